Background: an optimization exercise with open tools, aiming at small area. Do not read the settings as production practice. At most, simulation tests tie the RTL to the original design; equivalence was not proved. The runs stand in the order in which they began. Some may have run side by side, so a run need not build on the results above it, and the first need not be the original design. Not every run is shown, and edits may drop behaviour that the tests do not exercise. Only the layout flow was run in runs 3, 4, 11 and 12; the RTL was not checked for function there. No activity file was given, so power comes from the tool's default toggle rates.

### flow/constraint.sdc
create_clock -name core_clock -period 5.0 [get_ports {mco}]
set_input_delay 1.0000 -clock core_clock [delete_from_list [all_inputs] [get_ports {mco}]]
set_output_delay 1.0000 -clock core_clock [all_outputs]
set_load 0.01 [all_outputs]
### flow/run.sh
#!/bin/bash
# synth_recipe.tcl (not shown) runs the flow's synth.tcl, then flattens the netlist and writes it again
# the make line also repeats each setting of config.mk as NAME=value (left out here)
make -C /OpenROAD-flow-scripts/flow DESIGN_CONFIG=/design/flow/config.mk WORK_HOME=/design/flow/orfs CLKGATE_MAP_FILE= SYNTH_SCRIPT=/design/flow/synth_recipe.tcl finish
### flow/design.v
module synchronizer (
    input   wire            i_clk,
    input   wire            i_sig,
    output	wire			o_sig
    );
    reg	[1:0]	r_ff;
    always @(posedge i_clk) begin
        r_ff[1:0] <= {r_ff[0] , i_sig};
    end
    assign o_sig = r_ff[1];
endmodule
module spi_slave (
    input   wire            i_clk,
    input   wire            i_rst_n,
    input   wire            i_spi_clk,
    input   wire            i_spi_cs,
    input   wire            i_spi_mosi,
    input   wire            i_dc,
    output  reg     [ 7:0]  o_data,
    output  reg             o_dc,
    output  reg             o_rxdone
    );
    reg [ 2:0]  r_sck_ff;
    reg [ 1:0]  r_cs_ff;
    reg [ 1:0]  r_mosi_ff;
    reg [ 1:0]  r_dc_ff;
    always @(posedge i_clk or negedge i_rst_n) begin
        if (~i_rst_n) begin
            r_sck_ff[2:0]  <= 3'd0;
            r_cs_ff[1:0]   <= 2'b11;
            r_mosi_ff[1:0] <= 2'd0;
            r_dc_ff[1:0]   <= 2'd0;
        end else begin
            r_sck_ff[2:0]  <= {r_sck_ff[1:0], i_spi_clk};
            r_cs_ff[1:0]   <= {r_cs_ff[0], i_spi_cs};
            r_mosi_ff[1:0] <= {r_mosi_ff[0], i_spi_mosi};
            r_dc_ff[1:0]   <= {r_dc_ff[0], i_dc};
        end
    end
    wire        w_sck_rise = (r_sck_ff[2:1] == 2'b01);
    wire        w_cs       = r_cs_ff[1];
    wire        w_mosi     = r_mosi_ff[1];
    wire        w_dc       = r_dc_ff[1];
    reg [ 7:0]  r_mosi_shift_8;
    reg [ 2:0]  r_mosi_8bitCnt;
    wire        w_mosi_8bit_rx_fin = &r_mosi_8bitCnt[2:0];
    always @(posedge i_clk or negedge i_rst_n) begin
        if (~i_rst_n) begin
            r_mosi_8bitCnt[2:0] <= 3'd0;
            o_rxdone <= 1'b0;
        end else begin
            o_rxdone <= 1'b0;
            if (w_cs) begin
                r_mosi_8bitCnt[2:0] <= 3'd0;
            end else if (w_sck_rise) begin
                r_mosi_8bitCnt[2:0] <= r_mosi_8bitCnt[2:0] + 3'd1;
                if (w_mosi_8bit_rx_fin) begin
                    o_rxdone <= 1'b1;
                end
            end
        end
    end
    always @(posedge i_clk) begin
        if (~w_cs & w_sck_rise) begin
            r_mosi_shift_8[7:0] <= {r_mosi_shift_8[6:0], w_mosi};
            if (w_mosi_8bit_rx_fin) begin
                o_data[7:0] <= {r_mosi_shift_8[6:0], w_mosi};
                o_dc <= w_dc;
            end
        end
    end
endmodule
module inst_dec_reg (
    input   wire            i_clk,           
    input   wire            i_rst_n,         
    input	wire    [ 7:0]  i_spi_data,
    input   wire            i_spi_dc,
    input   wire            i_spi_rxdone,
    output  wire    [15:0]  o_pixel_data,
    output  reg     [31:0]  o_col_addr,      
    output  reg     [31:0]  o_row_addr,      
    output  wire            o_sram_clr_req,          
    output  wire            o_sram_write_req,        
    output  wire            o_sram_waddr_set_req,    
    output  reg             o_dispOn,
    output  reg     [ 7:0]  o_pwm_duty       
    );
    localparam CMD_NOP      = 8'h00;     
    localparam CMD_SWRESET  = 8'h01;     
    localparam CMD_DISPOFF  = 8'h28;     
    localparam CMD_DISPON   = 8'h29;     
    localparam CMD_CASET    = 8'h2A;     
    localparam CMD_RASET    = 8'h2B;     
    localparam CMD_RAMWR    = 8'h2C;     
    localparam CMD_PWMDS    = 8'h02;     
    reg [15:0]  r_mosi_16_pixel_data;
    reg         r_pixel_data_fin;
    reg [1:0]   r_inst_byte_cnt;
    reg [ 7:0]  r_inst_data;                 
    reg [3:0]   r_sram_clr_req;
    reg [3:0]   r_sram_write_req;
    reg [3:0]   r_sram_waddr_set_req;
    reg         r_inst_en;
    always @(posedge i_clk or negedge i_rst_n) begin
        if (~i_rst_n) begin
            r_inst_data[7:0] <= 8'd0;
            r_pixel_data_fin <= 1'b0;
            o_col_addr[31:0] <= 32'd0;
            r_inst_byte_cnt[1:0] <= 2'd0;
            o_row_addr[31:0] <= 32'd0;
            o_pwm_duty <= 8'd255;
            o_dispOn <= 1'b0;
            r_sram_clr_req[3:0] <= 4'd0;
            r_sram_write_req[3:0] <= 4'd0;
            r_sram_waddr_set_req[3:0] <= 4'd0;
        end else begin
            if (i_spi_rxdone & ~i_spi_dc) begin
                r_inst_data[7:0] <= i_spi_data[7:0];
                r_pixel_data_fin <= 1'b0;
                r_inst_byte_cnt[1:0] <= 2'd0;
                case (i_spi_data[7:0])
                    CMD_NOP : ;
                    CMD_SWRESET : begin
                            o_pwm_duty[7:0] <= 8'd255;
                            r_sram_clr_req[3:0] <= 4'd1;       
                            o_dispOn <= 1'b0;                  
                        end
                    CMD_DISPOFF : begin
                            o_dispOn <= 1'b0;
                        end
                    CMD_DISPON  : begin
                            o_dispOn <= 1'b1;
                        end
                    default : ;
                endcase
            end else if (i_spi_rxdone & i_spi_dc) begin
                case (r_inst_data[7:0])
                    CMD_RAMWR : begin
                            r_mosi_16_pixel_data[15:0] <= {r_mosi_16_pixel_data[7:0], i_spi_data[7:0]};
                            r_pixel_data_fin <= ~r_pixel_data_fin;
                            if (r_pixel_data_fin) begin
                                r_sram_write_req[3:0] <= 4'd1;
                            end
                        end
                    CMD_CASET : begin
                            o_col_addr[31:0] <= {o_col_addr[23:0], i_spi_data[7:0]};
                        end
                    CMD_RASET : begin
                            o_row_addr[31:0] <= {o_row_addr[23:0], i_spi_data[7:0]};
                            r_inst_byte_cnt[1:0] <= r_inst_byte_cnt[1:0] + 2'd1;
                            if (r_inst_byte_cnt[1:0] == 2'd3) begin
                                r_sram_waddr_set_req[3:0] <= 4'd1;
                            end
                        end
                    CMD_PWMDS : begin
                            o_pwm_duty[7:0] <= i_spi_data[7:0];
                        end
                    default : ;
                endcase
            end else begin
                r_sram_clr_req[3:0] <= {r_sram_clr_req[2:0], 1'b0};
                r_sram_write_req[3:0] <= {r_sram_write_req[2:0], 1'b0};
                r_sram_waddr_set_req[3:0] <= {r_sram_waddr_set_req[2:0], 1'b0};
            end
        end
    end
    assign o_pixel_data[15:0]   = r_mosi_16_pixel_data[15:0];
    assign o_sram_clr_req       = |r_sram_clr_req[3:0];
    assign o_sram_write_req     = |r_sram_write_req[3:0];
    assign o_sram_waddr_set_req = |r_sram_waddr_set_req[3:0];
endmodule
module pwm (
    input   wire            i_clk,
    input   wire            i_rst_n,
    input   wire    [7:0]   i_duty,
    output  wire            o_pwm
);
    reg [6:0]   r_prsc;
    wire        w_prsc_pls = &r_prsc[6:0];
    always @(posedge i_clk or negedge i_rst_n) begin
        if (~i_rst_n) begin
            r_prsc[6:0] <= 7'd0;
        end else begin
            r_prsc[6:0] <= r_prsc[6:0] + 7'd1;
        end
    end
    reg [7:0]  r_pwm_cmp;
    always @(posedge i_clk or negedge i_rst_n) begin
        if (~i_rst_n) begin
            r_pwm_cmp[7:0] <= 8'd0;
        end else if (w_prsc_pls) begin
            r_pwm_cmp[7:0] <= r_pwm_cmp[7:0] + 8'd1;
        end
    end
    assign o_pwm = (r_pwm_cmp[7:0] < i_duty) ? 1'b1 : 1'b0;
endmodule
module lcd_controller (
    input   wire            i_clk,           
    input   wire            i_rst_n,         
	output	wire	[16:0]	o_sram_raddr,
	output	wire	[16:0]	o_sram_raddr_max,
	output  wire	[15:0]	o_disp_width,
	output  reg             o_DispClockPort,
    output  wire            o_DispHsyncPort,
    output  wire            o_DispVsyncPort,
    output  wire            o_DispDataEnablePort,
    output  wire            o_DispDispPort
	);
    localparam DispWidth        = 480;
    localparam DispHeight       = 272;
    localparam DispHBackPorch   = 43;
    localparam DispHFrontPorch  = DispWidth + DispHBackPorch;
    localparam DispVBackPorch   = 12;
    localparam DispVFrontPorch  = DispHeight + DispVBackPorch;
    localparam DispHPeriodTime  = 531;
    localparam DispVPeriodTime  = 288;
    localparam DispSramMaxAddr  = DispWidth * DispHeight;
	assign o_DispDispPort        = 1'b1;
    assign o_DispDataEnablePort  = 1'b0;     
	reg [ 1:0]  r_state;
	always @(posedge i_clk or negedge i_rst_n) begin
		if (~i_rst_n) begin
			r_state[1:0] <= 2'd0;
		end else begin
			r_state[1:0] <= r_state[1:0] + 2'd1;
		end
	end
    reg [16:0]  r_displayCnt;
    reg [ 9:0]  r_hPeriodCnt;
    reg [ 8:0]  r_vPeriodCnt;
    reg         r_hInVisibleArea;
    reg         r_vInVisibleArea;
    always @(posedge i_clk or negedge i_rst_n) begin
        if (~i_rst_n) begin
            r_displayCnt[16:0] <= 17'd0;
            r_hPeriodCnt[9:0] <= 10'd0;
            r_vPeriodCnt[8:0] <= 9'd0;
            r_hInVisibleArea <= 1'd0;
            r_vInVisibleArea <= 1'd0;
            o_DispClockPort <= 1'b0;
        end else begin
            case (r_state[1:0])
                2'b01 : begin
                    o_DispClockPort <= 1'b1;
                    if (r_hPeriodCnt[9:0] == (DispHPeriodTime - 10'd1)) begin
                        r_hPeriodCnt[9:0] <= 10'd0;
                    end else begin
                        r_hPeriodCnt[9:0] <= r_hPeriodCnt[9:0] + 10'b1;
                    end
                    if (r_hPeriodCnt[9:0] == (DispHPeriodTime - 10'd1)) begin
                        if (r_vPeriodCnt[8:0] == (DispVPeriodTime - 9'd1)) begin
                            r_vPeriodCnt[8:0] <= 9'd0;
                            r_displayCnt[16:0] <= 17'd0;
                        end else begin
                            r_vPeriodCnt[8:0] <= r_vPeriodCnt[8:0] + 9'b1;
                        end
                    end
                end
                2'b10 : begin
                    r_hInVisibleArea <= (r_hPeriodCnt[9:0] == DispHBackPorch)  ? 1'b1 :
                                        (r_hPeriodCnt[9:0] == DispHFrontPorch) ? 1'b0 : r_hInVisibleArea;
                    r_vInVisibleArea <= (r_vPeriodCnt[8:0] == DispVBackPorch)  ? 1'b1 :
                                        (r_vPeriodCnt[8:0] == DispVFrontPorch) ? 1'b0 : r_vInVisibleArea;
                end
                2'b11 : begin
                    o_DispClockPort <= 1'b0;
                    if (r_hInVisibleArea & r_vInVisibleArea) begin
                        r_displayCnt[16:0] <= r_displayCnt[16:0] + 17'd1;
                    end
                end
            endcase
        end
    end
    assign o_DispHsyncPort 			= (r_hPeriodCnt[9:0] == 10'd0) ? 1'b0 : 1'b1;    
    assign o_DispVsyncPort 			= (r_vPeriodCnt[8:0] <= 9'd9)  ? 1'b0 : 1'b1;    
	assign o_sram_raddr[16:0]		= r_displayCnt[16:0];
	assign o_sram_raddr_max[16:0]	= DispSramMaxAddr;
	assign o_disp_width[15:0]		= DispWidth;
endmodule
module sram_controller (
    input   wire            i_clk,           
    input   wire            i_rst_n,         
    input   wire            i_height_is_270,
    input   wire    [15:0]  i_pixel_data,
    input   wire    [31:0]  i_col_addr,      
    input   wire    [31:0]  i_row_addr,      
    input   wire            i_sram_clr_req,
    input   wire            i_sram_write_req,
    input   wire            i_sram_waddr_set_req,
    input   wire            i_dispOn,
    input   wire    [16:0]  i_sram_raddr,
    input   wire    [16:0]  i_sram_raddr_max,
    input   wire    [15:0]  i_disp_width,
    output  wire            o_SRAMWriteEnablePort,
    output  wire            o_SRAMOutputEnablePort,
    output  wire    [23:0]  o_SRAMDataPort,
    output  wire            o_SRAMDataDrivePort,
    output  wire    [17:0]  o_SRAMAddrPort
    );
    reg [ 1:0]  r_state;
	always @(posedge i_clk or negedge i_rst_n) begin
		if (~i_rst_n) begin
			r_state[1:0] <= 2'd0;
		end else begin
			r_state[1:0] <= r_state[1:0] + 2'd1;
		end
	end
    reg     [16:0]  r_sramWriteAddr;
    reg             r_sram_OE;
    reg             r_sram_WE;
    reg             r_sram_clr_busy;
    reg     [8:0]   r_pos_win_x;
    reg     [8:0]   r_pos_win_y;
    wire    [23:0]  w_sram_wdata;
    always @(posedge i_clk or negedge i_rst_n) begin
        if (~i_rst_n) begin
            r_sramWriteAddr[16:0] <= 17'd0;
            r_sram_OE <= 1'b0;
            r_sram_WE <= 1'b0;
            r_sram_clr_busy <= 1'b0;
            r_pos_win_x[8:0] <= 9'd0;
            r_pos_win_y[8:0] <= 9'd0;
        end else begin
            case (r_state[1:0])
                2'b00: begin
                    if (i_sram_clr_req & ~r_sram_clr_busy) begin
                        r_sramWriteAddr[16:0] <= 17'd0;
                        r_sram_clr_busy <= 1'b1;
                        r_sram_OE <= 1'b0;
                        r_sram_WE <= 1'b1;
                    end if (r_sram_clr_busy) begin
                        if (r_sramWriteAddr[16:0] == i_sram_raddr_max[16:0]) begin
                            r_sram_clr_busy <= 1'b0;
                        end else begin
                            r_sramWriteAddr[16:0] <= r_sramWriteAddr[16:0] + 17'd1;
                            r_sram_OE <= 1'b0;
                            r_sram_WE <= 1'b1;
                        end
                    end else if (i_sram_write_req) begin
                        r_pos_win_x[8:0] <= r_pos_win_x[8:0] + 9'd1;
                        if (r_pos_win_x[8:0] >= i_col_addr[8:0]) begin
                            r_pos_win_x[8:0] <= i_col_addr[24:16];       
                            r_pos_win_y[8:0] <= r_pos_win_y[8:0] + 9'd1;
                            if (r_pos_win_y[8:0] >= i_row_addr[8:0]) begin
                                r_pos_win_y[8:0] <= i_row_addr[24:16];   
                            end
                        end
                        r_sramWriteAddr[16:0] <= ({8'd0, r_pos_win_y[8:0]} * i_disp_width[15:0]) + {8'd0, r_pos_win_x[8:0]} +
                                                 (i_height_is_270 ? 17'd480 : 17'd0);
                        r_sram_OE <= 1'b0;
                        r_sram_WE <= 1'b1;
                    end else if (i_sram_waddr_set_req) begin
                        r_pos_win_x[8:0] <= i_col_addr[24:16];     
                        r_pos_win_y[8:0] <= i_row_addr[24:16];     
                    end
                end
                2'b01: ;
                2'b10: begin
                    r_sram_OE <= i_dispOn;
                    r_sram_WE <= 1'b0;
                end
                2'b11: ;
            endcase
        end
    end
    assign o_SRAMWriteEnablePort  = ~r_sram_WE;
    assign o_SRAMOutputEnablePort = ~r_sram_OE;
    assign w_sram_wdata[23:0]    = (i_sram_clr_req | r_sram_clr_busy) ? 24'd0 :
                                  {8'b0, i_pixel_data[4:0], i_pixel_data[10:5], i_pixel_data[15:11]};
    assign o_SRAMDataPort[23:0]   = r_sram_WE ? w_sram_wdata[23:0] : 24'd0;
    assign o_SRAMDataDrivePort    = r_sram_WE | ~i_dispOn;
    assign o_SRAMAddrPort  = r_sram_OE ? {1'b0, i_sram_raddr[16:0]} :
                                         {1'b0, r_sramWriteAddr[16:0]};
endmodule
module spi_display_controller_top (
    input   wire            mco,
    input   wire            rst_n,
    input   wire            SPI_CLK,
    input   wire            SPI_CS,
    input   wire            SPI_MOSI,
    input   wire            DC,
    input   wire    [ 5:0]  iModeSelectorPort,
    output  wire            oDispClockPort,
    output  wire            oDispHsyncPort,
    output  wire            oDispVsyncPort,
    output  wire            oDispDataEnablePort,
    output  wire            oDispDispPort,
    output  wire            oDispLedSHDNPort,
    output  wire    [17:0]  oSRAMAddrPort,
    output  wire    [23:0]  oSRAMDataPort,
    output  wire            oSRAMDataDrivePort,
    output  wire            oSRAMWriteEnablePort,
    output  wire            oSRAMOutputEnablePort
    );
    wire        w_rst_n_sync;
    wire [ 7:0] w_spi_mosi_data;
    wire        w_spi_dc;
    wire        w_spi_rxdone;
    wire [15:0] w_pixel_data;
    wire [31:0] w_col_addr;
    wire [31:0] w_row_addr;
    wire        w_sram_clr_req;
    wire        w_sram_write_req;
    wire        w_sram_waddr_set_req;
    wire        w_dispOn;
    wire [ 7:0] w_pwm_duty;
    wire [16:0] w_sram_raddr;
    wire [16:0] w_sram_raddr_max;
    wire [15:0] w_disp_width;
    synchronizer sync_reset_inst (
        .i_clk ( mco ),                              
        .i_sig ( rst_n ),
        .o_sig ( w_rst_n_sync )                     
	);
    spi_slave spi_slave_inst (
        .i_clk ( mco ),                              
        .i_rst_n ( w_rst_n_sync ),                   
        .i_spi_clk ( SPI_CLK ),                      
        .i_spi_cs ( SPI_CS ),                        
        .i_spi_mosi ( SPI_MOSI ),                    
        .i_dc ( DC ),                                
        .o_data ( w_spi_mosi_data[7:0] ),            
        .o_dc ( w_spi_dc ),                          
        .o_rxdone ( w_spi_rxdone )                   
    );
    inst_dec_reg inst_dec_reg_inst (
        .i_clk ( mco ),                              
        .i_rst_n ( w_rst_n_sync ),                   
        .i_spi_data ( w_spi_mosi_data[7:0] ),        
        .i_spi_dc ( w_spi_dc ),                      
        .i_spi_rxdone ( w_spi_rxdone ),              
        .o_pixel_data ( w_pixel_data[15:0] ),        
        .o_col_addr ( w_col_addr[31:0] ),            
        .o_row_addr ( w_row_addr[31:0] ),            
        .o_sram_clr_req ( w_sram_clr_req ),              
        .o_sram_write_req ( w_sram_write_req ),          
        .o_sram_waddr_set_req ( w_sram_waddr_set_req ),  
        .o_dispOn ( w_dispOn ),                      
        .o_pwm_duty ( w_pwm_duty[7:0] )              
    );
    pwm pwm_lcd_inst (
        .i_clk ( mco ),                              
        .i_rst_n ( w_rst_n_sync ),                   
        .i_duty ( w_pwm_duty[7:0] ),                 
        .o_pwm ( oDispLedSHDNPort )                  
    );
    lcd_controller lcd_controller_inst (
        .i_clk ( mco ),                              
        .i_rst_n ( w_rst_n_sync ),                   
        .o_sram_raddr ( w_sram_raddr[16:0] ),        
        .o_sram_raddr_max ( w_sram_raddr_max[16:0] ),    
        .o_disp_width ( w_disp_width[15:0] ),
        .o_DispClockPort ( oDispClockPort ),         
        .o_DispHsyncPort ( oDispHsyncPort ),         
        .o_DispVsyncPort ( oDispVsyncPort ),         
        .o_DispDataEnablePort ( oDispDataEnablePort ),   
        .o_DispDispPort ( oDispDispPort )            
    );
    sram_controller sram_controller_inst (
        .i_clk ( mco ),                              
        .i_rst_n ( w_rst_n_sync ),                   
        .i_height_is_270 ( iModeSelectorPort[0] ),   
        .i_pixel_data ( w_pixel_data[15:0] ),        
        .i_col_addr ( w_col_addr[31:0] ),            
        .i_row_addr ( w_row_addr[31:0] ),            
        .i_sram_clr_req ( w_sram_clr_req ),          
        .i_sram_write_req ( w_sram_write_req ),      
        .i_sram_waddr_set_req ( w_sram_waddr_set_req ),  
        .i_dispOn ( w_dispOn ),                      
        .i_sram_raddr ( w_sram_raddr[16:0] ),        
        .i_sram_raddr_max ( w_sram_raddr_max[16:0] ),    
        .i_disp_width ( w_disp_width[15:0] ),
        .o_SRAMWriteEnablePort ( oSRAMWriteEnablePort ),     
        .o_SRAMOutputEnablePort ( oSRAMOutputEnablePort ),   
        .o_SRAMDataPort ( oSRAMDataPort ),
        .o_SRAMDataDrivePort ( oSRAMDataDrivePort ),                 
        .o_SRAMAddrPort ( oSRAMAddrPort )                    
    );
endmodule
### flow/config.mk
export PLATFORM = sky130hd
export DESIGN_NAME = spi_display_controller_top
export DESIGN_NICKNAME = spi_display_controller_top
export VERILOG_FILES = /design/flow/design.v
export SDC_FILE = /design/flow/constraint.sdc
export NUM_CORES = 4
export LEC_CHECK = 0
export CAP_MARGIN = 20
export CORE_MARGIN = 2
export CORE_UTILIZATION = 40
export SLEW_MARGIN = 20
==> flow_metrics.tcl, run 1 <==
set metrics [dict create \
    nets 1352 \
    worst-slew-pin-transition_ns 1.08 \
    cp-end-kind "register" \
    hold_path.class "reg -> async" \
    grt_pass1_wl_um 42100 \
    synth-async-reset-ratio 0.849 \
    grt_pass1_vias 8438 \
    drt_iter0_markers 522 \
    fmax_mhz 241 \
    final_common_cell "dfrtp_1" \
    avgSynthCellArea_um2 10.0 \
    finalPower_w 0.00382 \
    drt_wl_total_um 24800 \
    multiInputGateArea_mm2 0.00576 \
    clock_path_buffers 3 \
    num_rows 63 \
    grt_antenna_before_repair 0 \
    vdd_drop_max_mv 0.256 \
    rsz0062_at_grt "false" \
    synth-seq-cells 225 \
    status "timing/DRC/antenna clean" \
    p_sw_frac 0.208 \
    clkPwrFrac 0.499 \
    intPower_w 0.00302 \
    diodes 0 \
    post_cts_buffers 0 \
    grt_max_degree 78 \
    seqCellArea_mm2 0.00580 \
    crit_buf_inv 2 \
    gp_congestion 0.803 \
    cts.repair.resized 0 \
    p_leak_nw 6.12 \
    hpwl_um 17300 \
    synth_xor_area_frac 0.0332 \
    core_mm2 0.0297 \
    yosys_most_used_dff "dfrtp_1" \
    port_buffers 46 \
    final_hold_viol_count 0 \
    finalSetupTns_ns 0 \
    synth_fa_ha_area_frac 0.104 \
    io_pins 63 \
    num_vias 8587 \
    cts_hold_buffers 0 \
    drc 0 \
    drive_above_1_share 0.0906 \
    slew_viol_final 0 \
    finalCriticalPeriod_ns 4.15 \
    critPathMostFrequentCell "fa_1" \
    synth_mux_area_frac 0.0526 \
    start_util 0.408 \
    syn_inst 1208 \
    overflow 0 \
    syn_area_mm2 0.0121 \
    clk_pin_slew_ns 0.06 \
    first_pass_iters 4 \
    yosys.area_share.simple 0.165 \
    gr-usage-all-layers 0.162 \
    max_slew_margin 0.272 \
    startpoint_type "register" \
    tritoncts "built" \
    synth_top_family_by_area "simple AND/OR/NAND/NOR gates" \
    synth_top_cell_area_share 0.374 \
    cts-htree-levels 1 \
    dpl.cell_count 1614 \
    synthTopCellsByArea "dfrtp_1, edfxtp_1, ha_1, mux2_2, nand2_1" \
    p_switching_w 0.000796 \
    via_per_inst 5.18 \
    path_cells "fa_1 > fa_1 > inv_1 > fa_1 > fa_1 > inv_1 > ha_1 > nor2b_1 > o21ai_0 > nand2b_1 > nand4_1 > nor4bb_1 > xnor2_1 > a21oi_1" \
    p_per_area_mw_per_mm2 276 \
    cp.arrival_ns 4.57 \
    finalHoldWorstSlack_ns 0.239 \
    fin_cells 1659 \
    cts-root-buf "clkbuf_16" \
    postRouteAntennaNets 0 \
    p_seq_frac 0.490 \
    yosysSeqAreaShare 0.478 \
    cpMaxStageDelayCell "fa_1" \
    worstPathMaxFanout 8 \
    cts-buffers-inserted 25 \
    synth_compound_area_frac 0.116 \
    p_comb_frac 0.011 \
    final_cell_mix "dfrtp_1, nand2_1, inv_1" \
    drt-wirelength-per-cell_um 15.0 \
    fin_crit_sh 0.831 \
    yosysTopAreaCell "dfrtp_1" \
    finClkSkew_ns 0.00957 \
    synth_edf_count 32 \
    crit_required_ns 5.41 \
    fp.dieH_um 178 \
    die_x_um 178 \
    insertion_delay_ns 0.53 \
    area.growth.synth_to_final_pct 14.0 \
    cpPeakStageDelay_ns 0.55 \
    critical_path_class "reg -> reg" \
    synth.distinct_cells 60 \
    numClockSinks 225 \
    critical_path.top_delay_family "adder cells" \
    yosys_warnings 6 \
    die-area_mm2 0.0317 \
    drv_cap 0 \
    setup_violations 0 \
    nFillCells 2707 \
]
## final cells by class
type | instances | area share
clock buffer | 37 | 0.0545
clock inverter | 8 | 0.00823
inverter | 105 | 0.0285
multi-input combinational | 840 | 0.417
sequential | 225 | 0.419
tap | 390 | 0.0353
timing repair buffer | 54 | 0.0376
## stage by stage
step	worst slack, ns	cell area [um^2]	utilization
final	0.847	13800	0.465
after global routing	0.539	13800	0.465
after CTS	0.814	13800	0.465
after detailed placement	0.827	13000	0.436
after global placement	0.890	13000	0.436
after floorplan	1.12	12200	-
## power by group through the flow
stage	clock, W	sequential (W)	combinational, W
floorplan	0	0.00192	0.0000186
global placement	0	0.00191	0.0000453
detailed placement	0	0.00191	0.0000455
CTS	0.00196	0.00187	0.0000458
global route	0.00203	0.00187	0.0000517
finish	0.00190	0.00187	0.0000434
## synthesized netlist by cell type (6+ instances only)
library cell	n
nand2_1	128
o21ai_0	82
xnor2_1	27
dfrtp_1	181
a21o_1	17
xor2_1	19
nor2_1	71
buf_4	11
clkbuf_1	34
dfstp_2	10
nand3_1	51
o22ai_1	10
nor2b_1	8
o221ai_1	6
fa_1	20
nor3_1	26
nand2b_1	13
mux2i_1	12
nand4_1	21
a31oi_1	6
mux2_2	46
o31ai_1	11
o211ai_1	7
and2_1	29
inv_1	105
ha_1	69
a21oi_1	61
edfxtp_1	32
a22oi_1	7
and3_1	22
## sequential cells by signal, summed over array words and instances, names as in the netlist, 9 cells and up
register                                cells
inst_dec_reg_inst.o_col_addr               25
inst_dec_reg_inst.o_row_addr               25
inst_dec_reg_inst.r_mosi_16_pixel_data     16
lcd_controller_inst.r_displayCnt           17
lcd_controller_inst.r_hPeriodCnt           10
lcd_controller_inst.r_vPeriodCnt            9
sram_controller_inst.r_pos_win_x            9
sram_controller_inst.r_pos_win_y            9
sram_controller_inst.r_sramWriteAddr       17
## cell families after synthesis
family	count (synthesis)
AO/OA/AOI/OAI	234
XOR/XNOR	46
adder cells (fa/ha/maj)	89
buffers and inverters	152
flip-flops	225
multiplexers	58
other	2
AND/OR/NAND/NOR	402
## routing by layer
metal / wire (um) / up-vias / GRT usage
met5: 0 / - / 0
met4: 465 / 0 / 0.0403
met3: 793 / 36 / 0.0224
met2: 11600 / 107 / 0.264
met1: 12000 / 4174 / 0.228
li1: - / 4270 / -
## worst paths after layout
| path | endpoint | cells past startpoint | from | slack (ns) |
|---|---|---|---|---|
| min in group core_clock | sync_reset_inst.r_ff[1] | 0 | sync_reset_inst.r_ff[0] | 0.32 |
| max in group asynchronous | inst_dec_reg_inst.o_row_addr[5] | 1 | sync_reset_inst.r_ff[1] | 3.34 |
| hold / removal | spi_slave_inst.r_mosi_8bitCnt[2] | 0 | sync_reset_inst.r_ff[1] | 0.24 |
| setup reg to reg | sram_controller_inst.r_sramWriteAddr[16] | 14 | sram_controller_inst.r_pos_win_y[0] | 0.85 |
| hold reg to reg | spi_slave_inst.r_mosi_8bitCnt[2] | 0 | sync_reset_inst.r_ff[1] | 0.24 |
| setup / recovery | sram_controller_inst.r_sramWriteAddr[16] | 14 | sram_controller_inst.r_pos_win_y[0] | 0.85 |
==> run 2, diff against run 1 <==
==> flow/design.v (replaced) <==
module synchronizer (
    input   wire            i_clk,
    input   wire            i_sig,
    output  wire            o_rst
    );
    reg [1:0]   r_ff;
    always @(posedge i_clk) begin
        r_ff[1:0] <= {r_ff[0], i_sig};
    end
    assign o_rst = ~(r_ff[0] & r_ff[1]);
endmodule
module spi_slave (
    input   wire            i_clk,
    input   wire            i_rst,
    input   wire            i_spi_clk,
    input   wire            i_spi_cs,
    input   wire            i_spi_mosi,
    input   wire            i_dc,
    output  reg     [ 7:0]  o_data,
    output  reg             o_dc,
    output  wire            o_rxdone
    );
    reg         r_sck;
    reg [ 3:0]  r_cnt;       
    wire        w_rise = i_spi_clk & ~r_sck & ~i_spi_cs;
    always @(posedge i_clk) begin
        if (i_rst) begin
            r_sck <= 1'b0;
            r_cnt <= 4'd0;
        end else begin
            r_sck <= i_spi_clk;
            if (r_cnt[3]) begin
                r_cnt <= (r_cnt[1]) ? 4'd0 : r_cnt + 4'd1;
            end else if (i_spi_cs) begin
                r_cnt <= 4'd0;
            end else if (w_rise) begin
                r_cnt <= r_cnt + 4'd1;
            end
        end
    end
    always @(posedge i_clk) begin
        if (w_rise) begin
            o_data <= {o_data[6:0], i_spi_mosi};
            o_dc   <= i_dc;
        end
    end
    assign o_rxdone = r_cnt[3] & r_cnt[1];
endmodule
module inst_dec_reg (
    input   wire            i_clk,
    input   wire            i_rst,
    input   wire    [ 7:0]  i_spi_data,
    input   wire            i_spi_dc,
    input   wire            i_spi_rxdone,
    input   wire            i_slot,          
    output  reg     [15:0]  o_pixel_data,
    output  reg     [24:0]  o_col_addr,      
    output  reg     [24:0]  o_row_addr,      
    output  wire            o_sram_clr_req,
    output  wire            o_sram_write_req,
    output  wire            o_sram_waddr_set_req,
    output  reg             o_dispOn,
    output  reg     [ 7:0]  o_pwm_duty
    );
    localparam I_NONE  = 3'd0;
    localparam I_RESET = 3'd1;
    localparam I_RAMWR = 3'd4;
    localparam I_RASET = 3'd5;
    localparam I_CASET = 3'd6;
    localparam I_PWMDS = 3'd7;
    reg [2:0]   r_inst;
    reg [1:0]   r_byte_cnt;      
    reg         r_req;
    wire        w_cmd  = i_spi_rxdone & ~i_spi_dc;
    wire        w_data = i_spi_rxdone &  i_spi_dc;
    always @(posedge i_clk) begin
        if (i_rst) begin
            r_inst <= I_NONE;
            r_byte_cnt <= 2'd0;
            r_req <= 1'b0;
            o_col_addr <= 25'd0;
            o_row_addr <= 25'd0;
            o_pwm_duty <= 8'd255;
            o_dispOn <= 1'b0;
        end else begin
            if (i_slot) r_req <= 1'b0;
            if (w_cmd) begin
                r_byte_cnt <= 2'd0;
                case (i_spi_data)
                    8'h01: begin
                        r_inst <= I_RESET;
                        o_pwm_duty <= 8'd255;
                        o_dispOn <= 1'b0;
                        r_req <= 1'b1;
                    end
                    8'h28: begin r_inst <= I_NONE;  o_dispOn <= 1'b0; end
                    8'h29: begin r_inst <= I_NONE;  o_dispOn <= 1'b1; end
                    8'h2A: r_inst <= I_CASET;
                    8'h2B: r_inst <= I_RASET;
                    8'h2C: r_inst <= I_RAMWR;
                    8'h02: r_inst <= I_PWMDS;
                    default: r_inst <= I_NONE;
                endcase
            end else if (w_data) begin
                case (r_inst)
                    I_RAMWR: begin
                        r_byte_cnt <= r_byte_cnt + 2'd1;
                        if (r_byte_cnt[0]) r_req <= 1'b1;
                    end
                    I_CASET: o_col_addr <= {o_col_addr[16:0], i_spi_data};
                    I_RASET: begin
                        o_row_addr <= {o_row_addr[16:0], i_spi_data};
                        r_byte_cnt <= r_byte_cnt + 2'd1;
                        if (r_byte_cnt == 2'd3) r_req <= 1'b1;
                    end
                    I_PWMDS: o_pwm_duty <= i_spi_data;
                    default: ;
                endcase
            end
        end
    end
    always @(posedge i_clk) begin
        if (w_data & (r_inst == I_RAMWR))
            o_pixel_data <= {o_pixel_data[7:0], i_spi_data};
    end
    assign o_sram_clr_req       = r_req & (r_inst == I_RESET);
    assign o_sram_write_req     = r_req & (r_inst == I_RAMWR);
    assign o_sram_waddr_set_req = r_req & (r_inst == I_RASET);
endmodule
module pwm (
    input   wire            i_clk,
    input   wire            i_rst,
    input   wire    [7:0]   i_duty,
    output  wire    [1:0]   o_phase,
    output  wire            o_pwm
);
    reg [14:0]  r_cnt;
    always @(posedge i_clk) begin
        if (i_rst) r_cnt <= 15'd0;
        else       r_cnt <= r_cnt + 15'd1;
    end
    assign o_phase = r_cnt[1:0];
    assign o_pwm = (r_cnt[14:7] < i_duty);
endmodule
module lcd_controller (
    input   wire            i_clk,
    input   wire            i_rst,
    input   wire    [1:0]   i_phase,
    output  wire    [16:0]  o_sram_raddr,
    output  wire            o_DispClockPort,
    output  wire            o_DispHsyncPort,
    output  wire            o_DispVsyncPort,
    output  wire            o_DispDataEnablePort,
    output  wire            o_DispDispPort
    );
    assign o_DispDispPort       = 1'b1;
    assign o_DispDataEnablePort = 1'b0;
    assign o_DispClockPort      = i_phase[1];
    reg [ 9:0]  r_h;
    reg [ 8:0]  r_v;
    reg [11:0]  r_cnt_hi;
    wire        w_h_end  = (r_h == 10'd530);
    wire        w_line   = (r_h == 10'd487);           
    wire        w_h_vis  = (r_h < 10'd480);
    wire        w_v_vis  = (r_v < 9'd272);
    wire        w_vis    = w_h_vis & w_v_vis;
    always @(posedge i_clk) begin
        if (i_rst) begin
            r_h <= 10'd488;
            r_v <= 9'd276;
            r_cnt_hi <= 12'd0;
        end else begin
            if (i_phase == 2'b01) begin
                r_h <= w_h_end ? 10'd0 : r_h + 10'd1;
                if (w_line) begin
                    r_v <= (r_v == 9'd287) ? 9'd0 : r_v + 9'd1;
                    if (r_v == 9'd275) r_cnt_hi <= 12'd0;
                end
            end
            if ((i_phase == 2'b11) & w_vis & (&r_h[4:0]))
                r_cnt_hi <= r_cnt_hi + 12'd1;
        end
    end
    wire [4:0]  w_lo = r_h[4:0] + {4'd0, ~i_phase[1]};
    assign o_sram_raddr = {r_cnt_hi, w_vis ? w_lo : 5'd0};
    assign o_DispHsyncPort = ~(r_h == 10'd488);
    assign o_DispVsyncPort = ~((r_v >= 9'd276) & (r_v <= 9'd285));
endmodule
module sram_controller (
    input   wire            i_clk,
    input   wire            i_rst,
    input   wire    [1:0]   i_phase,
    input   wire            i_height_is_270,
    input   wire    [15:0]  i_pixel_data,
    input   wire    [24:0]  i_col_addr,
    input   wire    [24:0]  i_row_addr,
    input   wire            i_sram_clr_req,
    input   wire            i_sram_write_req,
    input   wire            i_sram_waddr_set_req,
    input   wire            i_dispOn,
    input   wire    [16:0]  i_sram_raddr,
    output  wire            o_SRAMWriteEnablePort,
    output  wire            o_SRAMOutputEnablePort,
    output  wire    [23:0]  o_SRAMDataPort,
    output  wire            o_SRAMDataDrivePort,
    output  wire    [17:0]  o_SRAMAddrPort
    );
    reg     [16:0]  r_waddr;
    reg             r_oe_on;         
    reg             r_we;
    reg             r_clr_busy;
    reg     [8:0]   r_x;
    reg     [8:0]   r_y;
    wire            w_slot = (i_phase == 2'b00);
    wire            w_x_end = (r_x >= i_col_addr[8:0]);
    wire            w_y_end = (r_y >= i_row_addr[8:0]);
    wire    [7:0]   w_ym = r_y[7:0] + {7'd0, i_height_is_270};
    wire    [11:0]  w_hi = {w_ym, r_x[8:5]} + {3'b111, ~r_y} + {11'd0, ~i_height_is_270};
    wire    [16:0]  w_addr = {w_hi, r_x[4:0]};
    always @(posedge i_clk) begin
        if (i_rst) begin
            r_waddr <= 17'd0;
            r_oe_on <= 1'b0;
            r_we <= 1'b0;
            r_clr_busy <= 1'b0;
            r_x <= 9'd0;
            r_y <= 9'd0;
        end else begin
            if (w_slot) begin
                r_we <= 1'b0;
                if (r_clr_busy) begin
                    if (&r_waddr[16:9]) begin
                        r_clr_busy <= 1'b0;
                    end else begin
                        r_waddr <= r_waddr + 17'd1;
                        r_we <= 1'b1;
                    end
                end else if (i_sram_clr_req) begin
                    r_waddr <= 17'd0;
                    r_clr_busy <= 1'b1;
                    r_we <= 1'b1;
                end else if (i_sram_write_req) begin
                    r_x <= r_x + 9'd1;
                    if (w_x_end) begin
                        r_x <= i_col_addr[24:16];
                        r_y <= r_y + 9'd1;
                        if (w_y_end) r_y <= i_row_addr[24:16];
                    end
                    r_waddr <= w_addr;
                    r_we <= 1'b1;
                end else if (i_sram_waddr_set_req) begin
                    r_x <= i_col_addr[24:16];
                    r_y <= i_row_addr[24:16];
                end
            end else if (i_phase == 2'b10) begin
                r_oe_on <= i_dispOn;
                r_we <= 1'b0;
            end
        end
    end
    wire            w_oe = r_oe_on & ~r_we;
    assign o_SRAMWriteEnablePort  = ~r_we;
    assign o_SRAMOutputEnablePort = ~w_oe;
    assign o_SRAMDataPort = (r_we & ~r_clr_busy) ?
        {8'b0, i_pixel_data[4:0], i_pixel_data[10:5], i_pixel_data[15:11]} : 24'd0;
    assign o_SRAMDataDrivePort = r_we | ~i_dispOn;
    assign o_SRAMAddrPort = {1'b0, w_oe ? i_sram_raddr : r_waddr};
endmodule
module spi_display_controller_top (
    input   wire            mco,
    input   wire            rst_n,
    input   wire            SPI_CLK,
    input   wire            SPI_CS,
    input   wire            SPI_MOSI,
    input   wire            DC,
    input   wire    [ 5:0]  iModeSelectorPort,
    output  wire            oDispClockPort,
    output  wire            oDispHsyncPort,
    output  wire            oDispVsyncPort,
    output  wire            oDispDataEnablePort,
    output  wire            oDispDispPort,
    output  wire            oDispLedSHDNPort,
    output  wire    [17:0]  oSRAMAddrPort,
    output  wire    [23:0]  oSRAMDataPort,
    output  wire            oSRAMDataDrivePort,
    output  wire            oSRAMWriteEnablePort,
    output  wire            oSRAMOutputEnablePort
    );
    wire        w_rst;
    wire [ 1:0] w_phase;
    wire [ 7:0] w_spi_mosi_data;
    wire        w_spi_dc;
    wire        w_spi_rxdone;
    wire [15:0] w_pixel_data;
    wire [24:0] w_col_addr;
    wire [24:0] w_row_addr;
    wire        w_sram_clr_req;
    wire        w_sram_write_req;
    wire        w_sram_waddr_set_req;
    wire        w_dispOn;
    wire [ 7:0] w_pwm_duty;
    wire [16:0] w_sram_raddr;
    synchronizer sync_reset_inst (
        .i_clk ( mco ),
        .i_sig ( rst_n ),
        .o_rst ( w_rst )
    );
    spi_slave spi_slave_inst (
        .i_clk ( mco ),
        .i_rst ( w_rst ),
        .i_spi_clk ( SPI_CLK ),
        .i_spi_cs ( SPI_CS ),
        .i_spi_mosi ( SPI_MOSI ),
        .i_dc ( DC ),
        .o_data ( w_spi_mosi_data ),
        .o_dc ( w_spi_dc ),
        .o_rxdone ( w_spi_rxdone )
    );
    inst_dec_reg inst_dec_reg_inst (
        .i_clk ( mco ),
        .i_rst ( w_rst ),
        .i_spi_data ( w_spi_mosi_data ),
        .i_spi_dc ( w_spi_dc ),
        .i_spi_rxdone ( w_spi_rxdone ),
        .i_slot ( w_phase == 2'b00 ),
        .o_pixel_data ( w_pixel_data ),
        .o_col_addr ( w_col_addr ),
        .o_row_addr ( w_row_addr ),
        .o_sram_clr_req ( w_sram_clr_req ),
        .o_sram_write_req ( w_sram_write_req ),
        .o_sram_waddr_set_req ( w_sram_waddr_set_req ),
        .o_dispOn ( w_dispOn ),
        .o_pwm_duty ( w_pwm_duty )
    );
    pwm pwm_lcd_inst (
        .i_clk ( mco ),
        .i_rst ( w_rst ),
        .i_duty ( w_pwm_duty ),
        .o_phase ( w_phase ),
        .o_pwm ( oDispLedSHDNPort )
    );
    lcd_controller lcd_controller_inst (
        .i_clk ( mco ),
        .i_rst ( w_rst ),
        .i_phase ( w_phase ),
        .o_sram_raddr ( w_sram_raddr ),
        .o_DispClockPort ( oDispClockPort ),
        .o_DispHsyncPort ( oDispHsyncPort ),
        .o_DispVsyncPort ( oDispVsyncPort ),
        .o_DispDataEnablePort ( oDispDataEnablePort ),
        .o_DispDispPort ( oDispDispPort )
    );
    sram_controller sram_controller_inst (
        .i_clk ( mco ),
        .i_rst ( w_rst ),
        .i_phase ( w_phase ),
        .i_height_is_270 ( iModeSelectorPort[0] ),
        .i_pixel_data ( w_pixel_data ),
        .i_col_addr ( w_col_addr ),
        .i_row_addr ( w_row_addr ),
        .i_sram_clr_req ( w_sram_clr_req ),
        .i_sram_write_req ( w_sram_write_req ),
        .i_sram_waddr_set_req ( w_sram_waddr_set_req ),
        .i_dispOn ( w_dispOn ),
        .i_sram_raddr ( w_sram_raddr ),
        .o_SRAMWriteEnablePort ( oSRAMWriteEnablePort ),
        .o_SRAMOutputEnablePort ( oSRAMOutputEnablePort ),
        .o_SRAMDataPort ( oSRAMDataPort ),
        .o_SRAMDataDrivePort ( oSRAMDataDrivePort ),
        .o_SRAMAddrPort ( oSRAMAddrPort )
    );
endmodule
==> run 2 against run 1 <==
Net effect:
- still clean on timing, DRC and antenna
- worst setup slack improved by 0.51 ns
- wire length decreased by 9.2%
- first-iteration DRC count increased by 18%
- cell count decreased by 8.0%
- sequential power decreased by about 20%
- die area decreased by 19%
- final area decreased by 21%
- clock-buffer cell count decreased by 20
- register-to-register slack improved by 1.1 ns
- critical path depth decreased by 9
- critical path type is now reg -> out
- largest power group is now sequential cells
==> flow_metrics.tcl, run 2 <==
set metrics [dict create \
    status "timing/DRC/antenna clean" \
    diodes 0 \
    yosys_warnings 6 \
    num_rows 57 \
    synth-seq-cells 181 \
    placedInstanceArea_mm2 0.0104 \
    insertion_delay_ns 0.43 \
    final_cell_mix "nand2_1, dfxtp_1, a21oi_1" \
    cp-end-kind "primary output" \
    port_buffers 46 \
    drive_above_1_share 0.0599 \
    slew_viol_final 0 \
    stdcell_area_mm2 0.0110 \
    p_comb_frac 0.026 \
    synth_most_common_cell "nand2_1" \
    clkPwrFrac 0.464 \
    final_common_cell "nand2_1" \
    cpMaxStageDelayCell "clkdlybuf4s50_1" \
    nFillCells 2397 \
    p_per_area_mw_per_mm2 265 \
    synth_edf_count 25 \
    vdd_drop_max_mv 0.180 \
    synthTopCellsByCount "nand2_1, dfxtp_1, a21oi_1" \
    grt_antenna_before_repair 0 \
    critical_path.top_delay_family "simple AND/OR/NAND/NOR gates" \
    fmax_mhz 275 \
    drc 0 \
    postRouteAntennaNets 0 \
    gp_congestion 0.825 \
    startpoint_type "register" \
    utilization 0.454 \
    drt_wl_total_um 22600 \
    grt_pass1_wl_um 38200 \
    cpPeakStageDelay_ns 0.54 \
    overflow 0 \
    route.met3.wl_um 718 \
    highest_layer "met4" \
    drt-wirelength-per-cell_um 14.8 \
    io_pins 63 \
    cts-root-buf "clkbuf_16" \
    die_x_um 160 \
    worstPathMaxFanout 19 \
    fp.dieH_um 160 \
    core_mm2 0.0242 \
    regToRegSetupSlack_ns 1.94 \
    yosysTopAreaCell "dfxtp_1" \
    first_pass_iters 5 \
    setup_violations 0 \
    p_leak_nw 3.80 \
    reg_top3 "inst_dec_reg_inst.o_col_addr x25, inst_dec_reg_inst.o_row_addr x25, sram_controller_inst.r_waddr x17" \
    drv_cap 0 \
    hpwl_um 15500 \
    clock_path_buffers 2 \
    crit_required_ns 4.00 \
    syn_area_mm2 0.00977 \
    hold_path.class "reg -> reg" \
    numClockSinks 181 \
    cts-buffers-inserted 17 \
    post_cts_buffers 0 \
    cts-htree-levels 4 \
    finalCriticalPeriod_ns 3.64 \
    synthTopCellsByArea "dfxtp_1, edfxtp_1, ha_1, nand2_1, a21oi_1" \
    drt-met1-wl_um 10900 \
    crit_buf_inv 2 \
    drt_iter0_markers 616 \
    syn_inst 1182 \
    synth-async-reset-ratio 0 \
    max_slew_margin 0.317 \
    yosys_most_used_dff "dfxtp_1" \
    p_seq_frac 0.511 \
    gr-usage-all-layers 0.180 \
    tritoncts "built" \
    clk_pin_slew_ns 0.08 \
    cts_hold_buffers 0 \
    num_vias 8182 \
    p_sw_frac 0.252 \
    synth_top_cell_area_share 0.320 \
    nets 1261 \
    avgSynthCellArea_um2 8.27 \
    die-area_mm2 0.0257 \
    rsz0062_at_grt "false" \
    grt_max_degree 70 \
    yosysSeqAreaShare 0.397 \
    finClkSkew_ns 0.0104 \
    synth.distinct_cells 69 \
    worst-slew-pin-transition_ns 1.03 \
    cp.arrival_ns 2.64 \
    grt_pass1_vias 7487 \
    path_cells "inv_1 > nand2_1 > nor2_1 > a22o_1 > clkdlybuf4s50_1" \
    fin_crit_sh 0.728 \
    final_hold_viol_count 0 \
    cts.repair.resized 0 \
    start_util 0.404 \
    critical_path_class "reg -> out" \
    via_per_inst 5.36 \
    finalSetupTns_ns 0 \
    intPower_w 0.00218 \
    p_switching_w 0.000734 \
    met2WireLength_um 10500 \
    area.growth.synth_to_final_pct 12.4 \
]
==> run 2: cell types whose count changed in the layout (fill, tap and decap cells not counted), moves of 33 or more <==
cell,change
o21ai_0,-40
inv_1,-51
a21oi_1,+42
mux2_2,-33
dfrtp_1,-181
nand2_1,+54
dfxtp_1,+155
==> run 2: area by class of cell <==
cell class                 instances  area (um^2)  share of cell area
multi-input combinational        881         5390               0.490
sequential                       181         3870               0.353
timing repair buffer              55          528              0.0481
clock buffer                      17          425              0.0387
tap                              324          405              0.0369
inverter                          54          203              0.0185
clock inverter                    15          165              0.0150
==> run 2: power by group through the flow <==
stage          Sequential (W)  Combinational (W)  Clock [W]
2_1_floorplan         0.00151          0.0000596          0
3_3_place_gp          0.00152          0.0000740          0
3_5_place_dp          0.00152          0.0000746          0
4_1_cts               0.00149          0.0000748    0.00139
5_1_grt               0.00149          0.0000824    0.00145
6_report              0.00149          0.0000744    0.00135
==> run 2: cells by family after synthesis <==
kind of cell / after synthesis / synth area share
adders and majority gates: 59 / 0.0771
buffers and inverters: 129 / 0.0570
xor gates and xnor gates: 41 / 0.0368
other: 2 / 0.000769
and+or+nand+nor: 486 / 0.239
DFF: 181 / 0.397
muxes: 26 / 0.0283
AOI/OAI and AO/OA: 258 / 0.165
==> run 2: layer usage <==
layer / vias to the layer above / track usage
met2: 157 / 0.289
met4: 0 / 0.0553
met3: 25 / 0.0319
met5: - / 0
met1: 3829 / 0.248
li1: 4171 / -
==> run 2: path summary, 6_finish.rpt <==
kind / cells after the start / start / end
worst min register to register: 0 / sync_reset_inst.r_ff[0] / sync_reset_inst.r_ff[1]
worst min-delay path: 0 / sync_reset_inst.r_ff[0] / sync_reset_inst.r_ff[1]
worst max register to register: 6 / pwm_lcd_inst.r_cnt[1] / sram_controller_inst.r_y[4]
worst max-delay path: 5 / sram_controller_inst.r_we / oSRAMAddrPort[1]
==> run 2: per-stage QoR <==
step	cells	setup slack, ns	total power [W]	hold WS, ns
floorplan	1191	2.07	0.00157	0.364
global placement	1495	1.33	0.00160	0.423
detailed placement	1495	1.35	0.00160	0.423
CTS	1527	1.31	0.00295	0.435
global route	1527	1.15	0.00302	0.455
finish	1527	1.36	0.00291	0.429
==> run 3, diff against run 2 <==
--- a/flow/design.v
+++ b/flow/design.v
@@ -78,4 +78,2 @@
             r_inst <= I_NONE;
-            r_byte_cnt <= 2'd0;
-            r_req <= 1'b0;
             o_col_addr <= 25'd0;
@@ -122,3 +120,3 @@
     always @(posedge i_clk) begin
-        if (w_data & (r_inst == I_RAMWR))
+        if (i_spi_rxdone)
             o_pixel_data <= {o_pixel_data[7:0], i_spi_data};
--- a/flow/config.mk
+++ b/flow/config.mk
@@ -10,2 +10,5 @@
 export CORE_UTILIZATION = 40
+export CTS_BUF_LIST = sky130_fd_sc_hd__clkbuf_4 sky130_fd_sc_hd__clkbuf_8
+export CTS_CLUSTER_DIAMETER = 50
+export CTS_CLUSTER_SIZE = 10
 export SLEW_MARGIN = 20
==> run 3 against run 2 <==
Net effect:
- final area down 2.6%
- first-iteration DRC count fell by 17%
- still clean
- critical path type unchanged
- critical endpoint is now oSRAMAddrPort[6]
- clock power decreased by 29%
- cell count decreased by 0.46%
- worst setup slack lost 0.24 ns
- area after synthesis down 0.41%
- utilization down 1.1 points
- die area is 0.40% lower
- clock-buffer cell count rose by 3
- wire length is 0.23% higher
- clock skew up 0.010 ns
- largest cell class unchanged
- critical path depth decreased by 1
- largest power group unchanged
==> flow_metrics.tcl, run 3 <==
set metrics [dict create \
    status "timing/DRC/antenna clean" \
    finalCriticalPeriod_ns 3.88 \
    yosysSeqAreaShare 0.401 \
    final_hold_viol_count 0 \
    post_cts_buffers 0 \
    synth_edf_count 28 \
    placedInstanceArea_mm2 0.0103 \
    reg2reg_depth 5 \
    cts-buffers-inserted 17 \
    core_mm2 0.0241 \
    numClockSinks 181 \
    worstPathMaxFanout 20 \
    io_pins 63 \
    crit_required_ns 4.00 \
    cp.arrival_ns 2.88 \
    fin_crit_sh 0.777 \
    cpMaxStageDelayCell "dfxtp_1" \
    cts-htree-levels 4 \
    synth_fa_ha_area_frac 0.0774 \
    clk_pin_slew_ns 0.09 \
    yosys.area_share.simple 0.246 \
    syn_inst 1177 \
    clkPwrFrac 0.379 \
    synth.distinct_cells 68 \
    synth_top_cell_area_share 0.315 \
    worstReg2RegEnd "sram_controller_inst.r_y[7]" \
    synthTopCellsByArea "dfxtp_1, edfxtp_1, ha_1, nand2_1, a21oi_1" \
    final_cell_mix "nand2_1, dfxtp_1, a21oi_1" \
    first_pass_iters 5 \
    use_met3 0.0278 \
    reg_top3 "inst_dec_reg_inst.o_col_addr x25, inst_dec_reg_inst.o_row_addr x25, sram_controller_inst.r_waddr x17" \
    hpwl_um 16000 \
    finalSetupTns_ns 0 \
    final_common_cell "nand2_1" \
    rr_startpoint "sram_controller_inst.r_clr_busy" \
    drt_wl_total_um 22600 \
    area.growth.synth_to_final_pct 9.93 \
    drt_iter0_markers 512 \
    hp-start "sync_reset_inst.r_ff[0]" \
    synthTopCellsByCount "nand2_1, dfxtp_1, a21oi_1" \
    p_seq_frac 0.592 \
    hold_end "sync_reset_inst.r_ff[1]" \
    die-area_mm2 0.0256 \
    overflow 0 \
    cp-end-kind "primary output" \
    p_leak_nw 3.71 \
    drive_above_1_share 0.0569 \
    syn_area_mm2 0.00973 \
    gr-usage-all-layers 0.180 \
    yosysTopAreaCell "dfxtp_1" \
    max_slew_margin 0.399 \
    synth-seq-cells 181 \
    met2_usage 0.297 \
    critical_path_class "reg -> out" \
    setup_violations 0 \
    drt-wirelength-per-cell_um 14.9 \
    drc 0 \
    synth_mux_area_frac 0.0213 \
    num_rows 57 \
    path_cells "inv_1 > nand2_1 > mux2_2 > clkdlybuf4s50_1" \
    slew_viol_final 0 \
    p_switching_w 0.000605 \
    cts.repair.resized 0 \
    cts_hold_buffers 0 \
    regToRegSetupSlack_ns 1.99 \
    postRouteAntennaNets 0 \
    cts-root-buf "clkbuf_8" \
    yosys_warnings 6 \
    top_usage_layer "met2" \
    num_vias 8108 \
    grt_pass1_vias 7527 \
    tritoncts "built" \
    grt_max_degree 63 \
    utilization 0.444 \
    drv_cap 0 \
    p_per_area_mw_per_mm2 235 \
    synth_top_family_by_area "simple AND/OR/NAND/NOR gates" \
    startpoint_type "register" \
    port_buffers 46 \
    grt_antenna_before_repair 0 \
    grt_pass1_wl_um 38100 \
    gp_congestion 0.827 \
    worst-slew-pin-transition_ns 0.901 \
    via_per_inst 5.33 \
    start_util 0.404 \
    p_sw_frac 0.240 \
    fmax_mhz 258 \
    p_comb_frac 0.029 \
    die_x_um 160 \
    nFillCells 2457 \
    synth_compound_area_frac 0.160 \
    avgSynthCellArea_um2 8.27 \
    met1_usage 0.246 \
    synth-async-reset-ratio 0 \
    fp.dieH_um 160 \
    rsz0062_at_grt "false" \
    worstHoldPathCells 0 \
    vdd_drop_max_mv 0.127 \
    synth_xor_area_frac 0.0387 \
    insertion_delay_ns 0.47 \
    finClkSkew_ns 0.0208 \
    yosys_most_used_dff "dfxtp_1" \
    clock_path_buffers 2 \
    stdcell_area_mm2 0.0107 \
    nets 1254 \
    hold_path.class "reg -> reg" \
    synth_most_common_cell "nand2_1" \
    diodes 0 \
    intPower_w 0.00191 \
    cpPeakStageDelay_ns 0.69 \
]
[run 3: cell types whose count changed after synthesis, sizes merged, moves of 6 or more]
cell | before | now
a21boi | 8 | 0
a22oi | 1 | 13
a31oi | 24 | 16
and2 | 25 | 13
and3 | 18 | 35
mux2i | 13 | 5
nand3 | 50 | 57
nor2b | 12 | 6
nor3 | 25 | 32
o21ai | 43 | 61
or3 | 19 | 10
[run 3: worst max-delay path by stage]
stage                         startpoint                                to  depth (start not counted)
3_3_place_gp        iModeSelectorPort[0]  sram_controller_inst.r_waddr[15]                         11
2_1_floorplan       iModeSelectorPort[0]  sram_controller_inst.r_waddr[12]                         10
3_5_place_dp        iModeSelectorPort[0]  sram_controller_inst.r_waddr[15]                         11
6_report       sram_controller_inst.r_we                  oSRAMAddrPort[6]                          4
4_1_cts        sram_controller_inst.r_we                  oSRAMAddrPort[6]                          4
5_1_grt        sram_controller_inst.r_we                 oSRAMAddrPort[14]                          5
[run 3: cell families (layout without fill, tap and decap cells)]
| kind of cell | count (synthesis) | in the layout |
|---|---|---|
| AND/OR/NAND/NOR | 489 | 489 |
| AO/OA/AOI/OAI | 259 | 259 |
| flip-flops | 181 | 181 |
| buffers and inverters | 125 | 135 |
| adder cells (fa/ha/maj) | 59 | 59 |
| XOR/XNOR | 43 | 43 |
| multiplexers | 19 | 19 |
| other | 2 | 11 |
[run 3: layout make-up]
| class | count | area (um^2) | area share |
|---|---|---|---|
| well taps | 324 | 405 | 0.0379 |
| multi-input cells | 880 | 5340 | 0.500 |
| clock inverters | 12 | 105 | 0.00983 |
| clock buffers | 20 | 256 | 0.0240 |
| inverters | 55 | 206 | 0.0193 |
| flip-flops and latches | 181 | 3900 | 0.365 |
| repair buffers | 48 | 475 | 0.0445 |
[run 3: power groups by stage]
| stage | Sequential [W] | Clock [W] | Combinational, W |
|---|---|---|---|
| 4_1_cts | 0.00149 | 0.000981 | 0.0000736 |
| 3_5_place_dp | 0.00153 | 0 | 0.0000731 |
| 3_3_place_gp | 0.00153 | 0 | 0.0000731 |
| 5_1_grt | 0.00149 | 0.00104 | 0.0000814 |
| 2_1_floorplan | 0.00152 | 0 | 0.0000587 |
| 6_report | 0.00149 | 0.000953 | 0.0000728 |
[run 3: layer usage]
| metal | vias up | wire, um |
|---|---|---|
| met3 | 23 | 644 |
| met5 | - | 0 |
| met1 | 3811 | 11000 |
| li1 | 4159 | - |
| met4 | 0 | 337 |
| met2 | 115 | 10600 |
[run 3: worst max-delay path: cells and delay by family, from the launching register on]
kind | cells | cell delay (ns)
buffers and inverters | 2 | 0.69
DFF | 1 | 0.69
muxes | 1 | 0.42
and+or+nand+nor | 1 | 0.62
[run 3: stage by stage]
step	cells	hold WS (ns)	total power, W	setup WS, ns
floorplan	1186	0.355	0.00158	2.21
global placement	1488	0.409	0.00160	1.46
detailed placement	1488	0.417	0.00160	1.45
CTS	1520	0.430	0.00255	1.05
global route	1520	0.437	0.00261	0.912
finish	1520	0.430	0.00252	1.12
==> run 4, diff against run 3 <==
--- a/flow/config.mk
+++ b/flow/config.mk
@@ -10,5 +10,3 @@
 export CORE_UTILIZATION = 40
-export CTS_BUF_LIST = sky130_fd_sc_hd__clkbuf_4 sky130_fd_sc_hd__clkbuf_8
-export CTS_CLUSTER_DIAMETER = 50
-export CTS_CLUSTER_SIZE = 10
+export CTS_BUF_LIST = sky130_fd_sc_hd__clkbuf_8
 export SLEW_MARGIN = 20
==> run 4 against run 3 <==
Net effect:
- utilization about the same
- worst hold slack hardly changed
- cell count stayed put
- via count about the same
- non-clock buffer count unchanged
- maximum frequency is 0.14% higher
- first-iteration DRC count is 7.8% lower
- highest routed layer unchanged
- still clean
- worst setup slack gained 0.0053 ns
==> flow_metrics.tcl, run 4 <==
set metrics [dict create \
    gr-usage-all-layers 0.179 \
    gp_congestion 0.827 \
    finalSetupTns_ns 0 \
    drt-wirelength-per-cell_um 14.9 \
    num_vias 8112 \
    yosysTopAreaCell "dfxtp_1" \
    max_slew_margin 0.400 \
    avgSynthCellArea_um2 8.27 \
    fmax_mhz 258 \
    via_per_inst 5.34 \
    die_x_um 160 \
    insertion_delay_ns 0.47 \
    final_cell_mix "nand2_1, dfxtp_1, a21oi_1" \
    hold_end "sync_reset_inst.r_ff[1]" \
    cts-htree-levels 4 \
    grt_antenna_before_repair 0 \
    synth.distinct_cells 68 \
    vdd_drop_max_mv 0.121 \
    crit_required_ns 4.00 \
    worstHoldPathCells 0 \
    drive_above_1_share 0.0543 \
    grt_max_degree 63 \
    drt_iter0_markers 472 \
    drv_cap 0 \
    port_buffers 46 \
    seqCellArea_mm2 0.00390 \
    yosys_most_used_dff "dfxtp_1" \
    die-area_mm2 0.0256 \
    finClkSkew_ns 0.0243 \
    num_rows 57 \
    reg_top3 "inst_dec_reg_inst.o_col_addr x25, inst_dec_reg_inst.o_row_addr x25, sram_controller_inst.r_waddr x17" \
    finalCriticalPeriod_ns 3.88 \
    synth_most_common_cell "nand2_1" \
    core_mm2 0.0241 \
    cts.repair.resized 0 \
    cts-buffers-inserted 17 \
    synthTopCellsByArea "dfxtp_1, edfxtp_1, ha_1, nand2_1, a21oi_1" \
    rsz0062_at_grt "false" \
    postRouteAntennaNets 0 \
    critical_path_class "reg -> out" \
    clk_pin_slew_ns 0.09 \
    utilization 0.443 \
    tritoncts "built" \
    synthTopCellsByCount "nand2_1, dfxtp_1, a21oi_1" \
    multiInputGateArea_mm2 0.00534 \
    p_per_area_mw_per_mm2 233 \
    path_cells "inv_1 > nand2_1 > mux2_2 > clkdlybuf4s50_1" \
    startpoint_type "register" \
    regToRegSetupSlack_ns 1.98 \
    area.growth.synth_to_final_pct 9.81 \
    cpPeakStageDelay_ns 0.69 \
    numClockSinks 181 \
    hold_path.class "reg -> reg" \
    overflow 0 \
    finalPower_w 0.00249 \
    post_cts_buffers 0 \
    hp-start "sync_reset_inst.r_ff[0]" \
    first_pass_iters 5 \
    clock_path_buffers 2 \
    drt_wl_total_um 22700 \
    nFillCells 2455 \
    p_leak_nw 3.72 \
    yosys_warnings 6 \
    syn_area_mm2 0.00973 \
    cts_hold_buffers 0 \
    start_util 0.404 \
    hpwl_um 16000 \
    final_common_cell "nand2_1" \
    drc 0 \
    critical_path.top_delay_family "flip-flops" \
    status "timing/DRC/antenna clean" \
    worstReg2RegEnd "sram_controller_inst.r_y[7]" \
    synth-async-reset-ratio 0 \
    syn_inst 1177 \
    fin_crit_sh 0.776 \
    setup_violations 0 \
    slew_viol_final 0 \
    grt_pass1_wl_um 38100 \
    synth_top_cell_area_share 0.315 \
    grt_pass1_vias 7509 \
    dpl_worst_slack_ns 1.45 \
    cp-end-kind "primary output" \
    synth-seq-cells 181 \
    diodes 0 \
    worst-slew-pin-transition_ns 0.900 \
    cts-root-buf "clkbuf_8" \
    yosysSeqAreaShare 0.401 \
    worstPathMaxFanout 20 \
    fin_ws_ns 1.12 \
    crit_buf_inv 2 \
    synth_edf_count 28 \
    fp.dieH_um 160 \
    nets 1254 \
    cpMaxStageDelayCell "dfxtp_1" \
    cp.arrival_ns 2.88 \
    final_hold_viol_count 0 \
    io_pins 63 \
    reg2reg_depth 5 \
    rr_startpoint "sram_controller_inst.r_clr_busy" \
]
==> run 4: worst max-delay path by stage <==
stage	from	endpoint	cells after the start
finish	sram_controller_inst.r_we	oSRAMAddrPort[6]	4
detailed placement	iModeSelectorPort[0]	sram_controller_inst.r_waddr[15]	11
floorplan	iModeSelectorPort[0]	sram_controller_inst.r_waddr[12]	10
global route	sram_controller_inst.r_we	oSRAMAddrPort[14]	5
CTS	sram_controller_inst.r_we	oSRAMAddrPort[6]	4
global placement	iModeSelectorPort[0]	sram_controller_inst.r_waddr[15]	11
==> run 4: per-layer routing <==
layer | track usage | share of wire | up-vias
li1 | - | - | 4155
met1 | 0.246 | 0.49 | 3837
met2 | 0.297 | 0.47 | 100
met3 | 0.0294 | 0.028 | 20
met4 | 0.0442 | 0.014 | 0
met5 | 0 | 0 | -
==> run 4: cell families (layout without fill, tap and decap cells) <==
family / Yosys count / in the layout / synth area share
AND/OR/NAND/NOR: 489 / 489 / 0.246
AO/OA/AOI/OAI: 259 / 259 / 0.160
flip-flops: 181 / 181 / 0.401
buffers and inverters: 125 / 135 / 0.0539
adder cells (fa/ha/maj): 59 / 59 / 0.0774
XOR/XNOR: 43 / 43 / 0.0387
multiplexers: 19 / 19 / 0.0213
other: 2 / 11 / 0.000772
==> run 4: final cells by class <==
type / instances / area share
clock buffers: 17 / 0.0219
clock inverters: 15 / 0.0109
inverters: 55 / 0.0193
multi-input cells: 880 / 0.500
flip-flops and latches: 181 / 0.365
well taps: 324 / 0.0379
repair buffers: 48 / 0.0445
==> run 4: power breakdown <==
group          internal, W  leakage [nW]  switching (W)  total (W)
logic            0.0000231          2.05      0.0000497  0.0000729
clock network     0.000387         0.181       0.000542   0.000929
registers          0.00148          1.49      0.0000112    0.00149
total              0.00189          3.72       0.000603    0.00249
==> run 4: metrics by stage <==
| stage | area [um^2] | cells | hold WS (ns) |
|---|---|---|---|
| global placement | 10300 | 1488 | 0.409 |
| global route | 10700 | 1520 | 0.437 |
| floorplan | 9760 | 1186 | 0.355 |
| detailed placement | 10300 | 1488 | 0.417 |
| finish | 10700 | 1520 | 0.430 |
| CTS | 10700 | 1520 | 0.430 |
==> run 5, diff against run 4 <==
--- a/flow/design.v
+++ b/flow/design.v
@@ -22,2 +22,15 @@
     );
+    function [16:0] f_inc;           
+        input [16:0] a;
+        input        ci;
+        integer i;
+        reg c;
+        begin
+            c = ci;
+            for (i = 0; i < 17; i = i + 1) begin
+                f_inc[i] = a[i] ^ c;
+                c = c & a[i];
+            end
+        end
+    endfunction
     reg         r_sck;
@@ -32,3 +45,3 @@
             if (r_cnt[3]) begin
-                r_cnt <= (r_cnt[1]) ? 4'd0 : r_cnt + 4'd1;
+                r_cnt <= (r_cnt[1]) ? 4'd0 : f_inc({13'd0, r_cnt}, 1'b1);
             end else if (i_spi_cs) begin
@@ -36,3 +49,3 @@
             end else if (w_rise) begin
-                r_cnt <= r_cnt + 4'd1;
+                r_cnt <= f_inc({13'd0, r_cnt}, 1'b1);
             end
@@ -64,2 +77,15 @@
     );
+    function [16:0] f_inc;           
+        input [16:0] a;
+        input        ci;
+        integer i;
+        reg c;
+        begin
+            c = ci;
+            for (i = 0; i < 17; i = i + 1) begin
+                f_inc[i] = a[i] ^ c;
+                c = c & a[i];
+            end
+        end
+    endfunction
     localparam I_NONE  = 3'd0;
@@ -104,3 +130,3 @@
                     I_RAMWR: begin
-                        r_byte_cnt <= r_byte_cnt + 2'd1;
+                        r_byte_cnt <= f_inc({15'd0, r_byte_cnt}, 1'b1);
                         if (r_byte_cnt[0]) r_req <= 1'b1;
@@ -110,3 +136,3 @@
                         o_row_addr <= {o_row_addr[16:0], i_spi_data};
-                        r_byte_cnt <= r_byte_cnt + 2'd1;
+                        r_byte_cnt <= f_inc({15'd0, r_byte_cnt}, 1'b1);
                         if (r_byte_cnt == 2'd3) r_req <= 1'b1;
@@ -134,2 +160,15 @@
 );
+    function [16:0] f_inc;           
+        input [16:0] a;
+        input        ci;
+        integer i;
+        reg c;
+        begin
+            c = ci;
+            for (i = 0; i < 17; i = i + 1) begin
+                f_inc[i] = a[i] ^ c;
+                c = c & a[i];
+            end
+        end
+    endfunction
     reg [14:0]  r_cnt;
@@ -137,6 +176,18 @@
         if (i_rst) r_cnt <= 15'd0;
-        else       r_cnt <= r_cnt + 15'd1;
+        else       r_cnt <= f_inc({2'd0, r_cnt}, 1'b1);
     end
     assign o_phase = r_cnt[1:0];
-    assign o_pwm = (r_cnt[14:7] < i_duty);
+    function f_lt8;
+        input [7:0] a;
+        input [7:0] b;
+        integer i;
+        reg lt;
+        begin
+            lt = 1'b0;
+            for (i = 0; i < 8; i = i + 1)
+                lt = (~a[i] & b[i]) | (~(a[i] ^ b[i]) & lt);
+            f_lt8 = lt;
+        end
+    endfunction
+    assign o_pwm = f_lt8(r_cnt[14:7], i_duty);
 endmodule
@@ -153,2 +204,15 @@
     );
+    function [16:0] f_inc;           
+        input [16:0] a;
+        input        ci;
+        integer i;
+        reg c;
+        begin
+            c = ci;
+            for (i = 0; i < 17; i = i + 1) begin
+                f_inc[i] = a[i] ^ c;
+                c = c & a[i];
+            end
+        end
+    endfunction
     assign o_DispDispPort       = 1'b1;
@@ -161,4 +225,4 @@
     wire        w_line   = (r_h == 10'd487);           
-    wire        w_h_vis  = (r_h < 10'd480);
-    wire        w_v_vis  = (r_v < 9'd272);
+    wire        w_h_vis  = ~(r_h[9] | (&r_h[8:5]));        
+    wire        w_v_vis  = ~r_v[8] | ~(|r_v[7:4]);         
     wire        w_vis    = w_h_vis & w_v_vis;
@@ -171,5 +235,5 @@
             if (i_phase == 2'b01) begin
-                r_h <= w_h_end ? 10'd0 : r_h + 10'd1;
+                r_h <= w_h_end ? 10'd0 : f_inc({7'd0, r_h}, 1'b1);
                 if (w_line) begin
-                    r_v <= (r_v == 9'd287) ? 9'd0 : r_v + 9'd1;
+                    r_v <= (r_v == 9'd287) ? 9'd0 : f_inc({8'd0, r_v}, 1'b1);
                     if (r_v == 9'd275) r_cnt_hi <= 12'd0;
@@ -178,6 +242,7 @@
             if ((i_phase == 2'b11) & w_vis & (&r_h[4:0]))
-                r_cnt_hi <= r_cnt_hi + 12'd1;
+                r_cnt_hi <= f_inc({5'd0, r_cnt_hi}, 1'b1);
         end
     end
-    wire [4:0]  w_lo = r_h[4:0] + {4'd0, ~i_phase[1]};
+    wire [16:0] w_lo17 = f_inc({12'd0, r_h[4:0]}, ~i_phase[1]);
+    wire [4:0]  w_lo = w_lo17[4:0];
     assign o_sram_raddr = {r_cnt_hi, w_vis ? w_lo : 5'd0};
@@ -205,2 +270,41 @@
     );
+    function [16:0] f_inc;           
+        input [16:0] a;
+        input        ci;
+        integer i;
+        reg c;
+        begin
+            c = ci;
+            for (i = 0; i < 17; i = i + 1) begin
+                f_inc[i] = a[i] ^ c;
+                c = c & a[i];
+            end
+        end
+    endfunction
+    function [11:0] f_add12;         
+        input [11:0] a;
+        input [11:0] b;
+        input        ci;
+        integer i;
+        reg c;
+        begin
+            c = ci;
+            for (i = 0; i < 12; i = i + 1) begin
+                f_add12[i] = a[i] ^ b[i] ^ c;
+                c = (a[i] & b[i]) | (c & (a[i] ^ b[i]));
+            end
+        end
+    endfunction
+    function f_ge9;                  
+        input [8:0] a;
+        input [8:0] b;
+        integer i;
+        reg ge;
+        begin
+            ge = 1'b1;
+            for (i = 0; i < 9; i = i + 1)
+                ge = (a[i] & ~b[i]) | (~(a[i] ^ b[i]) & ge);
+            f_ge9 = ge;
+        end
+    endfunction
     reg     [16:0]  r_waddr;
@@ -212,6 +316,7 @@
     wire            w_slot = (i_phase == 2'b00);
-    wire            w_x_end = (r_x >= i_col_addr[8:0]);
-    wire            w_y_end = (r_y >= i_row_addr[8:0]);
-    wire    [7:0]   w_ym = r_y[7:0] + {7'd0, i_height_is_270};
-    wire    [11:0]  w_hi = {w_ym, r_x[8:5]} + {3'b111, ~r_y} + {11'd0, ~i_height_is_270};
+    wire            w_x_end = f_ge9(r_x, i_col_addr[8:0]);
+    wire            w_y_end = f_ge9(r_y, i_row_addr[8:0]);
+    wire    [16:0]  w_ym17 = f_inc({9'd0, r_y[7:0]}, i_height_is_270);
+    wire    [7:0]   w_ym = w_ym17[7:0];
+    wire    [11:0]  w_hi = f_add12({w_ym, r_x[8:5]}, {3'b111, ~r_y}, ~i_height_is_270);
     wire    [16:0]  w_addr = {w_hi, r_x[4:0]};
@@ -232,3 +337,3 @@
                     end else begin
-                        r_waddr <= r_waddr + 17'd1;
+                        r_waddr <= f_inc(r_waddr, 1'b1);
                         r_we <= 1'b1;
@@ -240,6 +345,6 @@
                 end else if (i_sram_write_req) begin
-                    r_x <= r_x + 9'd1;
+                    r_x <= f_inc({8'd0, r_x}, 1'b1);
                     if (w_x_end) begin
                         r_x <= i_col_addr[24:16];
-                        r_y <= r_y + 9'd1;
+                        r_y <= f_inc({8'd0, r_y}, 1'b1);
                         if (w_y_end) r_y <= i_row_addr[24:16];
==> run 5 against run 4 <==
Net effect:
- still clean
- clock skew decreased by 0.0066 ns
- final area decreased by 4.5%
- non-clock buffer count increased by 4
- sequential cell count unchanged
- wire length decreased by 16%
- global-route usage decreased by 1.6 points
- area after synthesis decreased by 5.9%
- critical path depth increased by 15
- clock-buffer cell count unchanged
- total power increased by 3.4%
- first-iteration DRC count decreased by 21%
- critical endpoint is now sram_controller_inst.r_waddr[16]
- highest routed layer unchanged
==> flow_metrics.tcl, run 5 <==
set metrics [dict create \
    status "timing/DRC/antenna clean" \
    nets 1161 \
    seqCellArea_mm2 0.00390 \
    synthTopCellsByArea "dfxtp_1, ha_1, edfxtp_1, nand2_1, a21oi_1" \
    grt_antenna_before_repair 0 \
    p_per_area_mw_per_mm2 253 \
    start_util 0.406 \
    p_leak_nw 4.11 \
    nFillCells 2182 \
    synth.distinct_cells 62 \
    diodes 0 \
    cts-root-buf "clkbuf_8" \
    core_mm2 0.0226 \
    synth_most_common_cell "nand2_1" \
    synth_edf_count 28 \
    die-area_mm2 0.0241 \
    area.growth.synth_to_final_pct 11.4 \
    finalSetupTns_ns 0 \
    yosysTopAreaCell "dfxtp_1" \
    cts_hold_buffers 0 \
    drv_cap 0 \
    critPathMostFrequentCell "fa_2" \
    cp.arrival_ns 5.15 \
    gp_congestion 0.777 \
    cpPeakStageDelay_ns 0.42 \
    grt_pass1_vias 6485 \
    yosys_warnings 6 \
    numClockSinks 181 \
    postRouteAntennaNets 0 \
    fp.dieH_um 155 \
    num_vias 6802 \
    max_slew_margin 0.299 \
    via_per_inst 5.14 \
    hold_path.class "reg -> reg" \
    setup_violations 0 \
    overflow 0 \
    fmax_mhz 207 \
    grt_max_degree 96 \
    yosys_most_used_dff "dfxtp_1" \
    drt-wirelength-per-cell_um 14.4 \
    finalCriticalPeriod_ns 4.83 \
    syn_area_mm2 0.00916 \
    num_rows 55 \
    finalPower_w 0.00258 \
    clk_pin_slew_ns 0.11 \
    synth-async-reset-ratio 0 \
    drt_iter0_markers 372 \
    synth_top_cell_area_share 0.335 \
    critical_path_class "in -> reg" \
    vdd_drop_max_mv 0.145 \
    slew_viol_final 0 \
    worst-slew-pin-transition_ns 1.05 \
    die_x_um 155 \
    fin_crit_sh 0.965 \
    grt_pass1_wl_um 32300 \
    final_hold_viol_count 0 \
    tritoncts "built" \
    yosysSeqAreaShare 0.426 \
    worstPathMaxFanout 2 \
    multiInputGateArea_mm2 0.00484 \
    rsz0062_at_grt "false" \
    synthTopCellsByCount "nand2_1, dfxtp_1, ha_1" \
    cp-end-kind "register" \
    finClkSkew_ns 0.0177 \
    final_common_cell "nand2_1" \
    drt_wl_total_um 19100 \
    syn_inst 1006 \
    cts-buffers-inserted 17 \
    io_pins 63 \
    drc 0 \
    drive_above_1_share 0.0559 \
    finalHoldWorstSlack_ns 0.448 \
    cpMaxStageDelayCell "fa_1" \
    final_cell_mix "nand2_1, dfxtp_1, ha_1" \
    first_pass_iters 5 \
    avgSynthCellArea_um2 9.10 \
    path_cells "dlygate4sd2_1 > inv_2 > fa_2 > fa_2 > fa_2 > fa_1 > inv_1 > fa_2 > fa_2 > fa_2 > fa_2 > fa_1 > ha_1 > ha_1 > xor2_1 > xnor2_1 > o22ai_1 > a22oi_1 > nor2_1" \
    reg_top3 "inst_dec_reg_inst.o_col_addr x25, inst_dec_reg_inst.o_row_addr x25, sram_controller_inst.r_waddr x17" \
    crit_required_ns 5.32 \
    startpoint_type "primary input" \
    port_buffers 46 \
    cts-htree-levels 4 \
    gr-usage-all-layers 0.164 \
    synth-seq-cells 181 \
    clock_path_buffers 2 \
    hpwl_um 13400 \
    insertion_delay_ns 0.48 \
]
[run 5: cell count changes after synthesis, sizes merged, moves of 15 or more]
cell,delta
ha,+58
xor2,-18
nor3,-15
o21ai,-26
mux2i,+18
nand2,-21
xnor2,-16
nand4,-17
nand3,-42
[run 5: power breakdown]
group / internal, W / leakage [nW] / switching [W]
Clock: 0.000383 / 0.204 / 0.000624
Combinational: 0.0000268 / 2.41 / 0.0000482
Sequential: 0.00148 / 1.49 / 0.0000141
[run 5: area by class of cell]
type | instances | area share
multi-input combinational | 720 | 0.474
sequential | 181 | 0.383
timing repair buffer | 52 | 0.0494
tap | 285 | 0.0350
clock buffer | 17 | 0.0229
inverter | 53 | 0.0195
clock inverter | 15 | 0.0163
[run 5: timing repair]
action,CTS,global route
buffers inserted,0,0
pin swaps,1,2
setup endpoints to repair,2,1
gates cloned,0,0
gates resized for setup,8,1
[run 5: cell families (layout without fill, tap and decap cells)]
family / count (synthesis) / after routing / synth area share
AO/OA/AOI/OAI: 204 / 204 / 0.137
adder cells (fa/ha/maj): 124 / 124 / 0.177
XOR/XNOR: 9 / 9 / 0.00861
other: 2 / 11 / 0.000820
multiplexers: 25 / 25 / 0.0276
AND/OR/NAND/NOR: 347 / 347 / 0.170
buffers and inverters: 114 / 137 / 0.0529
flip-flops: 181 / 181 / 0.426
[run 5: critical path: cells and delay by family]
kind,cells,cell delay [ns]
adder cells (fa/ha/maj),11,3.12
buffers and inverters,3,0.39
XOR/XNOR,2,0.30
AO/OA/AOI/OAI,2,0.27
AND/OR/NAND/NOR,1,0.05
[run 5: stage by stage]
stage                     instance area (um^2)  setup WS, ns   util  std cells
after floorplan                           9190       0.00257      -       1015
after global placement                    9780        -0.702  0.433       1291
after detailed placement                  9780        -0.727  0.433       1291
after CTS                                10200         0.131  0.452       1323
after global routing                     10200       0.00872  0.452       1323
final                                    10200         0.174  0.452       1323
[run 5: worst paths after layout]
kind | slack (ns) | to | cells after the start | start
worst max-delay path | 0.17 | sram_controller_inst.r_waddr[16] | 19 | iModeSelectorPort[0]
worst min-delay path | 0.45 | inst_dec_reg_inst.o_row_addr[17] | 2 | inst_dec_reg_inst.o_row_addr[9]
worst max register to register | 0.51 | sram_controller_inst.r_waddr[16] | 18 | sram_controller_inst.r_y[0]
worst min register to register | 0.45 | inst_dec_reg_inst.o_row_addr[17] | 2 | inst_dec_reg_inst.o_row_addr[9]
[run 5: metal layers]
metal,part of all wire,global-route usage,vias up
met5,0,0,-
met4,0.012,0.0485,0
met3,0.020,0.0231,17
met2,0.47,0.275,71
met1,0.50,0.221,3189
li1,-,-,3525
==> run 6, diff against run 5 <==
==> flow/flow/run.sh (new file) <==
#!/bin/bash
# Standard ORFS layout with a lighter clock tree (no dummy loads) and
# minimum-size port buffers. The make output goes to a log file here.
set -euo pipefail
export CTS_ARGS="-sink_clustering_enable -repair_clock_nets -dont_use_dummy_load -buf_list sky130_fd_sc_hd__clkbuf_8"
export BUFFER_PORTS_ARGS="-buffer_cell sky130_fd_sc_hd__buf_1"
bash standard.sh > standard_flow.log 2>&1
==> flow/standard.sh (new file) <==
#!/bin/bash
# synth_recipe.tcl (not shown) runs the flow's synth.tcl, then flattens the netlist and writes it again
# the make line also repeats each setting of config.mk as NAME=value (left out here)
make -C /OpenROAD-flow-scripts/flow DESIGN_CONFIG=/design/flow/config.mk WORK_HOME=/design/flow/orfs CLKGATE_MAP_FILE= SYNTH_SCRIPT=/design/flow/synth_recipe.tcl "${@:-finish}"
--- a/flow/config.mk
+++ b/flow/config.mk
@@ -10,3 +10,2 @@
 export CORE_UTILIZATION = 40
-export CTS_BUF_LIST = sky130_fd_sc_hd__clkbuf_8
 export SLEW_MARGIN = 20
removed: flow/run.sh
==> run 6 against run 5 <==
Net effect:
- total power fell by 10%
- global-route usage barely moved
- largest power group unchanged
- combinational power down 7.5%
- critical path type unchanged
- via count is 1.5% lower
- still clean on timing, DRC and antenna
- worst hold slack gained 0.0023 ns
==> flow_metrics.tcl, run 6 <==
set metrics [dict create \
    status "timing/DRC/antenna clean" \
    die-area_mm2 0.0241 \
    yosys_warnings 6 \
    port_buffers 46 \
    synth_fa_ha_area_frac 0.177 \
    synth_top_cell_area_share 0.335 \
    cp-end-kind "register" \
    grt_max_degree 91 \
    synthTopCellsByCount "nand2_1, dfxtp_1, ha_1" \
    cts-buffers-inserted 17 \
    reg_top3 "inst_dec_reg_inst.o_col_addr x25, inst_dec_reg_inst.o_row_addr x25, sram_controller_inst.r_waddr x17" \
    gr-usage-all-layers 0.164 \
    p_leak_nw 3.91 \
    core_mm2 0.0226 \
    synth.distinct_cells 62 \
    insertion_delay_ns 0.47 \
    fmax_mhz 209 \
    avgSynthCellArea_um2 9.10 \
    finClkSkew_ns 0.0359 \
    grt_antenna_before_repair 0 \
    max_slew_margin 0.300 \
    num_rows 55 \
    nFillCells 2262 \
    drt-wirelength-per-cell_um 14.5 \
    slew_viol_final 0 \
    yosysTopAreaCell "dfxtp_1" \
    via_per_inst 5.13 \
    drv_cap 0 \
    overflow 0 \
    postRouteAntennaNets 0 \
    setup_violations 0 \
    synth-async-reset-ratio 0 \
    fp.dieH_um 155 \
    grt_pass1_wl_um 32100 \
    rsz0062_at_grt "false" \
    synthTopCellsByArea "dfxtp_1, ha_1, edfxtp_1, nand2_1, a21oi_1" \
    yosys_most_used_dff "dfxtp_1" \
    first_pass_iters 5 \
    rr_startpoint "sram_controller_inst.r_y[0]" \
    final_cell_mix "nand2_1, dfxtp_1, ha_1" \
    yosysSeqAreaShare 0.426 \
    syn_inst 1006 \
    crit_start "iModeSelectorPort[0]" \
    synth_xor_area_frac 0.00861 \
    synth_top_family_by_area "adder cells" \
    critical_path_class "in -> reg" \
    yosys.area_share.simple 0.170 \
    worst-slew-pin-transition_ns 1.05 \
    worstPathMaxFanout 2 \
    p_per_area_mw_per_mm2 238 \
    synth-seq-cells 181 \
    diodes 0 \
    nets 1160 \
    drt_wl_total_um 19000 \
    cts-root-buf "clkbuf_8" \
    drc 0 \
    synth_mux_area_frac 0.0276 \
    numClockSinks 181 \
    syn_area_mm2 0.00916 \
    drive_above_1_share 0.0372 \
    gp_congestion 0.773 \
    grt_pass1_vias 6372 \
    clk_pin_slew_ns 0.08 \
    crit_required_ns 5.29 \
    hpwl_um 13400 \
    reg2reg_depth 18 \
    multiInputGateArea_mm2 0.00483 \
    startpoint_type "primary input" \
    regToRegSetupSlack_ns 0.46 \
    cp.arrival_ns 5.08 \
    tritoncts "built" \
    seqCellArea_mm2 0.00390 \
    utilization 0.431 \
    start_util 0.406 \
    synth_edf_count 28 \
    final_hold_viol_count 0 \
    post_cts_buffers 0 \
    critPathCapture "sram_controller_inst.r_waddr[16]" \
    cts_hold_buffers 0 \
    io_pins 63 \
    drt_iter0_markers 412 \
    fin_crit_sh 0.958 \
    die_x_um 155 \
    vdd_drop_max_mv 0.109 \
    clock_path_buffers 2 \
    synth_most_common_cell "nand2_1" \
    num_vias 6703 \
    final_common_cell "nand2_1" \
    cts-htree-levels 4 \
    synth_compound_area_frac 0.137 \
    hold_path.class "reg -> reg" \
    area.growth.synth_to_final_pct 6.29 \
    finalCriticalPeriod_ns 4.79 \
    finalSetupTns_ns 0 \
    worstReg2RegEnd "sram_controller_inst.r_waddr[16]" \
]
## run 6: worst min path at each step
stage	from	endpoint	slack, ns	depth (start not counted)
2_1_floorplan	sync_reset_inst.r_ff[0]	sync_reset_inst.r_ff[1]	0.38	0
3_3_place_gp	inst_dec_reg_inst.o_pixel_data[6]	inst_dec_reg_inst.o_pixel_data[14]	0.43	0
3_5_place_dp	inst_dec_reg_inst.o_pixel_data[5]	inst_dec_reg_inst.o_pixel_data[13]	0.44	0
4_1_cts	inst_dec_reg_inst.o_pixel_data[4]	inst_dec_reg_inst.o_pixel_data[12]	0.46	0
5_1_grt	inst_dec_reg_inst.o_col_addr[19]	inst_dec_reg_inst.o_col_addr[19]	0.47	2
6_report	inst_dec_reg_inst.o_row_addr[13]	inst_dec_reg_inst.o_row_addr[21]	0.45	2
## run 6: metal layers
layer	share of wire	global-route usage
met2	0.48	0.274
met5	0	0
met1	0.49	0.219
met4	0.010	0.0441
met3	0.025	0.0306
## run 6: area by class of cell
type	instances	share of cell area
flip-flops and latches	181	0.401
multi-input cells	720	0.496
repair buffers	51	0.0216
well taps	285	0.0366
inverters	53	0.0204
clock buffers	17	0.0240
## run 6: what timing repair did
item,in CTS,in global routing
setup endpoints to repair,0,1
endpoints found under the hold margin,0,0
gates resized for setup,0,4
## run 6: stage by stage
step           worst slack [ns]  area, um^2  hold WS [ns]  std cells  total power (W)
2_1_floorplan           0.00257        9190         0.383       1015          0.00158
3_3_place_gp             -0.340        9490         0.433       1290          0.00160
3_5_place_dp             -0.400        9490         0.437       1290          0.00160
4_1_cts                  0.0879        9720         0.456       1307          0.00235
5_1_grt                  0.0102        9730         0.470       1307          0.00242
6_report                  0.209        9730         0.450       1307          0.00232
## run 6: where the power goes
| part | internal (W) | switching (W) | total [W] |
|---|---|---|---|
| clock network | 0.000301 | 0.000451 | 0.000752 |
| logic | 0.0000215 | 0.0000479 | 0.0000694 |
| registers | 0.00148 | 0.0000141 | 0.00150 |
## run 6: worst max-delay path, stage by stage
cell and delay, ns:
buf_1 0.10, inv_1 0.09, fa_2 0.22, fa_2 0.21, fa_1 0.20, fa_1 0.18, inv_1 0.05, fa_1 0.42
fa_2 0.38, fa_1 0.43, fa_2 0.38, fa_1 0.42, ha_1 0.20, ha_1 0.19, xor2_1 0.15, xnor2_1 0.14
o22ai_1 0.10, a22oi_1 0.18, nor2_1 0.05
## run 6: cell families after synthesis
| group | count (synthesis) |
|---|---|
| other | 2 |
| flip-flops | 181 |
| multiplexers | 25 |
| AO/OA/AOI/OAI | 204 |
| XOR/XNOR | 9 |
| buffers and inverters | 114 |
| AND/OR/NAND/NOR | 347 |
| adder cells (fa/ha/maj) | 124 |
==> run 7, diff against run 6 <==
==> flow/flow/run.sh (replaced) <==
#!/bin/bash
# Layout flow: the standard synthesis, then its combinational logic
# re-mapped for area by ABC (the flip-flops, their names and cell types
# are kept as the standard synthesis made them), then the standard ORFS
# layout with a lighter clock tree (no dummy loads) and minimum-size port
# buffers. Each tool's output goes to its own log file in this folder.
set -euo pipefail
W=$(pwd)
R=$W/orfs/results/$FLOW_PLATFORM/spi_display_controller_top/base
LIB=$FLOW_HOME/platforms/$FLOW_PLATFORM/lib/sky130_fd_sc_hd__tt_025C_1v80.lib
YOSYS=yosys
[[ -x $FLOW_HOME/../tools/install/yosys/bin/yosys ]] && YOSYS=$FLOW_HOME/../tools/install/yosys/bin/yosys
export CTS_ARGS="-sink_clustering_enable -repair_clock_nets -dont_use_dummy_load -buf_list sky130_fd_sc_hd__clkbuf_8"
export BUFFER_PORTS_ARGS="-buffer_cell sky130_fd_sc_hd__buf_1"

bash standard.sh synth > synth_standard.log 2>&1
cp "$R/1_2_yosys.v" "$W/standard_netlist.v"
python3 flow/gen_models.py "$LIB" "$W/standard_netlist.v" "$W/comb_models.v" > gen_models.log 2>&1

DONT_USE=""
for c in sky130_fd_sc_hd__probe_p_8 sky130_fd_sc_hd__probec_p_8; do DONT_USE="$DONT_USE -dont_use $c"; done
for c in $(grep -o 'cell *( *"\?sky130_fd_sc_hd__lpflow_[a-z0-9_]*' "$LIB" | grep -o 'sky130_fd_sc_hd__lpflow_[a-z0-9_]*' | sort -u); do
  DONT_USE="$DONT_USE -dont_use $c"
done
cat > resynth.ys <<EOS
read_verilog $W/comb_models.v
read_liberty -lib -ignore_redef $LIB
read_verilog $W/standard_netlist.v
hierarchy -check -top $FLOW_TOP
flatten
delete t:\$scopeinfo
techmap
opt -fast
abc -liberty $LIB $DONT_USE -script $W/flow/area.abc
setundef -zero
splitnets
opt_clean -purge
hilomap -singleton -hicell sky130_fd_sc_hd__conb_1 HI -locell sky130_fd_sc_hd__conb_1 LO
insbuf -buf sky130_fd_sc_hd__buf_4 A X
opt_clean -purge
stat -liberty $LIB
write_verilog -noattr -noexpr -nohex -nodec $R/1_2_yosys.v
EOS
$YOSYS -s resynth.ys > resynth.log 2>&1

bash standard.sh synth > synth_odb.log 2>&1
bash standard.sh > layout.log 2>&1
==> flow/flow/area.abc (new file) <==
strash; &get -n; &deepsyn -T 45; &dch -f; &nf -R 1000; &put
==> flow/flow/gen_models.py (new file) <==
#!/usr/bin/env python3
"""Write Verilog models of the combinational cells a netlist uses, from
their liberty functions, so that Yosys can re-map that logic.
usage: gen_models.py LIB NETLIST OUT"""
import re
import sys

lib, netlist, out = sys.argv[1:4]
txt = open(lib).read()
used = set(re.findall(r'^\s*(sky130_fd_sc_hd__\w+)\s+\S+\s*\(', open(netlist).read(), re.M))
parts = re.split(r'\n\s*cell\s*\(\s*"?([A-Za-z0-9_]+)"?\s*\)\s*\{', txt)
mods = []
for i in range(1, len(parts), 2):
    name, body = parts[i], parts[i + 1]
    if name not in used:
        continue
    if re.search(r'\b(ff|latch|statetable)\s*\(', body) or 'three_state' in body:
        continue
    ins, outs = [], []
    for pn, pb in re.findall(r'pin\s*\(\s*"?(\w+)"?\s*\)\s*\{(.*?)\n\s{8}\}', body, re.S):
        d = re.search(r'direction\s*:\s*"?(\w+)"?', pb)
        if not d:
            continue
        if d.group(1) == 'input':
            ins.append(pn)
        elif d.group(1) == 'output':
            f = re.search(r'function\s*:\s*"([^"]*)"', pb)
            outs.append((pn, f.group(1) if f else None))
    if not outs or any(f is None for _, f in outs):
        print('no model for', name)
        continue

    def conv(f):
        f = f.replace('!', '~')
        return re.sub(r'(\w|\))\s+(?=[\w~(])', r'\1 & ', f)

    s = 'module %s(%s);\n' % (name, ', '.join(ins + [o for o, _ in outs]))
    s += ''.join('  input %s;\n' % p for p in ins)
    s += ''.join('  output %s;\n  assign %s = %s;\n' % (o, o, conv(f)) for o, f in outs)
    mods.append(s + 'endmodule\n')
open(out, 'w').write(''.join(mods))
print('models:', len(mods), 'cells used:', len(used))
==> run 7 against run 6 <==
Net effect:
- final area down 15%
- clock skew is 0.00064 ns higher
- die area fell by 15%
- clock-buffer cell count unchanged
- worst hold slack lost 0.10 ns
- critical endpoint is now oDispLedSHDNPort
- critical path depth fell by 10
- largest cell class is now sequential cells
- worst setup slack improved by 0.25 ns
- maximum frequency grew 5.5%
- global-route usage rose by 0.20 points
- combinational power is 18% lower
- largest power group unchanged
- via count fell by 13%
- area after synthesis shrank 15%
==> flow_metrics.tcl, run 7 <==
set metrics [dict create \
    seqCellArea_mm2 0.00390 \
    clock_path_buffers 2 \
    finalCriticalPeriod_ns 4.54 \
    p_leak_nw 2.87 \
    gr-usage-all-layers 0.166 \
    io_pins 63 \
    slew_viol_final 0 \
    drt-wirelength-per-cell_um 14.5 \
    tritoncts "built" \
    num_rows 50 \
    via_per_inst 5.20 \
    finalSetupTns_ns 0 \
    cp-end-kind "primary output" \
    die-area_mm2 0.0205 \
    port_buffers 46 \
    hold_end "sync_reset_inst.r_ff[1]" \
    nets 874 \
    first_pass_iters 5 \
    fin_ws_ns 0.460 \
    p_per_area_mw_per_mm2 276 \
    max_slew_margin 0.373 \
    crit_required_ns 4.00 \
    overflow 0 \
    post_cts_buffers 0 \
    cts-htree-levels 4 \
    syn_area_mm2 0.00776 \
    yosys_warnings 6 \
    gp_congestion 0.784 \
    vdd_drop_max_mv 0.157 \
    drt_wl_total_um 16300 \
    regToRegSetupSlack_ns 1.32 \
    nFillCells 1876 \
    rsz0062_at_grt "false" \
    critical_path_class "reg -> out" \
    hpwl_um 11400 \
    drv_cap 0 \
    grt_pass1_vias 5285 \
    worst-slew-pin-transition_ns 0.928 \
    drive_above_1_share 0.0302 \
    multiInputGateArea_mm2 0.00349 \
    cts-buffers-inserted 17 \
    drc 0 \
    postRouteAntennaNets 0 \
    num_vias 5820 \
    crit_start "inst_dec_reg_inst.o_pwm_duty[0]" \
    drt_iter0_markers 411 \
    core_mm2 0.0189 \
    fin_crit_sh 0.908 \
    dpl_worst_slack_ns 0.924 \
    start_util 0.411 \
    setup_violations 0 \
    insertion_delay_ns 0.45 \
    syn_inst 818 \
    final_cell_mix "dfxtp_1, nand2_1, o21ai_0" \
    worstHoldPathCells 0 \
    cts-root-buf "clkbuf_8" \
    die_x_um 143 \
    status "timing/DRC/antenna clean" \
    startpoint_type "register" \
    grt_pass1_wl_um 27200 \
    reg_top3 "inst_dec_reg_inst.o_col_addr x25, inst_dec_reg_inst.o_row_addr x25, sram_controller_inst.r_waddr x17" \
    grt_max_degree 34 \
    hp-start "sync_reset_inst.r_ff[0]" \
    hold_path.class "reg -> reg" \
    numClockSinks 181 \
    area.growth.synth_to_final_pct 7.03 \
    fmax_mhz 220 \
    rr_startpoint "sram_controller_inst.r_y[1]" \
    grt_antenna_before_repair 0 \
    final_hold_viol_count 0 \
    worstReg2RegEnd "sram_controller_inst.r_waddr[16]" \
    final_common_cell "dfxtp_1" \
    cts_hold_buffers 0 \
    cp.arrival_ns 3.54 \
    finClkSkew_ns 0.0366 \
    cts.repair.resized 0 \
    clk_pin_slew_ns 0.09 \
    diodes 0 \
    fp.dieH_um 143 \
    worstPathMaxFanout 2 \
    avgSynthCellArea_um2 9.49 \
    reg2reg_depth 16 \
]
-- run 7: area by class of cell --
cell class,count,area share
flip-flops and latches,181,0.470
multi-input cells,576,0.421
well taps,260,0.0391
clock buffers,17,0.0282
repair buffers,54,0.0280
inverters,32,0.0145
-- run 7: metal layers --
metal / global-route usage / vias to the layer above / share of wire
met2: 0.252 / 99 / 0.44
met3: 0.0397 / 8 / 0.034
met4: 0.0485 / 0 / 0.0090
met1: 0.237 / 2683 / 0.51
met5: 0 / - / 0
li1: - / 3030 / -
-- run 7: metrics by stage --
stage,util,hold WS (ns),std cells,total power (W),area (um^2)
floorplan,-,0.343,827,0.00157,7800
global placement,0.427,0.356,1103,0.00158,8080
detailed placement,0.427,0.354,1103,0.00158,8080
CTS,0.440,0.346,1120,0.00233,8310
global route,0.440,0.357,1120,0.00239,8310
finish,0.440,0.349,1120,0.00230,8310
-- run 7: worst max path at each step --
stage	to	slack, ns
after floorplan	oDispLedSHDNPort	1.09
after global placement	oDispLedSHDNPort	0.91
after detailed placement	sram_controller_inst.r_waddr[16]	0.92
after CTS	oDispLedSHDNPort	0.40
after global routing	oDispLedSHDNPort	0.27
final	oDispLedSHDNPort	0.46
-- run 7: worst max-delay path: stages, from the launching register on --
cell     delay (ns)
dfxtp_1        0.32
nor2b_1        0.13
maj3_1         0.35
maj3_1         0.36
maj3_1         0.37
maj3_1         0.36
maj3_1         0.36
maj3_1         0.36
maj3_1         0.36
buf_1          0.14
-- run 7: report_power, final --
| group | internal [W] | switching [W] |
|---|---|---|
| clock network | 0.000301 | 0.000448 |
| logic | 0.0000162 | 0.0000410 |
| registers | 0.00148 | 0.0000110 |
==> run 8, diff against run 7 <==
--- a/flow/design.v
+++ b/flow/design.v
@@ -173,8 +173,14 @@
     endfunction
-    reg [14:0]  r_cnt;
+    reg [1:0]   r_ph;
+    reg [12:0]  r_cnt;           
     always @(posedge i_clk) begin
-        if (i_rst) r_cnt <= 15'd0;
-        else       r_cnt <= f_inc({2'd0, r_cnt}, 1'b1);
+        if (i_rst) begin
+            r_ph  <= 2'b00;
+            r_cnt <= 13'd0;
+        end else begin
+            r_ph  <= {r_ph[0], ~r_ph[1]};
+            r_cnt <= f_inc({4'd0, r_cnt}, r_ph[1] & ~r_ph[0]);
+        end
     end
-    assign o_phase = r_cnt[1:0];
+    assign o_phase = r_ph;
     function f_lt8;
@@ -191,3 +197,3 @@
     endfunction
-    assign o_pwm = f_lt8(r_cnt[14:7], i_duty);
+    assign o_pwm = f_lt8(r_cnt[12:5], i_duty);
 endmodule
@@ -241,3 +247,3 @@
             end
-            if ((i_phase == 2'b11) & w_vis & (&r_h[4:0]))
+            if ((i_phase == 2'b10) & w_vis & (&r_h[4:0]))
                 r_cnt_hi <= f_inc({5'd0, r_cnt_hi}, 1'b1);
@@ -357,3 +363,3 @@
                 end
-            end else if (i_phase == 2'b10) begin
+            end else if (i_phase == 2'b11) begin
                 r_oe_on <= i_dispOn;
==> flow/flow/area.abc (replaced) <==
strash; &get -n; &deepsyn -J 100 -T 600; &dch -f; &nf -R 1000; &put
==> run 8 against run 7 <==
Net effect:
- area after synthesis is 2.7% lower
- utilization rose by 0.49 points
- sequential power is essentially flat
- still clean on timing, DRC and antenna
- largest cell class unchanged
- register-to-register slack got worse by 0.75 ns
- maximum frequency decreased by 1.6%
- clock skew decreased by 0.0068 ns
- largest power group unchanged
- cell count is 3.8% lower
- synthesized cell count down 5.4%
- critical path depth rose by 14
- combinational power up 19%
- first-iteration DRC count fell by 16%
- non-clock buffer count is 12 higher
- highest routed layer unchanged
- critical path type is now in -> reg
==> flow_metrics.tcl, run 8 <==
set metrics [dict create \
    numClockSinks 181 \
    cp-end-kind "register" \
    drt_wl_total_um 16600 \
    grt_pass1_vias 5247 \
    max_slew_margin 0.428 \
    num_rows 50 \
    finClkSkew_ns 0.0297 \
    stdcell_area_mm2 0.00829 \
    clkPwrFrac 0.322 \
    cts_hold_buffers 0 \
    utilization 0.445 \
    start_util 0.405 \
    finalPower_w 0.00230 \
    finalCriticalPeriod_ns 4.61 \
    slew_viol_final 0 \
    hpwl_um 11500 \
    clock_path_buffers 2 \
    p_per_area_mw_per_mm2 277 \
    rsz0062_at_grt "false" \
    area.growth.synth_to_final_pct 9.75 \
    gp_congestion 0.821 \
    fmax_mhz 217 \
    startpoint_type "primary input" \
    final_cell_mix "dfxtp_1, nand2_1, a22o_1" \
    port_buffers 46 \
    dpl.cell_count 1061 \
    avgSynthCellArea_um2 9.76 \
    intPower_w 0.00180 \
    p_seq_frac 0.649 \
    critical_path_class "in -> reg" \
    drt_iter0_markers 347 \
    die-area_mm2 0.0200 \
    diodes 0 \
    status "timing/DRC/antenna clean" \
    setup_violations 0 \
    drc 0 \
    yosys_warnings 6 \
    finalHoldWorstSlack_ns 0.399 \
    cts-buffers-inserted 17 \
    worst-slew-pin-transition_ns 0.855 \
    cts-htree-levels 4 \
    final_hold_viol_count 0 \
    gr-usage-all-layers 0.171 \
    grt_max_degree 32 \
    fin_crit_sh 0.923 \
    drt-wirelength-per-cell_um 15.4 \
    p_leak_nw 2.99 \
    via_per_inst 5.39 \
    p_comb_frac 0.030 \
    io_pins 63 \
    final_common_cell "dfxtp_1" \
    nets 858 \
    p_sw_frac 0.215 \
    clk_pin_slew_ns 0.08 \
    cp.arrival_ns 4.91 \
    placedInstanceArea_mm2 0.00805 \
    crit_required_ns 5.30 \
    die_x_um 141 \
    syn_inst 774 \
    reg_top3 "inst_dec_reg_inst.o_col_addr x25, inst_dec_reg_inst.o_row_addr x25, sram_controller_inst.r_waddr x17" \
    cts-root-buf "clkbuf_8" \
    worstPathMaxFanout 2 \
    drv_cap 0 \
    grt_pass1_wl_um 27500 \
    grt_antenna_before_repair 0 \
    first_pass_iters 5 \
    num_vias 5810 \
    overflow 0 \
    core_mm2 0.0186 \
    syn_area_mm2 0.00755 \
    vdd_drop_max_mv 0.122 \
    hold_path.class "reg -> reg" \
    p_switching_w 0.000494 \
    fp.dieH_um 141 \
    fin_cells 1078 \
    drive_above_1_share 0.0486 \
    tritoncts "built" \
    postRouteAntennaNets 0 \
    insertion_delay_ns 0.45 \
]
[run 8: layer usage]
metal,vias up,part of all wire,GRT usage
met5,-,0,0
met4,0,0.014,0.0558
met3,18,0.033,0.0300
met2,100,0.45,0.263
met1,2721,0.51,0.246
li1,2971,-,-
[run 8: power by group through the flow]
stage	Combinational [W]	Clock, W	Sequential [W]
CTS	0.0000680	0.000765	0.00149
global route	0.0000758	0.000820	0.00149
floorplan	0.0000467	0	0.00152
finish	0.0000679	0.000739	0.00149
detailed placement	0.0000677	0	0.00153
global placement	0.0000671	0	0.00153
[run 8: timing repair]
| item | CTS | global route |
|---|---|---|
| buffers inserted | 0 | 0 |
| endpoints found under the setup margin | 0 | 2 |
| resized for setup | 0 | 3 |
| hold endpoints to repair | 0 | 0 |
[run 8: layout make-up]
class                      instances  area (um^2)
tap                              234          293
multi-input combinational        549         3420
clock buffer                      17          234
timing repair buffer              66          323
inverter                          31          116
fill                            1841        10400
sequential                       181         3900
[run 8: path summary, 6_finish.rpt]
path / from / endpoint / slack [ns] / cells past startpoint
worst max-delay path: iModeSelectorPort[0] / sram_controller_inst.r_waddr[14] / 0.39 / 23
worst min-delay path: sync_reset_inst.r_ff[0] / sync_reset_inst.r_ff[1] / 0.40 / 0
worst max register to register: sram_controller_inst.r_y[0] / sram_controller_inst.r_waddr[14] / 0.57 / 22
worst min register to register: sync_reset_inst.r_ff[0] / sync_reset_inst.r_ff[1] / 0.40 / 0
[run 8: worst max-delay path, stage by stage]
cell and delay, ns:
buf_1 0.11, buf_4 0.14, nand2_1 0.09, nand2_1 0.08, maj3_1 0.38, maj3_1 0.38
a21oi_1 0.17, and2_1 0.16, nor2b_2 0.15, nor2_1 0.06, or3_1 0.32, a21oi_1 0.15
nor2_1 0.06, and2_0 0.15, or3_1 0.33, a21boi_0 0.15, xnor2_1 0.21, o22ai_1 0.13
nor2_1 0.17, buf_4 0.14, nor2_1 0.05, xnor2_1 0.20, o221ai_1 0.14
[run 8: metrics by stage]
stage,setup TNS [ns],setup WS (ns)
2_1_floorplan,0,0.142
3_3_place_gp,-0.0404,-0.0404
3_5_place_dp,-0.278,-0.115
4_1_cts,0,0.347
5_1_grt,0,0.0100
6_report,0,0.386
==> run 9, diff against run 8 <==
--- a/flow/config.mk
+++ b/flow/config.mk
@@ -10,2 +10,3 @@
 export CORE_UTILIZATION = 40
+export GPL_TIMING_DRIVEN = 0
 export SLEW_MARGIN = 20
==> run 9 against run 8 <==
Net effect:
- global-route usage decreased by 0.17 points
- largest cell class unchanged
- maximum frequency decreased by 2.8%
- critical endpoint is now sram_controller_inst.r_waddr[15]
- clock power about the same
- sequential cell count unchanged
- worst setup slack got worse by 0.13 ns
- sequential power about the same
- register-to-register slack got worse by 0.20 ns
- via count increased by 0.15%
- first-iteration DRC count increased by 7.5%
==> flow_metrics.tcl, run 9 <==
set metrics [dict create \
    status "timing/DRC/antenna clean" \
    drv_cap 0 \
    placedInstanceArea_mm2 0.00813 \
    area.growth.synth_to_final_pct 11.2 \
    cts-root-buf "clkbuf_8" \
    fmax_mhz 211 \
    met1_usage 0.239 \
    core_mm2 0.0186 \
    finClkSkew_ns 0.0223 \
    drc 0 \
    use_met3 0.0310 \
    final_cell_mix "dfxtp_1, nand2_1, a22o_1" \
    grt_max_degree 33 \
    finalHoldWorstSlack_ns 0.395 \
    finalSetupTns_ns 0 \
    start_util 0.405 \
    gp_congestion 0.785 \
    drive_above_1_share 0.0679 \
    via_per_inst 5.35 \
    io_pins 63 \
    worst-slew-pin-transition_ns 1.13 \
    worstPathMaxFanout 4 \
    drt_iter0_markers 373 \
    p_per_area_mw_per_mm2 274 \
    postRouteAntennaNets 0 \
    syn_area_mm2 0.00755 \
    overflow 0 \
    fp.dieH_um 141 \
    first_pass_iters 5 \
    fin_ws_ns 0.255 \
    top_usage_layer "met2" \
    die_x_um 141 \
    gr-usage-all-layers 0.170 \
    critical_path.top_delay_family "simple AND/OR/NAND/NOR gates" \
    num_vias 5819 \
    diodes 0 \
    numClockSinks 181 \
    cp.arrival_ns 5.12 \
    max_slew_margin 0.243 \
    fin_cells 1088 \
    cp-end-kind "register" \
    reg_top3 "inst_dec_reg_inst.o_col_addr x25, inst_dec_reg_inst.o_row_addr x25, sram_controller_inst.r_waddr x17" \
    vdd_drop_max_mv 0.148 \
    hold_path.class "reg -> reg" \
    slew_viol_final 0 \
    cpPeakStageDelay_ns 0.40 \
    fin_crit_sh 0.949 \
    startpoint_type "primary input" \
    nets 868 \
    port_buffers 46 \
    path_cells "clkbuf_2 > xor2_2 > nand2_1 > nand2_1 > maj3_1 > maj3_1 > a21oi_1 > and2_1 > nor2b_2 > nor2_1 > or3_1 > a21oi_1 > nor2_1 > and2_0 > or3_1 > a21boi_0 > xnor2_1 > o22ai_2 > nor2_2 > nor2_1 > a21boi_0 > o21ai_0 > nand2_1" \
    grt_antenna_before_repair 0 \
    met2_usage 0.252 \
    finalCriticalPeriod_ns 4.75 \
    cts-htree-levels 4 \
    clock_path_buffers 2 \
    hpwl_um 11600 \
    tritoncts "built" \
    clk_pin_slew_ns 0.09 \
    p_leak_nw 3.05 \
    regToRegSetupSlack_ns 0.37 \
    critical_path_class "in -> reg" \
    syn_inst 774 \
    cts_hold_buffers 0 \
    die-area_mm2 0.0200 \
    drt_wl_total_um 16600 \
    insertion_delay_ns 0.45 \
    cpMaxStageDelayCell "maj3_1" \
    stdcell_area_mm2 0.00840 \
    drt-wirelength-per-cell_um 15.2 \
    grt_pass1_vias 5364 \
    grt_pass1_wl_um 27300 \
    dpl.cell_count 1069 \
    yosys_warnings 6 \
    crit_required_ns 5.38 \
    dpl_worst_slack_ns -0.433 \
    avgSynthCellArea_um2 9.76 \
    final_common_cell "dfxtp_1" \
    crit_buf_inv 1 \
    setup_violations 0 \
    final_hold_viol_count 0 \
    cts-buffers-inserted 17 \
    num_rows 50 \
]
## run 9: final cells by class
type / instances / area, um^2
fill: 1819 / 10200
sequential: 181 / 3900
multi-input combinational: 549 / 3440
tap: 234 / 293
timing repair buffer: 53 / 238
clock buffer: 17 / 234
buffer: 22 / 165
inverter: 31 / 120
timing repair inverter: 1 / 5.00
## run 9: what timing repair did
| item | in CTS | in global routing |
|---|---|---|
| setup endpoints to repair | 0 | 6 |
| gates resized for setup | 0 | 8 |
| setup buffers | 0 | 1 |
## run 9: metrics by stage
step,power [W],util
floorplan,0.00157,-
global placement,0.00159,0.432
detailed placement,0.00159,0.436
CTS,0.00233,0.448
global route,0.00240,0.451
finish,0.00230,0.451
## run 9: per-layer routing
metal / share of wire / up-vias
met5: 0 / -
met4: 0.029 / 0
met3: 0.045 / 30
met2: 0.43 / 138
met1: 0.49 / 2669
li1: - / 2982
## run 9: final timing paths
check,start,endpoint,cells after the start
worst max-delay path,iModeSelectorPort[0],sram_controller_inst.r_waddr[15],23
worst min-delay path,sync_reset_inst.r_ff[0],sync_reset_inst.r_ff[1],0
worst max register to register,sram_controller_inst.r_y[0],sram_controller_inst.r_waddr[15],22
worst min register to register,sync_reset_inst.r_ff[0],sync_reset_inst.r_ff[1],0
## run 9: power breakdown
| part | switching, W | internal (W) | total [W] |
|---|---|---|---|
| registers | 0.0000115 | 0.00148 | 0.00149 |
| logic | 0.0000454 | 0.0000243 | 0.0000696 |
| clock network | 0.000440 | 0.000301 | 0.000741 |
==> run 10, diff against run 9 <==
--- a/flow/config.mk
+++ b/flow/config.mk
@@ -7,3 +7,3 @@
 export LEC_CHECK = 0
-export CAP_MARGIN = 20
+export CAP_MARGIN = 5
 export CORE_MARGIN = 2
@@ -11,2 +11,2 @@
 export GPL_TIMING_DRIVEN = 0
-export SLEW_MARGIN = 20
+export SLEW_MARGIN = 5
==> run 10 against run 9 <==
Net effect:
- still clean on timing, DRC and antenna
- global-route usage fell by 0.11 points
- via count rose by 0.14%
- total power rose by 0.39%
- sequential share of layout area rose by 0.090 points
- cell count fell by 0.18%
- worst hold slack got worse by 0.0052 ns
- non-clock buffer count fell by 2
- utilization fell by 0.087 points
- final area fell by 0.19%
- maximum frequency rose by 1.1%
- area after synthesis did not move
- wire length fell by 0.16%
- largest power group unchanged
==> flow_metrics.tcl, run 10 <==
set metrics [dict create \
    status "timing/DRC/antenna clean" \
    p_per_area_mw_per_mm2 276 \
    port_buffers 46 \
    num_rows 50 \
    cts_hold_buffers 0 \
    diodes 0 \
    finalSetupTns_ns 0 \
    slew_viol_final 0 \
    final_cell_mix "dfxtp_1, nand2_1, a22o_1" \
    fmax_mhz 213 \
    placedInstanceArea_mm2 0.00811 \
    clk_pin_slew_ns 0.08 \
    drt-wirelength-per-cell_um 15.2 \
    syn_area_mm2 0.00755 \
    die_x_um 141 \
    final_common_cell "dfxtp_1" \
    nFillCells 1818 \
    worst-slew-pin-transition_ns 1.15 \
    num_vias 5827 \
    reg_top3 "inst_dec_reg_inst.o_col_addr x25, inst_dec_reg_inst.o_row_addr x25, sram_controller_inst.r_waddr x17" \
    startpoint_type "primary input" \
    hold_path.class "reg -> reg" \
    fp.dieH_um 141 \
    grt_pass1_vias 5322 \
    drive_above_1_share 0.0669 \
    fin_crit_sh 0.939 \
    via_per_inst 5.37 \
    gp_congestion 0.785 \
    tritoncts "built" \
    start_util 0.405 \
    max_slew_margin 0.233 \
    yosys_warnings 6 \
    insertion_delay_ns 0.46 \
    p_leak_nw 3.04 \
    drt_iter0_markers 458 \
    cts-buffers-inserted 17 \
    grt_antenna_before_repair 0 \
    stdcell_area_mm2 0.00839 \
    cp.arrival_ns 5.00 \
    drc 0 \
    cts-root-buf "clkbuf_8" \
    core_mm2 0.0186 \
    vdd_drop_max_mv 0.148 \
    worstPathMaxFanout 4 \
    numClockSinks 181 \
    critical_path_class "in -> reg" \
    clock_path_buffers 2 \
    grt_pass1_wl_um 27000 \
    nets 866 \
    cp-end-kind "register" \
    overflow 0 \
    cts-htree-levels 4 \
    drt_wl_total_um 16500 \
    final_hold_viol_count 0 \
    first_pass_iters 5 \
    regToRegSetupSlack_ns 0.42 \
    grt_max_degree 33 \
    gr-usage-all-layers 0.169 \
    hpwl_um 11600 \
    drv_cap 0 \
    finClkSkew_ns 0.0270 \
    setup_violations 0 \
    die-area_mm2 0.0200 \
    finalCriticalPeriod_ns 4.70 \
    postRouteAntennaNets 0 \
    syn_inst 774 \
    crit_required_ns 5.30 \
    avgSynthCellArea_um2 9.76 \
    area.growth.synth_to_final_pct 11.0 \
    io_pins 63 \
]
[run 10: what timing repair did]
action	4_1_cts	5_1_grt
setup buffers	0	1
gates resized for setup	0	9
setup endpoints to repair	0	5
[run 10: worst paths after layout]
| path | start | endpoint | cells after the start |
|---|---|---|---|
| setup / recovery | iModeSelectorPort[0] | sram_controller_inst.r_waddr[16] | 22 |
| hold / removal | sync_reset_inst.r_ff[0] | sync_reset_inst.r_ff[1] | 0 |
| setup reg to reg | sram_controller_inst.r_y[0] | sram_controller_inst.r_waddr[16] | 21 |
| hold reg to reg | sync_reset_inst.r_ff[0] | sync_reset_inst.r_ff[1] | 0 |
[run 10: layout make-up]
type,count,area [um^2],share of cell area
timing repair inverter,1,5.00,0.000597
clock buffer,17,234,0.0279
sequential,181,3900,0.466
timing repair buffer,51,223,0.0266
multi-input combinational,549,3440,0.410
tap,234,293,0.0349
inverter,31,120,0.0143
buffer,22,165,0.0197
[run 10: stage by stage]
step / hold slack, ns / instances / util / total power (W) / setup slack (ns)
6_report: 0.390 / 1086 / 0.450 / 0.00231 / 0.305
5_1_grt: 0.405 / 1086 / 0.450 / 0.00240 / -0.00731
4_1_cts: 0.390 / 1084 / 0.448 / 0.00233 / 0.0143
3_5_place_dp: 0.373 / 1067 / 0.435 / 0.00159 / -0.461
3_3_place_gp: 0.373 / 1063 / 0.432 / 0.00159 / -0.480
2_1_floorplan: 0.355 / 783 / - / 0.00157 / 0.142
[run 10: routing by layer]
| layer | up-vias | global-route usage | share of wire |
|---|---|---|---|
| li1 | 2975 | - | - |
| met1 | 2708 | 0.233 | 0.51 |
| met2 | 116 | 0.256 | 0.44 |
| met3 | 28 | 0.0304 | 0.033 |
| met4 | 0 | 0.0800 | 0.024 |
| met5 | - | 0 | 0 |
[run 10: critical path: stages]
cell,delay (ns)
clkbuf_2,0.12
xor2_2,0.18
nand2_1,0.10
nand2_1,0.08
maj3_1,0.40
maj3_2,0.35
a21oi_2,0.16
and2_4,0.17
nor2b_2,0.16
nor2_1,0.07
or3_1,0.33
a21oi_1,0.15
nor2_1,0.06
and2_0,0.15
or3_1,0.33
a21boi_0,0.15
xnor2_1,0.16
o22ai_1,0.17
nor2_1,0.11
nor4_2,0.28
xnor2_1,0.17
o221ai_1,0.13
[run 10: power by group]
| group | total [W] | switching (W) | internal, W |
|---|---|---|---|
| clock | 0.000750 | 0.000449 | 0.000301 |
| combinational | 0.0000700 | 0.0000453 | 0.0000247 |
| sequential | 0.00149 | 0.0000114 | 0.00148 |
| total | 0.00231 | 0.000506 | 0.00181 |
==> run 11, diff against run 10 <==
--- a/flow/design.v
+++ b/flow/design.v
@@ -228,3 +228,2 @@
     reg [ 8:0]  r_v;
-    reg [11:0]  r_cnt_hi;
     wire        w_h_end  = (r_h == 10'd530);
@@ -233,3 +232,2 @@
     wire        w_v_vis  = ~r_v[8] | ~(|r_v[7:4]);         
-    wire        w_vis    = w_h_vis & w_v_vis;
     always @(posedge i_clk) begin
@@ -238,18 +236,16 @@
             r_v <= 9'd276;
-            r_cnt_hi <= 12'd0;
-        end else begin
-            if (i_phase == 2'b01) begin
-                r_h <= w_h_end ? 10'd0 : f_inc({7'd0, r_h}, 1'b1);
-                if (w_line) begin
-                    r_v <= (r_v == 9'd287) ? 9'd0 : f_inc({8'd0, r_v}, 1'b1);
-                    if (r_v == 9'd275) r_cnt_hi <= 12'd0;
-                end
-            end
-            if ((i_phase == 2'b10) & w_vis & (&r_h[4:0]))
-                r_cnt_hi <= f_inc({5'd0, r_cnt_hi}, 1'b1);
+        end else if (i_phase == 2'b01) begin
+            r_h <= w_h_end ? 10'd0 : f_inc({7'd0, r_h}, 1'b1);
+            if (w_line)
+                r_v <= (r_v == 9'd287) ? 9'd0 : f_inc({8'd0, r_v}, 1'b1);
         end
     end
-    wire [16:0] w_lo17 = f_inc({12'd0, r_h[4:0]}, ~i_phase[1]);
-    wire [4:0]  w_lo = w_lo17[4:0];
-    assign o_sram_raddr = {r_cnt_hi, w_vis ? w_lo : 5'd0};
+    wire [16:0] w_x17 = f_inc({8'd0, r_h[8:0]}, ~i_phase[1]);
+    wire [8:0]  w_x   = w_h_vis ? w_x17[8:0] :
+                        ((r_h <= 10'd487) ? 9'd480 : 9'd0);
+    wire        w_v_end = ~w_v_vis & (r_v <= 9'd275);
+    wire [8:0]  w_line_no = w_v_vis ? r_v : (w_v_end ? 9'd272 : 9'd0);
+    wire [8:0]  w_x_eff = w_v_vis ? w_x : 9'd0;
+    wire [12:0] w_hi = {w_line_no, w_x_eff[8:5]} - {4'd0, w_line_no};
+    assign o_sram_raddr = {w_hi[11:0], w_x_eff[4:0]};
     assign o_DispHsyncPort = ~(r_h == 10'd488);
--- a/flow/flow/run.sh
+++ b/flow/flow/run.sh
@@ -38,3 +38,2 @@
 hilomap -singleton -hicell sky130_fd_sc_hd__conb_1 HI -locell sky130_fd_sc_hd__conb_1 LO
-insbuf -buf sky130_fd_sc_hd__buf_4 A X
 opt_clean -purge
==> run 11 against run 10 <==
Net effect:
- the layout now fails its checks (negative setup slack)
- critical path depth unchanged
- area after synthesis down 2.7%
- maximum frequency down 11%
- clock skew up 0.0098 ns
- global-route usage up 1.6 points
- utilization up 3.5 points
- via count up 7.8%
- critical path type is now reg -> out
- critical endpoint is now oSRAMAddrPort[16]
- largest cell class is now multi-input combinational cells
- largest power group unchanged
==> flow_metrics.tcl, run 11 <==
set metrics [dict create \
    p_comb_frac 0.028 \
    final_hold_viol_count 0 \
    placedInstanceArea_mm2 0.00791 \
    fin_ws_ns -0.260 \
    finalCriticalPeriod_ns 5.26 \
    grt_pass1_vias 5784 \
    cp-end-kind "primary output" \
    status "failed layout checks" \
    slew_viol_final 0 \
    tritoncts "built" \
    rsz0062_at_grt "true" \
    vdd_drop_max_mv 0.176 \
    cts_hold_buffers 0 \
    start_util 0.409 \
    clock_path_buffers 2 \
    grt_pass1_wl_um 29100 \
    num_vias 6283 \
    fmax_mhz 190 \
    dpl_worst_slack_ns -0.739 \
    grt_antenna_before_repair 0 \
    first_pass_iters 5 \
    cts-htree-levels 4 \
    hold_path.class "reg -> reg" \
    gp_congestion 0.825 \
    fp.dieH_um 140 \
    grt_max_degree 33 \
    critical_path_class "reg -> out" \
    via_per_inst 5.55 \
    finClkSkew_ns 0.0368 \
    die-area_mm2 0.0195 \
    final_common_cell "dfxtp_1" \
    clk_pin_slew_ns 0.09 \
    die_x_um 140 \
    core_mm2 0.0180 \
    clkPwrFrac 0.335 \
    drv_cap 0 \
    syn_area_mm2 0.00735 \
    yosys_warnings 6 \
    intPower_w 0.00170 \
    overflow 0 \
    num_rows 49 \
    drc 0 \
    reg_top3 "inst_dec_reg_inst.o_col_addr x25, inst_dec_reg_inst.o_row_addr x25, sram_controller_inst.r_waddr x17" \
    area.growth.synth_to_final_pct 18.6 \
    fin_crit_sh 1.05 \
    insertion_delay_ns 0.48 \
    max_slew_margin 0.146 \
    worstPathMaxFanout 5 \
    p_switching_w 0.000486 \
    drt_wl_total_um 18500 \
    nFillCells 1710 \
    setup_violations 7 \
    crit_required_ns 4.00 \
    startpoint_type "register" \
    port_buffers 46 \
    cts-buffers-inserted 17 \
    stdcell_area_mm2 0.00871 \
    gr-usage-all-layers 0.185 \
    syn_inst 788 \
    drive_above_1_share 0.121 \
    p_per_area_mw_per_mm2 251 \
    utilization 0.485 \
    p_leak_nw 3.03 \
    final_cell_mix "dfxtp_1, nand2_1, nor2_1, a22o_1, a21oi_1" \
    worst-slew-pin-transition_ns 1.28 \
    numClockSinks 169 \
    p_seq_frac 0.637 \
    postRouteAntennaNets 0 \
    drt_iter0_markers 487 \
    violatedChecks "negative setup slack" \
    drt-wirelength-per-cell_um 16.3 \
    diodes 0 \
    cp.arrival_ns 4.26 \
    nets 917 \
    cts-root-buf "clkbuf_8" \
    avgSynthCellArea_um2 9.32 \
    hpwl_um 11900 \
    io_pins 63 \
    p_sw_frac 0.222 \
]
## run 11: critical path: stages (launching register included)
cell and delay [ns]:
dfxtp_4 0.34, nor2b_4 0.13, and3_4 0.19, and3_4 0.23, and2_4 0.20, a21oi_4 0.07
nor3_4 0.27, xnor2_2 0.18, a31oi_4 0.06, a21oi_2 0.17, o21ai_2 0.08, a211oi_2 0.30
xnor2_1 0.20, o21ai_2 0.10, a22oi_2 0.17, a22oi_2 0.13, o21ai_2 0.08, o21ai_2 0.08
a21oi_2 0.23, nor2_2 0.07, a21oi_2 0.19, a22o_1 0.18, buf_2 0.13
## run 11: metrics by stage
stage               TNS (ns)  hold WS (ns)  total power (W)  cells
floorplan                  0         0.343          0.00146    797
finish                 -1.45         0.354          0.00219   1132
global route           -3.20         0.365          0.00227   1132
CTS                   -0.503         0.352          0.00221   1124
detailed placement     -3.39         0.359          0.00149   1076
global placement      -27.85         0.351          0.00148   1072
## run 11: power by group through the flow
stage	Sequential, W	Combinational, W	Clock (W)
floorplan	0.00142	0.0000399	0
global placement	0.00143	0.0000564	0
detailed placement	0.00143	0.0000597	0
CTS	0.00139	0.0000619	0.000757
global route	0.00139	0.0000686	0.000804
finish	0.00139	0.0000618	0.000733
## run 11: worst paths after layout
kind	startpoint	cells after the start	endpoint	slack [ns]
worst min register to register	sync_reset_inst.r_ff[0]	0	sync_reset_inst.r_ff[1]	0.35
worst max-delay path	lcd_controller_inst.r_h[0]	22	oSRAMAddrPort[16]	-0.26
worst min-delay path	sync_reset_inst.r_ff[0]	0	sync_reset_inst.r_ff[1]	0.35
worst max register to register	sync_reset_inst.r_ff[0]	6	inst_dec_reg_inst.o_pwm_duty[4]	0.83
## run 11: layout make-up
type                       count  area (um^2)  share of cell area
timing repair buffer          89          583              0.0669
clock buffer                  17          234              0.0269
tap                          229          287              0.0329
sequential                   169         3680               0.423
inverter                      44          165              0.0190
multi-input combinational    584         3760               0.432
## run 11: routing by layer
layer,up-vias,routed length [um],track usage
li1,3140,-,-
met1,2940,8680,0.249
met2,172,8480,0.292
met3,31,912,0.0416
met4,0,399,0.0686
met5,-,0,0
## run 11: repair_timing
action | in CTS | in global routing
hold endpoints to repair | 0 | 0
buffers inserted | 31 | 21
pin swaps | 21 | 21
resized for setup | 44 | 36
cloned | 0 | 0
setup endpoints to repair | 8 | 9
==> run 12, diff against run 11 <==
--- a/flow/config.mk
+++ b/flow/config.mk
@@ -7,6 +7,5 @@
 export LEC_CHECK = 0
-export CAP_MARGIN = 5
+export CAP_MARGIN = 20
 export CORE_MARGIN = 2
 export CORE_UTILIZATION = 40
-export GPL_TIMING_DRIVEN = 0
-export SLEW_MARGIN = 5
+export SLEW_MARGIN = 20
==> run 12 against run 11 <==
Net effect:
- the layout still fails its checks (negative setup slack)
- die area unchanged
- register-to-register slack improved by 0.18 ns
- clock skew decreased by 0.0037 ns
- critical path depth increased by 1
- sequential power about the same
- critical path type unchanged
- area after synthesis unchanged
==> flow_metrics.tcl, run 12 <==
set metrics [dict create \
    cts-buffers-inserted 17 \
    fin_crit_sh 1.02 \
    finClkSkew_ns 0.0331 \
    cts-root-buf "clkbuf_8" \
    port_buffers 46 \
    finalCriticalPeriod_ns 5.12 \
    critPathMostFrequentCell "a21oi_2" \
    final_hold_viol_count 0 \
    grt_max_degree 32 \
    cts-htree-levels 4 \
    die-area_mm2 0.0195 \
    nets 924 \
    path_cells "nor2b_4 > and3_4 > and3_4 > and2_4 > a21oi_2 > nor3_2 > xnor2_2 > a31oi_2 > a21oi_2 > o21ai_2 > a211oi_2 > buf_4 > xnor2_4 > o21ai_2 > a22oi_2 > a22oi_2 > o21ai_1 > o21ai_1 > a21oi_2 > nor2_2 > xnor2_1 > a21oi_1 > buf_2" \
    num_rows 49 \
    cp-end-kind "primary output" \
    final_common_cell "dfxtp_1" \
    crit_required_ns 4.00 \
    drive_above_1_share 0.112 \
    crit_buf_inv 2 \
    start_util 0.409 \
    gr-usage-all-layers 0.187 \
    via_per_inst 5.46 \
    gp_congestion 0.821 \
    cpPeakStageDelay_ns 0.32 \
    p_sw_frac 0.220 \
    clk_pin_slew_ns 0.09 \
    final_cell_mix "dfxtp_1, nor2_1, nand2_1" \
    worst-slew-pin-transition_ns 0.952 \
    crit_start "lcd_controller_inst.r_h[0]" \
    stdcell_area_mm2 0.00860 \
    die_x_um 140 \
    clock_path_buffers 2 \
    critPathCapture "oSRAMAddrPort[14]" \
    worstReg2RegEnd "sram_controller_inst.r_waddr[16]" \
    drt_iter0_markers 475 \
    regToRegSetupSlack_ns 1.01 \
    dpl.cell_count 1106 \
    finalSetupTns_ns -0.532 \
    vdd_drop_max_mv 0.173 \
    critical_path_class "reg -> out" \
    syn_area_mm2 0.00735 \
    p_switching_w 0.000480 \
    reg_top3 "inst_dec_reg_inst.o_col_addr x25, inst_dec_reg_inst.o_row_addr x25, sram_controller_inst.r_waddr x17" \
    fin_cells 1139 \
    insertion_delay_ns 0.47 \
    p_per_area_mw_per_mm2 254 \
    cp.arrival_ns 4.12 \
    drt_wl_total_um 17900 \
    status "failed layout checks" \
    reg2reg_depth 21 \
    placedInstanceArea_mm2 0.00810 \
    num_vias 6223 \
    first_pass_iters 6 \
    tritoncts "built" \
    worstPathMaxFanout 4 \
    cts_hold_buffers 0 \
    slew_viol_final 0 \
    hold_path.class "reg -> reg" \
    setup_violations 5 \
    postRouteAntennaNets 0 \
    p_leak_nw 3.05 \
    hp-start "sync_reset_inst.r_ff[0]" \
    p_comb_frac 0.028 \
    overflow 0 \
    drt-wirelength-per-cell_um 15.8 \
    grt_pass1_vias 5778 \
    numClockSinks 169 \
    syn_inst 788 \
    io_pins 63 \
    diodes 0 \
    rsz0062_at_grt "true" \
    clkPwrFrac 0.333 \
    avgSynthCellArea_um2 9.32 \
    grt_pass1_wl_um 29400 \
    fin_ws_ns -0.123 \
    grt_antenna_before_repair 0 \
    rr_startpoint "sram_controller_inst.r_y[0]" \
    yosys_warnings 6 \
    max_slew_margin 0.360 \
    finalHoldWorstSlack_ns 0.351 \
    finalPower_w 0.00218 \
    drv_cap 0 \
    intPower_w 0.00170 \
    hpwl_um 12300 \
    fp.dieH_um 140 \
    critical_path.top_delay_family "compound AO/OA/AOI/OAI gates" \
    core_mm2 0.0180 \
    fmax_mhz 195 \
    p_seq_frac 0.639 \
    path_depth 23 \
    violatedChecks "negative setup slack" \
    cpMaxStageDelayCell "dfxtp_2" \
    area.growth.synth_to_final_pct 17.1 \
    drc 0 \
    startpoint_type "register" \
]
run 12: area by class of cell:
class | instances | area (um^2)
Sequential cell | 169 | 3660
Timing Repair Buffer | 96 | 557
Tap cell | 229 | 287
Multi-Input combinational cell | 584 | 3690
Clock buffer | 17 | 234
Fill cell | 1739 | 9360
Inverter | 44 | 165
run 12: metrics by stage:
| stage | utilization | worst slack [ns] |
|---|---|---|
| CTS | 0.475 | -0.171 |
| floorplan | - | 0.0206 |
| global placement | 0.451 | -0.0735 |
| global route | 0.479 | -0.382 |
| detailed placement | 0.451 | -0.0982 |
| finish | 0.479 | -0.123 |
run 12: power groups by stage:
stage               Clock (W)  Sequential (W)  Combinational [W]
global placement            0         0.00143          0.0000614
CTS                  0.000744         0.00140          0.0000620
global route         0.000793         0.00140          0.0000695
detailed placement          0         0.00143          0.0000616
finish               0.000727         0.00139          0.0000622
floorplan                   0         0.00142          0.0000399
run 12: worst min-delay path by stage:
stage / depth (start not counted) / endpoint / slack, ns
finish: 0 / sync_reset_inst.r_ff[1] / 0.35
floorplan: 0 / sync_reset_inst.r_ff[1] / 0.34
detailed placement: 0 / sync_reset_inst.r_ff[1] / 0.36
CTS: 0 / sync_reset_inst.r_ff[1] / 0.35
global route: 0 / sync_reset_inst.r_ff[1] / 0.36
global placement: 0 / sync_reset_inst.r_ff[1] / 0.35
run 12: per-layer routing:
metal / vias up / global-route usage / part of all wire
li1: 3158 / - / -
met1: 2902 / 0.257 / 0.47
met2: 140 / 0.296 / 0.47
met3: 23 / 0.0372 / 0.045
met4: 0 / 0.0611 / 0.015
met5: - / 0 / 0
run 12: what timing repair did:
action	in CTS	in global routing
setup buffers	18	3
pin swaps	22	5
gates resized for setup	27	15
setup endpoints to repair	6	8
==> run 13, diff against run 12 <==
--- a/flow/design.v
+++ b/flow/design.v
@@ -228,2 +228,3 @@
     reg [ 8:0]  r_v;
+    reg [11:0]  r_cnt_hi;
     wire        w_h_end  = (r_h == 10'd530);
@@ -232,2 +233,3 @@
     wire        w_v_vis  = ~r_v[8] | ~(|r_v[7:4]);         
+    wire        w_vis    = w_h_vis & w_v_vis;
     always @(posedge i_clk) begin
@@ -236,16 +238,18 @@
             r_v <= 9'd276;
-        end else if (i_phase == 2'b01) begin
-            r_h <= w_h_end ? 10'd0 : f_inc({7'd0, r_h}, 1'b1);
-            if (w_line)
-                r_v <= (r_v == 9'd287) ? 9'd0 : f_inc({8'd0, r_v}, 1'b1);
+            r_cnt_hi <= 12'd0;
+        end else begin
+            if (i_phase == 2'b01) begin
+                r_h <= w_h_end ? 10'd0 : f_inc({7'd0, r_h}, 1'b1);
+                if (w_line) begin
+                    r_v <= (r_v == 9'd287) ? 9'd0 : f_inc({8'd0, r_v}, 1'b1);
+                    if (r_v == 9'd275) r_cnt_hi <= 12'd0;
+                end
+            end
+            if ((i_phase == 2'b10) & w_vis & (&r_h[4:0]))
+                r_cnt_hi <= f_inc({5'd0, r_cnt_hi}, 1'b1);
         end
     end
-    wire [16:0] w_x17 = f_inc({8'd0, r_h[8:0]}, ~i_phase[1]);
-    wire [8:0]  w_x   = w_h_vis ? w_x17[8:0] :
-                        ((r_h <= 10'd487) ? 9'd480 : 9'd0);
-    wire        w_v_end = ~w_v_vis & (r_v <= 9'd275);
-    wire [8:0]  w_line_no = w_v_vis ? r_v : (w_v_end ? 9'd272 : 9'd0);
-    wire [8:0]  w_x_eff = w_v_vis ? w_x : 9'd0;
-    wire [12:0] w_hi = {w_line_no, w_x_eff[8:5]} - {4'd0, w_line_no};
-    assign o_sram_raddr = {w_hi[11:0], w_x_eff[4:0]};
+    wire [16:0] w_lo17 = f_inc({12'd0, r_h[4:0]}, ~i_phase[1]);
+    wire [4:0]  w_lo = w_lo17[4:0];
+    assign o_sram_raddr = {r_cnt_hi, w_vis ? w_lo : 5'd0};
     assign o_DispHsyncPort = ~(r_h == 10'd488);
--- a/flow/config.mk
+++ b/flow/config.mk
@@ -7,5 +7,6 @@
 export LEC_CHECK = 0
-export CAP_MARGIN = 20
+export CAP_MARGIN = 5
 export CORE_MARGIN = 2
 export CORE_UTILIZATION = 40
-export SLEW_MARGIN = 20
+export GPL_TIMING_DRIVEN = 0
+export SLEW_MARGIN = 5
==> run 13 against run 12 <==
Net effect:
- the run now finishes clean
- sequential share of layout area grew 4.8 points
- utilization shrank 2.2 points
- area after synthesis grew 0.58%
- first-iteration DRC count shrank 34%
- register-to-register slack lost 0.59 ns
- maximum frequency grew 9.8%
- sequential cell count grew 12
- worst setup slack gained 0.46 ns
- critical path type is now in -> reg
==> flow_metrics.tcl, run 13 <==
set metrics [dict create \
    status "timing/DRC/antenna clean" \
    gr-usage-all-layers 0.168 \
    p_per_area_mw_per_mm2 279 \
    grt_antenna_before_repair 0 \
    first_pass_iters 4 \
    post_cts_buffers 0 \
    crit_required_ns 5.30 \
    avgSynthCellArea_um2 9.83 \
    clock_path_buffers 2 \
    reg_top3 "inst_dec_reg_inst.o_col_addr x25, inst_dec_reg_inst.o_row_addr x25, sram_controller_inst.r_waddr x17" \
    cp.arrival_ns 4.97 \
    syn_inst 752 \
    final_cell_mix "dfxtp_1, nand2_1, a22o_1" \
    max_slew_margin 0.248 \
    critical_path_class "in -> reg" \
    hpwl_um 11500 \
    clk_pin_slew_ns 0.09 \
    die_x_um 140 \
    setup_violations 0 \
    drt_wl_total_um 16300 \
    final_hold_viol_count 0 \
    vdd_drop_max_mv 0.167 \
    p_leak_nw 2.93 \
    nets 843 \
    grt_pass1_wl_um 26800 \
    drive_above_1_share 0.0434 \
    area.growth.synth_to_final_pct 11.3 \
    fmax_mhz 214 \
    slew_viol_final 0 \
    num_vias 5762 \
    final_common_cell "dfxtp_1" \
    finalHoldWorstSlack_ns 0.357 \
    finalCriticalPeriod_ns 4.67 \
    grt_max_degree 33 \
    yosys_warnings 6 \
    die-area_mm2 0.0196 \
    gp_congestion 0.780 \
    core_mm2 0.0180 \
    drt-wirelength-per-cell_um 15.4 \
    overflow 0 \
    nFillCells 1783 \
    startpoint_type "primary input" \
    worst-slew-pin-transition_ns 1.13 \
    postRouteAntennaNets 0 \
    cts.repair.resized 0 \
    worstPathMaxFanout 4 \
    cp-end-kind "register" \
    fp.dieH_um 140 \
    syn_area_mm2 0.00739 \
    drc 0 \
    hold_path.class "reg -> reg" \
    tritoncts "built" \
    port_buffers 46 \
    cts_hold_buffers 0 \
    grt_pass1_vias 5225 \
    fin_crit_sh 0.934 \
    numClockSinks 181 \
    finClkSkew_ns 0.0316 \
    num_rows 49 \
    drv_cap 0 \
    diodes 0 \
    start_util 0.410 \
    cts-root-buf "clkbuf_8" \
    utilization 0.456 \
    cts-buffers-inserted 17 \
    via_per_inst 5.45 \
    insertion_delay_ns 0.46 \
    drt_iter0_markers 315 \
    io_pins 63 \
    cts-htree-levels 4 \
]
==> run 13: final timing paths <==
path                                    start                          endpoint  slack [ns]  depth (start not counted)
setup / recovery         iModeSelectorPort[0]  sram_controller_inst.r_waddr[16]        0.33                         22
setup reg to reg  sram_controller_inst.r_y[0]  sram_controller_inst.r_waddr[16]        0.42                         21
hold reg to reg       sync_reset_inst.r_ff[0]           sync_reset_inst.r_ff[1]        0.36                          0
hold / removal        sync_reset_inst.r_ff[0]           sync_reset_inst.r_ff[1]        0.36                          0
==> run 13: per-layer routing <==
metal / vias up / global-route usage / wire [um]
met4: 0 / 0.0642 / 374
met1: 2686 / 0.234 / 8170
met3: 29 / 0.0335 / 573
li1: 2940 / - / -
met2: 107 / 0.258 / 7220
met5: - / 0 / 0
==> run 13: critical path, cell delays in order <==
cell and delay, ns:
clkbuf_2 0.12, xor2_2 0.18, nand2_1 0.10, nand2_1 0.08, maj3_1 0.40, maj3_2 0.35, a21oi_2 0.17, and2_4 0.17
nor2b_4 0.15, nor2_1 0.06, or3_1 0.32, a21oi_1 0.15, nor2_1 0.06, and2_0 0.15, or3_1 0.36, a21boi_0 0.16
xnor2_1 0.30, o22ai_2 0.15, nor2_2 0.17, nor4_2 0.07, xnor2_1 0.16, o221ai_1 0.13
==> run 13: report_power, final <==
part | total, W | internal, W | switching [W] | leakage, nW
registers | 0.00149 | 0.00148 | 0.0000117 | 1.49
logic | 0.0000620 | 0.0000188 | 0.0000432 | 1.32
clock network | 0.000745 | 0.000301 | 0.000444 | 0.122
==> run 13: area by class of cell <==
class,count,area (um^2),area share
Sequential cell,181,3900,0.475
Multi-Input combinational cell,549,3460,0.420
Tap cell,229,287,0.0348
Clock buffer,17,234,0.0284
Timing Repair Buffer,51,226,0.0275
Inverter,31,120,0.0146
==> run 13: stage by stage <==
step	setup slack, ns	instances	power (W)	setup TNS (ns)	area [um^2]
6_report	0.332	1058	0.00230	0	8230
5_1_grt	-0.00356	1058	0.00238	-0.00356	8230
3_5_place_dp	-0.408	1041	0.00159	-0.947	7950
4_1_cts	0.0504	1058	0.00232	0	8180
2_1_floorplan	0.142	761	0.00156	0	7420
3_3_place_gp	-0.620	1036	0.00158	-27.10	7880
==> run 14, diff against run 13 <==
--- a/flow/flow/run.sh
+++ b/flow/flow/run.sh
@@ -14,2 +14,3 @@
 export BUFFER_PORTS_ARGS="-buffer_cell sky130_fd_sc_hd__buf_1"
+export SKIP_REPAIR_TIE_FANOUT=1
 
--- a/flow/config.mk
+++ b/flow/config.mk
@@ -9,3 +9,3 @@
 export CORE_MARGIN = 2
-export CORE_UTILIZATION = 40
+export CORE_UTILIZATION = 65
 export GPL_TIMING_DRIVEN = 0
==> run 14 against run 13 <==
Net effect:
- wire length shrank 2.6%
- critical path depth is the same
- synthesized cell count is the same
- total power shrank 0.79%
- maximum frequency shrank 1.6%
- worst setup slack lost 0.074 ns
- sequential cell count is the same
- final area shrank 2.1%
- area after synthesis is the same
- largest power group unchanged
- highest routed layer unchanged
==> flow_metrics.tcl, run 14 <==
set metrics [dict create \
    hold_path.class "reg -> reg" \
    grt_antenna_before_repair 0 \
    cp.arrival_ns 5.03 \
    crit_required_ns 5.29 \
    finClkSkew_ns 0.0292 \
    io_pins 63 \
    crit_start "iModeSelectorPort[0]" \
    overflow 0 \
    critical_path_class "in -> reg" \
    num_rows 38 \
    gr-usage-all-layers 0.265 \
    drt-wirelength-per-cell_um 16.6 \
    startpoint_type "primary input" \
    clock_path_buffers 2 \
    vdd_drop_max_mv 0.254 \
    p_leak_nw 2.88 \
    drt_iter0_markers 482 \
    fin_ws_ns 0.258 \
    critical_path.top_delay_family "simple AND/OR/NAND/NOR gates" \
    cp-end-kind "register" \
    syn_inst 752 \
    dpl_worst_slack_ns -0.368 \
    fp.dieH_um 111 \
    die-area_mm2 0.0122 \
    via_per_inst 6.19 \
    utilization 0.733 \
    rr_startpoint "sram_controller_inst.r_y[0]" \
    worstReg2RegEnd "sram_controller_inst.r_waddr[16]" \
    crit_buf_inv 1 \
    finalCriticalPeriod_ns 4.74 \
    grt_pass1_vias 5465 \
    grt_pass1_wl_um 26600 \
    worstHoldPathCells 0 \
    syn_area_mm2 0.00739 \
    nets 832 \
    postRouteAntennaNets 0 \
    port_buffers 46 \
    drc 0 \
    drv_cap 0 \
    yosys_warnings 6 \
    fmax_mhz 211 \
    core_mm2 0.0110 \
    worst-slew-pin-transition_ns 1.09 \
    tritoncts "built" \
    p_sw_frac 0.211 \
    final_hold_viol_count 0 \
    insertion_delay_ns 0.45 \
    cts-buffers-inserted 17 \
    p_switching_w 0.000482 \
    worstPathMaxFanout 4 \
    max_slew_margin 0.276 \
    clkPwrFrac 0.320 \
    num_vias 5933 \
    final_common_cell "dfxtp_1" \
    drt_wl_total_um 15900 \
    p_seq_frac 0.654 \
    cpPeakStageDelay_ns 0.41 \
    p_per_area_mw_per_mm2 283 \
    first_pass_iters 5 \
    start_util 0.673 \
    diodes 0 \
    numClockSinks 181 \
    grt_max_degree 33 \
    p_comb_frac 0.026 \
    intPower_w 0.00180 \
    gp_congestion 0.834 \
    die_x_um 111 \
    hp-start "sync_reset_inst.r_ff[0]" \
    cpMaxStageDelayCell "maj3_1" \
    fin_crit_sh 0.948 \
    regToRegSetupSlack_ns 0.36 \
    cts-root-buf "clkbuf_8" \
    cts-htree-levels 4 \
    reg2reg_depth 21 \
    final_cell_mix "dfxtp_1, nand2_1, a22o_1" \
    path_cells "clkbuf_2 > xor2_1 > nand2_1 > nand2_1 > maj3_1 > maj3_1 > a21oi_2 > and2_4 > nor2b_4 > nor2_1 > or3_1 > a21oi_1 > nor2_1 > and2_0 > or3_1 > a21boi_0 > xnor2_1 > o22ai_1 > nor2_2 > nor4_4 > xnor2_1 > o221ai_1" \
    slew_viol_final 0 \
    clk_pin_slew_ns 0.07 \
    reg_top3 "inst_dec_reg_inst.o_col_addr x25, inst_dec_reg_inst.o_row_addr x25, sram_controller_inst.r_waddr x17" \
    drive_above_1_share 0.0379 \
    hold_end "sync_reset_inst.r_ff[1]" \
    area.growth.synth_to_final_pct 8.97 \
    avgSynthCellArea_um2 9.83 \
    status "timing/DRC/antenna clean" \
    setup_violations 0 \
    hpwl_um 11100 \
]
[run 14: worst max-delay path by stage]
| stage | end | slack (ns) | depth (start not counted) |
|---|---|---|---|
| 2_1_floorplan | sram_controller_inst.r_waddr[16] | 0.14 | 21 |
| 3_3_place_gp | sram_controller_inst.r_waddr[16] | -0.30 | 22 |
| 3_5_place_dp | sram_controller_inst.r_waddr[16] | -0.37 | 22 |
| 4_1_cts | sram_controller_inst.r_waddr[16] | 0.08 | 22 |
| 5_1_grt | sram_controller_inst.r_waddr[16] | -0.003 | 22 |
| 6_report | sram_controller_inst.r_waddr[16] | 0.26 | 22 |
[run 14: through the flow]
step | instances | area (um^2) | power (W) | TNS [ns] | hold WS, ns
finish | 958 | 8050 | 0.00228 | 0 | 0.374
global route | 958 | 8050 | 0.00235 | -0.00273 | 0.378
CTS | 957 | 8010 | 0.00229 | 0 | 0.370
detailed placement | 940 | 7770 | 0.00158 | -0.898 | 0.375
global placement | 938 | 7740 | 0.00158 | -4.70 | 0.370
floorplan | 752 | 7390 | 0.00156 | 0 | 0.355
[run 14: layer usage]
metal / track usage / vias to the layer above / routed length (um)
li1: - / 2924 / -
met1: 0.362 / 2837 / 7560
met2: 0.418 / 160 / 7380
met3: 0.0703 / 12 / 827
met4: 0.0758 / 0 / 153
met5: 0 / - / 0
[run 14: layout make-up]
| type | count | area (um^2) |
|---|---|---|
| fillers | 833 | 2930 |
| repair buffers | 49 | 204 |
| clock buffers | 17 | 234 |
| flip-flops and latches | 181 | 3900 |
| well taps | 140 | 175 |
| inverters | 31 | 120 |
| multi-input cells | 540 | 3420 |
[run 14: repair_timing]
action                     CTS  global route
hold buffers                 0             0
resized for setup            0            11
setup endpoints to repair    0             3
buffers inserted             0             1
[run 14: power by group through the flow]
stage	logic, W	registers, W	clock network (W)
2_1_floorplan	0.0000403	0.00152	0
3_3_place_gp	0.0000543	0.00152	0
3_5_place_dp	0.0000557	0.00153	0
4_1_cts	0.0000558	0.00149	0.000739
5_1_grt	0.0000659	0.00149	0.000794
6_report	0.0000593	0.00149	0.000730
==> run 15, diff against run 14 <==
--- a/flow/config.mk
+++ b/flow/config.mk
@@ -9,3 +9,3 @@
 export CORE_MARGIN = 2
-export CORE_UTILIZATION = 65
+export CORE_UTILIZATION = 40
 export GPL_TIMING_DRIVEN = 0
==> run 15 against run 14 <==
Net effect:
- critical path type unchanged
- worst setup slack got worse by 0.0072 ns
- final area increased by 1.8%
- clock power increased by 2%
- clock skew increased by 0.012 ns
- first-iteration DRC count decreased by 33%
- maximum frequency decreased by 0.15%
- cell count increased by 9.6%
- die area increased by 60%
- sequential share of layout area decreased by 0.86 points
- critical path depth unchanged
==> flow_metrics.tcl, run 15 <==
set metrics [dict create \
    status "timing/DRC/antenna clean" \
    drt_wl_total_um 16300 \
    max_slew_margin 0.258 \
    slew_viol_final 0 \
    grt_antenna_before_repair 0 \
    nFillCells 1801 \
    crit_required_ns 5.29 \
    final_cell_mix "dfxtp_1, nand2_1, a22o_1" \
    vdd_drop_max_mv 0.133 \
    overflow 0 \
    via_per_inst 5.43 \
    p_per_area_mw_per_mm2 281 \
    final_common_cell "dfxtp_1" \
    drc 0 \
    drt-met1-wl_um 8270 \
    setup_violations 0 \
    syn_inst 752 \
    cts-buffers-inserted 17 \
    area.growth.synth_to_final_pct 10.9 \
    critical_path_class "in -> reg" \
    drt_iter0_markers 324 \
    clk_pin_slew_ns 0.09 \
    cts_hold_buffers 0 \
    insertion_delay_ns 0.47 \
    yosys_warnings 6 \
    grt_max_degree 33 \
    io_pins 63 \
    p_leak_nw 2.90 \
    fin_ws_ns 0.251 \
    worst-slew-pin-transition_ns 1.11 \
    multiInputGateArea_mm2 0.00342 \
    highest_layer "met4" \
    first_pass_iters 4 \
    fmax_mhz 211 \
    numClockSinks 181 \
    gp_congestion 0.771 \
    gr-usage-all-layers 0.170 \
    worstPathMaxFanout 4 \
    num_vias 5701 \
    start_util 0.410 \
    reg_top3 "inst_dec_reg_inst.o_col_addr x25, inst_dec_reg_inst.o_row_addr x25, sram_controller_inst.r_waddr x17" \
    finalCriticalPeriod_ns 4.75 \
    finalHoldWorstSlack_ns 0.400 \
    core_mm2 0.0180 \
    postRouteAntennaNets 0 \
    cts-root-buf "clkbuf_8" \
    route.met3.wl_um 519 \
    die-area_mm2 0.0196 \
    fin_crit_sh 0.950 \
    drt-wirelength-per-cell_um 15.5 \
    num_rows 49 \
    dpl_worst_slack_ns -0.375 \
    hpwl_um 11400 \
    hold_path.class "reg -> reg" \
    startpoint_type "primary input" \
    syn_area_mm2 0.00739 \
    diodes 0 \
    grt_pass1_wl_um 27100 \
    avgSynthCellArea_um2 9.83 \
    tritoncts "built" \
    clock_path_buffers 2 \
    finalSetupTns_ns 0 \
    final_hold_viol_count 0 \
    port_buffers 46 \
    cts-htree-levels 4 \
    cp.arrival_ns 5.04 \
    fp.dieH_um 140 \
    drv_cap 0 \
    cp-end-kind "register" \
    drive_above_1_share 0.0438 \
    seqCellArea_mm2 0.00390 \
    grt_pass1_vias 5196 \
    nets 835 \
    met2WireLength_um 7280 \
    finClkSkew_ns 0.0409 \
    die_x_um 140 \
]
[run 15: where the power goes]
part	switching [W]	total, W	internal, W
logic	0.0000435	0.0000629	0.0000194
clock network	0.000447	0.000748	0.000301
registers	0.0000115	0.00149	0.00148
total	0.000502	0.00230	0.00180
[run 15: cell type report]
cell class / instances / area share
multi-input combinational: 540 / 0.417
clock buffer: 17 / 0.0285
timing repair buffer: 52 / 0.0290
inverter: 31 / 0.0147
sequential: 181 / 0.476
tap: 229 / 0.0350
[run 15: metal layers]
layer	vias up	GRT usage
met2	71	0.257
li1	2935	-
met5	-	0
met1	2681	0.242
met3	14	0.0366
met4	0	0.0547
[run 15: worst paths after layout]
kind                            slack, ns                        start                               end  cells after the start
worst max register to register       0.38  sram_controller_inst.r_y[0]  sram_controller_inst.r_waddr[16]                     21
worst min register to register       0.40      sync_reset_inst.r_ff[0]           sync_reset_inst.r_ff[1]                      0
worst min-delay path                 0.40      sync_reset_inst.r_ff[0]           sync_reset_inst.r_ff[1]                      0
worst max-delay path                 0.25         iModeSelectorPort[0]  sram_controller_inst.r_waddr[16]                     22
[run 15: through the flow]
stage / area (um^2) / power [W] / util / instances
floorplan: 7390 / 0.00156 / - / 752
global placement: 7850 / 0.00158 / 0.435 / 1027
detailed placement: 7920 / 0.00159 / 0.439 / 1032
CTS: 8150 / 0.00232 / 0.452 / 1049
global route: 8200 / 0.00239 / 0.455 / 1050
finish: 8200 / 0.00230 / 0.455 / 1050
[run 15: critical path: stages]
cell      delay [ns]
clkbuf_2        0.12
xor2_2          0.17
nand2_1         0.09
nand2_1         0.08
maj3_1          0.40
maj3_1          0.41
a21oi_2         0.17
and2_4          0.17
nor2b_2         0.17
nor2_1          0.07
or3_1           0.32
a21oi_1         0.15
nor2_1          0.06
and2_0          0.15
or3_1           0.35
a21boi_0        0.15
xnor2_1         0.28
o22ai_2         0.14
nor2_2          0.16
nor4_2          0.07
xnor2_1         0.19
o221ai_1        0.14
[run 15: repair_timing]
| item | 4_1_cts | 5_1_grt |
|---|---|---|
| hold endpoints to repair | 0 | 0 |
| gates resized for setup | 0 | 10 |
| endpoints found under the setup margin | 0 | 4 |
| buffers inserted | 0 | 1 |
==> run 16, diff against run 15 <==
--- a/flow/design.v
+++ b/flow/design.v
@@ -227,3 +227,4 @@
     reg [ 9:0]  r_h;
-    reg [ 8:0]  r_v;
+    reg         r_v_vis;         
+    reg [ 3:0]  r_v_blank;       
     reg [11:0]  r_cnt_hi;
@@ -232,4 +233,3 @@
     wire        w_h_vis  = ~(r_h[9] | (&r_h[8:5]));        
-    wire        w_v_vis  = ~r_v[8] | ~(|r_v[7:4]);         
-    wire        w_vis    = w_h_vis & w_v_vis;
+    wire        w_vis    = w_h_vis & r_v_vis;
     always @(posedge i_clk) begin
@@ -237,3 +237,4 @@
             r_h <= 10'd488;
-            r_v <= 9'd276;
+            r_v_vis <= 1'b0;
+            r_v_blank <= 4'd4;
             r_cnt_hi <= 12'd0;
@@ -243,4 +244,12 @@
                 if (w_line) begin
-                    r_v <= (r_v == 9'd287) ? 9'd0 : f_inc({8'd0, r_v}, 1'b1);
-                    if (r_v == 9'd275) r_cnt_hi <= 12'd0;
+                    if (r_v_vis) begin
+                        if (r_cnt_hi == 12'd4080) begin
+                            r_v_vis <= 1'b0;
+                            r_v_blank <= 4'd0;
+                        end
+                    end else begin
+                        r_v_blank <= f_inc({13'd0, r_v_blank}, 1'b1);
+                        if (&r_v_blank) r_v_vis <= 1'b1;
+                        if (r_v_blank == 4'd3) r_cnt_hi <= 12'd0;
+                    end
                 end
@@ -255,3 +264,3 @@
     assign o_DispHsyncPort = ~(r_h == 10'd488);
-    assign o_DispVsyncPort = ~((r_v >= 9'd276) & (r_v <= 9'd285));
+    assign o_DispVsyncPort = ~(~r_v_vis & (r_v_blank >= 4'd4) & (r_v_blank <= 4'd13));
 endmodule
--- a/flow/config.mk
+++ b/flow/config.mk
@@ -9,3 +9,3 @@
 export CORE_MARGIN = 2
-export CORE_UTILIZATION = 40
+export CORE_UTILIZATION = 65
 export GPL_TIMING_DRIVEN = 0
==> run 16 against run 15 <==
Net effect:
- final area fell by 4.0%
- global-route usage rose by 11 points
- area after synthesis fell by 1.7%
- critical path type unchanged
- synthesized cell count fell by 0.93%
- cell count fell by 9.6%
==> flow_metrics.tcl, run 16 <==
set metrics [dict create \
    port_buffers 46 \
    fin_ws_ns 0.680 \
    crit_buf_inv 1 \
    final_hold_viol_count 0 \
    post_cts_buffers 0 \
    drt_iter0_markers 487 \
    overflow 0 \
    p_per_area_mw_per_mm2 285 \
    num_vias 5865 \
    cts-htree-levels 4 \
    yosys_warnings 6 \
    fp.dieH_um 110 \
    hp-start "sync_reset_inst.r_ff[0]" \
    start_util 0.667 \
    cts.repair.resized 0 \
    grt_antenna_before_repair 0 \
    grt_pass1_wl_um 25800 \
    path_cells "buf_1 > xnor2_1 > o21ai_0 > maj3_1 > nand2_1 > a21oi_1 > a21oi_1 > and2_0 > nor2b_1 > o22a_1 > a21oi_1 > o21bai_1 > o21ai_0 > xnor2_1 > o21a_1 > a21oi_1 > nor2_1 > nor4_1 > xnor2_1 > o21ai_0" \
    fin_cells 949 \
    cp-end-kind "register" \
    hold_end "sync_reset_inst.r_ff[1]" \
    drc 0 \
    postRouteAntennaNets 0 \
    gr-usage-all-layers 0.280 \
    num_rows 38 \
    via_per_inst 6.18 \
    drt-wirelength-per-cell_um 17.0 \
    reg_top3 "inst_dec_reg_inst.o_col_addr x25, inst_dec_reg_inst.o_row_addr x25, sram_controller_inst.r_waddr x17" \
    die-area_mm2 0.0120 \
    syn_inst 745 \
    critical_path_class "in -> reg" \
    worstPathMaxFanout 4 \
    cts-root-buf "clkbuf_8" \
    final_cell_mix "dfxtp_1, nand2_1, a21oi_1" \
    critPathMostFrequentCell "a21oi_1" \
    area.growth.synth_to_final_pct 8.32 \
    first_pass_iters 5 \
    cpMaxStageDelayCell "maj3_1" \
    utilization 0.723 \
    worst-slew-pin-transition_ns 0.984 \
    crit_start "iModeSelectorPort[0]" \
    die_x_um 110 \
    syn_area_mm2 0.00726 \
    crit_required_ns 5.32 \
    io_pins 63 \
    worstReg2RegEnd "sram_controller_inst.r_y[7]" \
    numClockSinks 177 \
    tritoncts "built" \
    nets 823 \
    cts_hold_buffers 0 \
    worstHoldPathCells 0 \
    finalPower_w 0.00224 \
    core_mm2 0.0109 \
    finalSetupTns_ns 0 \
    cts-buffers-inserted 17 \
    avgSynthCellArea_um2 9.75 \
    cp.arrival_ns 4.64 \
    p_leak_nw 2.77 \
    final_common_cell "dfxtp_1" \
    grt_max_degree 28 \
    fin_crit_sh 0.864 \
    clk_pin_slew_ns 0.07 \
    vdd_drop_max_mv 0.274 \
    dpl_worst_slack_ns 0.257 \
    dpl.cell_count 932 \
    fmax_mhz 231 \
    status "timing/DRC/antenna clean" \
    gp_congestion 0.809 \
    reg2reg_depth 18 \
    slew_viol_final 0 \
    drv_cap 0 \
    max_slew_margin 0.344 \
    regToRegSetupSlack_ns 0.69 \
    rr_startpoint "sram_controller_inst.r_x[1]" \
    insertion_delay_ns 0.47 \
    critical_path.top_delay_family "compound AO/OA/AOI/OAI gates" \
    cpPeakStageDelay_ns 0.42 \
    finalCriticalPeriod_ns 4.32 \
    setup_violations 0 \
    clock_path_buffers 2 \
    hpwl_um 11300 \
    diodes 0 \
    finClkSkew_ns 0.0266 \
    startpoint_type "primary input" \
    rsz0062_at_grt "false" \
    drt_wl_total_um 16100 \
    grt_pass1_vias 5324 \
    drive_above_1_share 0.0260 \
    hold_path.class "reg -> reg" \
]
## run 16: cell type report
type / count / area [um^2]
Fill cell: 845 / 3020
Multi-Input combinational cell: 539 / 3340
Sequential cell: 177 / 3820
Tap cell: 140 / 175
Clock buffer: 17 / 234
Timing Repair Buffer: 47 / 188
Inverter: 29 / 109
## run 16: how the worst max path moves through the flow
stage,end,slack [ns],cells after the start
finish,sram_controller_inst.r_waddr[16],0.68,20
floorplan,sram_controller_inst.r_waddr[16],0.84,19
global route,sram_controller_inst.r_waddr[16],0.21,20
CTS,sram_controller_inst.r_y[7],0.68,18
detailed placement,sram_controller_inst.r_waddr[16],0.26,20
global placement,sram_controller_inst.r_waddr[16],0.36,20
## run 16: worst register-to-register path, cell delays in order (launching register included)
cell and delay [ns]:
dfxtp_1 0.39, clkinv_1 0.18, maj3_1 0.39, maj3_1 0.37, o21a_1 0.11, a221oi_1 0.22
o2bb2ai_1 0.11, maj3_1 0.36, maj3_1 0.35, a21oi_1 0.12, nor2_1 0.04, o21ai_0 0.14
and2_0 0.23, nand4_1 0.19, nor2_1 0.28, nand2_1 0.14, nor3_1 0.34, xnor2_1 0.17
o21ai_0 0.09
## run 16: power breakdown
group / switching [W] / internal [W]
clock: 0.000429 / 0.000300
combinational: 0.0000405 / 0.0000145
sequential: 0.0000101 / 0.00145
total: 0.000480 / 0.00176
## run 16: per-layer routing
metal  vias to the layer above  global-route usage  part of all wire
met2                       182               0.459              0.48
met3                        14              0.0622             0.055
li1                       2885                   -                 -
met5                         -                   0                 0
met1                      2784               0.366              0.45
met4                         0              0.0949             0.011
## run 16: per-stage QoR
step | hold WS, ns | cell area [um^2]
final | 0.383 | 7870
after global routing | 0.398 | 7870
after CTS | 0.385 | 7870
after detailed placement | 0.377 | 7630
after global placement | 0.363 | 7610
after floorplan | 0.355 | 7260
==> run 17, diff against run 16 <==
--- a/flow/config.mk
+++ b/flow/config.mk
@@ -9,3 +9,3 @@
 export CORE_MARGIN = 2
-export CORE_UTILIZATION = 65
+export CORE_UTILIZATION = 72
 export GPL_TIMING_DRIVEN = 0
==> run 17 against run 16 <==
Net effect:
- wire length decreased by 1.9%
- critical path type unchanged
- clock-buffer cell count is the same
- still clean on timing, DRC and antenna
- via count up 0.51%
- non-clock buffer count stayed put
- area after synthesis did not move
==> flow_metrics.tcl, run 17 <==
set metrics [dict create \
    critical_path_class "in -> reg" \
    core_mm2 0.00977 \
    area.growth.synth_to_final_pct 8.20 \
    hpwl_um 10900 \
    via_per_inst 6.26 \
    final_cell_mix "dfxtp_1, nand2_1, a21oi_1" \
    cp-end-kind "register" \
    max_slew_margin 0.366 \
    stdcell_area_mm2 0.00786 \
    grt_antenna_before_repair 0 \
    syn_inst 745 \
    worst-slew-pin-transition_ns 0.948 \
    clock_path_buffers 2 \
    diodes 0 \
    cts.repair.resized 0 \
    grt_pass1_wl_um 26400 \
    nets 823 \
    num_rows 36 \
    numClockSinks 177 \
    p_per_area_mw_per_mm2 284 \
    hold_path.class "reg -> reg" \
    grt_pass1_vias 5456 \
    reg_top3 "inst_dec_reg_inst.o_col_addr x25, inst_dec_reg_inst.o_row_addr x25, sram_controller_inst.r_waddr x17" \
    startpoint_type "primary input" \
    cts_hold_buffers 0 \
    post_cts_buffers 0 \
    die_x_um 104 \
    drv_cap 0 \
    slew_viol_final 0 \
    cts-root-buf "clkbuf_8" \
    cts-htree-levels 4 \
    crit_required_ns 5.30 \
    final_hold_viol_count 0 \
    final_common_cell "dfxtp_1" \
    setup_violations 0 \
    drive_above_1_share 0.0260 \
    fp.dieH_um 104 \
    overflow 0 \
    cts-buffers-inserted 17 \
    first_pass_iters 5 \
    gp_congestion 0.875 \
    worstPathMaxFanout 4 \
    die-area_mm2 0.0109 \
    insertion_delay_ns 0.46 \
    yosys_warnings 6 \
    finClkSkew_ns 0.0232 \
    postRouteAntennaNets 0 \
    placedInstanceArea_mm2 0.00762 \
    num_vias 5895 \
    io_pins 63 \
    avgSynthCellArea_um2 9.75 \
    fmax_mhz 224 \
    vdd_drop_max_mv 0.257 \
    clk_pin_slew_ns 0.07 \
    finalSetupTns_ns 0 \
    gr-usage-all-layers 0.299 \
    fin_crit_sh 0.893 \
    port_buffers 46 \
    cp.arrival_ns 4.77 \
    p_leak_nw 2.77 \
    grt_max_degree 28 \
    drt-wirelength-per-cell_um 16.8 \
    drt_iter0_markers 492 \
    syn_area_mm2 0.00726 \
    finalHoldWorstSlack_ns 0.378 \
    drt_wl_total_um 15800 \
    finalCriticalPeriod_ns 4.46 \
    rsz0062_at_grt "false" \
    tritoncts "built" \
    drc 0 \
    status "timing/DRC/antenna clean" \
    start_util 0.743 \
]
[run 17: critical path, stage by stage]
cell      delay (ns)
buf_1           0.11
xnor2_1         0.35
o21ai_0         0.20
maj3_1          0.42
nand2_1         0.09
a21oi_1         0.08
a21oi_1         0.15
and2_0          0.21
nor2b_1         0.23
o22a_1          0.21
a21oi_1         0.07
o21bai_1        0.22
o21ai_0         0.21
xnor2_1         0.18
o21a_1          0.14
a21oi_1         0.17
nor2_1          0.10
nor4_1          0.33
xnor2_1         0.19
o21ai_0         0.10
[run 17: layout make-up]
cell class	instances	area, um^2
Fill cell	659	1910
Sequential cell	177	3820
Clock buffer	17	234
Inverter	29	109
Multi-Input combinational cell	539	3340
Tap cell	133	166
Timing Repair Buffer	47	188
[run 17: where the power goes]
group / switching (W) / internal [W]
Sequential: 0.0000104 / 0.00145
Clock: 0.000421 / 0.000300
Combinational: 0.0000408 / 0.0000145
[run 17: worst paths after layout]
kind,from,to,slack [ns],depth (start not counted)
worst max register to register,sram_controller_inst.r_x[1],sram_controller_inst.r_y[7],0.64,18
worst min-delay path,sync_reset_inst.r_ff[0],sync_reset_inst.r_ff[1],0.38,0
worst max-delay path,iModeSelectorPort[0],sram_controller_inst.r_waddr[16],0.54,20
worst min register to register,sync_reset_inst.r_ff[0],sync_reset_inst.r_ff[1],0.38,0
[run 17: metal layers]
metal | vias to the layer above | share of wire | global-route usage
met3 | 21 | 0.051 | 0.0658
met5 | - | 0 | 0
met2 | 150 | 0.48 | 0.481
met4 | 0 | 0.017 | 0.102
li1 | 2879 | - | -
met1 | 2845 | 0.45 | 0.400
[run 17: through the flow]
step | setup WS [ns] | cells | utilization | power (W)
finish | 0.537 | 942 | 0.804 | 0.00224
global route | 0.252 | 942 | 0.804 | 0.00230
CTS | 0.587 | 942 | 0.804 | 0.00224
detailed placement | 0.147 | 925 | 0.780 | 0.00155
global placement | 0.376 | 924 | 0.778 | 0.00154
floorplan | 0.840 | 745 | - | 0.00153
==> run 18, diff against run 17 <==
--- a/flow/config.mk
+++ b/flow/config.mk
@@ -9,3 +9,3 @@
 export CORE_MARGIN = 2
-export CORE_UTILIZATION = 72
+export CORE_UTILIZATION = 58
 export GPL_TIMING_DRIVEN = 0
==> run 18 against run 17 <==
Net effect:
- clock-buffer cell count did not move
- clock skew barely moved
- final area rose by 0.51%
- highest routed layer unchanged
- critical endpoint is now sram_controller_inst.r_waddr[15]
- total power barely moved
==> flow_metrics.tcl, run 18 <==
set metrics [dict create \
    num_vias 5810 \
    cp.arrival_ns 4.77 \
    clock_path_buffers 2 \
    syn_area_mm2 0.00726 \
    slew_viol_final 0 \
    die_x_um 116 \
    numClockSinks 177 \
    reg_top3 "inst_dec_reg_inst.o_col_addr x25, inst_dec_reg_inst.o_row_addr x25, sram_controller_inst.r_waddr x17" \
    hold_path.class "reg -> reg" \
    cts.repair.resized 0 \
    drive_above_1_share 0.0260 \
    io_pins 63 \
    cts-buffers-inserted 17 \
    tritoncts "built" \
    setup_violations 0 \
    critPathMostFrequentCell "a21oi_1" \
    intPower_w 0.00176 \
    path_cells "buf_1 > xnor2_1 > o21ai_0 > maj3_1 > nand2_1 > a21oi_1 > a21oi_1 > and2_0 > nor2b_1 > o22a_1 > a21oi_1 > o21bai_1 > o21ai_0 > xnor2_1 > o21a_1 > a21oi_1 > nor2_1 > nor4_1 > o21ai_0 > o31ai_1" \
    grt_max_degree 28 \
    avgSynthCellArea_um2 9.75 \
    port_buffers 46 \
    critical_path.top_delay_family "compound AO/OA/AOI/OAI gates" \
    max_slew_margin 0.337 \
    cpMaxStageDelayCell "maj3_1" \
    fin_crit_sh 0.884 \
    overflow 0 \
    status "timing/DRC/antenna clean" \
    postRouteAntennaNets 0 \
    final_common_cell "dfxtp_1" \
    rsz0062_at_grt "false" \
    drt_iter0_markers 363 \
    drc 0 \
    p_per_area_mw_per_mm2 283 \
    drt-wirelength-per-cell_um 15.9 \
    via_per_inst 5.95 \
    insertion_delay_ns 0.47 \
    crit_buf_inv 1 \
    vdd_drop_max_mv 0.236 \
    final_hold_viol_count 0 \
    die-area_mm2 0.0134 \
    core_mm2 0.0121 \
    startpoint_type "primary input" \
    clkPwrFrac 0.322 \
    syn_inst 745 \
    utilization 0.652 \
    drt_wl_total_um 15600 \
    gr-usage-all-layers 0.247 \
    p_sw_frac 0.211 \
    p_comb_frac 0.025 \
    drv_cap 0 \
    final_cell_mix "dfxtp_1, nand2_1, a21oi_1" \
    yosys_warnings 6 \
    start_util 0.600 \
    finalSetupTns_ns 0 \
    cts_hold_buffers 0 \
    critical_path_class "in -> reg" \
    num_rows 40 \
    finalCriticalPeriod_ns 4.42 \
    p_seq_frac 0.653 \
    fmax_mhz 226 \
    cp-end-kind "register" \
    p_switching_w 0.000471 \
    area.growth.synth_to_final_pct 8.75 \
    worstPathMaxFanout 4 \
    diodes 0 \
    grt_antenna_before_repair 0 \
    cpPeakStageDelay_ns 0.41 \
    post_cts_buffers 0 \
    gp_congestion 0.836 \
    finClkSkew_ns 0.0229 \
    grt_pass1_wl_um 25900 \
    worst-slew-pin-transition_ns 0.991 \
    p_leak_nw 2.77 \
    cts-root-buf "clkbuf_8" \
    clk_pin_slew_ns 0.07 \
    fp.dieH_um 116 \
    grt_pass1_vias 5321 \
    first_pass_iters 5 \
    nets 823 \
    cts-htree-levels 4 \
    hpwl_um 11200 \
    crit_required_ns 5.35 \
]
-- run 18: power groups by stage --
stage	clock [W]	combinational, W	sequential (W)
after floorplan	0	0.0000394	0.00149
after global placement	0	0.0000530	0.00149
after detailed placement	0	0.0000548	0.00149
after CTS	0.000741	0.0000548	0.00146
after global routing	0.000794	0.0000618	0.00146
final	0.000720	0.0000554	0.00146
-- run 18: layout make-up --
class / count / area [um^2]
repair buffers: 47 / 184
fillers: 1063 / 4210
inverters: 29 / 109
multi-input cells: 539 / 3340
flip-flops and latches: 177 / 3820
well taps: 168 / 210
clock buffers: 17 / 234
-- run 18: routing by layer --
layer	vias up	GRT usage	share of wire
met4	0	0.0881	0.020
met3	28	0.0581	0.050
met1	2749	0.333	0.47
met2	148	0.391	0.46
met5	-	0	0
li1	2885	-	-
-- run 18: final timing paths --
kind	start	endpoint	slack (ns)	depth (start not counted)
setup / recovery	iModeSelectorPort[0]	sram_controller_inst.r_waddr[15]	0.58	20
hold / removal	sync_reset_inst.r_ff[0]	sync_reset_inst.r_ff[1]	0.38	0
setup reg to reg	sram_controller_inst.r_y[0]	sram_controller_inst.r_waddr[15]	0.79	19
hold reg to reg	sync_reset_inst.r_ff[0]	sync_reset_inst.r_ff[1]	0.38	0
-- run 18: metrics by stage --
stage	instance area (um^2)	hold WS (ns)	power (W)	instances	worst slack, ns
detailed placement	7670	0.372	0.00155	960	0.195
finish	7900	0.377	0.00223	977	0.579
global route	7900	0.393	0.00232	977	0.158
global placement	7650	0.366	0.00154	959	0.337
floorplan	7260	0.355	0.00153	745	0.840
CTS	7900	0.378	0.00225	977	0.664
==> run 19, diff against run 18 <==
--- a/flow/flow/run.sh
+++ b/flow/flow/run.sh
@@ -2,3 +2,3 @@
 # Layout flow: the standard synthesis, then its combinational logic
-# re-mapped for area by ABC (the flip-flops, their names and cell types
+# re-mapped for area by ABC (the flip-flops and full adders, their names and cell types
 # are kept as the standard synthesis made them), then the standard ORFS
--- a/flow/flow/gen_models.py
+++ b/flow/flow/gen_models.py
@@ -2,3 +2,4 @@
 """Write Verilog models of the combinational cells a netlist uses, from
-their liberty functions, so that Yosys can re-map that logic.
+their liberty functions, so that Yosys can re-map that logic. Full-adder
+cells get no model: they stay as the standard synthesis placed them.
 usage: gen_models.py LIB NETLIST OUT"""
@@ -14,3 +15,3 @@
     name, body = parts[i], parts[i + 1]
-    if name not in used:
+    if name not in used or name.startswith('sky130_fd_sc_hd__fa_'):
         continue
--- a/flow/config.mk
+++ b/flow/config.mk
@@ -9,3 +9,3 @@
 export CORE_MARGIN = 2
-export CORE_UTILIZATION = 58
+export CORE_UTILIZATION = 65
 export GPL_TIMING_DRIVEN = 0
==> run 19 against run 18 <==
Net effect:
- sequential share of layout area grew 0.33 points
- synthesized cell count up 0.27%
- critical path depth shrank 3
- utilization grew 7.2 points
- largest power group unchanged
==> flow_metrics.tcl, run 19 <==
set metrics [dict create \
    status "timing/DRC/antenna clean" \
    die-area_mm2 0.0120 \
    nets 836 \
    nFillCells 833 \
    fmax_mhz 213 \
    worstHoldPathCells 0 \
    cts.repair.resized 0 \
    drt-wirelength-per-cell_um 16.0 \
    utilization 0.724 \
    final_common_cell "dfxtp_1" \
    io_pins 63 \
    cts-buffers-inserted 17 \
    hpwl_um 10600 \
    via_per_inst 6.02 \
    port_buffers 46 \
    cp-end-kind "register" \
    critical_path_class "in -> reg" \
    clk_pin_slew_ns 0.07 \
    finalSetupTns_ns 0 \
    grt_max_degree 27 \
    num_rows 38 \
    p_sw_frac 0.213 \
    p_seq_frac 0.651 \
    fin_crit_sh 0.938 \
    numClockSinks 177 \
    p_switching_w 0.000477 \
    drc 0 \
    rsz0062_at_grt "false" \
    yosys_warnings 6 \
    hold_path.class "reg -> reg" \
    fin_cells 953 \
    finalCriticalPeriod_ns 4.69 \
    start_util 0.666 \
    first_pass_iters 5 \
    post_cts_buffers 0 \
    diodes 0 \
    crit_start "iModeSelectorPort[0]" \
    tritoncts "built" \
    slew_viol_final 0 \
    setup_violations 0 \
    drv_cap 0 \
    rr_startpoint "sram_controller_inst.r_y[0]" \
    clock_path_buffers 2 \
    grt_pass1_wl_um 24900 \
    finClkSkew_ns 0.0239 \
    grt_antenna_before_repair 0 \
    worstPathMaxFanout 5 \
    drive_above_1_share 0.0283 \
    hold_end "sync_reset_inst.r_ff[1]" \
    final_hold_viol_count 0 \
    grt_pass1_vias 5247 \
    reg2reg_depth 16 \
    crit_required_ns 5.34 \
    num_vias 5733 \
    p_leak_nw 2.75 \
    cts_hold_buffers 0 \
    p_per_area_mw_per_mm2 285 \
    final_cell_mix "dfxtp_1, nor2_1, a22o_1" \
    drt_wl_total_um 15300 \
    max_slew_margin 0.352 \
    core_mm2 0.0108 \
    gp_congestion 0.815 \
    reg_top3 "inst_dec_reg_inst.o_col_addr x25, inst_dec_reg_inst.o_row_addr x25, sram_controller_inst.r_waddr x17" \
    fp.dieH_um 109 \
    area.growth.synth_to_final_pct 8.66 \
    cp.arrival_ns 5.03 \
    regToRegSetupSlack_ns 0.52 \
    overflow 0 \
    syn_inst 747 \
    intPower_w 0.00176 \
    p_comb_frac 0.023 \
    dpl.cell_count 935 \
    startpoint_type "primary input" \
    insertion_delay_ns 0.47 \
    hp-start "sync_reset_inst.r_ff[0]" \
    cts-root-buf "clkbuf_8" \
    die_x_um 109 \
    worst-slew-pin-transition_ns 0.971 \
    worstReg2RegEnd "sram_controller_inst.r_waddr[16]" \
    drt_iter0_markers 464 \
    syn_area_mm2 0.00722 \
    postRouteAntennaNets 0 \
    avgSynthCellArea_um2 9.67 \
    clkPwrFrac 0.325 \
    vdd_drop_max_mv 0.239 \
    gr-usage-all-layers 0.267 \
    cts-htree-levels 4 \
]
==> run 19: how the worst max path moves through the flow <==
stage	to	slack, ns
2_1_floorplan	sram_controller_inst.r_waddr[16]	0.20
3_3_place_gp	sram_controller_inst.r_waddr[16]	-0.14
3_5_place_dp	sram_controller_inst.r_waddr[16]	-0.18
4_1_cts	sram_controller_inst.r_waddr[16]	0.29
5_1_grt	sram_controller_inst.r_waddr[16]	0.07
6_report	sram_controller_inst.r_waddr[16]	0.31
==> run 19: metrics by stage <==
stage / setup slack (ns) / instance area (um^2) / total power [W] / hold WS (ns)
floorplan: 0.201 / 7220 / 0.00152 / 0.355
global placement: -0.140 / 7570 / 0.00154 / 0.367
detailed placement: -0.183 / 7600 / 0.00154 / 0.368
CTS: 0.287 / 7840 / 0.00224 / 0.378
global route: 0.0669 / 7850 / 0.00230 / 0.382
finish: 0.311 / 7850 / 0.00224 / 0.382
==> run 19: area by class of cell <==
type | count | area, um^2 | share of cell area
Timing Repair Buffer | 49 | 206 | 0.0263
Sequential cell | 177 | 3820 | 0.487
Clock buffer | 17 | 234 | 0.0298
Multi-Input combinational cell | 533 | 3270 | 0.417
Tap cell | 140 | 175 | 0.0223
Inverter | 37 | 139 | 0.0177
==> run 19: power groups by stage <==
stage,Clock (W),Combinational (W),Sequential (W)
2_1_floorplan,0,0.0000361,0.00149
3_3_place_gp,0,0.0000485,0.00149
3_5_place_dp,0,0.0000512,0.00149
4_1_cts,0.000731,0.0000513,0.00146
5_1_grt,0.000785,0.0000591,0.00146
6_report,0.000729,0.0000523,0.00146
==> run 19: metal layers <==
| layer | track usage | wire length [um] |
|---|---|---|
| met5 | 0 | 0 |
| met4 | 0.0913 | 203 |
| met3 | 0.0622 | 612 |
| met2 | 0.430 | 7220 |
| met1 | 0.356 | 7220 |
==> run 19: critical path, cell delays in order <==
cell and delay [ns]:
buf_1 0.14, clkinv_1 0.10, fa_1 0.20, fa_1 0.21
fa_1 0.21, fa_1 0.18, clkinv_1 0.08, fa_1 0.42
fa_1 0.43, fa_1 0.42, fa_1 0.39, fa_1 0.43
or3_1 0.35, o21ai_0 0.17, nand3_1 0.15, nand2_1 0.09
o22ai_1 0.06
==> run 20, diff against run 19 <==
--- a/flow/design.v
+++ b/flow/design.v
@@ -75,3 +75,3 @@
     output  reg             o_dispOn,
-    output  reg     [ 7:0]  o_pwm_duty
+    output  reg     [ 7:0]  o_pwm_duty_n     
     );
@@ -106,3 +106,3 @@
             o_row_addr <= 25'd0;
-            o_pwm_duty <= 8'd255;
+            o_pwm_duty_n <= 8'd0;
             o_dispOn <= 1'b0;
@@ -115,3 +115,3 @@
                         r_inst <= I_RESET;
-                        o_pwm_duty <= 8'd255;
+                        o_pwm_duty_n <= 8'd0;
                         o_dispOn <= 1'b0;
@@ -139,3 +139,3 @@
                     end
-                    I_PWMDS: o_pwm_duty <= i_spi_data;
+                    I_PWMDS: o_pwm_duty_n <= ~i_spi_data;
                     default: ;
@@ -156,3 +156,3 @@
     input   wire            i_rst,
-    input   wire    [7:0]   i_duty,
+    input   wire    [7:0]   i_duty_n,        
     output  wire    [1:0]   o_phase,
@@ -197,3 +197,3 @@
     endfunction
-    assign o_pwm = f_lt8(r_cnt[12:5], i_duty);
+    assign o_pwm = f_lt8(r_cnt[12:5], ~i_duty_n);
 endmodule
@@ -418,3 +418,3 @@
     wire        w_dispOn;
-    wire [ 7:0] w_pwm_duty;
+    wire [ 7:0] w_pwm_duty_n;
     wire [16:0] w_sram_raddr;
@@ -450,3 +450,3 @@
         .o_dispOn ( w_dispOn ),
-        .o_pwm_duty ( w_pwm_duty )
+        .o_pwm_duty_n ( w_pwm_duty_n )
     );
@@ -455,3 +455,3 @@
         .i_rst ( w_rst ),
-        .i_duty ( w_pwm_duty ),
+        .i_duty_n ( w_pwm_duty_n ),
         .o_phase ( w_phase ),
==> run 20 against run 19 <==
Net effect:
- highest routed layer unchanged
- synthesized cell count is 0.80% higher
- critical endpoint unchanged
- sequential power barely moved
- final area fell by 0.35%
==> flow_metrics.tcl, run 20 <==
set metrics [dict create \
    fin_crit_sh 0.935 \
    fmax_mhz 214 \
    max_slew_margin 0.316 \
    avgSynthCellArea_um2 9.56 \
    hold_path.class "reg -> reg" \
    hp-start "sync_reset_inst.r_ff[0]" \
    crit_start "iModeSelectorPort[0]" \
    grt_max_degree 29 \
    grt_pass1_vias 5349 \
    p_per_area_mw_per_mm2 286 \
    critical_path_class "in -> reg" \
    postRouteAntennaNets 0 \
    via_per_inst 6.02 \
    clk_pin_slew_ns 0.07 \
    num_rows 38 \
    worstPathMaxFanout 5 \
    rr_startpoint "sram_controller_inst.r_y[0]" \
    die-area_mm2 0.0119 \
    drt-wirelength-per-cell_um 16.3 \
    cts.repair.resized 0 \
    grt_antenna_before_repair 0 \
    core_mm2 0.0108 \
    gr-usage-all-layers 0.276 \
    slew_viol_final 0 \
    crit_required_ns 5.31 \
    insertion_delay_ns 0.45 \
    final_hold_viol_count 0 \
    gp_congestion 0.880 \
    clock_path_buffers 2 \
    final_cell_mix "dfxtp_1, nor2_1, nand2_1" \
    final_common_cell "dfxtp_1" \
    drc 0 \
    drt_iter0_markers 566 \
    tritoncts "built" \
    io_pins 63 \
    numClockSinks 177 \
    drv_cap 0 \
    grt_pass1_wl_um 25500 \
    finalCriticalPeriod_ns 4.67 \
    fp.dieH_um 109 \
    cp-end-kind "register" \
    rsz0062_at_grt "false" \
    reg_top3 "inst_dec_reg_inst.o_col_addr x25, inst_dec_reg_inst.o_row_addr x25, sram_controller_inst.r_waddr x17" \
    status "timing/DRC/antenna clean" \
    finClkSkew_ns 0.0194 \
    nets 841 \
    stdcell_area_mm2 0.00782 \
    worst-slew-pin-transition_ns 1.02 \
    drive_above_1_share 0.0281 \
    diodes 0 \
    cts-buffers-inserted 17 \
    post_cts_buffers 0 \
    finalPower_w 0.00224 \
    area.growth.synth_to_final_pct 8.66 \
    first_pass_iters 5 \
    cp.arrival_ns 4.99 \
    startpoint_type "primary input" \
    cts-root-buf "clkbuf_8" \
    yosys_warnings 6 \
    syn_area_mm2 0.00720 \
    overflow 0 \
    start_util 0.664 \
    vdd_drop_max_mv 0.277 \
    placedInstanceArea_mm2 0.00758 \
    port_buffers 46 \
    num_vias 5768 \
    syn_inst 753 \
    drt_wl_total_um 15600 \
    setup_violations 0 \
    cts_hold_buffers 0 \
    cts-htree-levels 4 \
    die_x_um 109 \
    hpwl_um 10900 \
    p_leak_nw 2.80 \
]
## run 20: critical path, cell delays in order
cell and delay (ns):
buf_1 0.20, clkinv_1 0.17, fa_1 0.48, fa_1 0.48, fa_1 0.47, fa_1 0.43
clkinv_1 0.07, fa_1 0.20, fa_1 0.21, fa_1 0.20, fa_1 0.20, fa_1 0.19
nand2_1 0.07, o21ai_0 0.35, nand3_1 0.13, nand2_1 0.09, o22ai_1 0.06
## run 20: power breakdown
| part | internal, W | total, W | switching, W |
|---|---|---|---|
| Clock | 0.000300 | 0.000729 | 0.000428 |
| Combinational | 0.0000136 | 0.0000527 | 0.0000390 |
| Sequential | 0.00145 | 0.00146 | 0.00000984 |
| Total | 0.00176 | 0.00224 | 0.000477 |
## run 20: routing by layer
layer / wire length (um) / share of wire / track usage
met2: 7170 / 0.46 / 0.437
met5: 0 / 0 / 0
met3: 630 / 0.040 / 0.0598
met1: 7430 / 0.48 / 0.366
met4: 385 / 0.025 / 0.118
## run 20: final cells by class
cell class                      count  area [um^2]
Fill cell                         850         3020
Timing Repair Buffer               48          199
Multi-Input combinational cell    549         3290
Tap cell                          140          175
Clock buffer                       17          234
Inverter                           27          101
Sequential cell                   177         3820
## run 20: worst paths after layout
path	to	slack (ns)	cells after the start
hold reg to reg	sync_reset_inst.r_ff[1]	0.38	0
hold / removal	sync_reset_inst.r_ff[1]	0.38	0
setup / recovery	sram_controller_inst.r_waddr[16]	0.33	17
setup reg to reg	sram_controller_inst.r_waddr[16]	0.55	16
## run 20: stage by stage
stage | hold WS, ns | TNS (ns) | util | setup slack [ns] | cells
3_3_place_gp | 0.361 | -7.82 | 0.696 | -0.165 | 939
3_5_place_dp | 0.375 | -0.246 | 0.700 | -0.135 | 941
5_1_grt | 0.401 | 0 | 0.721 | 0.113 | 958
2_1_floorplan | 0.355 | 0 | - | 0.388 | 753
6_report | 0.383 | 0 | 0.721 | 0.327 | 958
4_1_cts | 0.385 | 0 | 0.721 | 0.331 | 958

## what the ideal ports hide
The results above use ideal ports. As a check the final layouts listed here were re-extracted and re-timed, cells and wires unchanged. Step 1 (the two cells are an assumption about what drives the block):
set clk [get_ports {mco}]
set_driving_cell -lib_cell sky130_fd_sc_hd__clkbuf_16 $clk
set_driving_cell -lib_cell sky130_fd_sc_hd__buf_2 [delete_from_list [all_inputs] $clk]
Step 2 moves the port delays by t, midway between the first and last clock arrival at a register: inputs arrive t later, outputs are due t later. That takes back most of the time a late clock gives input paths. Three values: no drivers, after step 1, after step 2; two values: the first two.
run | t, ns | slack for setup (ns) | clock arrival spread, ns | cell pins on the clock port's net
run 1 | 0.575 | 0.847 / 0.847 / 0.847 | 0.011 / 0.011 | 1
run 2 | 0.477 | 1.361 / 1.315 / 1.291 | 0.015 / 0.015 | 1
run 3 | 0.500 | 1.117 / 1.076 / 1.430 | 0.021 / 0.021 | 1
run 4 | 0.495 | 1.122 / 1.081 / 1.432 | 0.024 / 0.024 | 1
run 5 | 0.511 | 0.174 / 0.198 / -0.313 | 0.018 / 0.018 | 1
run 6 | 0.492 | 0.209 / 0.230 / -0.262 | 0.039 / 0.039 | 1
run 7 | 0.481 | 0.460 / 0.417 / 0.856 | 0.039 / 0.039 | 1
run 8 | 0.486 | 0.386 / 0.407 / -0.078 | 0.041 / 0.041 | 1
run 9 | 0.481 | 0.255 / 0.270 / -0.211 | 0.026 / 0.025 | 1
run 10 | 0.484 | 0.305 / 0.324 / -0.160 | 0.030 / 0.031 | 1
run 11 | 0.500 | -0.260 / -0.301 / 0.135 | 0.037 / 0.038 | 1
run 12 | 0.498 | -0.123 / -0.165 / 0.334 | 0.034 / 0.033 | 1
run 13 | 0.487 | 0.332 / 0.349 / -0.138 | 0.032 / 0.032 | 1
run 14 | 0.475 | 0.258 / 0.272 / -0.203 | 0.030 / 0.030 | 1
run 15 | 0.489 | 0.251 / 0.267 / -0.221 | 0.041 / 0.041 | 1
run 16 | 0.492 | 0.680 / 0.686 / 0.199 | 0.027 / 0.027 | 1
run 17 | 0.488 | 0.537 / 0.551 / 0.062 | 0.024 / 0.025 | 1
run 18 | 0.487 | 0.579 / 0.593 / 0.105 | 0.026 / 0.027 | 1
run 19 | 0.490 | 0.311 / 0.328 / -0.162 | 0.026 / 0.026 | 1
run 20 | 0.479 | 0.327 / 0.341 / -0.139 | 0.020 / 0.021 | 1
With both steps, setup timing fails in 10 of these runs, where it was met with ideal ports. For run 5, which loses most, drivers alone change the setup slack by +0.024 ns; drivers and shift together by -0.487 ns.
